This is an optimization exercise on Yosys and OpenROAD, whose aim is small area and few clock cycles per item, not a production implementation.
In this exercise RTL edits were held to simulation tests only and were not proved equivalent to the original.
Runs are listed by start time; runs that overlapped did not see each other's results, and the first one shown may already differ from the original design.
Not every run is shown, and edits may drop behaviour that the tests do not exercise.
Power figures rest on the tool's default switching activity, not on a simulated workload.

==> flow/design.v <==
module DCSformer(
	clk,
	rst_n,
	i_valid,
	w_valid,
	i_data,
	w_data,
	w_ready,
	o_valid,
	o_data
);
input               clk, rst_n, i_valid, w_valid;
input         [7:0] i_data, w_data;
output logic        w_ready, o_valid;
output logic [31:0] o_data;
parameter S_OUT = 1'b0, S_OP = 1'b1;
logic [19:0] pipe_vec_0, pipe_vec_0_comb;
logic [19:0] pipe_vec_1, pipe_vec_1_comb;
logic [19:0] pipe_vec_2, pipe_vec_2_comb;
logic [19:0] pipe_vec_3, pipe_vec_3_comb;
logic [19:0] pipe_vec_4, pipe_vec_4_comb;
logic [19:0] pipe_vec_5, pipe_vec_5_comb;
logic [19:0] pipe_vec_6, pipe_vec_6_comb;
logic [19:0] pipe_vec_7, pipe_vec_7_comb;
logic [6:0][19:0] pipe_reg_0, pipe_reg_comb_0;
logic [7:0][19:0] pipe_reg_1, pipe_reg_comb_1;
logic [8:0][19:0] pipe_reg_2, pipe_reg_comb_2;
logic [0:0][19:0] pipe_reg_4, pipe_reg_comb_4;
logic [0:0][19:0] pipe_reg_6, pipe_reg_comb_6;
logic [7:0][19:0] matrix_out_0, matrix_out_comb_0;
logic [7:1][19:0] matrix_out_1, matrix_out_comb_1;
logic [7:2][19:0] matrix_out_2, matrix_out_comb_2;
logic [7:3][19:0] matrix_out_3, matrix_out_comb_3;
logic [7:4][19:0] matrix_out_4, matrix_out_comb_4;
logic [7:5][19:0] matrix_out_5, matrix_out_comb_5;
logic [7:6][19:0] matrix_out_6, matrix_out_comb_6;
logic [7:7][19:0] matrix_out_7, matrix_out_comb_7;
logic [7:0][7:0][19:0] matrix_out, matrix_out_comb; 
logic [ 4:0] pipe_cnt,   pipe_cnt_comb ;
logic [7:0][31:0] vec_rat_comb;
logic        out_flag , out_flag_comb;
logic        i_valid_reg_0, i_valid_reg_1, i_valid_reg_2, i_valid_reg_3;
logic        w_valid_reg_0, w_valid_reg_1, w_valid_reg_2, w_valid_reg_3, w_valid_reg_4;
logic [ 7:0] w_data_reg_0,  w_data_reg_1,  w_data_reg_2;
logic [7:0][19:0] vec_in_A_comb, vec_in_A;
logic [7:0][7:0] vec_in_B_comb, vec_in_B;
logic [7:0][27:0] vec_out_1_comb, vec_out_1;
logic [7:0][31:0] vec_out_2_comb, vec_out_2;
logic [31:0] o_data_comb;
logic [7:0][31:0] vec_o_comb, vec_o;
logic [7:0][22:0] vec_sum_comb, vec_sum;
logic [7:0][21:0] vec_sum_comb_1, vec_sum_1;
logic [7:0][22:0] vec_sum_comb_2, vec_sum_2;
logic [7:0][19:0] vec_avg_comb, vec_avg, vec_avg_temp, vec_avg_reg;
logic [7:0][15:0][8:0] matrix_I_comb, matrix_I;
logic [7:0][7:0][19:0] matrix_IIT_comb, matrix_IIT;
logic [8:0] cnt, cnt_comb;
logic       cnt_flag, cnt_flag_comb;
logic       w_ready_reg_0, w_ready_reg_1, w_ready_reg_2, w_ready_reg_3;
logic       o_valid_comb;
logic       state, next;
logic [3:0] o_cnt, o_cnt_comb;
always_comb begin : fsm_comb
	next = state;
	case(state)
		S_OP:  next = (cnt[3] && w_valid_reg_3) ? S_OUT : state;
		S_OUT: next = (o_cnt == 8) ? S_OP : state;
	endcase
	if(i_valid | w_valid) next = S_OP;
end
always_ff @(posedge clk) begin
	state <= next;
	o_cnt <= o_cnt_comb;
end
always_ff @(posedge clk) begin
	i_valid_reg_0 <= i_valid;
	i_valid_reg_1 <= i_valid_reg_0;
	i_valid_reg_2 <= i_valid_reg_1;
	i_valid_reg_3 <= i_valid_reg_2;
	w_valid_reg_0 <= w_valid;
	w_valid_reg_1 <= w_valid_reg_0;
	w_valid_reg_2 <= w_valid_reg_1;
	w_valid_reg_3 <= w_valid_reg_2;
	w_valid_reg_4 <= w_valid_reg_3;
	w_data_reg_0 <= w_data;
end
always_comb begin : input_matrix_comb
	matrix_IIT_comb = matrix_IIT;
	matrix_I_comb   = matrix_I;
	matrix_I_comb[0][0] = matrix_I[0][1];  	matrix_I_comb[0][1] = matrix_I[0][2];  	matrix_I_comb[0][2] = matrix_I[0][3];  	matrix_I_comb[0][3] = matrix_I[0][4];  	matrix_I_comb[0][4] = matrix_I[0][5];  	matrix_I_comb[0][5] = matrix_I[0][6];  	matrix_I_comb[0][6] = matrix_I[0][7];  	matrix_I_comb[0][7] = matrix_I[0][8];  	matrix_I_comb[0][8] = matrix_I[0][9];  	matrix_I_comb[0][9] = matrix_I[0][10];  	matrix_I_comb[0][10] = matrix_I[0][11];  	matrix_I_comb[0][11] = matrix_I[0][12];  	matrix_I_comb[0][12] = matrix_I[0][13];  	matrix_I_comb[0][13] = matrix_I[0][14];  	matrix_I_comb[0][14] = matrix_I[0][15];  	matrix_I_comb[0][15] = matrix_I[1][0];
	matrix_I_comb[1][0] = matrix_I[1][1];  	matrix_I_comb[1][1] = matrix_I[1][2];  	matrix_I_comb[1][2] = matrix_I[1][3];  	matrix_I_comb[1][3] = matrix_I[1][4];  	matrix_I_comb[1][4] = matrix_I[1][5];  	matrix_I_comb[1][5] = matrix_I[1][6];  	matrix_I_comb[1][6] = matrix_I[1][7];  	matrix_I_comb[1][7] = matrix_I[1][8];  	matrix_I_comb[1][8] = matrix_I[1][9];  	matrix_I_comb[1][9] = matrix_I[1][10];  	matrix_I_comb[1][10] = matrix_I[1][11];  	matrix_I_comb[1][11] = matrix_I[1][12];  	matrix_I_comb[1][12] = matrix_I[1][13];  	matrix_I_comb[1][13] = matrix_I[1][14];  	matrix_I_comb[1][14] = matrix_I[1][15];  	matrix_I_comb[1][15] = matrix_I[2][0];
	matrix_I_comb[2][0] = matrix_I[2][1];  	matrix_I_comb[2][1] = matrix_I[2][2];  	matrix_I_comb[2][2] = matrix_I[2][3];  	matrix_I_comb[2][3] = matrix_I[2][4];  	matrix_I_comb[2][4] = matrix_I[2][5];  	matrix_I_comb[2][5] = matrix_I[2][6];  	matrix_I_comb[2][6] = matrix_I[2][7];  	matrix_I_comb[2][7] = matrix_I[2][8];  	matrix_I_comb[2][8] = matrix_I[2][9];  	matrix_I_comb[2][9] = matrix_I[2][10];  	matrix_I_comb[2][10] = matrix_I[2][11];  	matrix_I_comb[2][11] = matrix_I[2][12];  	matrix_I_comb[2][12] = matrix_I[2][13];  	matrix_I_comb[2][13] = matrix_I[2][14];  	matrix_I_comb[2][14] = matrix_I[2][15];  	matrix_I_comb[2][15] = matrix_I[3][0];
	matrix_I_comb[3][0] = matrix_I[3][1];  	matrix_I_comb[3][1] = matrix_I[3][2];  	matrix_I_comb[3][2] = matrix_I[3][3];  	matrix_I_comb[3][3] = matrix_I[3][4];  	matrix_I_comb[3][4] = matrix_I[3][5];  	matrix_I_comb[3][5] = matrix_I[3][6];  	matrix_I_comb[3][6] = matrix_I[3][7];  	matrix_I_comb[3][7] = matrix_I[3][8];  	matrix_I_comb[3][8] = matrix_I[3][9];  	matrix_I_comb[3][9] = matrix_I[3][10];  	matrix_I_comb[3][10] = matrix_I[3][11];  	matrix_I_comb[3][11] = matrix_I[3][12];  	matrix_I_comb[3][12] = matrix_I[3][13];  	matrix_I_comb[3][13] = matrix_I[3][14];  	matrix_I_comb[3][14] = matrix_I[3][15];  	matrix_I_comb[3][15] = matrix_I[4][0];
	matrix_I_comb[4][0] = matrix_I[4][1];  	matrix_I_comb[4][1] = matrix_I[4][2];  	matrix_I_comb[4][2] = matrix_I[4][3];  	matrix_I_comb[4][3] = matrix_I[4][4];  	matrix_I_comb[4][4] = matrix_I[4][5];  	matrix_I_comb[4][5] = matrix_I[4][6];  	matrix_I_comb[4][6] = matrix_I[4][7];  	matrix_I_comb[4][7] = matrix_I[4][8];  	matrix_I_comb[4][8] = matrix_I[4][9];  	matrix_I_comb[4][9] = matrix_I[4][10];  	matrix_I_comb[4][10] = matrix_I[4][11];  	matrix_I_comb[4][11] = matrix_I[4][12];  	matrix_I_comb[4][12] = matrix_I[4][13];  	matrix_I_comb[4][13] = matrix_I[4][14];  	matrix_I_comb[4][14] = matrix_I[4][15];  	matrix_I_comb[4][15] = matrix_I[5][0];
	matrix_I_comb[5][0] = matrix_I[5][1];  	matrix_I_comb[5][1] = matrix_I[5][2];  	matrix_I_comb[5][2] = matrix_I[5][3];  	matrix_I_comb[5][3] = matrix_I[5][4];  	matrix_I_comb[5][4] = matrix_I[5][5];  	matrix_I_comb[5][5] = matrix_I[5][6];  	matrix_I_comb[5][6] = matrix_I[5][7];  	matrix_I_comb[5][7] = matrix_I[5][8];  	matrix_I_comb[5][8] = matrix_I[5][9];  	matrix_I_comb[5][9] = matrix_I[5][10];  	matrix_I_comb[5][10] = matrix_I[5][11];  	matrix_I_comb[5][11] = matrix_I[5][12];  	matrix_I_comb[5][12] = matrix_I[5][13];  	matrix_I_comb[5][13] = matrix_I[5][14];  	matrix_I_comb[5][14] = matrix_I[5][15];  	matrix_I_comb[5][15] = matrix_I[6][0];
	matrix_I_comb[6][0] = matrix_I[6][1];  	matrix_I_comb[6][1] = matrix_I[6][2];  	matrix_I_comb[6][2] = matrix_I[6][3];  	matrix_I_comb[6][3] = matrix_I[6][4];  	matrix_I_comb[6][4] = matrix_I[6][5];  	matrix_I_comb[6][5] = matrix_I[6][6];  	matrix_I_comb[6][6] = matrix_I[6][7];  	matrix_I_comb[6][7] = matrix_I[6][8];  	matrix_I_comb[6][8] = matrix_I[6][9];  	matrix_I_comb[6][9] = matrix_I[6][10];  	matrix_I_comb[6][10] = matrix_I[6][11];  	matrix_I_comb[6][11] = matrix_I[6][12];  	matrix_I_comb[6][12] = matrix_I[6][13];  	matrix_I_comb[6][13] = matrix_I[6][14];  	matrix_I_comb[6][14] = matrix_I[6][15];  	matrix_I_comb[6][15] = matrix_I[7][0];
	matrix_I_comb[7][0] = matrix_I[7][1];	matrix_I_comb[7][1] = matrix_I[7][2];  	matrix_I_comb[7][2] = matrix_I[7][3];  	matrix_I_comb[7][3] = matrix_I[7][4];  	matrix_I_comb[7][4] = matrix_I[7][5];  	matrix_I_comb[7][5] = matrix_I[7][6];  	matrix_I_comb[7][6] = matrix_I[7][7];  	matrix_I_comb[7][7] = matrix_I[7][8];  	matrix_I_comb[7][8] = matrix_I[7][9];  	matrix_I_comb[7][9] = matrix_I[7][10];  	matrix_I_comb[7][10] = matrix_I[7][11];  	matrix_I_comb[7][11] = matrix_I[7][12];  	matrix_I_comb[7][12] = matrix_I[7][13];  	matrix_I_comb[7][13] = matrix_I[7][14];  	matrix_I_comb[7][14] = matrix_I[7][15];  	matrix_I_comb[7][15] = i_data;
	if(w_valid_reg_0) begin
		matrix_IIT_comb[0][0] = matrix_IIT[0][1];	matrix_IIT_comb[0][1] = matrix_IIT[0][2];	matrix_IIT_comb[0][2] = matrix_IIT[0][3];	matrix_IIT_comb[0][3] = matrix_IIT[0][4];	matrix_IIT_comb[0][4] = matrix_IIT[0][5];	matrix_IIT_comb[0][5] = matrix_IIT[0][6];	matrix_IIT_comb[0][6] = matrix_IIT[0][7];	matrix_IIT_comb[0][7] = 0;
		matrix_IIT_comb[1][0] = matrix_IIT[1][1];	matrix_IIT_comb[1][1] = matrix_IIT[1][2];	matrix_IIT_comb[1][2] = matrix_IIT[1][3];	matrix_IIT_comb[1][3] = matrix_IIT[1][4];	matrix_IIT_comb[1][4] = matrix_IIT[1][5];	matrix_IIT_comb[1][5] = matrix_IIT[1][6];	matrix_IIT_comb[1][6] = matrix_IIT[1][7];	matrix_IIT_comb[1][7] = 0;
		matrix_IIT_comb[2][0] = matrix_IIT[2][1];	matrix_IIT_comb[2][1] = matrix_IIT[2][2];	matrix_IIT_comb[2][2] = matrix_IIT[2][3];	matrix_IIT_comb[2][3] = matrix_IIT[2][4];	matrix_IIT_comb[2][4] = matrix_IIT[2][5];	matrix_IIT_comb[2][5] = matrix_IIT[2][6];	matrix_IIT_comb[2][6] = matrix_IIT[2][7];	matrix_IIT_comb[2][7] = 0;
		matrix_IIT_comb[3][0] = matrix_IIT[3][1];	matrix_IIT_comb[3][1] = matrix_IIT[3][2];	matrix_IIT_comb[3][2] = matrix_IIT[3][3];	matrix_IIT_comb[3][3] = matrix_IIT[3][4];	matrix_IIT_comb[3][4] = matrix_IIT[3][5];	matrix_IIT_comb[3][5] = matrix_IIT[3][6];	matrix_IIT_comb[3][6] = matrix_IIT[3][7];	matrix_IIT_comb[3][7] = 0;
		matrix_IIT_comb[4][0] = matrix_IIT[4][1];	matrix_IIT_comb[4][1] = matrix_IIT[4][2];	matrix_IIT_comb[4][2] = matrix_IIT[4][3];	matrix_IIT_comb[4][3] = matrix_IIT[4][4];	matrix_IIT_comb[4][4] = matrix_IIT[4][5];	matrix_IIT_comb[4][5] = matrix_IIT[4][6];	matrix_IIT_comb[4][6] = matrix_IIT[4][7];	matrix_IIT_comb[4][7] = 0;
		matrix_IIT_comb[5][0] = matrix_IIT[5][1];	matrix_IIT_comb[5][1] = matrix_IIT[5][2];	matrix_IIT_comb[5][2] = matrix_IIT[5][3];	matrix_IIT_comb[5][3] = matrix_IIT[5][4];	matrix_IIT_comb[5][4] = matrix_IIT[5][5];	matrix_IIT_comb[5][5] = matrix_IIT[5][6];	matrix_IIT_comb[5][6] = matrix_IIT[5][7];	matrix_IIT_comb[5][7] = 0;
		matrix_IIT_comb[6][0] = matrix_IIT[6][1];	matrix_IIT_comb[6][1] = matrix_IIT[6][2];	matrix_IIT_comb[6][2] = matrix_IIT[6][3];	matrix_IIT_comb[6][3] = matrix_IIT[6][4];	matrix_IIT_comb[6][4] = matrix_IIT[6][5];	matrix_IIT_comb[6][5] = matrix_IIT[6][6];	matrix_IIT_comb[6][6] = matrix_IIT[6][7];	matrix_IIT_comb[6][7] = 0;
		matrix_IIT_comb[7][0] = matrix_IIT[7][1];	matrix_IIT_comb[7][1] = matrix_IIT[7][2];	matrix_IIT_comb[7][2] = matrix_IIT[7][3];	matrix_IIT_comb[7][3] = matrix_IIT[7][4];	matrix_IIT_comb[7][4] = matrix_IIT[7][5];	matrix_IIT_comb[7][5] = matrix_IIT[7][6];	matrix_IIT_comb[7][6] = matrix_IIT[7][7];	matrix_IIT_comb[7][7] = 0;
	end
	if(out_flag) begin
		matrix_IIT_comb[0][0] = matrix_out_0[0];	matrix_IIT_comb[0][1] = matrix_out_0[1];	matrix_IIT_comb[0][2] = matrix_out_0[2];	matrix_IIT_comb[0][3] = matrix_out_0[3];	matrix_IIT_comb[0][4] = matrix_out_0[4];	matrix_IIT_comb[0][5] = matrix_out_0[5];	matrix_IIT_comb[0][6] = matrix_out_0[6];	matrix_IIT_comb[0][7] = matrix_out_0[7];
		matrix_IIT_comb[1][0] = matrix_out_0[1];	matrix_IIT_comb[1][1] = matrix_out_1[1];	matrix_IIT_comb[1][2] = matrix_out_1[2];	matrix_IIT_comb[1][3] = matrix_out_1[3];	matrix_IIT_comb[1][4] = matrix_out_1[4];	matrix_IIT_comb[1][5] = matrix_out_1[5];	matrix_IIT_comb[1][6] = matrix_out_1[6];	matrix_IIT_comb[1][7] = matrix_out_1[7];
		matrix_IIT_comb[2][0] = matrix_out_0[2];	matrix_IIT_comb[2][1] = matrix_out_1[2];	matrix_IIT_comb[2][2] = matrix_out_2[2];	matrix_IIT_comb[2][3] = matrix_out_2[3];	matrix_IIT_comb[2][4] = matrix_out_2[4];	matrix_IIT_comb[2][5] = matrix_out_2[5];	matrix_IIT_comb[2][6] = matrix_out_2[6];	matrix_IIT_comb[2][7] = matrix_out_2[7];
		matrix_IIT_comb[3][0] = matrix_out_0[3];	matrix_IIT_comb[3][1] = matrix_out_1[3];	matrix_IIT_comb[3][2] = matrix_out_2[3];	matrix_IIT_comb[3][3] = matrix_out_3[3];	matrix_IIT_comb[3][4] = matrix_out_3[4];	matrix_IIT_comb[3][5] = matrix_out_3[5];	matrix_IIT_comb[3][6] = matrix_out_3[6];	matrix_IIT_comb[3][7] = matrix_out_3[7];
		matrix_IIT_comb[4][0] = matrix_out_0[4];	matrix_IIT_comb[4][1] = matrix_out_1[4];	matrix_IIT_comb[4][2] = matrix_out_2[4];	matrix_IIT_comb[4][3] = matrix_out_3[4];	matrix_IIT_comb[4][4] = matrix_out_4[4];	matrix_IIT_comb[4][5] = matrix_out_4[5];	matrix_IIT_comb[4][6] = matrix_out_4[6];	matrix_IIT_comb[4][7] = matrix_out_4[7];
		matrix_IIT_comb[5][0] = matrix_out_0[5];	matrix_IIT_comb[5][1] = matrix_out_1[5];	matrix_IIT_comb[5][2] = matrix_out_2[5];	matrix_IIT_comb[5][3] = matrix_out_3[5];	matrix_IIT_comb[5][4] = matrix_out_4[5];	matrix_IIT_comb[5][5] = matrix_out_5[5];	matrix_IIT_comb[5][6] = matrix_out_5[6];	matrix_IIT_comb[5][7] = matrix_out_5[7];
		matrix_IIT_comb[6][0] = matrix_out_0[6];	matrix_IIT_comb[6][1] = matrix_out_1[6];	matrix_IIT_comb[6][2] = matrix_out_2[6];	matrix_IIT_comb[6][3] = matrix_out_3[6];	matrix_IIT_comb[6][4] = matrix_out_4[6];	matrix_IIT_comb[6][5] = matrix_out_5[6];	matrix_IIT_comb[6][6] = matrix_out_6[6];	matrix_IIT_comb[6][7] = matrix_out_6[7];
		matrix_IIT_comb[7][0] = matrix_out_0[7];	matrix_IIT_comb[7][1] = matrix_out_1[7];	matrix_IIT_comb[7][2] = matrix_out_2[7];	matrix_IIT_comb[7][3] = matrix_out_3[7];	matrix_IIT_comb[7][4] = matrix_out_4[7];	matrix_IIT_comb[7][5] = matrix_out_5[7];	matrix_IIT_comb[7][6] = matrix_out_6[7];	matrix_IIT_comb[7][7] = matrix_out_7[7];
	end
end
always_ff @(posedge clk) begin
	matrix_I <= matrix_I_comb;
end
always_comb begin : mult_mtx_init_comb
	vec_rat_comb[0] = (vec_avg[0] > matrix_IIT[0][0]) ? 0 : matrix_IIT[0][0];
	vec_rat_comb[1] = (vec_avg[1] > matrix_IIT[1][0]) ? 0 : matrix_IIT[1][0];
	vec_rat_comb[2] = (vec_avg[2] > matrix_IIT[2][0]) ? 0 : matrix_IIT[2][0];
	vec_rat_comb[3] = (vec_avg[3] > matrix_IIT[3][0]) ? 0 : matrix_IIT[3][0];
	vec_rat_comb[4] = (vec_avg[4] > matrix_IIT[4][0]) ? 0 : matrix_IIT[4][0];
	vec_rat_comb[5] = (vec_avg[5] > matrix_IIT[5][0]) ? 0 : matrix_IIT[5][0];
	vec_rat_comb[6] = (vec_avg[6] > matrix_IIT[6][0]) ? 0 : matrix_IIT[6][0];
	vec_rat_comb[7] = (vec_avg[7] > matrix_IIT[7][0]) ? 0 : matrix_IIT[7][0];
	if(i_valid_reg_0) begin
		vec_in_A_comb[0] = matrix_I[0][15];
		vec_in_A_comb[1] = matrix_I[1][15];
		vec_in_A_comb[2] = matrix_I[2][15];
		vec_in_A_comb[3] = matrix_I[3][15];
		vec_in_A_comb[4] = matrix_I[4][15];
		vec_in_A_comb[5] = matrix_I[5][15];
		vec_in_A_comb[6] = matrix_I[6][15];
		vec_in_A_comb[7] = matrix_I[7][15];
		vec_in_B_comb[0] = matrix_I[7][15];
		vec_in_B_comb[1] = matrix_I[7][15];
		vec_in_B_comb[2] = matrix_I[7][15];
		vec_in_B_comb[3] = matrix_I[7][15];
		vec_in_B_comb[4] = matrix_I[7][15];
		vec_in_B_comb[5] = matrix_I[7][15];
		vec_in_B_comb[6] = matrix_I[7][15];
		vec_in_B_comb[7] = matrix_I[7][15];
	end
	else if(w_valid_reg_0) begin
		vec_in_A_comb[0] = vec_rat_comb[0];
		vec_in_A_comb[1] = vec_rat_comb[1];
		vec_in_A_comb[2] = vec_rat_comb[2];
		vec_in_A_comb[3] = vec_rat_comb[3];
		vec_in_A_comb[4] = vec_rat_comb[4];
		vec_in_A_comb[5] = vec_rat_comb[5];
		vec_in_A_comb[6] = vec_rat_comb[6];
		vec_in_A_comb[7] = vec_rat_comb[7];
		vec_in_B_comb[0] = w_data_reg_0;
		vec_in_B_comb[1] = w_data_reg_0;
		vec_in_B_comb[2] = w_data_reg_0;
		vec_in_B_comb[3] = w_data_reg_0;
		vec_in_B_comb[4] = w_data_reg_0;
		vec_in_B_comb[5] = w_data_reg_0;
		vec_in_B_comb[6] = w_data_reg_0;
		vec_in_B_comb[7] = w_data_reg_0;
	end
	else begin
		vec_in_A_comb[0] = 0;
		vec_in_A_comb[1] = 0;
		vec_in_A_comb[2] = 0;
		vec_in_A_comb[3] = 0;
		vec_in_A_comb[4] = 0;
		vec_in_A_comb[5] = 0;
		vec_in_A_comb[6] = 0;
		vec_in_A_comb[7] = 0;
		vec_in_B_comb[0] = 0;
		vec_in_B_comb[1] = 0;
		vec_in_B_comb[2] = 0;
		vec_in_B_comb[3] = 0;
		vec_in_B_comb[4] = 0;
		vec_in_B_comb[5] = 0;
		vec_in_B_comb[6] = 0;
		vec_in_B_comb[7] = 0;
	end
end
always_ff @(posedge clk) begin : vec_in_ff
	vec_in_A <= vec_in_A_comb;
	vec_in_B <= vec_in_B_comb;
end
assign vec_out_1_comb[0] = vec_in_A[0] * vec_in_B[0];
assign vec_out_1_comb[1] = vec_in_A[1] * vec_in_B[1];
assign vec_out_1_comb[2] = vec_in_A[2] * vec_in_B[2];
assign vec_out_1_comb[3] = vec_in_A[3] * vec_in_B[3];
assign vec_out_1_comb[4] = vec_in_A[4] * vec_in_B[4];
assign vec_out_1_comb[5] = vec_in_A[5] * vec_in_B[5];
assign vec_out_1_comb[6] = vec_in_A[6] * vec_in_B[6];
assign vec_out_1_comb[7] = vec_in_A[7] * vec_in_B[7];
always_comb begin : vec_add_comb
	cnt_comb = (i_valid_reg_3 | w_valid_reg_2) ? cnt + 1 : 0;
	cnt_flag_comb = (cnt_comb[3:0] == 0);
	vec_out_2_comb[0] = (cnt_flag_comb) ? vec_out_1[0] : vec_out_2[0] + vec_out_1[0];
	vec_out_2_comb[1] = (cnt_flag_comb) ? vec_out_1[1] : vec_out_2[1] + vec_out_1[1];
	vec_out_2_comb[2] = (cnt_flag_comb) ? vec_out_1[2] : vec_out_2[2] + vec_out_1[2];
	vec_out_2_comb[3] = (cnt_flag_comb) ? vec_out_1[3] : vec_out_2[3] + vec_out_1[3];
	vec_out_2_comb[4] = (cnt_flag_comb) ? vec_out_1[4] : vec_out_2[4] + vec_out_1[4];
	vec_out_2_comb[5] = (cnt_flag_comb) ? vec_out_1[5] : vec_out_2[5] + vec_out_1[5];
	vec_out_2_comb[6] = (cnt_flag_comb) ? vec_out_1[6] : vec_out_2[6] + vec_out_1[6];
	vec_out_2_comb[7] = (cnt_flag_comb) ? vec_out_1[7] : vec_out_2[7] + vec_out_1[7];
	pipe_vec_0_comb = vec_out_2[0];
	pipe_vec_1_comb = vec_out_2[1]; 
	pipe_vec_2_comb = vec_out_2[2]; 
	pipe_vec_3_comb = vec_out_2[3]; 
	pipe_vec_4_comb = vec_out_2[4]; 
	pipe_vec_5_comb = vec_out_2[5]; 
	pipe_vec_6_comb = vec_out_2[6]; 
	pipe_vec_7_comb = vec_out_2[7]; 
end
always_comb begin : matrix_insert_comb
	out_flag_comb = {~cnt_flag, cnt[7:4]} == 8;
	matrix_out_comb_0 = matrix_out_0; 
	matrix_out_comb_1 = matrix_out_1; 
	matrix_out_comb_2 = matrix_out_2; 
	matrix_out_comb_3 = matrix_out_3; 
	matrix_out_comb_4 = matrix_out_4; 
	matrix_out_comb_5 = matrix_out_5; 
	matrix_out_comb_6 = matrix_out_6; 
	matrix_out_comb_7 = matrix_out_7; 
	pipe_reg_comb_0[0] = matrix_out_0[0];		pipe_reg_comb_0[1] = pipe_reg_0[0];	pipe_reg_comb_0[2] = pipe_reg_0[1];	pipe_reg_comb_0[3] = pipe_reg_0[2]; 	pipe_reg_comb_0[4] = pipe_reg_0[3];	pipe_reg_comb_0[5] = pipe_reg_0[4]; pipe_reg_comb_0[6] = pipe_reg_0[5];  
	pipe_reg_comb_1[0] = matrix_out_0[1];		pipe_reg_comb_1[1] = pipe_reg_1[0];	pipe_reg_comb_1[2] = pipe_reg_1[1];	pipe_reg_comb_1[3] = pipe_reg_1[2]; 	pipe_reg_comb_1[4] = pipe_reg_1[3];	pipe_reg_comb_1[5] = pipe_reg_1[4];	pipe_reg_comb_1[6] = pipe_reg_1[5]; pipe_reg_comb_1[7] = pipe_reg_1[6];  
	pipe_reg_comb_2[0] = matrix_out_0[2];		pipe_reg_comb_2[1] = pipe_reg_2[0];	pipe_reg_comb_2[2] = pipe_reg_2[1];	pipe_reg_comb_2[3] = pipe_reg_2[2]; 	pipe_reg_comb_2[4] = pipe_reg_2[3];	pipe_reg_comb_2[5] = pipe_reg_2[4];	pipe_reg_comb_2[6] = pipe_reg_2[5];	pipe_reg_comb_2[7] = pipe_reg_2[6]; pipe_reg_comb_2[8] = pipe_reg_2[7];  
	pipe_reg_comb_4[0] = matrix_out_0[4];		
	pipe_reg_comb_6[0] = matrix_out_0[6];		
	matrix_out_comb_0[0] = matrix_out_1[1];	matrix_out_comb_1[1] = matrix_out_2[2];	matrix_out_comb_2[2] = matrix_out_3[3];	matrix_out_comb_3[3] = matrix_out_4[4];	matrix_out_comb_4[4] = matrix_out_5[5];	matrix_out_comb_5[5] = matrix_out_6[6];	matrix_out_comb_6[6] = matrix_out_7[7];	matrix_out_comb_7[7] = pipe_reg_0[6];
	matrix_out_comb_0[1] = matrix_out_1[2];	matrix_out_comb_1[2] = matrix_out_2[3];	matrix_out_comb_2[3] = matrix_out_3[4];	matrix_out_comb_3[4] = matrix_out_4[5];	matrix_out_comb_4[5] = matrix_out_5[6];	matrix_out_comb_5[6] = matrix_out_6[7];	matrix_out_comb_6[7] = pipe_reg_1[7];
	matrix_out_comb_0[2] = matrix_out_1[3];	matrix_out_comb_1[3] = matrix_out_2[4];	matrix_out_comb_2[4] = matrix_out_3[5];	matrix_out_comb_3[5] = matrix_out_4[6];	matrix_out_comb_4[6] = matrix_out_5[7]; matrix_out_comb_5[7] = pipe_reg_2[8];
	matrix_out_comb_0[3] = matrix_out_1[4];	matrix_out_comb_1[4] = matrix_out_2[5];	matrix_out_comb_2[5] = matrix_out_3[6];	matrix_out_comb_3[6] = matrix_out_4[7];	matrix_out_comb_4[7] = matrix_out_0[3];
	matrix_out_comb_0[4] = matrix_out_1[5];	matrix_out_comb_1[5] = matrix_out_2[6];	matrix_out_comb_2[6] = matrix_out_3[7];	matrix_out_comb_3[7] = pipe_reg_4[0];
	matrix_out_comb_0[5] = matrix_out_1[6];	matrix_out_comb_1[6] = matrix_out_2[7];	matrix_out_comb_2[7] = matrix_out_0[5];
	matrix_out_comb_0[6] = matrix_out_1[7]; matrix_out_comb_1[7] = pipe_reg_6[0];
	if(cnt_flag) begin
		matrix_out_comb_0[7] = pipe_vec_0;
		matrix_out_comb_1[7] = pipe_vec_1;
		matrix_out_comb_2[7] = pipe_vec_2;
		matrix_out_comb_3[7] = pipe_vec_3;
		matrix_out_comb_4[7] = pipe_vec_4;
		matrix_out_comb_5[7] = pipe_vec_5;
		matrix_out_comb_6[7] = pipe_vec_6;
		matrix_out_comb_7[7] = pipe_vec_7;
	end
end
always_ff @(posedge clk) begin : vec_out_ff
	vec_out_1 <= vec_out_1_comb;
	vec_out_2 <= vec_out_2_comb;
end
always_ff @(posedge clk) begin : cnt_ff
	cnt <= cnt_comb;
	cnt_flag <= cnt_flag_comb;
	out_flag <= out_flag_comb;
end
always_ff @(posedge clk) begin : pipe_ff
	pipe_vec_0 <= pipe_vec_0_comb;
	pipe_vec_1 <= pipe_vec_1_comb;
	pipe_vec_2 <= pipe_vec_2_comb;
	pipe_vec_3 <= pipe_vec_3_comb;
	pipe_vec_4 <= pipe_vec_4_comb;
	pipe_vec_5 <= pipe_vec_5_comb;
	pipe_vec_6 <= pipe_vec_6_comb;
	pipe_vec_7 <= pipe_vec_7_comb;
	pipe_reg_0 <= pipe_reg_comb_0;
	pipe_reg_1 <= pipe_reg_comb_1;
	pipe_reg_2 <= pipe_reg_comb_2;
	pipe_reg_4 <= pipe_reg_comb_4;
	pipe_reg_6 <= pipe_reg_comb_6;
end
always_ff @(posedge clk) begin : matrix_out_ff
	matrix_IIT <= matrix_IIT_comb;
	matrix_out_0 <= matrix_out_comb_0; 
	matrix_out_1 <= matrix_out_comb_1; 
	matrix_out_2 <= matrix_out_comb_2; 
	matrix_out_3 <= matrix_out_comb_3; 
	matrix_out_4 <= matrix_out_comb_4; 
	matrix_out_5 <= matrix_out_comb_5; 
	matrix_out_6 <= matrix_out_comb_6; 
	matrix_out_7 <= matrix_out_comb_7; 
end
always_comb begin
	vec_sum_comb_1[0] = matrix_IIT[0][0] + matrix_IIT[0][1] + matrix_IIT[0][2] + matrix_IIT[0][3];
	vec_sum_comb_1[1] = matrix_IIT[1][0] + matrix_IIT[1][1] + matrix_IIT[1][2] + matrix_IIT[1][3];
	vec_sum_comb_1[2] = matrix_IIT[2][0] + matrix_IIT[2][1] + matrix_IIT[2][2] + matrix_IIT[2][3];
	vec_sum_comb_1[3] = matrix_IIT[3][0] + matrix_IIT[3][1] + matrix_IIT[3][2] + matrix_IIT[3][3];
	vec_sum_comb_1[4] = matrix_IIT[4][0] + matrix_IIT[4][1] + matrix_IIT[4][2] + matrix_IIT[4][3];
	vec_sum_comb_1[5] = matrix_IIT[5][0] + matrix_IIT[5][1] + matrix_IIT[5][2] + matrix_IIT[5][3];
	vec_sum_comb_1[6] = matrix_IIT[6][0] + matrix_IIT[6][1] + matrix_IIT[6][2] + matrix_IIT[6][3];
	vec_sum_comb_1[7] = matrix_IIT[7][0] + matrix_IIT[7][1] + matrix_IIT[7][2] + matrix_IIT[7][3];
	vec_sum_comb_2[0] = vec_sum_1[0] + matrix_IIT[0][4] + matrix_IIT[0][5] + matrix_IIT[0][6] + matrix_IIT[0][7];
	vec_sum_comb_2[1] = vec_sum_1[1] + matrix_IIT[1][4] + matrix_IIT[1][5] + matrix_IIT[1][6] + matrix_IIT[1][7];
	vec_sum_comb_2[2] = vec_sum_1[2] + matrix_IIT[2][4] + matrix_IIT[2][5] + matrix_IIT[2][6] + matrix_IIT[2][7];
	vec_sum_comb_2[3] = vec_sum_1[3] + matrix_IIT[3][4] + matrix_IIT[3][5] + matrix_IIT[3][6] + matrix_IIT[3][7];
	vec_sum_comb_2[4] = vec_sum_1[4] + matrix_IIT[4][4] + matrix_IIT[4][5] + matrix_IIT[4][6] + matrix_IIT[4][7];
	vec_sum_comb_2[5] = vec_sum_1[5] + matrix_IIT[5][4] + matrix_IIT[5][5] + matrix_IIT[5][6] + matrix_IIT[5][7];
	vec_sum_comb_2[6] = vec_sum_1[6] + matrix_IIT[6][4] + matrix_IIT[6][5] + matrix_IIT[6][6] + matrix_IIT[6][7];
	vec_sum_comb_2[7] = vec_sum_1[7] + matrix_IIT[7][4] + matrix_IIT[7][5] + matrix_IIT[7][6] + matrix_IIT[7][7];
	vec_avg_temp[0] = vec_sum_2[0] >> 3;
	vec_avg_temp[1] = vec_sum_2[1] >> 3;
	vec_avg_temp[2] = vec_sum_2[2] >> 3;
	vec_avg_temp[3] = vec_sum_2[3] >> 3;
	vec_avg_temp[4] = vec_sum_2[4] >> 3;
	vec_avg_temp[5] = vec_sum_2[5] >> 3;
	vec_avg_temp[6] = vec_sum_2[6] >> 3;
	vec_avg_temp[7] = vec_sum_2[7] >> 3;
	vec_avg_comb[0] = (w_ready_reg_2) ? vec_avg_temp[0] : vec_avg[0];
	vec_avg_comb[1] = (w_ready_reg_2) ? vec_avg_temp[1] : vec_avg[1];
	vec_avg_comb[2] = (w_ready_reg_2) ? vec_avg_temp[2] : vec_avg[2];
	vec_avg_comb[3] = (w_ready_reg_2) ? vec_avg_temp[3] : vec_avg[3];
	vec_avg_comb[4] = (w_ready_reg_2) ? vec_avg_temp[4] : vec_avg[4];
	vec_avg_comb[5] = (w_ready_reg_2) ? vec_avg_temp[5] : vec_avg[5];
	vec_avg_comb[6] = (w_ready_reg_2) ? vec_avg_temp[6] : vec_avg[6];
	vec_avg_comb[7] = (w_ready_reg_2) ? vec_avg_temp[7] : vec_avg[7];
end
always_ff @(posedge clk) begin
	vec_sum_1 <= vec_sum_comb_1;
	vec_sum_2 <= vec_sum_comb_2;
	vec_avg <= vec_avg_comb;
end
always_ff @(posedge clk) begin
	w_ready_reg_0 <= out_flag;
	w_ready_reg_1 <= w_ready_reg_0;
	w_ready_reg_2 <= w_ready_reg_1;
end
always_ff @(posedge clk, negedge rst_n) begin
	if(~rst_n) w_ready <= 0;
	else       w_ready <= w_ready_reg_2;
end
always_comb begin
	o_valid_comb = 0;
	o_cnt_comb   = 0;
	o_data_comb  = 0;
	vec_o_comb[0] = vec_out_2[0];
	vec_o_comb[1] = vec_out_2[1];
	vec_o_comb[2] = vec_out_2[2];
	vec_o_comb[3] = vec_out_2[3];
	vec_o_comb[4] = vec_out_2[4];
	vec_o_comb[5] = vec_out_2[5];
	vec_o_comb[6] = vec_out_2[6];
	vec_o_comb[7] = vec_out_2[7];
	if(state == S_OUT) begin
		vec_o_comb[0] = vec_o[1];
		vec_o_comb[1] = vec_o[2];
		vec_o_comb[2] = vec_o[3];
		vec_o_comb[3] = vec_o[4];
		vec_o_comb[4] = vec_o[5];
		vec_o_comb[5] = vec_o[6];
		vec_o_comb[6] = vec_o[7];
		vec_o_comb[7] = 1;
		o_cnt_comb    = o_cnt + 1;
		o_valid_comb = ~(o_cnt == 8);
		o_data_comb  =  (o_cnt == 8) ? 0 : vec_o[0];
	end
end
always_ff @(posedge clk) begin
	vec_o[0] <= vec_o_comb[0];
	vec_o[1] <= vec_o_comb[1];
	vec_o[2] <= vec_o_comb[2];
	vec_o[3] <= vec_o_comb[3];
	vec_o[4] <= vec_o_comb[4];
	vec_o[5] <= vec_o_comb[5];
	vec_o[6] <= vec_o_comb[6];
	vec_o[7] <= vec_o_comb[7];
end 
always_ff @(posedge clk, negedge rst_n) begin
	if(~rst_n) begin
		o_valid <= 0;
		o_data  <= 0;
	end
	else begin
		o_valid <= o_valid_comb;
		o_data  <= o_data_comb;
	end
end
endmodule
==> flow/run.sh <==
#!/bin/bash
# synth_recipe.tcl (not shown) runs the flow's synth.tcl, then flattens the netlist and writes it again
# the make line also repeats each setting of config.mk as NAME=value (left out here)
make -C /OpenROAD-flow-scripts/flow DESIGN_CONFIG=/design/flow/config.mk WORK_HOME=/design/flow/orfs CLKGATE_MAP_FILE= SYNTH_SCRIPT=/design/flow/synth_recipe.tcl finish
==> flow/config.mk <==
export PLATFORM = sky130hd
export DESIGN_NAME = DCSformer
export DESIGN_NICKNAME = DCSformer
export VERILOG_FILES = /design/flow/design.v
export SDC_FILE = /design/flow/constraint.sdc
export NUM_CORES = 4
export LEC_CHECK = 0
export CAP_MARGIN = 20
export CORE_MARGIN = 2
export CORE_UTILIZATION = 40
export SLEW_MARGIN = 20
==> flow/constraint.sdc <==
create_clock -name core_clock -period 6.0 [get_ports {clk}]
set_input_delay 1.2000 -clock core_clock [delete_from_list [all_inputs] [get_ports {clk}]]
set_output_delay 1.2000 -clock core_clock [all_outputs]
set_load 0.01 [all_outputs]
==> metrics list, run 1 <==
- The flow ran to the end and the layout has no timing, DRC or antenna violations.
- TritonCTS built the clock tree.
* Max_cap viols: 0
- Net count after synthesis: about 21000
* Mean routed wirelength per cell: about 25 microns
* Class of the tightest hold or removal check: in -> async
- Of all cell types, the one taking the most synthesized area is sky130_fd_sc_hd__dfxtp_1.
- Biggest cell delay along the critical path: approximately 0.7 ns
- Initial core utilization: 0.402
- For the pin with the worst max-slew slack, the measured transition is 1.34 ns.
- Maximum clock rate: between 150 and 200 MHz
- Measured in cells, the most critical reg-to-reg path has a length of 17.
* Clock-pin transition on the worst setup and hold timing paths: ~0.06 ns
* Largest registers: matrix_IIT: 1280 flops, matrix_I: 904 flops
- Routability cong.: about 0.93
- Max Slew Vio Count: 0
- Worst r2r dst: vec_out_1[83]
- Placeable core region: approximately 550000 sq um
- Shortest clock period the worst path allows after layout: between 5 and 6 ns
- Of all nets on the critical path, the largest fanout is 15.
- For this run, the total global-route usage over all layers was measured as 0.232.
* RSZ-0062 raised after global routing: false
- The share of synthesized area in the top cell type comes to 0.321.
- The most common cell in the synthesized netlist is sky130_fd_sc_hd__dfxtp_1.
* Initial DRC count: approximately 13000
- Sorting the synthesized cells by area gives the leading types as sky130_fd_sc_hd__dfxtp_1 32%, sky130_fd_sc_hd__edfxtp_1 20%, sky130_fd_sc_hd__fa_1 15%.
- Number of levels the H-tree was split into: 6
- The total overflow left after global routing is 0.
* Reg2reg start: vec_in_B[60]
* Antenna violation net count after detailed routing: 0
* Mean area per synthesized cell: 12.1 sq um
* Height of the die: 749 microns
* Number of enable-type register cells in the synthesized netlist: around 1500
* Proportion of synthesized chip area in sequential cells: 0.522
- Fraction of synthesis flops using an asynchronous set or reset pin: 0.00673
- P&R area growth vs syn: 13.1%
* Via Count: approximately 130k
- Reg with most FFs: matrix_IIT
- Buffers placed on the I/O ports in this run total 53.
- The cell that appears most often on the critical path is sky130_fd_sc_hd__fa_1.
- Post-synthesis cell area: 222000 sq um
- Pin count of the biggest net entering global routing: 200
* Initial antenna violation count: 119
- The worst setup path is of the reg -> reg kind.
- The first global-routing pass estimated approximately 950000 microns of wire.
* Vias per cell: about 5.1
* Largest register FFs: 1280
- For this run, the number of Yosys warnings is 1.
* Cells after Synth: around 18000
- In this run the tightest slew margin relative to its limit is 0.103.
* Total clock buffers created by CTS: 536
- Tracing the worst setup path back leads to its startpoint at vec_in_B[60].
- Worst slack on hold paths: 0.214 ns
- Insertion delay to the later sink of the worst-skew pair: 1.14 ns
* Max stage delay cell, worst path: sky130_fd_sc_hd__dfxtp_4
* Crit-path cells: buf_12 -> and2_1 -> fa_1 -> fa_1 -> fa_1 -> inv_1 -> fa_1 -> inv_1 -> ha_1 -> nor3_1 -> a211oi_1 -> buf_4 -> o41a_1 -> or2_1 -> nor3b_1 -> a2111o_1 -> xnor2_1
- Synthesized flop and latch total: ~5100
* Startpoint type of the worst setup path: flop
- Total wire length: approximately 660000 microns
- Ports placed on the boundary: 54
* Dpl hpwl: slightly above 500000 microns
- Of the available clock period, the critical path in the final layout requires 0.965.
- On the final layout, the worst clock skew is 0.115 ns.
- The cell sitting at the root of the clock tree is a sky130_fd_sc_hd__clkbuf_16.
- The number of global-route vias before repair was ~140k.
- The commonest cells after synthesis are 3558 x sky130_fd_sc_hd__dfxtp_1, 2048 x sky130_fd_sc_hd__inv_1, 1656 x sky130_fd_sc_hd__fa_1, 1460 x sky130_fd_sc_hd__edfxtp_1, 1206 x sky130_fd_sc_hd__and2_1.
- Of the cells placed in the final design, the portion with a size suffix greater than 1 is 0.0977.
- Following the worst setup path forward leads to its endpoint at vec_out_1[83].
- From left edge to right edge, the die measures between 700 and 800 microns.
- At the worst endpoint, the required time is 6.91 ns.
* Post-synthesis cell type count: 95
- The filler cells instantiated in the layout total between 40000 and 50000.
* Number of iterations in the first detailed-routing pass: 6
- Data arrives at the worst endpoint at 6.70 ns.
* CP Capture Type: flop
- Before CTS, the worst setup slack after placement is ~0.067 ns.
* Power density over the cells: between 500 and 600 nW/um^2
- Die outline area: 561000 sq um
* Net count of the finished layout: 21400
- Sink count of the clock tree: 5052
- Row generation in the floorplan step produced around 270 rows.
* Setup violation total in the final timing report: 0
- The final number of hold-violating endpoints was 0.
* Main flop type after synthesis: sky130_fd_sc_hd__dfxtp_1
- The clock passes through at most 4 buffers.
- For this run, design rule violations remaining after detail routing come to 0.
- Total leakage power: roughly 110 nW
- In the post-route analysis, the smallest setup slack over all paths is between 0.2 and 0.25 ns.
* Worst reg-to-reg setup slack: between 0.2 and 0.25 ns
- Worst-case vdd ir drop: 314 uV
-- cells by family (layout without fill, tap and decap cells) --
kind of cell / after synthesis / in the layout / share of synthesized area
buf+inv: 2552 / 3320 / 0.0433
flops: 5052 / 5052 / 0.522
other cells: 0 / 68 / 0
fa+ha+maj: 2787 / 2787 / 0.213
xor+xnor: 597 / 597 / 0.0236
compound gates: 2882 / 2882 / 0.0794
mux: 654 / 654 / 0.0331
simple gates: 3752 / 3752 / 0.0854
-- how the worst min path moves through the flow --
stage | to | slack, ns | cells after the start
after floorplan | i_valid_reg_2 | 0.31 | 0
after global placement | matrix_I[405] | 0.31 | 0
after detailed placement | w_ready_reg_2 | 0.31 | 0
after CTS | o_data[3] | 0.13 | 1
after global routing | o_data[2] | 0.23 | 1
final | w_ready | 0.21 | 1
-- cells in the final DEF (no fill, tap or decap), drive strengths merged, types with 66 or more instances in the layout --
master,netlist,final
dfxtp,3558,3558
inv,2048,2089
fa,1656,1656
edfxtp,1460,1460
and2,1206,1206
nand2,1197,1197
o21ai,1189,1189
ha,1131,1131
clkbuf,457,769
mux2,644,644
a21oi,641,641
nor2,538,538
xnor2,383,383
a21o,332,332
buf,47,231
xor2,214,214
nor3,181,181
clkinv,0,135
nand3,116,116
o21a,114,114
nor2b,111,111
nand2b,86,86
nand4,81,81
a22o,73,73
diode,0,68
and3,66,66
-- metal layers --
metal	GRT usage	vias up	wire, microns
met2	0.372	4278	301000
met1	0.320	67400	286000
li1	-	61600	-
met5	0	-	371
met3	0.0369	858	47200
met4	0.0829	30	27000
-- area by class of cell --
class / count / area [sq um] / share of cell area
Clock inverter: 220 / 2820 / 0.0113
Sequential cell: 5052 / 116000 / 0.462
Clock buffer: 768 / 15800 / 0.0630
Inverter: 2048 / 7690 / 0.0307
Tap cell: 7287 / 9120 / 0.0363
Timing Repair Buffer: 284 / 2790 / 0.0111
Antenna cell: 68 / 170 / 0.000678
Multi-Input combinational cell: 10700 / 96600 / 0.385
-- metrics by stage --
stage	TNS [ns]	cells	instance area [sq um]	util	total power, W
3_3_place_gp	0	25300	232000	0.420	0.0925
2_1_floorplan	-5882.26	18300	222000	-	0.0750
5_1_grt	0	26400	251000	0.454	0.134
4_1_cts	0	26300	251000	0.454	0.128
3_5_place_dp	0	25300	232000	0.420	0.0928
6_report	0	26400	251000	0.454	0.127
-- critical path, delay by kind of cell, from the launching register on --
family / cells / cell delay [ns]
buffers and inverters: 4 / 0.54
adder cells (fa/ha/maj): 5 / 2.13
flip-flops: 1 / 0.70
AO/OA/AOI/OAI: 3 / 1.03
AND/OR/NAND/NOR: 4 / 1.08
XOR/XNOR: 1 / 0.13
-- report_power, final --
part	total (W)	switching [W]	internal, W
registers	0.0509	0.00688	0.0440
logic	0.0419	0.0245	0.0174
clock network	0.0345	0.0146	0.0199
-- what timing repair did --
action | CTS | global route
gates resized for setup | 0 | 3
hold buffers | 0 | 0
hold endpoints to repair | 0 | 0
endpoints found under the setup margin | 0 | 16
buffers inserted | 0 | 6
Testbench counts, summed over its fixed seeds: cycles 30,328, items 192.
==> inputs of run 2 (changes only) <==
==> flow/design.v (replaced) <==
module DCSformer(
	clk,
	rst_n,
	i_valid,
	w_valid,
	i_data,
	w_data,
	w_ready,
	o_valid,
	o_data
);
input               clk, rst_n, i_valid, w_valid;
input         [7:0] i_data, w_data;
output logic        w_ready, o_valid;
output logic [31:0] o_data;
logic [6:0] icnt;    
logic       evt;     
logic       act;     
logic [4:0] ost;     
always_ff @(posedge clk, negedge rst_n) begin
	if (!rst_n) begin
		icnt    <= '0;
		evt     <= 1'b0;
		w_ready <= 1'b0;
		act     <= 1'b0;
		ost     <= '0;
		o_valid <= 1'b0;
	end else begin
		if (i_valid) icnt <= icnt + 7'd1;
		evt     <= i_valid && (icnt[3:0] == 4'd15);
		w_ready <= evt && (icnt == 7'd0);
		if (act) begin
			ost <= ost + 5'd1;
			if (ost == 5'd24) act <= 1'b0;
		end else if (w_valid) begin
			act <= 1'b1;
			ost <= '0;
		end
		o_valid <= act && (ost >= 5'd16) && (ost <= 5'd23);
	end
end
logic [111:0][7:0] xc;
always_ff @(posedge clk) begin
	xc[0] <= i_valid ? i_data : (w_valid ? w_data : xc[7]);
	for (int d = 1; d < 112; d++) xc[d] <= xc[d-1];
end
wire [7:0] bop = i_valid ? i_data : xc[0];
logic [7:0][19:0] r0, r1, r2, r3;
logic [3:0][19:0] r4;
logic [7:0][30:0] acc;
wire ren = evt | act;
always_ff @(posedge clk) begin
	if (ren) begin
		for (int k = 0; k < 7; k++) begin
			r0[k] <= r0[k+1];
			r1[k] <= r1[k+1];
			r2[k] <= r2[k+1];
			r3[k] <= r3[k+1];
		end
		for (int k = 0; k < 3; k++) r4[k] <= r4[k+1];
		r0[7] <= act ? r0[0] : acc[7][19:0];
		r1[7] <= act ? r1[0] : acc[0][19:0];
		r2[7] <= act ? r2[0] : acc[1][19:0];
		r3[7] <= act ? r3[0] : acc[2][19:0];
		r4[3] <= act ? r4[0] : acc[3][19:0];
		r1[0] <= act ? r1[1] : acc[6][19:0];
		r2[1] <= act ? r2[2] : acc[5][19:0];
		r3[2] <= act ? r3[3] : acc[4][19:0];
	end
end
logic [7:0][19:0] tapv;
assign tapv[7] = r0[0];
assign tapv[6] = r1[0];
assign tapv[5] = r2[0];
assign tapv[4] = r3[0];
assign tapv[0] = r1[1];
assign tapv[1] = r2[2];
assign tapv[2] = r3[3];
assign tapv[3] = r4[0];
wire [22:0] rsum = tapv[0] + tapv[1] + tapv[2] + tapv[3]
                 + tapv[4] + tapv[5] + tapv[6] + tapv[7];
wire [19:0] avg = rsum[22:3];
logic [7:0] cmp;
always_comb for (int j = 0; j < 8; j++) cmp[j] = (tapv[j] >= avg);
logic [7:0][7:0] mdl;
always_ff @(posedge clk) begin
	for (int j = 0; j < 8; j++) begin
		mdl[j][0] <= cmp[j];
		for (int k = 1; k < 8; k++) mdl[j][k] <= mdl[j][k-1];
	end
end
logic [7:0] msk;
always_comb begin
	for (int j = 0; j < 7; j++) msk[6-j] = mdl[j][j];
	msk[7] = mdl[7][7];
end
wire hi6 = act && (ost >= 5'd1) && (ost <= 5'd8);
wire lo6 = act && (ost >= 5'd9) && (ost <= 5'd16);
logic [6:0] hsr, lsr;
always_ff @(posedge clk) begin
	hsr <= {hsr[5:0], hi6};
	lsr <= {lsr[5:0], lo6};
end
logic [7:0] hi, lo;
always_comb begin
	hi[6] = hi6;  lo[6] = lo6;
	for (int j = 0; j < 6; j++) begin
		hi[j] = hsr[5-j];
		lo[j] = lsr[5-j];
	end
	hi[7] = hsr[6];  lo[7] = lsr[6];
end
wire clr = (icnt[3:0] == 4'd0);
logic [7:0][7:0]  xtap;
logic [7:0][9:0]  aop;
logic [7:0][17:0] prod;
logic [7:0][30:0] opnd;
always_comb begin
	for (int j = 0; j < 7; j++) xtap[j] = xc[16*(j+1)-1];
	xtap[7] = i_data;
	for (int j = 0; j < 8; j++) begin
		if (i_valid)
			aop[j] = {2'b00, xtap[j]};
		else if ((hi[j] | lo[j]) & msk[j])
			aop[j] = hi[j] ? tapv[j][19:10] : tapv[j][9:0];
		else
			aop[j] = '0;
		prod[j] = aop[j] * bop;
	end
	for (int j = 0; j < 8; j++) begin
		if (i_valid)
			opnd[j] = clr ? 31'd0 : acc[j];
		else if (j == 6)
			opnd[j] = hi6 ? 31'd0 : {acc[7][20:0], 10'd0};
		else
			opnd[j] = acc[(j+1)%8];
	end
end
always_ff @(posedge clk) begin
	for (int j = 0; j < 8; j++) acc[j] <= opnd[j] + {13'd0, prod[j]};
end
assign o_data = o_valid ? {1'b0, acc[7]} : 32'd0;
endmodule
==> run 2 against run 1 <==
Now fails the layout checks on negative setup slack. Clock skew down 0.016 ns. Synthesized cell count down 61%. Sequential share of layout area down 3.7 points.
==> metrics list, run 2 <==
- The final cycle utilization of the critical path is 1.03 (was 0.965).
* Clock tree root driver cell: sky130_fd_sc_hd__clkbuf_16 (unchanged)
* Global route overflow: 0 (unchanged)
* Post-synthesis mux area share: 0.0250 (was 0.0331)
* Synthesized flop and latch total: 1930 (was 5052)
- Placeable core region: 217000 sq um (was 553000 sq um)
* Vias in the first global route: 56700 (was 136000)
* Fraction of post-synthesis cell area in the top cell type by area: 0.275 (was 0.321)
- Final number of hold-violating endpoints: 0 (unchanged)
- Top cells by area in the synthesized netlist: sky130_fd_sc_hd__dfxtp_1 27%, sky130_fd_sc_hd__edfxtp_1 25%, sky130_fd_sc_hd__fa_1 15% (was sky130_fd_sc_hd__dfxtp_1 32%, sky130_fd_sc_hd__edfxtp_1 20%, sky130_fd_sc_hd__fa_1 15%).
* Dpl hpwl: 208000 microns (was 518000 microns)
- Total wire length: 269000 microns (was 661000 microns)
- Setup violation total in the final timing report: 11 (was 0)
* Clock tree from TritonCTS: done (unchanged)
- The initial antenna violation count came to 33 (was 119).
- The insertion delay of the later-clocked pin in the worst-skew pair came to 0.91 ns (was 1.14 ns).
- The endpoint kind of the worst setup timing path was a flop (unchanged).
* Standard cell area after detailed placement: 99000 sq um (was 232000 sq um)
- The number of DRC violations after detailed-routing iteration 0 was 5400 (was 13200).
- Ports placed on the boundary: 54 (unchanged)
- Number of enable-type register cells in the synthesized netlist: 720 (was 1460)
* Number of buffers inserted by port buffering: 52 (was 53)
* Most frequent cells in the layout: 1194 x sky130_fd_sc_hd__dfxtp_1, 933 x sky130_fd_sc_hd__inv_1, 919 x sky130_fd_sc_hd__buf_4 (was 3545 x sky130_fd_sc_hd__dfxtp_1, 2047 x sky130_fd_sc_hd__inv_1, 1656 x sky130_fd_sc_hd__fa_1)
- Cell type with the highest aggregate area in the netlist: sky130_fd_sc_hd__dfxtp_1 (unchanged)
- The proportion of synthesized chip area in sequential cells came to 0.528 (was 0.522).
* Detailed-route DRC error count: 0 (unchanged)
- The multi-input logic area was 38800 sq um (was 96600 sq um).
- Largest family of logic cells by synthesized area: adder cells (unchanged)
- The row count came to 171 (was 273).
- The x dimension of the die was 470 microns (was 749 microns).
- Largest register FFs: 896 (was 1280)
* Largest registers: xc: 896 flops, acc: 248 flops (was matrix_IIT: 1280 flops, matrix_I: 904 flops)
* Initial core utilization: 0.402 (about the same)
- Maximum clock rate: 161 MHz (was 173 MHz)
- Post-synthesis cell type count: 91 (was 95)
* Cells after Synth: 7188 (was 18300)
- The post-route minimum period is 6.20 ns (was 5.79 ns).
- The remaining max-slew budget at the tightest pin was 0.159 (was 0.103).
- The routability congestion estimate from global placement was 0.965 (was 0.930).
* Clock-pin transition on the worst setup and hold timing paths: 0.06 ns (about the same)
* Synthesis Warnings: 1 (unchanged)
* Main flop type after synthesis: sky130_fd_sc_hd__dfxtp_1 (unchanged)
- The finished layout cell area is 108000 sq um (was 251000 sq um).
- The post-route worst setup slack came to -0.201 ns (was 0.209 ns).
* Height of the die: 470 microns (was 749 microns)
- The fill cell instance count of the final layout came to 19100 (was 50000).
- Data arrival at the endpoint of the critical path: 6.95 ns (was 6.70 ns)
* Area share of and/or/nand/nor cells after synthesis: 0.0806 (was 0.0854)
* Post-synthesis cell area: 87000 sq um (was 222000 sq um)
- Reg with most FFs: xc (was matrix_IIT)
* Most frequent cell after synthesis: sky130_fd_sc_hd__dfxtp_1 (unchanged)
- Class of the tightest hold or removal check: reg -> reg (was in -> async)
- The H-tree level count was 4 (was 6).
* Die outline area: 221000 sq um (was 561000 sq um)
- The number of clock sinks seen by CTS came to 1930 (was 5052).
- Outcome: finished with violations (was no timing/DRC/antenna violations)
- The number of buffers created by CTS is 194 (was 536).
* Antenna violation net count after detailed routing: 0 (unchanged)
- The number of max-slew violations in the final report came to 0 (unchanged).
* Layout Check Fails: negative setup slack
- Pin count of the biggest net entering global routing: 170 (was 200)
- The worst-path maximum fanout was 5 (was 15).
- RSZ-0062 raised after global routing: true (was false).
- The max-capacitance violation count was 0 (unchanged).
* Worst-case clock buffer depth: 3 (was 4)
* Crit path kind: reg -> reg (unchanged)
* Fraction of synthesis flops using an asynchronous set or reset pin: 0.00829 (was 0.00673)
- The global routing usage summed across all routing layers came to 0.240 (was 0.232).
- The detailed-routing iteration count for the pre-antenna-repair pass is 7 (was 6).
- The net count reported at finish is 9430 (was 21400).
- The data required time of the worst path came to 6.75 ns (was 6.91 ns).
* Global-route wire length before repair: 387000 microns (was 949000 microns)
- Register cell area after layout: 45900 sq um (was 116000 sq um)
* P&R area growth vs syn: 24.2% (was 13.1%)
* Mean routed wirelength per cell: 23.8 microns (was 25.0 microns)
- The critical path launch point type is a flop (unchanged).
* Fraction of layout cells with a size suffix above 1: 0.221 (was 0.0977)
- The parity-gate share of the synthesized area counting xor and xnor cells came to 0.0208 (was 0.0236).
- The slew at the pin closest to its max-slew limit came to 1.26 ns (was 1.34 ns).
- Fraction of the mapped netlist area in adder cells: 0.221 (was 0.213)
- The net count after synthesis was 8369 (was 21100).
- Via Count: 57400 (was 134000)
* Most common cell after layout, fill and taps aside: sky130_fd_sc_hd__dfxtp_1 (unchanged)
* Vias per cell: 5.09 (was 5.08)
- Most used standard cells in the synthesized netlist: 1194 x sky130_fd_sc_hd__dfxtp_1, 954 x sky130_fd_sc_hd__inv_1, 720 x sky130_fd_sc_hd__edfxtp_1, 630 x sky130_fd_sc_hd__fa_1, 544 x sky130_fd_sc_hd__nand2_1 (was 3558 x sky130_fd_sc_hd__dfxtp_1, 2048 x sky130_fd_sc_hd__inv_1, 1656 x sky130_fd_sc_hd__fa_1, 1460 x sky130_fd_sc_hd__edfxtp_1, 1206 x sky130_fd_sc_hd__and2_1)
- Compound-gate portion of the synthesized area: 0.0732 (was 0.0794)
* Clock Skew: 0.0986 ns (was 0.115 ns)
* Mean area per synthesized cell: 12.1 sq um (about the same)
run 2: changes by cell type after synthesis, moves of 740 or more:
cell                       before   now
sky130_fd_sc_hd__and2_1      1206    78
sky130_fd_sc_hd__o21ai_0     1179   249
sky130_fd_sc_hd__inv_1       2048   954
sky130_fd_sc_hd__dfxtp_1     3558  1194
sky130_fd_sc_hd__fa_1        1656   630
sky130_fd_sc_hd__edfxtp_1    1460   720
run 2: path summary, 6_finish.rpt:
check	from	endpoint	slack (ns)	depth (start not counted)
max in group asynchronous	rst_n	act	4.63	1
max reg2reg	r2[45]	mdl[32]	-0.20	21
max	r2[45]	mdl[32]	-0.20	21
min reg2reg	xc[838]	xc[846]	0.26	0
min	xc[838]	xc[846]	0.26	0
min in group asynchronous	rst_n	icnt[2]	0.75	1
run 2: worst max-delay path, stage by stage, from the launching register on:
cell and delay, ns:
sky130_fd_sc_hd__edfxtp_1 0.48, sky130_fd_sc_hd__fa_1 0.52, sky130_fd_sc_hd__inv_1 0.08, sky130_fd_sc_hd__fa_1 0.46, sky130_fd_sc_hd__fa_1 0.52, sky130_fd_sc_hd__inv_1 0.06
sky130_fd_sc_hd__fa_1 0.47, sky130_fd_sc_hd__ha_1 0.32, sky130_fd_sc_hd__a21o_1 0.22, sky130_fd_sc_hd__a221o_1 0.39, sky130_fd_sc_hd__o31ai_4 0.32, sky130_fd_sc_hd__a31oi_4 0.17
sky130_fd_sc_hd__o211ai_1 0.33, sky130_fd_sc_hd__a21boi_2 0.12, sky130_fd_sc_hd__or3_4 0.38, sky130_fd_sc_hd__nand2_8 0.11, sky130_fd_sc_hd__buf_8 0.14, sky130_fd_sc_hd__ha_1 0.25
sky130_fd_sc_hd__a21o_1 0.19, sky130_fd_sc_hd__a21o_1 0.19, sky130_fd_sc_hd__a211oi_2 0.22, sky130_fd_sc_hd__o21ai_1 0.10
run 2: cell families (layout without fill, tap and decap cells):
| group | Yosys count | in the layout |
|---|---|---|
| adders and majority gates | 1161 | 1161 |
| buffers and inverters | 1166 | 2391 |
| xor gates and xnor gates | 207 | 207 |
| and+or+nand+nor | 1510 | 1510 |
| other | 1 | 12 |
| AOI/OAI and AO/OA | 1010 | 1010 |
| DFF | 1930 | 1930 |
| muxes | 203 | 203 |
run 2: layer usage:
metal,global-route usage,share of wire
met1,0.339,0.43
met2,0.371,0.45
met3,0.0396,0.076
met4,0.0912,0.042
met5,0,0.00048
run 2: area by class of cell:
cell class              instances  area share
diodes                         11    0.000255
clock buffers                 263      0.0503
clock inverters                97      0.0112
inverters                     955      0.0334
multi-input cells            4092       0.360
flip-flops and latches       1930       0.425
well taps                    2854      0.0331
repair buffers               1076      0.0868
run 2: metrics by stage:
stage	setup slack, ns	instances	setup TNS, ns	hold slack (ns)	utilization
after floorplan	-0.494	7188	-358.28	0.310	-
after global placement	-1.02	10800	-97.67	0.310	0.457
after detailed placement	-0.974	10800	-103.83	0.312	0.457
after CTS	-0.230	11200	-1.51	0.253	0.491
after global routing	-0.477	11300	-6.16	0.262	0.499
final	-0.201	11300	-1.59	0.259	0.499
run 2: repair_timing:
item,CTS,global route
gates cloned,0,7
endpoints found under the hold margin,0,0
setup buffers,29,44
setup endpoints to repair,41,105
resized for setup,94,245
hold buffers,0,0
pin swaps,57,137
Testbench counts for the RTL of run 2, summed over its fixed seeds: cycles 29,752, items 192.
Power of run 2 is not shown: default switching activity piles up to over one toggle a cycle in this logic, so the estimate is an artifact.
--- run 3: outline of the changes from run 2 ---
flow/design.v: 143 -> 4165 lines; modules unchanged: 0
  DCSformer: edited, 143 -> 4165 lines, shown in part
==> module DCSformer, changes in run 3, first 64 of 4206 lines <==
@@ -14,41 +14,56 @@
 output logic        w_ready, o_valid;
 output logic [31:0] o_data;
 logic [6:0] icnt;    
+logic       evt1;    
 logic       evt;     
+logic       pre;     
 logic       act;     
 logic [4:0] ost;     
+logic       clr;     
+logic       hi6;     
+logic       lo6;     
 always_ff @(posedge clk, negedge rst_n) begin
 	if (!rst_n) begin
 		icnt    <= '0;
+		evt1    <= 1'b0;
 		evt     <= 1'b0;
+		pre     <= 1'b0;
 		w_ready <= 1'b0;
 		act     <= 1'b0;
 		ost     <= '0;
 		o_valid <= 1'b0;
+		clr     <= 1'b1;
+		hi6     <= 1'b0;
+		lo6     <= 1'b0;
 	end else begin
 		if (i_valid) icnt <= icnt + 7'd1;
-		evt     <= i_valid && (icnt[3:0] == 4'd15);
-		w_ready <= evt && (icnt == 7'd0);
+		clr     <= (icnt[3:0] == 4'd0);
+		evt1    <= i_valid && (icnt[3:0] == 4'd15);
+		evt     <= evt1;
+		w_ready <= evt1 && (icnt == 7'd0);
+		pre     <= w_valid && !pre && !act;
 		if (act) begin
 			ost <= ost + 5'd1;
-			if (ost == 5'd24) act <= 1'b0;
-		end else if (w_valid) begin
+			if (ost == 5'd23) act <= 1'b0;
+		end else if (pre) begin
 			act <= 1'b1;
 			ost <= '0;
 		end
+		hi6     <= act && (ost <= 5'd7);
+		lo6     <= act && (ost >= 5'd8) && (ost <= 5'd15);
 		o_valid <= act && (ost >= 5'd16) && (ost <= 5'd23);
 	end
 end
-logic [111:0][7:0] xc;
+logic [112:0][7:0] xc;
 always_ff @(posedge clk) begin
 	xc[0] <= i_valid ? i_data : (w_valid ? w_data : xc[7]);
-	for (int d = 1; d < 112; d++) xc[d] <= xc[d-1];
+	for (int d = 1; d < 113; d++) xc[d] <= xc[d-1];
 end
-wire [7:0] bop = i_valid ? i_data : xc[0];
+wire [7:0] bop = act ? xc[1] : xc[0];
 logic [7:0][19:0] r0, r1, r2, r3;
 logic [3:0][19:0] r4;
 logic [7:0][30:0] acc;
-wire ren = evt | act;
+wire ren = evt | act | pre;
 always_ff @(posedge clk) begin
 	if (ren) begin
==> flow/config.mk (replaced) <==
export PLATFORM = sky130hd
export DESIGN_NAME = DCSformer
export DESIGN_NICKNAME = DCSformer
export VERILOG_FILES = /design/flow/design.v
export SDC_FILE = /design/flow/constraint.sdc
export NUM_CORES = 4
export LEC_CHECK = 0
export CAP_MARGIN = 0
export CORE_MARGIN = 2
export CORE_UTILIZATION = 55
export SLEW_MARGIN = 0
==> run 3 against run 2 <==
The run now finishes clean. Critical path depth is the same. Sequential share of layout area grew 5.6 points. Count of clock-buffer cells in the layout grew 9. Largest cell class unchanged. Fmax grew 6.1%. Non-clock buffer count shrank 666. Area after synthesis shrank 2.9%. Final area shrank 10%. Die area shrank 29%. Register-to-register slack gained 0.35 ns. Hold slack gained 0.030 ns. Utilization grew 14 points. Final cell count shrank 15%.
==> metrics list, run 3 <==
- Largest registers: xc: 904 flops, acc: 248 flops (was xc: 896 flops, acc: 248 flops)
* Number of iterations in the first detailed-routing pass: 6 (was 7)
* Main flop type after synthesis: sky130_fd_sc_hd__dfxtp_1 (unchanged)
- The data arrival time of the worst path was 6.58 ns (was 6.95 ns).
- The number of buffers created by CTS was 188 (was 194).
- The global routing usage summed across all routing layers was 0.324 (was 0.240).
- The final number of hold-violating endpoints came to 0 (unchanged).
- FF-to-FF path depth: 21 (unchanged)
- Top cells by area in the synthesized netlist: sky130_fd_sc_hd__dfxtp_1 29%, sky130_fd_sc_hd__edfxtp_1 26%, sky130_fd_sc_hd__fa_1 15% (was sky130_fd_sc_hd__dfxtp_1 27%, sky130_fd_sc_hd__edfxtp_1 25%, sky130_fd_sc_hd__fa_1 15%).
- The row count came to 143 (was 171).
- The post-DP HPWL was 196000 microns (was 208000 microns).
* Cells after Synth: 6917 (was 7188)
* Worst min-delay path endpoint: xc[365] (was xc[846])
* Post-synthesis cell type count: 83 (was 91)
- Most frequent cells in the layout: 1227 x sky130_fd_sc_hd__dfxtp_1, 1027 x sky130_fd_sc_hd__inv_1, 720 x sky130_fd_sc_hd__edfxtp_1 (was 1194 x sky130_fd_sc_hd__dfxtp_1, 933 x sky130_fd_sc_hd__inv_1, 919 x sky130_fd_sc_hd__buf_4).
* WHS Path Cells: 0 (unchanged)
- The endpoint kind of the worst setup timing path is a flop (unchanged).
- The area inside the core boundary came to 152000 sq um (was 217000 sq um).
- Reg with most FFs: xc (unchanged)
- The data required time of the worst path came to 6.74 ns (was 6.75 ns).
- RSZ-0062 raised after global routing: true (unchanged).
- The final total negative setup slack was 0 ns (was -1.59 ns).
- Sink count of the clock tree: 1969 (was 1930)
* Post-synthesis cell area: 84500 sq um (was 87000 sq um)
- Net count after synthesis: 7955 (was 8369)
- Total wire length: 251000 microns (was 269000 microns)
- The count of final setup violators came to 0 (was 11).
- The routability congestion estimate from global placement came to 1.00 (was 0.965).
* Hold path start: xc[357] (was xc[838])
- P&R area growth vs syn: 15.0% (was 24.2%)
- Die outline area: 157000 sq um (was 221000 sq um)
- The dominant cell by count in the synthesized netlist is sky130_fd_sc_hd__dfxtp_1 (unchanged).
* Max Slew Vio Count: 0 (unchanged)
- Clock Skew: 0.0755 ns (was 0.0986 ns)
- Proportion of synthesized chip area in sequential cells: 0.553 (was 0.528)
* Vias per cell: 5.54 (was 5.09)
* Reg2reg start: act (was r2[45])
- The initial antenna violation count came to 15 (was 33).
- The via count came to 52800 (was 57400).
- Worst-case clock buffer depth: 3 (unchanged)
- Most used standard cells in the synthesized netlist: 1228 x sky130_fd_sc_hd__dfxtp_1, 1028 x sky130_fd_sc_hd__inv_1, 720 x sky130_fd_sc_hd__edfxtp_1, 620 x sky130_fd_sc_hd__fa_1, 582 x sky130_fd_sc_hd__nand2_1 (was 1194 x sky130_fd_sc_hd__dfxtp_1, 954 x sky130_fd_sc_hd__inv_1, 720 x sky130_fd_sc_hd__edfxtp_1, 630 x sky130_fd_sc_hd__fa_1, 544 x sky130_fd_sc_hd__nand2_1)
* Fraction of post-synthesis cell area in the top cell type by area: 0.291 (was 0.275)
- The H-tree level count is 4 (unchanged).
- The remaining max-slew budget at the tightest pin came to 0.223 (was 0.159).
- The count of flip-flops with a built-in enable after synthesis was 720 (unchanged).
- The critical path launch point type is a flop (unchanged).
- Synthesis Warnings: 1 (unchanged)
- The commonest non-fill, non-tap cell in the layout is sky130_fd_sc_hd__dfxtp_1 (unchanged).
- Fraction of synthesis flops using an asynchronous set or reset pin: 0.0107 (was 0.00829)
* Shortest clock period the worst path allows after layout: 5.85 ns (was 6.20 ns)
- The number of DRC violations after detailed-routing iteration 0 was 5687 (was 5400).
- Worst reg-to-reg setup slack: 0.15 ns (was -0.20 ns)
- Antenna violation net count after detailed routing: 0 (unchanged)
* Mean routed wirelength per cell: 26.3 microns (was 23.8 microns)
- Ports placed on the boundary: 54 (unchanged)
- The insertion delay of the later-clocked pin in the worst-skew pair is 0.86 ns (was 0.91 ns).
- The final cycle utilization of the critical path is 0.974 (was 1.03).
- The fill cell instance count of the final layout came to 12000 (was 19100).
- Mean area per synthesized cell: 12.2 sq um (was 12.1 sq um)
- The x dimension of the die was 396 microns (was 470 microns).
- Vias in the first global route: 52200 (was 56700)
- The number of hold buffers added after CTS was 0 (unchanged).
- The number of input and output port buffers inserted is 52 (unchanged).
- The clock-pin slew on the worst setup and hold paths is 0.07 ns (was 0.06 ns).
- Maximum clock rate: 171 MHz (was 161 MHz)
- The first-pass GRT wire length was 362000 microns (was 387000 microns).
- Clock tree from TritonCTS: done (unchanged)
- The net count reported at finish is 8381 (was 9430).
* Max_cap viols: 0 (unchanged)
* Class of the tightest hold or removal check: reg -> reg (unchanged)
* Slew at the pin with the worst max-slew slack: 1.17 ns (was 1.26 ns)
* Clock tree root driver cell: sky130_fd_sc_hd__clkbuf_16 (unchanged)
- The critical register-to-register path endpoint is acc[149] (was mdl[32]).
- Crit path kind: reg -> reg (unchanged)
* Fraction of layout cells with a size suffix above 1: 0.112 (was 0.221)
* Height of the die: 396 microns (was 470 microns)
* Cell type with the highest aggregate area in the netlist: sky130_fd_sc_hd__dfxtp_1 (unchanged)
* Global route overflow: 0 (unchanged)
- Largest register FFs: 904 (was 896)
- Detailed-route DRC error count: 0 (unchanged)
- Highest fanout seen on the critical path: 26 (was 5)
* Outcome: no timing/DRC/antenna violations (was finished with violations)
- Synthesized flop and latch total: 1969 (was 1930)
- The pin count of the biggest net entering global routing came to 145 (was 170).
* Initial core utilization: 0.555 (was 0.402)
## run 3: critical path, stage by stage (launching register included)
cell	delay [ns]
sky130_fd_sc_hd__dfrtp_4	0.55
sky130_fd_sc_hd__inv_2	0.13
sky130_fd_sc_hd__buf_12	0.22
sky130_fd_sc_hd__nand2_1	0.12
sky130_fd_sc_hd__and3_1	0.30
sky130_fd_sc_hd__nor2_1	0.27
sky130_fd_sc_hd__fa_1	0.46
sky130_fd_sc_hd__fa_1	0.46
sky130_fd_sc_hd__fa_1	0.50
sky130_fd_sc_hd__inv_1	0.05
sky130_fd_sc_hd__fa_1	0.49
sky130_fd_sc_hd__inv_1	0.04
sky130_fd_sc_hd__ha_1	0.35
sky130_fd_sc_hd__nand3_1	0.09
sky130_fd_sc_hd__o221ai_1	0.17
sky130_fd_sc_hd__a21o_1	0.17
sky130_fd_sc_hd__o31a_1	0.34
sky130_fd_sc_hd__and3_1	0.33
sky130_fd_sc_hd__a21o_1	0.26
sky130_fd_sc_hd__buf_12	0.16
sky130_fd_sc_hd__nand3_1	0.10
sky130_fd_sc_hd__xnor2_1	0.16
## run 3: routing by layer
layer	vias up	global-route usage	part of all wire	wire (microns)
met2	2271	0.475	0.43	107000
li1	23600	-	-	-
met5	-	0	0.00016	40
met4	6	0.125	0.044	10900
met1	26500	0.473	0.44	109000
met3	462	0.0699	0.094	23600
## run 3: repair_timing
item                                    4_1_cts  5_1_grt
pin swaps                                     1       14
endpoints found under the setup margin       13       97
setup buffers                                 2        6
gates resized for setup                       4       60
## run 3: cells by family after synthesis
group                      Yosys count  synth area share
AOI/OAI and AO/OA                  914            0.0736
xor gates and xnor gates           245            0.0254
adders and majority gates         1018             0.206
buffers and inverters             1202            0.0536
DFF                               1969             0.553
muxes                               74           0.00972
other                                1         0.0000444
and+or+nand+nor                   1494            0.0784
## run 3: how the worst max path moves through the flow
stage / startpoint / endpoint / slack [ns] / cells past startpoint
floorplan: act / r0[0] / -0.44 / 6
global placement: act / acc[117] / -0.09 / 24
detailed placement: act / acc[179] / -0.20 / 23
CTS: act / acc[82] / 0.04 / 24
global route: act / acc[246] / -0.04 / 21
finish: act / acc[149] / 0.15 / 21
## run 3: stage by stage
stage | worst slack, ns | hold slack (ns) | instance area, sq um | util | instances
final | 0.153 | 0.288 | 97100 | 0.638 | 9538
after global routing | -0.0363 | 0.288 | 97100 | 0.638 | 9534
after CTS | 0.0364 | 0.279 | 96800 | 0.636 | 9528
after detailed placement | -0.195 | 0.312 | 90200 | 0.592 | 9175
after global placement | -0.0878 | 0.309 | 90200 | 0.592 | 9175
after floorplan | -0.441 | 0.310 | 84500 | - | 6917
## run 3: final cells by class
| class | count | area, sq um | share of cell area |
|---|---|---|---|
| Antenna cell | 4 | 10.0 | 0.000103 |
| Clock inverter | 79 | 1010 | 0.0104 |
| Tap cell | 2030 | 2540 | 0.0261 |
| Multi-Input combinational cell | 3746 | 33500 | 0.345 |
| Clock buffer | 272 | 5600 | 0.0576 |
| Inverter | 1028 | 3860 | 0.0397 |
| Sequential cell | 1969 | 46700 | 0.481 |
| Timing Repair Buffer | 410 | 3860 | 0.0397 |
Testbench counts for the RTL of run 3, summed over its fixed seeds: cycles 29,944, items 192.
Power of run 3 is left out for the same reason.
## Run 4: large edit since run 3, in outline
flow/design.v: 4165 -> 7039 lines; modules unchanged: 0
  DCSformer: edited, 4165 -> 7039 lines, shown in part
==> module DCSformer, changes in run 4, first 67 of 6057 lines <==
@@ -18,10 +18,12 @@
 logic       evt;     
 logic       pre;     
 logic       act;     
+logic [7:0] actm;    
 logic [4:0] ost;     
 logic       clr;     
 logic       hi6;     
 logic       lo6;     
+wire act_n = act ? (ost != 5'd23) : pre;
 always_ff @(posedge clk, negedge rst_n) begin
 	if (!rst_n) begin
 		icnt    <= '0;
@@ -30,6 +32,7 @@
 		pre     <= 1'b0;
 		w_ready <= 1'b0;
 		act     <= 1'b0;
+		actm    <= '0;
 		ost     <= '0;
 		o_valid <= 1'b0;
 		clr     <= 1'b1;
@@ -42,13 +45,12 @@
 		evt     <= evt1;
 		w_ready <= evt1 && (icnt == 7'd0);
 		pre     <= w_valid && !pre && !act;
-		if (act) begin
+		act     <= act_n;
+		actm    <= {8{act_n}};
+		if (act)
 			ost <= ost + 5'd1;
-			if (ost == 5'd23) act <= 1'b0;
-		end else if (pre) begin
-			act <= 1'b1;
+		else if (pre)
 			ost <= '0;
-		end
 		hi6     <= act && (ost <= 5'd7);
 		lo6     <= act && (ost >= 5'd8) && (ost <= 5'd15);
 		o_valid <= act && (ost >= 5'd16) && (ost <= 5'd23);
@@ -59,7 +61,7 @@
 	xc[0] <= i_valid ? i_data : (w_valid ? w_data : xc[7]);
 	for (int d = 1; d < 113; d++) xc[d] <= xc[d-1];
 end
-wire [7:0] bop = act ? xc[1] : xc[0];
+wire [7:0] bop = actm[0] ? xc[1] : xc[0];
 logic [7:0][19:0] r0, r1, r2, r3;
 logic [3:0][19:0] r4;
 logic [7:0][30:0] acc;
@@ -138,10 +140,10 @@
 	for (int j = 0; j < 8; j++) begin
 		aop[j] = ({10{hs[j]}} & tapv[j][19:10])
 		       | ({10{ls[j]}} & tapv[j][9:0])
-		       | ({10{!act}} & {2'b00, xtap[j]});
+		       | ({10{!actm[j]}} & {2'b00, xtap[j]});
 	end
 	for (int j = 0; j < 8; j++) begin
-		if (!act)
+		if (!actm[j])
 			opnd[j] = {acc[(j+1)%8][30:20], clr ? 20'd0 : acc[j][19:0]};
 		else if (j == 6)
 			opnd[j] = hi6 ? 31'd0 : {acc[7][20:0], 10'd0};
@@ -1913,6 +1915,1302 @@
 wire m_1758;
 wire m_1759;
 wire m_1760;
+wire m_1761;
+wire m_1762;
==> run 4 against run 3 <==
Global-route usage fell by 1.0 points. Setup slack got worse by 0.018 ns. Final area fell by 2.1%. Non-clock buffer count fell by 56. Critical path depth did not move. Utilization fell by 0.35 points. Hold slack got worse by 0.016 ns. Count of clock-buffer cells in the layout fell by 25. Via count fell by 7.2%. Highest routed layer unchanged. Synthesized cell count fell by 6.3%. Fmax fell by 0.31%. Critical endpoint is now acc[15].
==> metrics list, run 4 <==
* Max Slew Vio Count: 0 (unchanged)
* # hold bufs at CTS: 0 (unchanged)
* Most frequent cell after synthesis: sky130_fd_sc_hd__dfxtp_1 (unchanged)
* Final period utilization: 0.977 (was 0.974)
* Setup violation total in the final timing report: 0 (unchanged)
* Insertion delay to the later sink of the worst-skew pair: 0.84 ns (was 0.86 ns)
* Number of levels the H-tree was split into: 4 (unchanged)
* Reg with most FFs: xc (unchanged)
* Worst-case clock buffer depth: 3 (unchanged)
- Number of buffers inserted by port buffering: 52 (unchanged)
* Global-route total usage across every layer: 0.314 (was 0.324)
* Maximum clock rate: 171 MHz (about the same)
- Via Count: 49000 (was 52800)
- Most frequent cells in the layout: 1228 x sky130_fd_sc_hd__dfxtp_1, 933 x sky130_fd_sc_hd__inv_1, 720 x sky130_fd_sc_hd__edfxtp_1 (was 1227 x sky130_fd_sc_hd__dfxtp_1, 1027 x sky130_fd_sc_hd__inv_1, 720 x sky130_fd_sc_hd__edfxtp_1)
- The internal reg-to-reg setup slack was 0.14 ns (was 0.15 ns).
- The unique cell type count in the Yosys netlist is 80 (was 83).
- Global-route wire length before repair: 341000 microns (was 362000 microns)
- Number of enable-type register cells in the synthesized netlist: 720 (unchanged)
- Most used standard cells in the synthesized netlist: 1228 x sky130_fd_sc_hd__dfxtp_1, 933 x sky130_fd_sc_hd__inv_1, 720 x sky130_fd_sc_hd__edfxtp_1, 693 x sky130_fd_sc_hd__fa_1, 618 x sky130_fd_sc_hd__nand2_1 (was 1228 x sky130_fd_sc_hd__dfxtp_1, 1028 x sky130_fd_sc_hd__inv_1, 720 x sky130_fd_sc_hd__edfxtp_1, 620 x sky130_fd_sc_hd__fa_1, 582 x sky130_fd_sc_hd__nand2_1).
- Net count of the finished layout: 8012 (was 8381)
* Most common cell after layout, fill and taps aside: sky130_fd_sc_hd__dfxtp_1 (unchanged)
- The starting density of the core came to 0.555 (about the same).
* Horiz. Die Dim: 393 microns (was 396 microns)
- The most used flip-flop cell after synthesis was sky130_fd_sc_hd__dfxtp_1 (unchanged).
- Number of placement rows: 142 (was 143)
- Outcome: no timing/DRC/antenna violations (unchanged).
* Clock-pin transition on the worst setup and hold timing paths: 0.06 ns (was 0.07 ns)
- The top-area cell type share of the netlist area was 0.296 (was 0.291).
- The proportion of synthesized chip area in sequential cells was 0.562 (was 0.553).
- The total detailed-routing wirelength is 238000 microns (was 251000 microns).
- The number of DRC violations after detailed-routing iteration 0 was 5168 (was 5687).
- Mean routed wirelength per cell: 26.4 microns (was 26.3 microns)
- The final number of hold-violating endpoints came to 0 (unchanged).
* Global route overflow: 0 (unchanged)
- The share of final-layout standard cells stronger than drive strength 1 came to 0.109 (was 0.112).
* Synthesized flop and latch total: 1969 (unchanged)
* Detailed-route DRC error count: 0 (unchanged)
- Cells after Synth: 6480 (was 6917)
* Slew at the pin with the worst max-slew slack: 1.18 ns (was 1.17 ns)
- Largest registers: xc: 904 flops, acc: 248 flops (unchanged)
- The detailed-route vias per instance is 5.42 (was 5.54).
- Data arrival at the endpoint of the critical path: 6.53 ns (was 6.58 ns)
* Clock Skew: 0.0650 ns (was 0.0755 ns)
- Hold path start: xc[850] (was xc[357])
* WHS Path Cells: 0 (unchanged)
* Vias in the first global route: 48100 (was 52200)
* Post-synthesis cell area: 83200 sq um (was 84500 sq um)
- Shortest clock period the worst path allows after layout: 5.86 ns (was 5.85 ns)
- The remaining max-slew budget at the tightest pin was 0.205 (was 0.223).
* Worst min-delay path endpoint: xc[858] (was xc[365])
- Mean area per synthesized cell: 12.8 sq um (was 12.2 sq um)
- Die outline area: 154000 sq um (was 157000 sq um)
- The detailed-routing iteration count for the pre-antenna-repair pass came to 7 (was 6).
* Worst r2r dst: acc[15] (was acc[149])
* Startpoint type of the worst setup path: flop (unchanged)
- The post-DP HPWL was 184000 microns (was 196000 microns).
- Cell type with the highest aggregate area in the netlist: sky130_fd_sc_hd__dfxtp_1 (unchanged)
* Final Util: 0.634 (was 0.638)
- The proportion of register bits with asynchronous set or reset after synthesis was 0.0107 (unchanged).
- Reg2reg start: actm[0] (was act)
- CP Capture Type: flop (unchanged)
* Top cells by area in the synthesized netlist: sky130_fd_sc_hd__dfxtp_1 30%, sky130_fd_sc_hd__edfxtp_1 26%, sky130_fd_sc_hd__fa_1 17% (was sky130_fd_sc_hd__dfxtp_1 29%, sky130_fd_sc_hd__edfxtp_1 26%, sky130_fd_sc_hd__fa_1 15%)
* Antenna violation net count after detailed routing: 0 (unchanged)
- Filler cell count in the final layout: 11700 (was 12000)
- Pin count of the biggest net entering global routing: 185 (was 145)
* Height of the die: 393 microns (was 396 microns)
- The number of clock sinks seen by CTS came to 1969 (unchanged).
- Synthesis Warnings: 1 (unchanged)
- The flip-flop count of the largest register, all copies and words added came to 904 (unchanged).
- Initial antenna violation count: 10 (was 15)
- Total clock buffers created by CTS: 189 (was 188)
- P&R area growth vs syn: 14.4% (was 15.0%)
* Clock tree from TritonCTS: done (unchanged)
- Ports placed on the boundary: 54 (unchanged)
* Worst path required time: 6.67 ns (was 6.74 ns)
- The area inside the core boundary was 150000 sq um (was 152000 sq um).
- FF-to-FF path depth: 21 (unchanged)
- The type of the tightest min-delay check is reg -> reg (unchanged).
- The worst-path maximum fanout is 21 (was 26).
* Clock tree root driver cell: sky130_fd_sc_hd__clkbuf_16 (unchanged)
* Crit path kind: reg -> reg (unchanged)
- The routability congestion estimate from global placement is 1.01 (was 1.00).
- The max-capacitance violation count is 0 (unchanged).
- Net count after synthesis: 7631 (was 7955)
-- run 4: how the worst max path moves through the flow --
stage	start	endpoint
detailed placement	actm[0]	acc[48]
global placement	actm[0]	acc[78]
floorplan	actm[0]	r0[0]
CTS	actm[0]	acc[58]
finish	actm[0]	acc[15]
global route	actm[0]	acc[170]
-- run 4: per-stage QoR --
| step | setup WS (ns) | TNS (ns) | hold slack [ns] | cells | area (sq um) |
|---|---|---|---|---|---|
| 6_report | 0.135 | 0 | 0.272 | 9048 | 95100 |
| 4_1_cts | 0.00392 | 0 | 0.263 | 9033 | 94900 |
| 5_1_grt | -0.0559 | -0.138 | 0.265 | 9043 | 95100 |
| 3_5_place_dp | -0.0556 | -0.161 | 0.312 | 8673 | 88200 |
| 2_1_floorplan | -0.418 | -300.71 | 0.310 | 6480 | 83200 |
| 3_3_place_gp | -0.0224 | -0.0235 | 0.309 | 8673 | 88200 |
-- run 4: per-layer routing --
metal  vias up  global-route usage  routed length [microns]
li1      22100                   -                        -
met1     24700               0.466                   106000
met2      1908               0.456                   102000
met3       351              0.0768                    22100
met4         2              0.0958                     7930
met5         -                   0                       10
-- run 4: layout make-up --
| cell class | count | area (sq um) | share of cell area |
|---|---|---|---|
| clock inverter | 110 | 1230 | 0.0129 |
| multi-input combinational | 3413 | 32500 | 0.341 |
| clock buffer | 247 | 5390 | 0.0566 |
| antenna | 5 | 12.5 | 0.000132 |
| timing repair buffer | 354 | 3270 | 0.0343 |
| sequential | 1969 | 46700 | 0.491 |
| inverter | 934 | 3510 | 0.0369 |
| tap | 2016 | 2520 | 0.0265 |
-- run 4: logic make-up (layout without fill, tap and decap cells) --
| kind of cell | count (synthesis) | count (layout) | share of synthesized area |
|---|---|---|---|
| multiplexers | 79 | 79 | 0.0105 |
| flip-flops | 1969 | 1969 | 0.562 |
| other | 1 | 6 | 0.0000451 |
| XOR/XNOR | 138 | 138 | 0.0145 |
| buffers and inverters | 1098 | 1645 | 0.0506 |
| AO/OA/AOI/OAI | 696 | 696 | 0.0575 |
| AND/OR/NAND/NOR | 1368 | 1368 | 0.0724 |
| adder cells (fa/ha/maj) | 1131 | 1131 | 0.233 |
-- run 4: worst max-delay path, stage by stage (launching register included) --
cell and delay [ns]:
sky130_fd_sc_hd__dfrtp_4 0.53, sky130_fd_sc_hd__clkbuf_4 0.21, sky130_fd_sc_hd__buf_4 0.17, sky130_fd_sc_hd__a21oi_4 0.14
sky130_fd_sc_hd__buf_12 0.24, sky130_fd_sc_hd__buf_4 0.27, sky130_fd_sc_hd__nor2_1 0.09, sky130_fd_sc_hd__ha_1 0.31
sky130_fd_sc_hd__fa_1 0.48, sky130_fd_sc_hd__inv_1 0.05, sky130_fd_sc_hd__fa_1 0.50, sky130_fd_sc_hd__fa_1 0.52
sky130_fd_sc_hd__inv_1 0.04, sky130_fd_sc_hd__ha_1 0.33, sky130_fd_sc_hd__a21o_1 0.27, sky130_fd_sc_hd__or2_2 0.37
sky130_fd_sc_hd__nand2_1 0.11, sky130_fd_sc_hd__o31ai_1 0.07, sky130_fd_sc_hd__buf_4 0.16, sky130_fd_sc_hd__a31o_2 0.25
sky130_fd_sc_hd__fa_1 0.43, sky130_fd_sc_hd__xor2_1 0.18
-- run 4: what timing repair did --
action / CTS / global route
buffers inserted: 3 / 9
cloned: 0 / 1
gates resized for setup: 2 / 32
pin swaps: 0 / 5
endpoints found under the hold margin: 0 / 0
setup endpoints to repair: 6 / 81
Testbench counts for the RTL of run 4, summed over its fixed seeds: cycles 29,944, items 192.
Power of run 4 is left out for the same reason.
==> inputs of run 5 (changes only) <==
--- a/flow/config.mk
+++ b/flow/config.mk
@@ -8,4 +8,6 @@
 export CAP_MARGIN = 0
 export CORE_MARGIN = 2
 export CORE_UTILIZATION = 55
+export CTS_CLUSTER_DIAMETER = 80
+export CTS_CLUSTER_SIZE = 24
 export SLEW_MARGIN = 0
==> run 5 against run 4 <==
Still clean. Synthesized cell count unchanged. Register-to-register slack better by 0.02 ns. Wire length down 0.83%. Critical path depth up 1. First-iteration DRC count up 0.79%. Sequential share of layout area up 1.4 points. Clock skew down 0.013 ns. Area after synthesis unchanged. Global-route usage down 0.38 points. Setup slack better by 0.024 ns. Sequential cell count unchanged. Critical endpoint is now acc[170]. Highest routed layer unchanged.
==> metrics list, run 5 <==
* Outcome: no timing/DRC/antenna violations (unchanged)
* Slew at the pin with the worst max-slew slack: 1.24 ns (was 1.18 ns)
- Vias in the first global route: 47000 (was 48100)
* Mean routed wirelength per cell: 26.6 microns (was 26.4 microns)
- Data arrival at the endpoint of the critical path: 6.51 ns (was 6.53 ns)
- Area share of and/or/nand/nor cells after synthesis: 0.0724 (unchanged)
- Initial DRC count: 5209 (was 5168)
- The type of the tightest min-delay check is reg -> reg (unchanged).
* Maximum clock rate: 171 MHz (about the same)
* Net count of the finished layout: 7945 (was 8012)
- The TritonCTS clock tree was done (unchanged).
* Fraction of the mapped netlist area in adder cells: 0.233 (unchanged)
- The met1 track demand over resource is 0.465 (was 0.466).
* Cells after Synth: 6480 (unchanged)
* Horiz. Die Dim: 393 microns (unchanged)
- Max stage delay cell, worst path: sky130_fd_sc_hd__fa_1 (was sky130_fd_sc_hd__dfrtp_4)
- The detailed-routing iteration count for the pre-antenna-repair pass was 6 (was 7).
- Largest register FFs: 904 (unchanged)
- The combinational family with the most area after synthesis is adder cells (unchanged).
- The critical path class is reg -> reg (unchanged).
- Routability cong.: 1.01 (unchanged)
- The H-tree level count is 3 (was 4).
* Post-synthesis cell type count: 80 (unchanged)
- Placeable core region: 150000 sq um (unchanged)
- Clock tree root driver cell: sky130_fd_sc_hd__clkbuf_16 (unchanged)
* Met2 Use GR: 0.454 (was 0.456)
- The net count after synthesis is 7631 (unchanged).
- Reg with most FFs: xc (unchanged)
- Clock-pin transition on the worst setup and hold timing paths: 0.10 ns (was 0.06 ns)
- The proportion of synthesized chip area in sequential cells is 0.562 (unchanged).
- Largest registers: xc: 904 flops, acc: 248 flops (unchanged).
* Number of placement rows: 142 (unchanged)
- Placed instance count: 8673 (unchanged)
- The overall die area is 154000 sq um (unchanged).
- The area fraction in compound gates after synthesis came to 0.0575 (unchanged).
* CP Capture Type: flop (unchanged)
* Most used standard cells in the synthesized netlist: 1228 x sky130_fd_sc_hd__dfxtp_1, 933 x sky130_fd_sc_hd__inv_1, 720 x sky130_fd_sc_hd__edfxtp_1, 693 x sky130_fd_sc_hd__fa_1, 618 x sky130_fd_sc_hd__nand2_1 (unchanged)
- The met3 demand-to-capacity share in global routing is 0.0714 (was 0.0768).
- Worst-case clock buffer depth: 3 (unchanged)
- Fraction of synthesis flops using an asynchronous set or reset pin: 0.0107 (unchanged)
- The max-capacitance violation count is 0 (unchanged).
* Synthesis Warnings: 1 (unchanged)
- The number of clock sinks seen by CTS came to 1969 (unchanged).
- The number of input and output port buffers inserted came to 52 (unchanged).
- The count of flip-flops with a built-in enable after synthesis is 720 (unchanged).
- The pin count of the biggest net entering global routing is 185 (unchanged).
* Most frequent cells in the layout: 1228 x sky130_fd_sc_hd__dfxtp_1, 933 x sky130_fd_sc_hd__inv_1, 720 x sky130_fd_sc_hd__edfxtp_1 (unchanged)
- The post-route minimum period came to 5.84 ns (was 5.86 ns).
- Insertion delay to the later sink of the worst-skew pair: 0.80 ns (was 0.84 ns)
* Cell Count, Final, Fillers Out: 8901 (was 9048)
- Setup violation total in the final timing report: 0 (unchanged)
- The clock tree skew after final layout came to 0.0517 ns (was 0.0650 ns).
* Initial core utilization: 0.555 (unchanged)
* Most frequent cell after synthesis: sky130_fd_sc_hd__dfxtp_1 (unchanged)
- The initial antenna violation count was 13 (was 10).
* Height of the die: 393 microns (unchanged)
- The final number of hold-violating endpoints is 0 (unchanged).
- The parity-gate share of the synthesized area counting xor and xnor cells is 0.0145 (unchanged).
- Global route overflow: 0 (unchanged)
- The via count was 48600 (was 49000).
- The number of design rule violations left after detail routing came to 0 (unchanged).
- Dpl hpwl: 184000 microns (unchanged)
- Total clock buffers created by CTS: 111 (was 189)
- The number of max-slew violations in the final report came to 0 (unchanged).
- Synthesized flop and latch total: 1969 (unchanged)
- Top cells by area in the synthesized netlist: sky130_fd_sc_hd__dfxtp_1 30%, sky130_fd_sc_hd__edfxtp_1 26%, sky130_fd_sc_hd__fa_1 17% (unchanged)
- Global-route total usage across every layer: 0.310 (was 0.314)
* Sum of buffers and inverters on the critical path: 7 (unchanged)
- The cell family with the largest share of critical-path delay is adder cells (unchanged).
- The critical path launch point type was a flop (unchanged).
* Cell type with the highest aggregate area in the netlist: sky130_fd_sc_hd__dfxtp_1 (unchanged)
- The summed instance area of the synthesized netlist was 83200 sq um (unchanged).
- Mean area per synthesized cell: 12.8 sq um (unchanged)
- P&R area growth vs syn: 11.2% (was 14.4%)
* Antenna violation net count after detailed routing: 0 (unchanged)
* Fraction of layout cells with a size suffix above 1: 0.0896 (was 0.109)
* # hold bufs at CTS: 0 (unchanged)
- Cell seen most often among critical-path stages: sky130_fd_sc_hd__fa_1 (unchanged)
* Vias per cell: 5.46 (was 5.42)
- The data required time of the worst path is 6.67 ns (about the same).
- Global-route wire length before repair: 337000 microns (was 341000 microns)
- Most common cell after layout, fill and taps aside: sky130_fd_sc_hd__dfxtp_1 (unchanged)
* Layer with the highest usage: met1 (unchanged)
- Post-synthesis mux area share: 0.0105 (unchanged)
- Biggest cell delay along the critical path: 0.55 ns (was 0.53 ns)
- Crit-path cells: buf_2 -> buf_4 -> a21o_2 -> buf_12 -> nand2_1 -> fa_1 -> inv_1 -> fa_1 -> fa_1 -> inv_1 -> fa_1 -> inv_1 -> ha_1 -> buf_4 -> a21oi_1 -> o21bai_1 -> a211oi_4 -> nand2_1 -> a21o_1 -> a21o_1 -> fa_1 -> xor2_1 (was clkbuf_4 -> buf_4 -> a21oi_4 -> buf_12 -> buf_4 -> nor2_1 -> ha_1 -> fa_1 -> inv_1 -> fa_1 -> fa_1 -> inv_1 -> ha_1 -> a21o_1 -> or2_2 -> nand2_1 -> o31ai_1 -> buf_4 -> a31o_2 -> fa_1 -> xor2_1).
- The total detailed-routing wirelength came to 237000 microns (was 238000 microns).
- Highest fanout seen on the critical path: 19 (was 21)
- The final cycle utilization of the critical path is 0.974 (was 0.977).
- Main flop type after synthesis: sky130_fd_sc_hd__dfxtp_1 (unchanged)
- The remaining max-slew budget at the tightest pin came to 0.166 (was 0.205).
- Fraction of post-synthesis cell area in the top cell type by area: 0.296 (unchanged)
- Ports placed on the boundary: 54 (unchanged)
==> run 5: metrics by stage <==
stage	hold WS, ns	TNS, ns	utilization	worst slack, ns	cell area, sq um
floorplan	0.310	-300.71	-	-0.418	83200
global placement	0.309	-0.0235	0.588	-0.0224	88200
detailed placement	0.312	-0.161	0.588	-0.0556	88200
CTS	0.316	0	0.614	0.00429	92100
global route	0.317	-0.0375	0.617	-0.0274	92500
finish	0.314	0	0.617	0.159	92500
==> run 5: per-layer routing <==
layer / share of wire / vias to the layer above / wire length (microns)
met4: 0.031 / 4 / 7340
met2: 0.43 / 1950 / 102000
met3: 0.093 / 312 / 22100
met1: 0.44 / 24500 / 105000
li1: - / 21800 / -
met5: 0.00011 / - / 26
==> run 5: cell type report <==
| type | count | area, sq um |
|---|---|---|
| well taps | 2016 | 2520 |
| multi-input cells | 3413 | 32500 |
| inverters | 934 | 3510 |
| clock inverters | 44 | 749 |
| fillers | 12000 | 57500 |
| diodes | 2 | 5.00 |
| repair buffers | 365 | 3380 |
| clock buffers | 158 | 3060 |
| flip-flops and latches | 1969 | 46700 |
==> run 5: path summary, 6_finish.rpt <==
| kind | start | slack (ns) | to | cells after the start |
|---|---|---|---|---|
| setup / recovery | actm[0] | 0.16 | acc[170] | 22 |
| max in group asynchronous | rst_n | 4.19 | actm[0] | 1 |
| setup reg to reg | actm[0] | 0.16 | acc[170] | 22 |
| hold reg to reg | mdl[33] | 0.31 | mdl[34] | 0 |
| hold / removal | mdl[33] | 0.31 | mdl[34] | 0 |
| min in group asynchronous | rst_n | 1.00 | icnt[6] | 1 |
==> run 5: what timing repair did <==
| item | in CTS | in global routing |
|---|---|---|
| cloned | 0 | 2 |
| resized for setup | 3 | 46 |
| pin swaps | 0 | 7 |
| setup endpoints to repair | 13 | 85 |
| setup buffers | 4 | 19 |
==> run 5: cells by family (layout without fill, tap and decap cells) <==
| family | count (synthesis) | count (layout) |
|---|---|---|
| buf+inv | 1098 | 1501 |
| other cells | 1 | 3 |
| mux | 79 | 79 |
| compound gates | 696 | 696 |
| xor+xnor | 138 | 138 |
| flops | 1969 | 1969 |
| simple gates | 1368 | 1368 |
| fa+ha+maj | 1131 | 1131 |
Power of run 5 is left out for the same reason.
==> inputs of run 6 (changes only) <==
--- a/flow/config.mk
+++ b/flow/config.mk
@@ -8,6 +8,6 @@
 export CAP_MARGIN = 0
 export CORE_MARGIN = 2
 export CORE_UTILIZATION = 55
-export CTS_CLUSTER_DIAMETER = 80
-export CTS_CLUSTER_SIZE = 24
+export CTS_CLUSTER_DIAMETER = 70
+export CTS_CLUSTER_SIZE = 32
 export SLEW_MARGIN = 0
==> run 6 against run 5 <==
Hold slack got worse by 0.0011 ns. Die area unchanged. Global-route usage decreased by 0.074 points. Final cell count increased by 0.10%. Synthesized cell count unchanged. Utilization increased by 0.47 points. Sequential share of layout area decreased by 0.38 points. Via count increased by 0.28%. Final area increased by 0.75%. Critical path type unchanged.
==> metrics list, run 6 <==
- Outcome: no timing/DRC/antenna violations (unchanged)
- Horiz. Die Dim: 393 microns (unchanged)
- The share of final-layout standard cells stronger than drive strength 1 is 0.0943 (was 0.0896).
- The met2 track demand over resource in global routing came to 0.451 (was 0.454).
- The H-tree level count is 3 (unchanged).
- The pin count of the biggest net entering global routing was 185 (unchanged).
* Initial core utilization: 0.555 (unchanged)
* Clock tree root driver cell: sky130_fd_sc_hd__clkbuf_16 (unchanged)
* Most common cell after layout, fill and taps aside: sky130_fd_sc_hd__dfxtp_1 (unchanged)
- Shortest clock period the worst path allows after layout: 5.86 ns (was 5.84 ns)
* Global-route total usage across every layer: 0.309 (was 0.310)
- Initial DRC count: 5129 (was 5209)
* CP Capture Type: flop (unchanged)
* # hold bufs at CTS: 0 (unchanged)
- Maximum clock rate: 171 MHz (about the same)
* Post-synthesis cell type count: 80 (unchanged)
- The max-capacitance violation count came to 0 (unchanged).
- Detailed-route DRC error count: 0 (unchanged)
* Hold path start: mdl[33] (unchanged)
* Placeable core region: 150000 sq um (unchanged)
* Number of buffers inserted by port buffering: 52 (unchanged)
- Crit path kind: reg -> reg (unchanged)
- The register bit total from synthesis was 1969 (unchanged).
* Highest fanout seen on the critical path: 12 (was 19)
- The synthesis warning total came to 1 (unchanged).
- The start of the worst register-to-register path was actm[0] (unchanged).
- Sink count of the clock tree: 1969 (unchanged)
- The met1 track demand over resource is 0.462 (was 0.465).
- Initial antenna violation count: 12 (was 13)
- Largest registers: xc: 904 flops, acc: 248 flops (unchanged)
- Fraction of post-synthesis cell area in the top cell type by area: 0.296 (unchanged)
* Setup violation total in the final timing report: 0 (unchanged)
- The launching element of the worst setup path was actm[0] (unchanged).
* Net count after synthesis: 7631 (unchanged)
* Total wire length: 236000 microns (was 237000 microns)
- The routability congestion estimate from global placement is 1.01 (unchanged).
* Vias in the first global route: 47100 (was 47000)
- The data arrival time of the worst path is 6.50 ns (was 6.51 ns).
- P&R area growth vs syn: 12.0% (was 11.2%)
- The detailed-route vias per instance was 5.47 (was 5.46).
- The count of flip-flops with a built-in enable after synthesis was 720 (unchanged).
- Mean area per synthesized cell: 12.8 sq um (unchanged)
- The net count reported at finish was 7943 (was 7945).
- Most frequent cells in the layout: 1228 x sky130_fd_sc_hd__dfxtp_1, 933 x sky130_fd_sc_hd__inv_1, 720 x sky130_fd_sc_hd__edfxtp_1 (unchanged)
* Number of iterations in the first detailed-routing pass: 6 (unchanged)
- The post-DP HPWL came to 184000 microns (unchanged).
- The met3 demand-to-capacity share in global routing is 0.0724 (was 0.0714).
- Antenna violation net count after detailed routing: 0 (unchanged)
* Layer with the highest usage: met1 (unchanged)
- The remaining max-slew budget at the tightest pin was 0.190 (was 0.166).
* Worst setup margin: 0.138 ns (was 0.159 ns)
- Cell type with the highest aggregate area in the netlist: sky130_fd_sc_hd__dfxtp_1 (unchanged)
- Cells after Synth: 6480 (unchanged)
- The final cycle utilization of the critical path was 0.977 (was 0.974).
- Number of placement rows: 142 (unchanged)
* Clock Skew: 0.0612 ns (was 0.0517 ns)
- The worst slack at placement came to -0.0556 ns (unchanged).
* Fraction of synthesis flops using an asynchronous set or reset pin: 0.0107 (unchanged)
- The clock-pin slew on the worst setup and hold paths was 0.11 ns (was 0.10 ns).
- The critical path launch point type was a flop (unchanged).
* Proportion of synthesized chip area in sequential cells: 0.562 (unchanged)
- Largest register FFs: 904 (unchanged)
- Slew at the pin with the worst max-slew slack: 1.20 ns (was 1.24 ns)
- The most flop-heavy register is xc (unchanged).
- Top cells by area in the synthesized netlist: sky130_fd_sc_hd__dfxtp_1 30%, sky130_fd_sc_hd__edfxtp_1 26%, sky130_fd_sc_hd__fa_1 17% (unchanged)
- The overall die area was 154000 sq um (unchanged).
- The leftover overflow at the end of global routing is 0 (unchanged).
* Global-route wire length before repair: 336000 microns (was 337000 microns)
- The number of max-slew violations in the final report is 0 (unchanged).
* Via Count: 48700 (was 48600)
- Setup repair after global routing could not meet its margin everywhere.
- Final number of hold-violating endpoints: 0 (unchanged)
- Main flop type after synthesis: sky130_fd_sc_hd__dfxtp_1 (unchanged)
- Most frequent cell after synthesis: sky130_fd_sc_hd__dfxtp_1 (unchanged)
* Ports placed on the boundary: 54 (unchanged)
* Worst-case clock buffer depth: 3 (unchanged)
- Most used standard cells in the synthesized netlist: 1228 x sky130_fd_sc_hd__dfxtp_1, 933 x sky130_fd_sc_hd__inv_1, 720 x sky130_fd_sc_hd__edfxtp_1, 693 x sky130_fd_sc_hd__fa_1, 618 x sky130_fd_sc_hd__nand2_1 (unchanged).
* Class of the tightest hold or removal check: reg -> reg (unchanged)
* Mean routed wirelength per cell: 26.5 microns (was 26.6 microns)
- The data required time of the worst path was 6.64 ns (was 6.67 ns).
* Post-synthesis cell area: 83200 sq um (unchanged)
- The insertion delay of the later-clocked pin in the worst-skew pair is 0.79 ns (was 0.80 ns).
- The number of buffers created by CTS was 109 (was 111).
- Clock tree from TritonCTS: done (unchanged)
* Height of the die: 393 microns (unchanged)
run 6: changes by cell type in the layout (fill, tap and decap cells not counted), moves of 4 or more:
cell	previous run	this run
sky130_fd_sc_hd__clkbuf_1	41	11
sky130_fd_sc_hd__diode_2	2	9
sky130_fd_sc_hd__clkinv_16	6	28
sky130_fd_sc_hd__clkinv_2	2	7
sky130_fd_sc_hd__buf_4	269	265
sky130_fd_sc_hd__inv_8	1	6
run 6: layout make-up:
cell class / instances / area (sq um)
antenna: 9 / 22.5
clock buffer: 123 / 2840
clock inverter: 81 / 1590
fill: 11900 / 56800
inverter: 934 / 3510
multi-input combinational: 3413 / 32600
sequential: 1969 / 46700
tap: 2016 / 2520
timing repair buffer: 365 / 3410
run 6: metal layers:
metal	vias up	share of wire
li1	21800	-
met3	334	0.093
met1	24600	0.45
met5	-	0.00014
met2	1872	0.43
met4	6	0.033
run 6: timing repair:
action / CTS / global route
cloned: 0 / 2
gates resized for setup: 7 / 49
setup buffers: 3 / 19
pin swaps: 0 / 14
setup endpoints to repair: 19 / 84
run 6: cells by family after synthesis:
| group | after synthesis | synth area share |
|---|---|---|
| xor gates and xnor gates | 138 | 0.0145 |
| and+or+nand+nor | 1368 | 0.0724 |
| other | 1 | 0.0000451 |
| muxes | 79 | 0.0105 |
| buffers and inverters | 1098 | 0.0506 |
| DFF | 1969 | 0.562 |
| AOI/OAI and AO/OA | 696 | 0.0575 |
| adders and majority gates | 1131 | 0.233 |
run 6: final timing paths:
kind                            to  slack [ns]  cells after the start
max reg2reg                acc[15]        0.14                     21
min in group asynchronous  icnt[6]        1.03                      1
max                        acc[15]        0.14                     21
max in group asynchronous  actm[0]        4.16                      1
min                        mdl[34]        0.31                      0
min reg2reg                mdl[34]        0.31                      0
run 6: per-stage QoR:
| stage | area [sq um] | TNS [ns] | util | hold slack (ns) | instances |
|---|---|---|---|---|---|
| floorplan | 83200 | -300.71 | - | 0.310 | 6480 |
| global placement | 88200 | -0.0235 | 0.588 | 0.309 | 8673 |
| detailed placement | 88200 | -0.161 | 0.588 | 0.312 | 8673 |
| CTS | 92700 | 0 | 0.618 | 0.310 | 8880 |
| global route | 93200 | -0.309 | 0.621 | 0.312 | 8902 |
| finish | 93200 | 0 | 0.621 | 0.313 | 8910 |
run 6: worst max-delay path, cell delays in order (launching register included):
cell	delay (ns)
sky130_fd_sc_hd__dfrtp_4	0.56
sky130_fd_sc_hd__buf_2	0.20
sky130_fd_sc_hd__buf_4	0.18
sky130_fd_sc_hd__a21oi_4	0.19
sky130_fd_sc_hd__buf_12	0.21
sky130_fd_sc_hd__buf_6	0.20
sky130_fd_sc_hd__nor2_1	0.08
sky130_fd_sc_hd__ha_1	0.31
sky130_fd_sc_hd__fa_1	0.48
sky130_fd_sc_hd__inv_1	0.05
sky130_fd_sc_hd__fa_1	0.50
sky130_fd_sc_hd__fa_1	0.52
sky130_fd_sc_hd__inv_1	0.04
sky130_fd_sc_hd__ha_1	0.33
sky130_fd_sc_hd__a21o_1	0.27
sky130_fd_sc_hd__or2_2	0.38
sky130_fd_sc_hd__nand2_1	0.12
sky130_fd_sc_hd__o31ai_1	0.07
sky130_fd_sc_hd__buf_4	0.16
sky130_fd_sc_hd__a31o_2	0.25
sky130_fd_sc_hd__fa_1	0.43
sky130_fd_sc_hd__xor2_1	0.18
Power of run 6 is left out for the same reason.
==> inputs of run 7 (changes only) <==
--- a/flow/design.v
+++ b/flow/design.v
@@ -57,11 +57,13 @@
 	end
 end
 logic [112:0][7:0] xc;
+logic [7:0]        bop;     
+wire [7:0] xc0_n = i_valid ? i_data : (w_valid ? w_data : xc[7]);
 always_ff @(posedge clk) begin
-	xc[0] <= i_valid ? i_data : (w_valid ? w_data : xc[7]);
+	xc[0] <= xc0_n;
 	for (int d = 1; d < 113; d++) xc[d] <= xc[d-1];
+	bop <= act_n ? xc[0] : xc0_n;
 end
-wire [7:0] bop = actm[0] ? xc[1] : xc[0];
 logic [7:0][19:0] r0, r1, r2, r3;
 logic [3:0][19:0] r4;
 logic [7:0][30:0] acc;
==> flow/flow/run.sh (new file) <==
#!/bin/bash
# Own flow: the standard synthesis, then flow/bubble.py removes inverters
# around full adders in the synthesized netlist (a full adder is self-dual, so
# it can be implemented in complemented form), then the standard layout
# from that netlist. Each step logs to its own file in this folder.
set -euo pipefail
R=orfs/results/${FLOW_PLATFORM}/DCSformer/base
bash standard.sh synth > synth.log 2>&1
cp "$R/1_2_yosys.v" "$R/1_2_yosys.std.v"
python3 flow/bubble.py "$R/1_2_yosys.std.v" "$R/1_2_yosys.v" > bubble.log 2>&1
rm -f "$R/1_synth.odb" "$R/1_synth.sdc"
bash standard.sh > layout.log 2>&1
==> flow/flow/bubble.py (new file) <==
#!/usr/bin/env python3
"""Removes inverters around full adders in a gate-level netlist.

A full adder is self-dual: FA(~a,~b,~c) = (~cout, ~sum). The synthesis leaves
many inverters between full adders (its carry-save trees come out with mixed
polarities). This script picks, for each full adder, whether to implement its
complement (inputs and outputs inverted) so that as few inverters as possible
remain, then rewrites the netlist. Registers and all other cells are kept.

usage: bubble.py in.v out.v
"""
import re, sys, random
from collections import defaultdict

src = re.sub(r'\(\*.*?\*\)', '', open(sys.argv[1]).read())
m = re.search(r'\bmodule\s+(\S+)\s*\(', src)
body_start = src.index(';', m.end()) + 1
end = src.rindex('endmodule')

CELL = re.compile(r'\s*(sky130_fd_sc_hd__\w+)\s+(\S+)\s*\((.*?)\);', re.S)
PIN = re.compile(r'\.(\w+)\(\s*((?:\\\S+\s)|[^()\s]+)\s*\)')
OUTP = {'X', 'Y', 'SUM', 'COUT', 'Q', 'Q_N', 'HI', 'LO'}

# split body into cell instances and other text (declarations)
pieces = []   # ('txt', text) or ('cell', [typ, name, {pin: net}])
pos = body_start
text = src[body_start:end]
for cm in re.finditer(r'\n\s*(sky130_fd_sc_hd__\w+)\s+(\S+)\s*\((.*?)\);', text, re.S):
    pass
cells = {}
order = []
other = []
last = 0
for cm in re.finditer(r'(?m)^\s*(sky130_fd_sc_hd__\w+)\s+(\S+)\s*\((.*?)\);', text, re.S):
    other.append(text[last:cm.start()])
    typ, name, pb = cm.group(1), cm.group(2), cm.group(3)
    pins = {}
    for p, n in PIN.findall(pb):
        pins[p] = n.strip() if not n.startswith('\\') else n.rstrip()
    cells[name] = [typ, pins]
    order.append(name)
    last = cm.end()
other.append(text[last:])
decl_text = "".join(other)

# ports
hdr = src[:body_start]
ports = set()
for dm in re.finditer(r'(?m)^\s*(input|output)\s+(\[[^\]]+\]\s*)?([^;]+);', decl_text):
    for nm in dm.group(3).split(','):
        ports.add(nm.strip())
def is_port(net):
    b = net.split('[')[0].strip()
    return b in ports

def short(t):
    return t.split('__')[1]
def is_inv(n): return short(cells[n][0]).startswith('inv_')
def is_fa(n): return short(cells[n][0]).startswith('fa_')

def build():
    drv, loads = {}, defaultdict(list)
    for n, (t, pins) in cells.items():
        for p, net in pins.items():
            if p in OUTP: drv[net] = (n, p)
            else: loads[net].append((n, p))
    return drv, loads
drv, loads = build()
n_inv0 = sum(1 for n in cells if is_inv(n))

# ---------------------------------------------------------------- model
fas = [n for n in cells if is_fa(n)]
def base(net):
    d = drv.get(net)
    if d and is_inv(d[0]) and not is_port(net):
        return cells[d[0]][1]['A'], 1
    return net, 0
cons = defaultdict(list)
portfixed = set()
for n, (t, pins) in cells.items():
    if is_inv(n):
        # inverter driving a port: its input needs the inverted value, fixed
        y = pins['Y']
        if is_port(y):
            portfixed.add(pins['A'])
        continue
    for p, net in pins.items():
        if p in OUTP: continue
        b, par = base(net)
        cons[b].append((n, par))
# nets directly observed by ports (non-inverted)
for net in list(drv):
    if is_port(net):
        cons[net].append((None, 0))
for a in portfixed:
    cons[a].append((None, 1))
x = {f: 0 for f in fas}
def dcell(net):
    d = drv.get(net); return d[0] if d else None
def cost(b):
    f = dcell(b); xf = x.get(f, 0)
    need1 = False
    for (g, par) in cons[b]:
        if par ^ xf ^ x.get(g, 0): need1 = True; break
    return 1 if need1 else 0
touch = defaultdict(set)
for b in cons:
    f = dcell(b)
    if f in x: touch[f].add(b)
    for (g, par) in cons[b]:
        if g in x: touch[g].add(b)
for f in fas:
    for p in ('SUM', 'COUT'):
        net = cells[f][1].get(p)
        if net is not None: touch[f].add(net)
total = lambda: sum(cost(b) for b in cons)
best = total(); bestx = dict(x)
random.seed(1)
for restart in range(6):
    if restart:
        x = dict(bestx)
        for f in random.sample(fas, len(fas) // 10): x[f] ^= 1
    improved = True
    while improved:
        improved = False
        order_f = list(fas); random.shuffle(order_f)
        for f in order_f:
            before = sum(cost(b) for b in touch[f])
            x[f] ^= 1
            after = sum(cost(b) for b in touch[f])
            if after < before: improved = True
            elif after > before: x[f] ^= 1
            # ties: keep flipped with prob 1/2 to wander
            elif random.random() < 0.5: x[f] ^= 1
    t = total()
    if t < best: best, bestx = t, dict(x)
x = bestx
print(f"inverters: {n_inv0} before, model {best}", file=sys.stderr)

# ---------------------------------------------------------------- rewrite
newn = [0]
new_wires = []
def fresh():
    newn[0] += 1
    w = f"bub_{newn[0]}"
    new_wires.append(w)
    return w
newc = [0]
def add_inv(a, y):
    newc[0] += 1
    nm = f"bub_inv_{newc[0]}"
    cells[nm] = ['sky130_fd_sc_hd__inv_1', {'A': a, 'Y': y}]
    order.append(nm)
    return nm
inv_of = {}
for n in list(cells):
    if is_inv(n): inv_of.setdefault(cells[n][1]['A'], cells[n][1]['Y'])
def complement(net):
    d = drv.get(net)
    if d and is_inv(d[0]): return cells[d[0]][1]['A']
    if net in inv_of: return inv_of[net]
    w = fresh(); add_inv(net, w); inv_of[net] = w
    return w
flips = [f for f in fas if x[f]]
for f in flips:
    pins = cells[f][1]
    for p in ('A', 'B', 'CIN'):
        pins[p] = complement(pins[p])
for f in flips:
    pins = cells[f][1]
    for p in ('SUM', 'COUT'):
        o = pins[p]; w = fresh(); pins[p] = w
        add_inv(w, o)
# cleanup: double inverters and dead inverters
changed = True
while changed:
    changed = False
    drv, loads = build()
    for n in list(cells):
        if n not in cells or not is_inv(n): continue
        a, y = cells[n][1]['A'], cells[n][1]['Y']
        d = drv.get(a)
        if d and is_inv(d[0]) and not is_port(y):
            src_net = cells[d[0]][1]['A']
            for (g, p) in loads[y]:
                cells[g][1][p] = src_net
            del cells[n]; changed = True
    drv, loads = build()
    for n in list(cells):
        if is_inv(n) and not loads[cells[n][1]['Y']] and not is_port(cells[n][1]['Y']):
            del cells[n]; changed = True
n_inv1 = sum(1 for n in cells if is_inv(n))
print(f"inverters after rewrite: {n_inv1}, full adders flipped: {len(flips)}", file=sys.stderr)

out = [hdr]
out.append("".join(other[:1]))
for w in new_wires:
    out.append(f"  wire {w};\n")
for n in order:
    if n not in cells: continue
    t, pins = cells[n]
    pl = ",\n".join(f"    .{p}({v}{' ' if v.startswith(chr(92)) and not v.endswith(' ') else ''})" for p, v in pins.items())
    out.append(f"  {t} {n} (\n{pl}\n  );\n")
out.append("".join(other[1:]))
out.append(src[end:])
open(sys.argv[2], 'w').write("".join(out))
==> flow/standard.sh (new file) <==
#!/bin/bash
# synth_recipe.tcl (not shown) runs the flow's synth.tcl, then flattens the netlist and writes it again
# the make line also repeats each setting of config.mk as NAME=value (left out here)
make -C /OpenROAD-flow-scripts/flow DESIGN_CONFIG=/design/flow/config.mk WORK_HOME=/design/flow/orfs CLKGATE_MAP_FILE= SYNTH_SCRIPT=/design/flow/synth_recipe.tcl "${@:-finish}"
--- a/flow/config.mk
+++ b/flow/config.mk
@@ -8,6 +8,6 @@
 export CAP_MARGIN = 0
 export CORE_MARGIN = 2
 export CORE_UTILIZATION = 55
-export CTS_CLUSTER_DIAMETER = 70
-export CTS_CLUSTER_SIZE = 32
+export CTS_CLUSTER_DIAMETER = 80
+export CTS_CLUSTER_SIZE = 24
 export SLEW_MARGIN = 0
removed: flow/run.sh
==> run 7 against run 6 <==
Still clean on timing, DRC and antenna. Register-to-register slack better by 0.06 ns. Area after synthesis is 1.5% lower. Count of clock-buffer cells in the layout grew 24. Hold slack worse by 0.0011 ns. Final cell count decreased by 8.2%. Non-clock buffer count fell by 94. Clock skew decreased by 0.033 ns. Global-route usage down 2.9 points. Die area down 1.5%. Utilization is 1.4 points lower. Sequential share of layout area increased by 2.1 points. Critical path type unchanged. Largest cell class unchanged.
==> metrics list, run 7 <==
- Routability cong.: 0.949 (was 1.01)
- Via Count: 44900 (was 48700)
- The cell depth of the worst min-delay path was 0 (unchanged).
* Initial core utilization: 0.554 (was 0.555)
- The number of clock sinks seen by CTS is 1977 (was 1969).
* Startpoint type of the worst setup path: flop (unchanged)
* Setup violation total in the final timing report: 0 (unchanged)
- Final period utilization: 0.968 (was 0.977)
- The clock tree skew after final layout is 0.0282 ns (was 0.0612 ns).
- Final number of hold-violating endpoints: 0 (unchanged)
- The post-DP HPWL came to 163000 microns (was 184000 microns).
* Pin count of the biggest net entering global routing: 135 (was 185)
* Net count of the finished layout: 7326 (was 7943)
- Antenna violation net count after detailed routing: 0 (unchanged)
* Worst-case clock buffer depth: 3 (unchanged)
- The overall die area was 152000 sq um (was 154000 sq um).
- Number of levels the H-tree was split into: 3 (unchanged)
* Most common cell after layout, fill and taps aside: sky130_fd_sc_hd__dfxtp_1 (unchanged)
* Number of placement rows: 141 (was 142)
- Fraction of layout cells with a size suffix above 1: 0.0798 (was 0.0943)
* Max Slew Vio Count: 0 (unchanged)
- Highest fanout seen on the critical path: 16 (was 12)
* Placeable core region: 148000 sq um (was 150000 sq um)
* Insertion delay to the later sink of the worst-skew pair: 0.76 ns (was 0.79 ns)
- Worst path required time: 6.63 ns (was 6.64 ns)
- Filler cell count in the final layout: 11800 (was 11900)
- The first-pass GRT wire length was 306000 microns (was 336000 microns).
- The start of the worst register-to-register path is actm[0] (unchanged).
- Net count after synthesis: 7114 (was 7631)
- FF-to-FF path depth: 19 (was 21)
- Total Negative Setup Slacks: 0 ns (unchanged)
- Slew HR: 0.307 (was 0.190)
* Total wire length: 210000 microns (was 236000 microns)
* Worst reg-to-reg setup slack: 0.19 ns (was 0.14 ns)
* Post-synthesis cell area: 81900 sq um (was 83200 sq um)
- Number of buffers inserted by port buffering: 52 (unchanged)
- The number of global-route vias before repair came to 44500 (was 47100).
- Clock-pin transition on the worst setup and hold timing paths: 0.09 ns (was 0.11 ns)
- The average footprint of a synthesized cell was 13.7 sq um (was 12.8 sq um).
- Worst r2r dst: acc[120] (was acc[15])
* Worst min-delay path endpoint: xc[658] (was mdl[34])
- P&R area growth vs syn: 9.63% (was 12.0%)
- Outcome: no timing/DRC/antenna violations (unchanged)
- Clock tree from TritonCTS: done (unchanged)
* Global-route total usage across every layer: 0.280 (was 0.309)
* Largest registers: xc: 904 flops, acc: 248 flops (unchanged)
- The detailed-route vias per instance came to 5.49 (was 5.47).
- Crit path kind: reg -> reg (unchanged)
* Largest register FFs: 904 (unchanged)
* Max_cap viols: 0 (unchanged)
- Shortest clock period the worst path allows after layout: 5.81 ns (was 5.86 ns)
* Mean routed wirelength per cell: 25.6 microns (was 26.5 microns)
- The endpoint kind of the worst setup timing path is a flop (unchanged).
* Reg with most FFs: xc (unchanged)
- Slew at the pin with the worst max-slew slack: 1.04 ns (was 1.20 ns)
* Number of iterations in the first detailed-routing pass: 6 (unchanged)
- Detailed-route DRC error count: 0 (unchanged)
* Clock tree root driver cell: sky130_fd_sc_hd__clkbuf_16 (unchanged)
- Data arrival at the endpoint of the critical path: 6.44 ns (was 6.50 ns)
- The x dimension of the die is 390 microns (was 393 microns).
- RSZ-0062 raised after global routing: false (was true)
- Synthesis Warnings: 1 (unchanged)
- The startpoint of the most critical hold path was xc[650] (was mdl[33]).
- The number of buffers created by CTS was 109 (unchanged).
- The floorplan die height is 390 microns (was 393 microns).
- Most frequent cells in the layout: 1227 x sky130_fd_sc_hd__dfxtp_1, 720 x sky130_fd_sc_hd__edfxtp_1, 693 x sky130_fd_sc_hd__fa_1 (was 1228 x sky130_fd_sc_hd__dfxtp_1, 933 x sky130_fd_sc_hd__inv_1, 720 x sky130_fd_sc_hd__edfxtp_1).
- The type of the tightest min-delay check is reg -> reg (unchanged).
- Initial DRC count: 4548 (was 5129)
- Maximum clock rate: 172 MHz (was 171 MHz)
* Ports placed on the boundary: 54 (unchanged)
- The leftover overflow at the end of global routing was 0 (unchanged).
* Cells after Synth: 5963 (was 6480)
- The initial antenna violation count is 7 (was 12).
-- run 7: layer usage --
metal / part of all wire / global-route usage / vias up
li1: - / - / 20300
met1: 0.45 / 0.425 / 22800
met2: 0.44 / 0.420 / 1593
met3: 0.077 / 0.0471 / 232
met4: 0.026 / 0.0724 / 2
met5: 0.000062 / 0 / -
-- run 7: stage by stage --
step                      cell area, sq um  cells  hold slack [ns]  utilization  setup slack (ns)
after detailed placement             86100   7992            0.312        0.583             0.130
after global placement               86100   7992            0.310        0.583             0.205
after CTS                            89700   8179            0.309        0.607             0.115
after floorplan                      82000   5963            0.310            -            -0.323
after global routing                 89800   8181            0.305        0.607           0.00393
final                                89800   8182            0.311        0.607             0.193
-- run 7: worst max-delay path: stages (launching register included) --
cell and delay [ns]:
sky130_fd_sc_hd__dfrtp_4 0.54, sky130_fd_sc_hd__buf_12 0.18, sky130_fd_sc_hd__buf_4 0.19, sky130_fd_sc_hd__o21ai_2 0.27, sky130_fd_sc_hd__nand2_1 0.12, sky130_fd_sc_hd__fa_1 0.50, sky130_fd_sc_hd__inv_1 0.05, sky130_fd_sc_hd__fa_1 0.44
sky130_fd_sc_hd__fa_1 0.54, sky130_fd_sc_hd__fa_1 0.42, sky130_fd_sc_hd__ha_1 0.34, sky130_fd_sc_hd__a21oi_1 0.20, sky130_fd_sc_hd__nor2b_1 0.07, sky130_fd_sc_hd__o21a_1 0.17, sky130_fd_sc_hd__a211o_1 0.42, sky130_fd_sc_hd__a2111o_1 0.53
sky130_fd_sc_hd__nand4_2 0.22, sky130_fd_sc_hd__nor3_1 0.09, sky130_fd_sc_hd__ha_1 0.20, sky130_fd_sc_hd__xor2_1 0.17
-- run 7: area by class of cell --
| class | instances | area, sq um | area share |
|---|---|---|---|
| antenna | 1 | 2.50 | 0.0000279 |
| clock buffer | 147 | 2990 | 0.0333 |
| clock inverter | 40 | 593 | 0.00660 |
| inverter | 573 | 2150 | 0.0240 |
| multi-input combinational | 3243 | 32300 | 0.360 |
| sequential | 1977 | 46900 | 0.522 |
| tap | 1930 | 2410 | 0.0269 |
| timing repair buffer | 271 | 2440 | 0.0272 |
-- run 7: worst max-delay path by stage --
stage / slack [ns] / startpoint / depth (start not counted) / end
6_report: 0.19 / actm[0] / 19 / acc[120]
5_1_grt: 0.004 / r3[157] / 19 / acc[153]
4_1_cts: 0.11 / actm[0] / 19 / acc[120]
3_5_place_dp: 0.13 / actm[0] / 19 / acc[120]
3_3_place_gp: 0.21 / r3[155] / 19 / acc[153]
2_1_floorplan: -0.32 / actm[0] / 4 / r0[0]
-- run 7: repair_timing --
item | 4_1_cts | 5_1_grt
gates resized for setup | 0 | 19
endpoints found under the setup margin | 0 | 26
endpoints found under the hold margin | 0 | 0
hold buffers | 0 | 0
setup buffers | 0 | 2
Testbench counts for the RTL of run 7, summed over its fixed seeds: cycles 29,944, items 192.
Power of run 7 is left out for the same reason.
==> inputs of run 8 (changes only) <==
--- a/flow/config.mk
+++ b/flow/config.mk
@@ -7,7 +7,7 @@
 export LEC_CHECK = 0
 export CAP_MARGIN = 0
 export CORE_MARGIN = 2
-export CORE_UTILIZATION = 55
+export CORE_UTILIZATION = 62
 export CTS_CLUSTER_DIAMETER = 80
 export CTS_CLUSTER_SIZE = 24
 export SLEW_MARGIN = 0
==> run 8 against run 7 <==
Still clean on timing, DRC and antenna. Synthesized cell count unchanged. Sequential cell count unchanged. Sequential share of layout area increased by 0.26 points. Setup slack got worse by 0.082 ns. Global-route usage increased by 2.8 points. Critical path depth unchanged.
==> metrics list, run 8 <==
- Crit path kind: reg -> reg (unchanged)
* Largest registers: xc: 904 flops, acc: 248 flops (unchanged)
- Class of the tightest hold or removal check: reg -> reg (unchanged)
* Synthesis Warnings: 1 (unchanged)
* Mean routed wirelength per cell: 25.6 microns (about the same)
- The floorplan die height is 367 microns (was 390 microns).
- Maximum clock rate: 170 MHz (was 172 MHz)
* Detailed-route DRC error count: 0 (unchanged)
- The cell at the slowest stage of the critical path is sky130_fd_sc_hd__edfxtp_1 (was sky130_fd_sc_hd__dfrtp_4).
* Pin count of the biggest net entering global routing: 163 (was 135)
- The number of buffer and inverter instances along the worst setup path is 2 (was 3).
- Clock tree root driver cell: sky130_fd_sc_hd__clkbuf_16 (unchanged)
- The met1 track demand over resource came to 0.456 (was 0.425).
- The critical path launch point type is a flop (unchanged).
* Largest delay contributor family on the critical path: adder cells (unchanged)
- The number of DRC violations after detailed-routing iteration 0 is 4537 (was 4548).
- Number of buffers inserted by port buffering: 52 (unchanged)
- The global routing usage summed across all routing layers came to 0.308 (was 0.280).
- Outcome: no timing/DRC/antenna violations (unchanged).
- The clock-pin slew on the worst setup and hold paths came to 0.10 ns (was 0.09 ns).
- The number of clock sinks seen by CTS came to 1977 (unchanged).
- Number of placement rows: 133 (was 141)
- The routability congestion estimate from global placement is 0.949 (about the same).
- The data required time of the worst path was 6.66 ns (was 6.63 ns).
- The post-route minimum period is 5.89 ns (was 5.81 ns).
* Met2 Use GR: 0.456 (was 0.420)
- The leftover overflow at the end of global routing came to 0 (unchanged).
* Most frequent cells in the layout: 1227 x sky130_fd_sc_hd__dfxtp_1, 720 x sky130_fd_sc_hd__edfxtp_1, 693 x sky130_fd_sc_hd__fa_1 (unchanged)
* Max Slew Vio Count: 0 (unchanged)
* Global-route wire length before repair: 301000 microns (was 306000 microns)
- The cell area reported after detailed placement was 85700 sq um (was 86100 sq um).
* Post-synthesis cell area: 81900 sq um (unchanged)
* Placeable core region: 131000 sq um (was 148000 sq um)
- Cells after Synth: 5963 (unchanged)
* Reg with most FFs: xc (unchanged)
- The share of final-layout standard cells stronger than drive strength 1 was 0.0794 (was 0.0798).
- The I/O pin total came to 54 (unchanged).
* Biggest cell delay along the critical path: 0.60 ns (was 0.54 ns)
* Die outline area: 135000 sq um (was 152000 sq um)
* Slew at the pin with the worst max-slew slack: 0.970 ns (was 1.04 ns)
- Setup violation total in the final timing report: 0 (unchanged)
- The total detailed-routing wirelength is 205000 microns (was 210000 microns).
- The buffer levels on the longest clock path is 3 (unchanged).
- The detailed-routing iteration count for the pre-antenna-repair pass is 5 (was 6).
* Dpl hpwl: 157000 microns (was 163000 microns)
- Slew HR: 0.353 (was 0.307)
* Total clock buffers created by CTS: 104 (was 109)
- Initial antenna violation count: 6 (was 7)
- The starting density of the core came to 0.624 (was 0.554).
- Number of levels the H-tree was split into: 3 (unchanged)
- The x dimension of the die came to 367 microns (was 390 microns).
- Crit-path cells: a22oi_1 -> o21ai_1 -> and2_1 -> fa_1 -> fa_1 -> fa_1 -> fa_1 -> ha_1 -> o21a_1 -> nor2_1 -> nor3_1 -> a21oi_1 -> buf_4 -> a21oi_1 -> buf_4 -> nand3_1 -> nor2_1 -> ha_1 -> xor2_1 (was buf_12 -> buf_4 -> o21ai_2 -> nand2_1 -> fa_1 -> inv_1 -> fa_1 -> fa_1 -> fa_1 -> ha_1 -> a21oi_1 -> nor2b_1 -> o21a_1 -> a211o_1 -> a2111o_1 -> nand4_2 -> nor3_1 -> ha_1 -> xor2_1)
* Placed instance count: 7796 (was 7992)
* Vias in the first global route: 44900 (was 44500)
- The worst-path maximum fanout came to 4 (was 16).
- Max_cap viols: 0 (unchanged)
- Vias per cell: 5.64 (was 5.49)
* Via Count: 45100 (was 44900)
* P&R area growth vs syn: 9.09% (was 9.63%)
- Most common cell after layout, fill and taps aside: sky130_fd_sc_hd__dfxtp_1 (unchanged)
- The data arrival time of the worst path came to 6.55 ns (was 6.44 ns).
- The clock tree skew after final layout was 0.0415 ns (was 0.0282 ns).
- The final number of hold-violating endpoints was 0 (unchanged).
- The dominant cell type by count on the critical path is sky130_fd_sc_hd__fa_1 (unchanged).
* Net count of the finished layout: 7312 (was 7326)
- The final cycle utilization of the critical path came to 0.981 (was 0.968).
- The fill cell instance count of the final layout was 9386 (was 11800).
* CP Capture Type: flop (unchanged)
- Clock tree from TritonCTS: done (unchanged)
- The final instance count without filler cells was 7993 (was 8182).
- The remaining antenna violation count after routing is 0 (unchanged).
- Fin area: 89300 sq um (was 89800 sq um)
- Insertion delay to the later sink of the worst-skew pair: 0.76 ns (about the same)
- The average footprint of a synthesized cell came to 13.7 sq um (unchanged).
- Net count after synthesis: 7114 (unchanged)
* Layer with the highest usage: met1 (unchanged)
- The flip-flop count of the largest register, all copies and words added is 904 (unchanged).
* Met3 track demand over resource in global routing: 0.0647 (was 0.0471)
==> run 8: path summary, 6_finish.rpt <==
path	start	endpoint	slack, ns	cells after the start
hold / removal	mdl[42]	mdl[43]	0.30	0
min in group asynchronous	rst_n	hi6	0.82	2
max in group asynchronous	rst_n	clr	4.88	2
setup / recovery	r3[156]	acc[151]	0.11	19
setup reg to reg	r3[156]	acc[151]	0.11	19
hold reg to reg	mdl[42]	mdl[43]	0.30	0
==> run 8: layout make-up <==
type                            count  area (sq um)  area share
Clock inverter                     35           430     0.00482
Timing Repair Buffer              262          2390      0.0268
Sequential cell                  1977         46900       0.525
Tap cell                         1755          2200      0.0246
Inverter                          573          2150      0.0241
Multi-Input combinational cell   3243         32400       0.363
Antenna cell                        4          10.0    0.000112
Clock buffer                      144          2860      0.0320
==> run 8: timing repair <==
action                                  CTS  global route
resized for setup                         0            43
hold buffers                              0             0
buffers inserted                          0            13
endpoints found under the setup margin    0            53
==> run 8: per-layer routing <==
layer  up-vias  part of all wire
met4         4             0.036
li1      20200                 -
met5         -           0.00016
met2      1660              0.44
met3       294             0.089
met1     22900              0.43
==> run 8: through the flow <==
step	hold slack (ns)	worst slack, ns	utilization	setup TNS, ns
after floorplan	0.310	-0.323	-	-232.43
after global placement	0.310	0.104	0.653	0
after detailed placement	0.312	0.0948	0.653	0
after CTS	0.309	0.0409	0.678	0
after global routing	0.316	-0.0307	0.680	-0.0938
final	0.299	0.112	0.681	0
Power of run 8 is left out for the same reason.
==> inputs of run 9 (changes only) <==
--- a/flow/config.mk
+++ b/flow/config.mk
@@ -7,7 +7,7 @@
 export LEC_CHECK = 0
 export CAP_MARGIN = 0
 export CORE_MARGIN = 2
-export CORE_UTILIZATION = 62
-export CTS_CLUSTER_DIAMETER = 80
-export CTS_CLUSTER_SIZE = 24
+export CORE_UTILIZATION = 55
+export CTS_CLUSTER_DIAMETER = 85
+export CTS_CLUSTER_SIZE = 28
 export SLEW_MARGIN = 0
==> run 9 against run 8 <==
Fmax is 1.5% higher. Die area is 13% higher. Global-route usage is 2.8 points lower. First-iteration DRC count is 3.8% lower. Sequential share of layout area is 0.071 points higher. Wire length is 2.2% higher. Via count is 0.64% lower. Largest cell class unchanged.
==> metrics list, run 9 <==
- The TritonCTS clock tree is done (unchanged).
* Most frequent cells in the layout: 1227 x sky130_fd_sc_hd__dfxtp_1, 720 x sky130_fd_sc_hd__edfxtp_1, 693 x sky130_fd_sc_hd__fa_1 (unchanged)
- Total wire length: 209000 microns (was 205000 microns)
* Maximum clock rate: 172 MHz (was 170 MHz)
* Class of the tightest hold or removal check: reg -> reg (unchanged)
- The critical path class is reg -> reg (unchanged).
* Detailed-route DRC error count: 0 (unchanged)
- Antenna violation net count after detailed routing: 0 (unchanged)
- Net count after synthesis: 7114 (unchanged)
- The synthesis warning total was 1 (unchanged).
* Die outline area: 152000 sq um (was 135000 sq um)
- The starting density of the core came to 0.554 (was 0.624).
- The startpoint of the most critical hold path is xc[587] (was mdl[42]).
* Number of buffers inserted by port buffering: 52 (unchanged)
* Largest register FFs: 904 (unchanged)
* Net count of the finished layout: 7309 (was 7312)
- P&R area growth vs syn: 8.95% (was 9.09%)
- Shortest clock period the worst path allows after layout: 5.80 ns (was 5.89 ns)
- Crit path launch: r4[73] (was r3[156])
* Vias per cell: 5.50 (was 5.64)
* Worst setup margin: 0.198 ns (was 0.112 ns)
* # hold bufs at CTS: 0 (unchanged)
- Setup violation total in the final timing report: 0 (unchanged)
- The path depth of the worst reg2reg path came to 17 (was 19).
- Setup repair after global routing could not meet its margin everywhere.
* Initial DRC count: 4366 (was 4537)
- Number of levels the H-tree was split into: 3 (unchanged)
- The share of final-layout standard cells stronger than drive strength 1 came to 0.0754 (was 0.0794).
- The summed instance area of the synthesized netlist is 81900 sq um (unchanged).
- Largest registers: xc: 904 flops, acc: 248 flops (unchanged).
- Pre-CTS setup slack: 0.130 ns (was 0.0948 ns)
* Max Slew Vio Count: 0 (unchanged)
- Via Count: 44800 (was 45100)
* Global-route wire length before repair: 305000 microns (was 301000 microns)
* Final period utilization: 0.967 (was 0.981)
- The global routing usage summed across all routing layers is 0.280 (was 0.308).
- The cell depth of the worst min-delay path is 0 (unchanged).
- Highest fanout seen on the critical path: 5 (was 4)
* Global route overflow: 0 (unchanged)
* Ports placed on the boundary: 54 (unchanged)
* Data arrival at the endpoint of the critical path: 6.46 ns (was 6.55 ns)
- The max-capacitance violation count was 0 (unchanged).
- The insertion delay of the later-clocked pin in the worst-skew pair came to 0.79 ns (was 0.76 ns).
- The routability congestion estimate from global placement came to 0.949 (about the same).
* Horiz. Die Dim: 390 microns (was 367 microns)
* Clock tree root driver cell: sky130_fd_sc_hd__clkbuf_16 (unchanged)
* Dpl hpwl: 163000 microns (was 157000 microns)
- The number of antenna cells inserted is 0 (was 4).
* Vias in the first global route: 44400 (was 44900)
* Startpoint type of the worst setup path: flop (unchanged)
- CP Capture Type: flop (unchanged)
- Reg with most FFs: xc (unchanged)
- The data required time of the worst path is 6.66 ns (about the same).
- The cell count after synthesis is 5963 (unchanged).
- The area inside the core boundary is 148000 sq um (was 131000 sq um).
* Initial antenna violation count: 8 (was 6)
* Slew HR: 0.308 (was 0.353)
- Pin count of the biggest net entering global routing: 135 (was 163)
* Clock Skew: 0.0656 ns (was 0.0415 ns)
- Worst-case clock buffer depth: 3 (unchanged)
- Height of the die: 390 microns (was 367 microns)
- The final number of hold-violating endpoints came to 0 (unchanged).
* Slew at the pin with the worst max-slew slack: 1.04 ns (was 0.970 ns)
- The clock-pin slew on the worst setup and hold paths was 0.10 ns (about the same).
* Outcome: no timing/DRC/antenna violations (unchanged)
* Sink count of the clock tree: 1977 (unchanged)
- The average footprint of a synthesized cell is 13.7 sq um (unchanged).
* Total clock buffers created by CTS: 92 (was 104)
- Mean routed wirelength per cell: 25.7 microns (was 25.6 microns)
* Most common cell after layout, fill and taps aside: sky130_fd_sc_hd__dfxtp_1 (unchanged)
* Reg2reg start: r4[73] (was r3[156])
* Number of placement rows: 141 (was 133)
- Number of iterations in the first detailed-routing pass: 5 (unchanged)
==> run 9: layout make-up <==
cell class	count	area [sq um]
Inverter	573	2150
Clock inverter	37	588
Multi-Input combinational cell	3243	32300
Tap cell	1930	2410
Fill cell	11800	58600
Clock buffer	119	2470
Sequential cell	1977	46900
Timing Repair Buffer	271	2440
==> run 9: worst paths after layout <==
check	to	slack (ns)
setup / recovery	acc[120]	0.20
hold / removal	xc[595]	0.31
setup reg to reg	acc[120]	0.20
hold reg to reg	xc[595]	0.31
max in group asynchronous	actm[0]	4.86
min in group asynchronous	icnt[6]	0.80
==> run 9: what timing repair did <==
item	in CTS	in global routing
buffers inserted	0	2
endpoints found under the setup margin	0	19
gates resized for setup	0	11
==> run 9: routing by layer <==
layer | track usage | wire [microns] | up-vias
met4 | 0.0756 | 6290 | 4
li1 | - | - | 20200
met5 | 0 | 27 | -
met2 | 0.416 | 91600 | 1557
met3 | 0.0508 | 15900 | 259
met1 | 0.423 | 95300 | 22800
==> run 9: critical path: stages, from the launching register on <==
cell                       delay, ns
sky130_fd_sc_hd__edfxtp_1       0.52
sky130_fd_sc_hd__a22oi_1        0.35
sky130_fd_sc_hd__o21ai_0        0.22
sky130_fd_sc_hd__and2_1         0.23
sky130_fd_sc_hd__fa_1           0.45
sky130_fd_sc_hd__fa_1           0.50
sky130_fd_sc_hd__fa_1           0.57
sky130_fd_sc_hd__fa_1           0.42
sky130_fd_sc_hd__ha_1           0.34
sky130_fd_sc_hd__a21oi_1        0.20
sky130_fd_sc_hd__nor2b_1        0.07
sky130_fd_sc_hd__o21a_1         0.17
sky130_fd_sc_hd__a211o_1        0.41
sky130_fd_sc_hd__a2111o_1       0.53
sky130_fd_sc_hd__nand4_2        0.23
sky130_fd_sc_hd__nor3_1         0.10
sky130_fd_sc_hd__ha_1           0.20
sky130_fd_sc_hd__xor2_1         0.17
==> run 9: through the flow <==
stage / hold WS (ns) / cell area [sq um] / TNS, ns / util / std cells
6_report: 0.310 / 89200 / 0 / 0.604 / 8150
5_1_grt: 0.316 / 89200 / -0.176 / 0.604 / 8150
4_1_cts: 0.314 / 89200 / 0 / 0.603 / 8148
3_5_place_dp: 0.312 / 86100 / 0 / 0.583 / 7992
3_3_place_gp: 0.310 / 86100 / 0 / 0.583 / 7992
2_1_floorplan: 0.310 / 82000 / -232.43 / - / 5963
Power of run 9 is left out for the same reason.
==> inputs of run 10 (changes only) <==
--- a/flow/config.mk
+++ b/flow/config.mk
@@ -7,7 +7,7 @@
 export LEC_CHECK = 0
 export CAP_MARGIN = 0
 export CORE_MARGIN = 2
-export CORE_UTILIZATION = 55
-export CTS_CLUSTER_DIAMETER = 85
-export CTS_CLUSTER_SIZE = 28
+export CORE_UTILIZATION = 58
+export CTS_CLUSTER_DIAMETER = 80
+export CTS_CLUSTER_SIZE = 24
 export SLEW_MARGIN = 0
==> run 10 against run 9 <==
Critical path depth did not move. Final area rose by 0.56%. Synthesized cell count did not move. Still clean. Hold slack got worse by 0.019 ns. Global-route usage rose by 1.2 points. Count of clock-buffer cells in the layout rose by 26. Wire length fell by 0.39%. Final cell count fell by 0.17%. Critical endpoint is now acc[182]. Critical path type unchanged. Largest cell class unchanged. Fmax fell by 0.58%.
==> metrics list, run 10 <==
* Most common cell after layout, fill and taps aside: sky130_fd_sc_hd__dfxtp_1 (unchanged)
- Synthesis Warnings: 1 (unchanged)
* RSZ-0062 raised after global routing: true (unchanged)
* Largest registers: xc: 904 flops, acc: 248 flops (unchanged)
* Sink count of the clock tree: 1977 (unchanged)
- Global route overflow: 0 (unchanged)
- The remaining antenna violation count after routing is 0 (unchanged).
* Number of placement rows: 137 (was 141)
- Die outline area: 144000 sq um (was 152000 sq um)
* Final period utilization: 0.973 (was 0.967)
- The number of design rule violations left after detail routing was 0 (unchanged).
- The clock-pin slew on the worst setup and hold paths came to 0.10 ns (about the same).
- Total clock buffers created by CTS: 106 (was 92)
- Total Negative Setup Slacks: 0 ns (unchanged)
- The layout overhead on the synthesized area was 9.56% (was 8.95%).
* Initial antenna violation count: 8 (unchanged)
* FF-to-FF path depth: 17 (unchanged)
* Placed instance count: 7951 (was 7992)
* Net count of the finished layout: 7336 (was 7309)
* Net count after synthesis: 7114 (unchanged)
- Worst path required time: 6.65 ns (was 6.66 ns)
* Hold path start: xc[246] (was xc[587])
- The mean routed wirelength per cell was 25.6 microns (was 25.7 microns).
* Slew at the pin with the worst max-slew slack: 0.919 ns (was 1.04 ns)
- Post-synthesis cell area: 81900 sq um (unchanged)
- Max Slew Vio Count: 0 (unchanged)
- The worst-case hold path end point is xc[254] (was xc[595]).
* Startpoint type of the worst setup path: flop (unchanged)
- The buffer levels on the longest clock path came to 3 (unchanged).
* Reg with most FFs: xc (unchanged)
- The detailed-route vias per instance is 5.51 (was 5.50).
- The number of hold buffers added after CTS was 0 (unchanged).
- Max stage delay cell, worst path: sky130_fd_sc_hd__edfxtp_1 (was sky130_fd_sc_hd__fa_1)
- Class of the tightest hold or removal check: reg -> reg (unchanged)
- Final Util: 0.642 (was 0.604)
* Routability cong.: 0.934 (was 0.949)
* Largest register FFs: 904 (unchanged)
- The worst-path maximum fanout was 6 (was 5).
* Fraction of layout cells with a size suffix above 1: 0.0818 (was 0.0754)
- Cells after Synth: 5963 (unchanged)
* Final number of hold-violating endpoints: 0 (unchanged)
- Clock tree from TritonCTS: done (unchanged)
* CP Capture Type: flop (unchanged)
- The I/O pin total is 54 (unchanged).
- Maximum clock rate: 171 MHz (was 172 MHz)
- The number of DRC violations after detailed-routing iteration 0 was 4198 (was 4366).
- The internal reg-to-reg setup slack was 0.16 ns (was 0.20 ns).
- Worst r2r dst: acc[182] (was acc[120])
- Crit-path cells: a22oi_1 -> o21ai_4 -> buf_4 -> and2_1 -> fa_1 -> fa_1 -> fa_1 -> fa_1 -> ha_1 -> nor2b_1 -> o21a_1 -> a211o_1 -> a2111o_1 -> nand4_2 -> nor3_1 -> ha_1 -> xor2_1 (was a22oi_1 -> o21ai_0 -> and2_1 -> fa_1 -> fa_1 -> fa_1 -> fa_1 -> ha_1 -> a21oi_1 -> nor2b_1 -> o21a_1 -> a211o_1 -> a2111o_1 -> nand4_2 -> nor3_1 -> ha_1 -> xor2_1)
- Slew HR: 0.387 (was 0.308)
- Biggest cell delay along the critical path: 0.63 ns (was 0.57 ns)
- The x dimension of the die came to 380 microns (was 390 microns).
* Cell seen most often among critical-path stages: sky130_fd_sc_hd__fa_1 (unchanged)
* Initial core utilization: 0.586 (was 0.554)
- The max-capacitance violation count was 0 (unchanged).
* Number of iterations in the first detailed-routing pass: 6 (was 5)
- The cell depth of the worst min-delay path was 0 (unchanged).
- The data arrival time of the worst path is 6.48 ns (was 6.46 ns).
- The start of the worst register-to-register path was r2[154] (was r4[73]).
* Cell Count, Final, Fillers Out: 8136 (was 8150)
- The insertion delay of the later-clocked pin in the worst-skew pair came to 0.80 ns (was 0.79 ns).
- The critical path class is reg -> reg (unchanged).
* Number of levels the H-tree was split into: 3 (unchanged)
- The area inside the core boundary came to 140000 sq um (was 148000 sq um).
- The via count came to 44800 (about the same).
- Height of the die: 380 microns (was 390 microns)
- Global-route wire length before repair: 303000 microns (was 305000 microns)
- The post-route minimum period came to 5.84 ns (was 5.80 ns).
- Most frequent cells in the layout: 1225 x sky130_fd_sc_hd__dfxtp_1, 720 x sky130_fd_sc_hd__edfxtp_1, 693 x sky130_fd_sc_hd__fa_1 (was 1227 x sky130_fd_sc_hd__dfxtp_1, 720 x sky130_fd_sc_hd__edfxtp_1, 693 x sky130_fd_sc_hd__fa_1)
- The post-DP HPWL was 161000 microns (was 163000 microns).
* Number of buffers inserted by port buffering: 52 (unchanged)
* Clock Skew: 0.0528 ns (was 0.0656 ns)
* Global-route total usage across every layer: 0.292 (was 0.280)
* Vias in the first global route: 44300 (was 44400)
* Outcome: no timing/DRC/antenna violations (unchanged)
- The total detailed-routing wirelength is 208000 microns (was 209000 microns).
* Filler cell count in the final layout: 10700 (was 11800)
- Mean area per synthesized cell: 13.7 sq um (unchanged)
- Clock tree root driver cell: sky130_fd_sc_hd__clkbuf_16 (unchanged)
- Setup violation total in the final timing report: 0 (unchanged)
- Pin count of the biggest net entering global routing: 144 (was 135)
==> run 10: cell types whose count changed in the layout (fill, tap and decap cells not counted), moves of 3 or more <==
cell	change
sky130_fd_sc_hd__buf_4	+15
sky130_fd_sc_hd__clkbuf_16	+14
sky130_fd_sc_hd__clkbuf_1	+12
sky130_fd_sc_hd__o21ai_2	+7
sky130_fd_sc_hd__o21ai_1	-6
sky130_fd_sc_hd__buf_12	-4
sky130_fd_sc_hd__clkinv_8	+4
sky130_fd_sc_hd__diode_2	+3
sky130_fd_sc_hd__o21ai_0	-3
==> run 10: worst max path at each step <==
stage,start,endpoint,slack [ns],cells after the start
CTS,r3[153],acc[153],0.03,20
detailed placement,hs[6],acc[215],0.11,21
global placement,r3[153],acc[153],0.13,20
finish,r2[154],acc[182],0.16,17
global route,actm[0],acc[215],-0.007,21
floorplan,actm[0],r0[0],-0.32,4
==> run 10: area by class of cell <==
cell class	instances	area, sq um	area share
clock inverters	35	603	0.00672
inverters	573	2150	0.0240
well taps	1876	2350	0.0262
clock buffers	145	2870	0.0319
repair buffers	284	2510	0.0280
multi-input cells	3243	32300	0.360
flip-flops and latches	1977	46900	0.523
diodes	3	7.51	0.0000837
==> run 10: worst max-delay path: cells and delay by family (launching register included) <==
family                   cells  cell delay [ns]
AO/OA/AOI/OAI                5             1.68
flip-flops                   1             0.63
XOR/XNOR                     1             0.16
adder cells (fa/ha/maj)      6             2.50
AND/OR/NAND/NOR              4             0.56
buffers and inverters        1             0.18
==> run 10: stage by stage <==
stage	hold slack [ns]	instance area, sq um	worst slack [ns]
after floorplan	0.310	82000	-0.323
after global placement	0.309	86100	0.126
after detailed placement	0.312	86100	0.113
after CTS	0.304	89600	0.0328
after global routing	0.308	89700	-0.00718
final	0.292	89700	0.164
==> run 10: what timing repair did <==
item / CTS / global route
endpoints found under the setup margin: 0 / 53
resized for setup: 0 / 34
setup buffers: 0 / 2
==> run 10: metal layers <==
metal | vias to the layer above | share of wire | GRT usage
met2 | 1505 | 0.43 | 0.425
met3 | 288 | 0.090 | 0.0750
met5 | - | 0.00012 | 0
met1 | 22700 | 0.44 | 0.428
met4 | 4 | 0.038 | 0.0976
li1 | 20300 | - | -
Power of run 10 is left out for the same reason.

[port drivers added, routing unchanged]
No port has a modelled driver above. Below, the same layouts with a new extraction and two added sets of constraints.
Step 1 sets driving cells, clkbuf_16 on the clock port and buf_2 on the other inputs (assumed; they add their load-dependent delay and slew).
Step 2, shift: input delay + t, output delay - t, t = (earliest + latest rising clock arrival at the registers) / 2. This alone moves slack from input paths to output paths.
a / b / c = ideal / step 1 / step 2; a / b = the first two.
run | t, ns | setup WS [ns] | worst setup path after step 2 | worst slew at a driven data input, ns
run 1 | 1.204 | 0.209 / 0.209 / 0.209 | register to register | 0.07
run 2 | 0.952 | -0.201 / -0.201 / -0.833 | input to register | 0.05
run 3 | 0.909 | 0.153 / 0.153 / 0.153 | register to register | 0.03
run 4 | 0.889 | 0.135 / 0.135 / 0.135 | register to register | 0.03
run 5 | 0.862 | 0.159 / 0.159 / 0.159 | register to register | 0.03
run 6 | 0.845 | 0.138 / 0.138 / 0.138 | register to register | 0.03
run 7 | 0.827 | 0.193 / 0.193 / 0.193 | register to register | 0.04
run 8 | 0.824 | 0.112 / 0.112 / 0.112 | register to register | 0.04
run 9 | 0.837 | 0.198 / 0.198 / 0.198 | register to register | 0.04
run 10 | 0.845 | 0.164 / 0.164 / 0.164 | register to register | 0.03
The setup slack of run 2, which loses most, moves by 0.000 ns with the drivers and by -0.632 ns with both steps.
